From an optimization exercise on the open Yosys and OpenROAD flow, aimed at small area, a short achievable clock period and few clock cycles per item; shortcuts taken in it are not production practice.
Where RTL was checked, it was by simulation tests only, not by an equivalence proof against the original.
Runs are listed by start time; runs that overlapped did not see each other's results, and the first one shown may already differ from the original design.
Some runs may be left out. An edit can pass the tests and still lose a function that they never use.
The RTL of runs 3 to 5 and 21 was laid out without a check of its function.
Power and IR drop assume default switching activity.

==> design.v <==
module sbox(b, Sb);
    input[7:0] b;
    output[7:0] Sb;
    wire[7:0] g;
    wire[9:0] m;
    wire[3:0] p,l;
    wire[17:0] e;
    Input M1(b, g, m);
    Top M2(g, m, p);
    Middle M3(p, l);
    Bottom M4(g, m, l, e);
    Output M5(e, Sb);
endmodule
module XOR(t, a, b);
    output t;
    input a,
    b;
    xor(t, a, b);
endmodule
module XNOR(t, a, b);
    output t;
    input a,
    b;
    xnor(t, a, b);
endmodule
module NAND(t, a, b);
    output t;
    input a,
    b;
    nand(t, a, b);
endmodule
module NOR(t, a, b);
    output t;
    input a,
    b;
    nor(t, a, b);
endmodule
module Input(b, g, m);
    input[7:0] b;
    output[7:0] g;
    output[9:0] m;
    wire t1,
        t2,
        t3,
        t4,
        t5,
        t6,
        t7,
        t8,
        t9,
        t10,
        t11,
        t12,
        t13,
        t14,
        t15,
        t16,
        t17;
    XOR m1(t1, b[7], b[5]);
    XNOR m2(t2, b[5], b[1]);
    XNOR m3(t3, b[0], t2);
    XOR m4(t4, b[6], b[2]);
    XOR m5(t5, b[3], t3);
    XOR m6(t6, b[4], t1);
    XOR m7(t7, b[1], t5);
    XOR m8(t8, b[1], t4);
    XOR m9(t9, t6, t8);
    XOR m10(t10, t6, t7);
    XNOR m11(t11, b[3], t1);
    XNOR m12(t12, b[6], t9);
    XOR m13(t13, t4, t10);
    XOR m14(t14, t2, t11);
    XOR m15(t15, t12, t14);
    XOR m16(t16, t3, t12);
    XOR m17(t17, t11, t16);
    assign g = {t15, t14, ~b[0], t2, t5, t13, t7, t10};
    assign m = {t12, t9, t17, b[1], t11, t4, t16, t8, t3, t6};
endmodule
module Top(g, m, d);
    input[7:0] g;
    input[9:0] m;
    output[3:0] d;
    wire t1,
        t2,
        t3,
        t4,
        t5,
        t6,
        t7,
        t8,
        t9,
        t10,
        t11,
        t12,
        t13,
        t14,
        t15,
        t16,
        t17,
        t18,
        t19,
        t20,
        t21,
        t22,
        t23,
        t24;
    NAND m1(t1, g[5], g[1]);
    NAND m2(t2, m[1], m[0]);
    NAND m3(t3, g[4], g[0]);
    NAND m4(t4, g[7], g[3]);
    NAND m5(t5, m[9], m[8]);
    NOR m6(t6, g[6], g[2]);
    NOR m7(t7, g[7], g[3]);
    NOR m8(t8, m[9], m[8]);
    NOR m9(t9, m[7], m[6]);
    NAND m10(t10, m[3], m[2]);
    NAND m11(t11, m[5], m[4]);
    NOR m12(t12, m[3], m[2]);
    XOR m13(t13, t1, t2);
    XOR m14(t14, t3, t2);
    XOR m15(t15, t4, t13);
    XOR m16(t16, t5, t14);
    XOR m17(t17, t9, t10);
    XOR m18(t18, t11, t12);
    XOR m19(t19, t6, t15);
    XOR m20(t20, t7, t16);
    XOR m21(t21, t19, t17);
    XOR m22(t22, t20, t18);
    XOR m23(t23, t8, t15);
    XOR m24(t24, t6, t16);
    assign d[3] = t21;
    assign d[2] = t22;
    assign d[1] = t23;
    assign d[0] = t24;
endmodule
module Middle(p, l);
    input[3:0] p;
    output[3:0] l;
    wire t1,
        t2,
        t3,
        t4,
        t5,
        t6,
        t7,
        t8,
        t9,
        t10,
        t11,
        t12,
        t13,
        t14,
        t15;
    NAND m1(t1, p[3], p[0]);
    NOR m2(t2, t1, p[2]);
    NAND m3(t3, p[2], p[0]);
    XOR m4(t4, p[1], t3);
    NOR m5(t5, p[2], t4);
    NAND m6(t6, p[1], t4);
    NOR m7(t7, p[3], t4);
    NOR m8(t8, t7, t2);
    XNOR m9(t9, t5, t7);
    XNOR m10(t10, t9, p[3]);
    NAND m11(t11, t6, t8);
    NAND m12(t12, t8, p[1]);
    XNOR m13(t13, p[0], t12);
    NAND m14(t14, t1, p[2]);
    NAND m15(t15, t9, t14);
    assign l[3] = t13;
    assign l[2] = t11;
    assign l[1] = t15;
    assign l[0] = t10;
endmodule
module Bottom(g, m, l, e);
    input[7:0] g;
    input[9:0] m;
    input[3:0] l;
    output[17:0] e;
    wire k4,
        k3,
        k2,
        k1,
        k0;
    XOR m1(k4, l[3], l[2]);
    XOR m2(k3, l[3], l[1]);
    XOR m3(k2, l[2], l[0]);
    XOR m4(k1, k3, k2);
    XOR m5(k0, l[1], l[0]);
    NAND m6(e[17], g[2], l[2]);
    NAND m7(e[16], g[3], l[3]);
    NAND m8(e[15], m[8], k4);
    NAND m9(e[14], m[2], k1);
    NAND m10(e[13], m[4], k2);
    NAND m11(e[12], m[6], k3);
    NAND m12(e[11], g[0], l[0]);
    NAND m13(e[10], g[1], l[1]);
    NAND m14(e[9], m[0], k0);
    NAND m15(e[8], g[6], l[2]);
    NAND m16(e[7], g[7], l[3]);
    NAND m17(e[6], m[9], k4);
    NAND m18(e[5], m[3], k1);
    NAND m19(e[4], m[5], k2);
    NAND m20(e[3], m[7], k3);
    NAND m21(e[2], g[4], l[0]);
    NAND m22(e[1], g[5], l[1]);
    NAND m23(e[0], m[1], k0);
endmodule
module Output(e, Sb);
    input[17:0] e;
    output[7:0] Sb;
    wire E11,
        E10,
        E9,
        E8,
        E7,
        E6,
        E5,
        E4,
        E3,
        E2,
        E1,
        E0;
    wire t1,
        t2,
        t3,
        t4,
        t5,
        t6,
        t7,
        t8,
        t9,
        t10,
        t11,
        t12,
        t13,
        t14,
        t15,
        t16;
    XOR m1(E11, e[17], e[16]);
    XOR m2(E10, e[15], e[16]);
    XOR m3(E9, e[14], e[13]);
    XOR m4(E8, e[12], e[13]);
    XOR m5(E7, e[11], e[10]);
    XOR m6(E6, e[9], e[10]);
    XOR m7(E5, e[8], e[7]);
    XOR m8(E4, e[6], e[7]);
    XOR m9(E3, e[5], e[4]);
    XOR m10(E2, e[3], e[4]);
    XOR m11(E1, e[2], e[1]);
    XOR m12(E0, e[0], e[1]);
    XOR m13(t1, E9, E7);
    XOR m14(t2, E1, t1);
    XOR m15(t3, E3, t2);
    XOR m16(t4, E5, E3);
    XOR m17(t5, E4, t4);
    XOR m18(t6, E4, E0);
    XOR m19(t7, E11, E7);
    XOR m20(t8, t1, t4);
    XOR m21(t9, t1, t6);
    XOR m22(t10, E2, t5);
    XOR m23(t11, E10, E8);
    XNOR m24(t12, t3, t11);
    XOR m25(t13, t10, t12);
    XNOR m26(t14, t3, t7);
    XNOR m27(t15, E10, E6);
    XOR m28(t16, t6, t14);
    assign Sb = {t15, t13, t8, t14, t11, t9, t12, t16};
endmodule
module ck (
    clk,en,init,out
);
    input               clk;
    input               en;
    input               init;
    output  [7:0]       out;
    reg     [7:0]       temp;
    wire    [7:0]       temp_cur;
    assign temp_cur = (!en) ? temp : (init ? 8'b00000000 : temp + 8'b00000111);
    always @(posedge clk) begin
        if (en)
            temp <= temp_cur;
    end
    assign out = {temp_cur[0],temp_cur[1],temp_cur[2],temp_cur[3],temp_cur[4],temp_cur[5],temp_cur[6],temp_cur[7]};
endmodule
module control (
    clk,rst,start,d_ck,
    ctrl_k,ctrl_s,ctrl_rt_s,ctrl_sbox,ctrl_sbox_k,ctrl_ck,ctrl_init_ck,
    done,ck,fk
);
    input           clk;
    input           rst;
    input           start;
    input   [7:0]   d_ck;
    output  [1:0]   ctrl_k;
    output  [2:0]   ctrl_s;
    output          ctrl_rt_s;
    output          ctrl_sbox;
    output          ctrl_sbox_k;
    output          ctrl_ck;
    output          ctrl_init_ck;
    output          done;
    output          ck;
    output          fk;
    localparam [0:127] d_fk = {32'ha3b1bac6,32'h56aa3350,32'h677d9197,32'hb27022dc};
    reg     [5:0]   round;   
    reg     [6:0]   count; 
    reg     [1:0]   ctrl_k;
    reg     [2:0]   ctrl_s;
    reg             ctrl_rt_s;
    reg             ctrl_sbox;
    reg             ctrl_sbox_k;
    reg             ctrl_ck;
    reg             ck;
    reg             ctrl_init_ck;
    reg             done;
    wire    [7:0]   d_ck;
    wire            fk;
    assign fk = d_fk[count];
    always @(posedge clk or negedge rst) begin
        if(!rst)begin
            count   <= 0;
            round   <= 0;
        end
        else begin  
            if (start == 0 ) begin
                count   <= 0;
                round   <= 0;
            end    
            else begin   
                if (round == 0 && count == 7'b1111111) begin   
                    round <= round + 6'b000001;
                    count <= 6'b000000;
                end 
                if (round == 35 && count == 7'b1111111) begin   
                    round <= 0;
                    count <= 6'b000000;
                end 
                else if (round != 0 && round != 35 && count == 7'b0011111) begin
                    round <= round + 6'b000001;
                    count <= 6'b000000;
                end
                else    count <= count +  7'b0000001; 
            end
        end
    end
    always @(*) begin
        if (round != 0 && 0 <= count && count <= 12) begin
            ctrl_k = 2'b01;
        end
        else if (round != 0 && 13 <= count && count <= 22) begin
            ctrl_k = 2'b11;
        end
        else if (round != 0 && 23 <= count && count <= 31) begin
            ctrl_k = 2'b10;
        end
        else ctrl_k = 2'b00;
    end
    always @(*) begin
        if ( 2 <= round && round <= 33 && 0 <= count && count <= 1) begin
            ctrl_s = 3'b001;
        end
        else if ( 2 <= round && round <= 33 && 2 <= count && count <= 9) begin
            ctrl_s = 3'b011;
        end
        else if ( 2 <= round && round <= 33 && 10 <= count && count <= 17) begin
            ctrl_s = 3'b010;
        end
        else if ( 2 <= round && round <= 33 && 18 <= count && count <= 23) begin
            ctrl_s = 3'b110;
        end
        else if ( 2 <= round && round <= 33 && 24 <= count && count <= 31) begin
            ctrl_s = 3'b111;
        end
        else if (round == 34) begin
            ctrl_s = 3'b101;
        end
        else if (round == 1 || (35 == round )) begin
            ctrl_s = 3'b100;
        end
        else ctrl_s = 3'b000;
    end
    always @(*) begin
        if (2 <= round && 24 <= count) begin
            ctrl_rt_s = 1;
        end
        else ctrl_rt_s = 0;
    end
    always @(*) begin
        if (count == 127) begin
            ctrl_sbox = 1;
        end
        else if (round != 0 && count[2:0] == 7) begin
            ctrl_sbox = 1;
        end
        else ctrl_sbox = 0;
    end
    always @(*) begin
        if (round != 0 && count[2:0] == 0) begin     
            ctrl_sbox_k = 1;
        end
        else ctrl_sbox_k = 0;
    end    
    always @(*) begin
        if (count == 120) 
            ctrl_ck = 1;
        else if (round !=0 && count[2:0] == 0 ) 
            ctrl_ck = 1;
        else ctrl_ck = 0;
    end
    always @(*) begin
        if (120 <= count && count <= 127) begin
            ck = d_ck[count[2:0]];
        end
        else if (round != 0) begin
            ck = d_ck[count[2:0]];
        end     
        else ck = 0;
    end
    always @(*) begin
        if (count == 120 ) 
            ctrl_init_ck = 1;
        else ctrl_init_ck = 0;
    end
    always @(*) begin
        if ( round == 35 ) begin
            done = 1;
        end
        else done = 0;
    end
endmodule
module reg_key (
    clk,in,fk,ck,rt_out_k,
    ctrl_k,
    out_rk,rt_in_k
);
    input           clk;
    input           in;
    input           fk;
    input           ck;
    input           rt_out_k;
    input   [1:0]   ctrl_k;
    output          out_rk;
    output          rt_in_k;
    reg    [31:0]   r0_p,r1_p,r2_p,r3_p;
    wire   [1:0]    ctrl_k;
    assign rt_in_k = r1_p[23] ^ r2_p[23] ^ r3_p[23] ^ ck;
    assign out_rk = r3_p[23];
    always @(posedge clk) begin
        r0_p[31:24] <= r0_p[30:23];
        r0_p[22:14] <= r0_p[21:13];
        r0_p[12:0] <= {r0_p[11:0],r1_p[31]};
        r1_p <= {r1_p[30:0],r2_p[31]};
        r2_p <= {r2_p[30:0],r3_p[31]};
        r3_p[31:24] <= r3_p[30:23];
        r3_p[22:14] <= r3_p[21:13];
        r3_p[12:1] <= r3_p[11:0];
        if (ctrl_k == 1) begin             
            r0_p[23] <= r0_p[22] ^ rt_out_k;
            r0_p[13] <= r0_p[12] ^ rt_out_k;
            r3_p[23] <= r3_p[22];
            r3_p[13] <= r3_p[12];
            r3_p[0] <= r0_p[31] ^ rt_out_k;
        end
        else if (ctrl_k == 3) begin
            r0_p[23] <= r0_p[22] ^ rt_out_k;
            r0_p[13] <= r0_p[12];
            r3_p[23] <= r3_p[22];
            r3_p[13] <= r3_p[12] ^ rt_out_k;
            r3_p[0] <= r0_p[31] ^ rt_out_k;
        end
        else if (ctrl_k == 2) begin
            r0_p[23] <= r0_p[22];
            r0_p[13] <= r0_p[12];
            r3_p[23] <= r3_p[22] ^ rt_out_k;
            r3_p[13] <= r3_p[12] ^ rt_out_k;
            r3_p[0] <= r0_p[31] ^ rt_out_k;
        end
        else begin
            r0_p[23] <= r0_p[22];
            r0_p[13] <= r0_p[12];
            r3_p[23] <= r3_p[22];
            r3_p[13] <= r3_p[12];
            r3_p[0] <= in ^ fk;
        end
    end
endmodule
module reg_state (
    clk,in,rk,rt_out_s,
    ctrl_s,ctrl_rt_s,done,
    out_c,rt_in_s
);
    input           clk;
    input           in;
    input           rk;
    input           rt_out_s;
    input   [2:0]   ctrl_s;
    input           ctrl_rt_s;
    input           done;
    output          out_c;
    output          rt_in_s;
    reg    [31:0]   r0_p,r1_p,r2_p,r3_p;
    wire   [2:0]    ctrl_s;
    wire            temp;
    wire            done;  
    assign temp = r0_p[23] ^ r1_p[23] ^ r2_p[23] ^ rk;
    assign rt_in_s = (ctrl_rt_s) ? temp ^ rt_out_s : temp;
    assign out_c = (done) ? r0_p[31] : 0 ;
    always @(posedge clk) begin
        r0_p[31: 1] <= r0_p[30: 0];
            r1_p[31: 1] <= r1_p[30: 0];
            r2_p[31:25] <= r2_p[30:24];
            r2_p[23:19] <= r2_p[22:18];
            r2_p[17:11] <= r2_p[16:10];
            r2_p[ 9: 3] <= r2_p[ 8: 2];
            r2_p[1] <= r2_p[0];
            r3_p[31:25] <= r3_p[30:24];
            r3_p[23:19] <= r3_p[22:18];
            r3_p[17:11] <= r3_p[16:10];
            r3_p[ 9: 3] <= r3_p[ 8: 2];
            r3_p[1] <= r3_p[0];
            if (ctrl_s == 1) begin  
                r0_p[ 0] <= r1_p[31];
                r1_p[ 0] <= r2_p[31];
                r2_p[24] <= r2_p[23];
                r2_p[18] <= r2_p[17];
                r2_p[10] <= r2_p[ 9];
                r2_p[ 2] <= r2_p[ 1];
                r2_p[ 0] <= r3_p[31] ^ rt_out_s;
                r3_p[24] <= r3_p[23] ^ rt_out_s;
                r3_p[18] <= r3_p[17] ^ rt_out_s;
                r3_p[10] <= r3_p[ 9] ^ rt_out_s;
                r3_p[ 2] <= r3_p[ 1] ^ rt_out_s;
                r3_p[ 0] <= r0_p[31];
            end
            else if (ctrl_s == 3) begin
                r0_p[ 0] <= r1_p[31];
                r1_p[ 0] <= r2_p[31];
                r2_p[24] <= r2_p[23];
                r2_p[18] <= r2_p[17];
                r2_p[10] <= r2_p[ 9];
                r2_p[ 2] <= r2_p[ 1] ^ rt_out_s;
                r2_p[ 0] <= r3_p[31] ^ rt_out_s;
                r3_p[24] <= r3_p[23] ^ rt_out_s;
                r3_p[18] <= r3_p[17] ^ rt_out_s;
                r3_p[10] <= r3_p[ 9] ^ rt_out_s;
                r3_p[ 2] <= r3_p[ 1];
                r3_p[ 0] <= r0_p[31];
            end
            else if (ctrl_s == 2) begin
                r0_p[ 0] <= r1_p[31];
                r1_p[ 0] <= r2_p[31];
                r2_p[24] <= r2_p[23];
                r2_p[18] <= r2_p[17];
                r2_p[10] <= r2_p[ 9] ^ rt_out_s;
                r2_p[ 2] <= r2_p[ 1] ^ rt_out_s;
                r2_p[ 0] <= r3_p[31] ^ rt_out_s;
                r3_p[24] <= r3_p[23] ^ rt_out_s;
                r3_p[18] <= r3_p[17] ^ rt_out_s;
                r3_p[10] <= r3_p[ 9];
                r3_p[ 2] <= r3_p[ 1];
                r3_p[ 0] <= r0_p[31];
            end
            else if (ctrl_s == 6) begin
                r0_p[ 0] <= r1_p[31];
                r1_p[ 0] <= r2_p[31];
                r2_p[24] <= r2_p[23];
                r2_p[18] <= r2_p[17] ^ rt_out_s;
                r2_p[10] <= r2_p[ 9] ^ rt_out_s;
                r2_p[ 2] <= r2_p[ 1] ^ rt_out_s;
                r2_p[ 0] <= r3_p[31] ^ rt_out_s;
                r3_p[24] <= r3_p[23] ^ rt_out_s;
                r3_p[18] <= r3_p[17];
                r3_p[10] <= r3_p[ 9];
                r3_p[ 2] <= r3_p[ 1];
                r3_p[ 0] <= r0_p[31];
            end
            else if (ctrl_s == 7) begin
                r0_p[ 0] <= r1_p[31];
                r1_p[ 0] <= r2_p[31];
                r2_p[24] <= r2_p[23] ^ rt_out_s;
                r2_p[18] <= r2_p[17] ^ rt_out_s;
                r2_p[10] <= r2_p[ 9] ^ rt_out_s;
                r2_p[ 2] <= r2_p[ 1] ^ rt_out_s;
                r2_p[ 0] <= r3_p[31] ^ rt_out_s;
                r3_p[24] <= r3_p[23];
                r3_p[18] <= r3_p[17];
                r3_p[10] <= r3_p[ 9];
                r3_p[ 2] <= r3_p[ 1];
                r3_p[ 0] <= r0_p[31];
            end
            else if (ctrl_s == 5) begin
                r0_p[ 0] <= r2_p[31];
                r1_p[ 0] <= r1_p[31];
                r2_p[24] <= r2_p[23];
                r2_p[18] <= r2_p[17];
                r2_p[10] <= r2_p[ 9];
                r2_p[ 2] <= r2_p[ 1];
                r2_p[ 0] <= r0_p[31];
                r3_p[24] <= r3_p[23];
                r3_p[18] <= r3_p[17];
                r3_p[10] <= r3_p[ 9];
                r3_p[ 2] <= r3_p[ 1];
                r3_p[ 0] <= r3_p[31];                
            end
            else if (ctrl_s == 4) begin
                r0_p[ 0] <= r1_p[31];
                r1_p[ 0] <= r2_p[31];
                r2_p[24] <= r2_p[23];
                r2_p[18] <= r2_p[17];
                r2_p[10] <= r2_p[ 9];
                r2_p[ 2] <= r2_p[ 1];
                r2_p[ 0] <= r3_p[31];
                r3_p[24] <= r3_p[23];
                r3_p[18] <= r3_p[17];
                r3_p[10] <= r3_p[ 9];
                r3_p[ 2] <= r3_p[ 1];
                r3_p[ 0] <= r0_p[31];
            end
            else begin
                r0_p[ 0] <= r1_p[31];
                r1_p[ 0] <= r2_p[31];
                r2_p[24] <= r2_p[23];
                r2_p[18] <= r2_p[17];
                r2_p[10] <= r2_p[ 9];
                r2_p[ 2] <= r2_p[ 1];
                r2_p[ 0] <= r3_p[31];
                r3_p[24] <= r3_p[23];
                r3_p[18] <= r3_p[17];
                r3_p[10] <= r3_p[ 9];
                r3_p[ 2] <= r3_p[ 1];
                r3_p[ 0] <= in;
            end
    end
endmodule
module reg_t (
    clk,in,sbox_out,ctrl_sbox,sbox_in,out
);
    input           clk;
    input           in;
    input   [7:0]   sbox_out;
    input           ctrl_sbox;              
    output          out;
    output  [7:0]   sbox_in;
    reg     [7:0]  temp_p;         
    assign sbox_in = {temp_p[6:0],in};
    assign out = temp_p[7]; 
    always @(posedge clk) begin         
        if (ctrl_sbox) 
            temp_p [7:0] <= sbox_out;   
        else  temp_p[7:0] <= {temp_p[6:0],in};  
    end
endmodule
module reg_t_k (
    clk,in,sbox_out,ctrl_sbox,sbox_in,out
);
    input           clk;
    input           in;
    input   [7:0]   sbox_out;
    input           ctrl_sbox;              
    output          out;
    output  [7:0]   sbox_in;
    reg     [7:0]  temp_p;         
    assign  sbox_in = temp_p[7:0];
    assign out = (ctrl_sbox) ? sbox_out[7] : temp_p[7]; 
    always @(posedge clk) begin         
        if (ctrl_sbox) begin
            temp_p [7:0] <= {sbox_out[6:0],in};  
        end  
        else  begin
            temp_p[7:0] <= {temp_p[6:0],in};
        end
    end
endmodule
module sm4_top (
    clk,rst,start,i_plaintext,i_key,
    o_data,o_done
);
    input           clk;
    input           rst;
    input           start;
    input           i_plaintext;
    input           i_key;
    output          o_data;
    output          o_done;
    wire            fk;
    wire            ck;
    wire            rk;
    wire            rt_out_k;
    wire            rt_in_k;
    wire    [1:0]   ctrl_k;
    wire    [2:0]   ctrl_s;
    wire            ctrl_rt_s;
    wire            rt_out_s;
    wire            rt_in_s;
    wire            ctrl_sbox;
    wire            ctrl_sbox_k;
    wire    [7:0]   sbox_in;
    wire    [7:0]   sbox_in_k;  
    wire    [7:0]   sbox_out;
    wire    [7:0]   sbox_in_s;
    wire            ctrl_ck;
    wire    [7:0]   d_ck;
    wire            ctrl_init_ck;
    assign sbox_in = (ctrl_sbox_k) ? sbox_in_k : sbox_in_s; 
    control c(
        .clk(clk),
        .rst(rst),
        .start(start),
        .d_ck(d_ck),
        .ctrl_k(ctrl_k),
        .ctrl_s(ctrl_s),
        .ctrl_rt_s(ctrl_rt_s),
        .ctrl_sbox(ctrl_sbox),
        .ctrl_sbox_k(ctrl_sbox_k),
        .ctrl_ck(ctrl_ck),
        .ctrl_init_ck(ctrl_init_ck),
        .done(o_done),
        .ck(ck),
        .fk(fk)
    );
    reg_key key(
    .clk(clk),
    .in(i_key),
    .fk(fk),
    .ck(ck),
    .rt_out_k(rt_out_k),
    .ctrl_k(ctrl_k),
    .out_rk(rk),
    .rt_in_k(rt_in_k)
    );
    reg_state state(
    .clk(clk),
    .in(i_plaintext),
    .rk(rk),
    .rt_out_s(rt_out_s),
    .ctrl_s(ctrl_s),
    .ctrl_rt_s(ctrl_rt_s),
    .done(o_done),
    .out_c(o_data),
    .rt_in_s(rt_in_s)
    );
    reg_t_k t_key(
    .clk(clk),
    .in(rt_in_k),
    .sbox_out(sbox_out),
    .ctrl_sbox(ctrl_sbox_k),
    .sbox_in(sbox_in_k),
    .out(rt_out_k)
    );
    reg_t t_state(
    .clk(clk),
    .in(rt_in_s),
    .sbox_out(sbox_out),
    .ctrl_sbox(ctrl_sbox),
    .sbox_in(sbox_in_s),
    .out(rt_out_s)
    );
    ck ck0(
    .clk(clk),
    .en(ctrl_ck),
    .init(ctrl_init_ck),
    .out(d_ck)
    );
    sbox s(
    .b(sbox_in),
    .Sb(sbox_out)
    );
endmodule
==> run.sh <==
#!/bin/bash
# synth_recipe.tcl (not shown) runs the flow's synth.tcl, then flattens the netlist and writes it again
# the make line also repeats each setting of config.mk as NAME=value (left out here)
make -C /OpenROAD-flow-scripts/flow DESIGN_CONFIG=/design/flow/config.mk WORK_HOME=/design/flow/orfs CLKGATE_MAP_FILE= SYNTH_SCRIPT=/design/flow/synth_recipe.tcl finish
==> config.mk <==
export PLATFORM = sky130hd
export DESIGN_NAME = sm4_top
export DESIGN_NICKNAME = sm4_top
export VERILOG_FILES = /design/flow/design.v
export SDC_FILE = /design/flow/constraint.sdc
export NUM_CORES = 4
export LEC_CHECK = 0
export CAP_MARGIN = 20
export CORE_MARGIN = 2
export CORE_UTILIZATION = 40
export SLEW_MARGIN = 20
==> constraint.sdc <==
create_clock -name core_clock -period 6.5 [get_ports {clk}]
set_input_delay 1.3000 -clock core_clock [delete_from_list [all_inputs] [get_ports {clk}]]
set_output_delay 1.3000 -clock core_clock [all_outputs]
set_load 0.01 [all_outputs]
==> key figures, run 1 <==
Timing
  • Tmin final: 6.08 ns
  • Final period utilization: 93.6%
  • Setup violators final: 0
  • Hold Fails Final Rpt: 0
  • Final slew viol count: 0
  • Max-slew headroom: 35.5%
  • Setup TNS: 0 ns
  • RSZ-0062 raised after global routing: false
  • Max Clock Freq: roughly 0.16 GHz
  • Slew @ Worst Pin: 0.960 ns
  • Final Skew: 0.00735 ns
  • Hold WS: ~0.32 ns

Worst setup path
  • Worst Path Max Fanout: 7
  • WP data arrival: 6.51 ns
  • Critical-path top delay cell: xnor3_2
  • RR Startpoint: c.round[5]
  • Crit path from: c.round[5]
  • CP required: about 6.9 ns
  • R2r setup slk: 0.42 ns
  • Register-to-Register Path Depth: 23
  • Cell breakdown of the critical path: nor4_4 > a21o_4 > mux2i_4 > xor2_2 > xor2_2 > ha_1 > buf_4 > nor2_1 > o21ai_1 > a21boi_2 > mux2_2 > xnor2_4 > nand2_1 > o21ai_0 > ha_1 > a221oi_1 > a31oi_1 > a41oi_1 > nand3_2 > xnor2_1 > xnor3_2 > xnor2_1 > mux2_2
  • Crit end category: register
  • Critical Path Sink: t_state.temp_p[6]
  • CP Launch Type: register
  • Worst Setup Path Type: reg -> reg
  • Reg2reg end: t_state.temp_p[6]
  • Worst stage delay on the critical path: approximately 0.52 ns

Detailed routing
  • Residual DRC: 0
  • Final ANT Viol Nets: 0
  • Iter 0 DRT Violations: 579
  • Post-DR wirelength/cell: 14.4 um
  • Vias per Instance: 4.80
  • Initial DRT Pass Iterations: 8
  • Via count: 6,079
  • Drt total wl: 18.2 mm

GRT
  • Total gr overflow: 0
  • Global-route wire length before repair: about 29 mm
  • Vias in the first global route: 5,620
  • Largest net degree at the start of global routing: 28
  • Initial antenna violation count: 0
  • GRT Util Overall: between 10% and 20%

Yosys
  • Library cells used by synthesis: 79
  • Post-synth ARST share: 4.44%
  • Largest family of logic cells by synthesized area: simple AND/OR/NAND/NOR gates
  • Synth Instances: 870
  • Count leader, synth: dfxtp_1
  • Mux share of post-synthesis cell area: under 10%
  • Yosys reg bits: around 290
  • Simple-gate share of the synthesized area: 11.7%
  • XOR/XNOR Fraction of Synth Area: a little under a tenth
  • Sequential fraction of the synthesis area: 59.8%
  • Synth Area in Compound Gates: 10.2%
  • Top post-synthesis cells by count: 272 x dfxtp_1, 73 x nand2_1, 72 x nor2_1, 52 x xnor2_1, 43 x o21ai_0
  • Post-synth EDFFs: 8
  • Synthesized Nets: 891
  • Primary FF master, synth: dfxtp_1
  • Cell taking the most area after synthesis: dfxtp_1
  • Synth Area in Adders: 1.99%
  • Ys Warns: 6
  • Share of Yosys cell area claimed by the top area cell type: 54.2%
  • Synth Area per Inst: 11.5 um2
  • Top cells by area, synth: dfxtp_1 54%, xnor2_1 4.5%, dfrtp_1 3.2%, nand2_1 2.7%, nor2_1 2.7%
  • Post-Syn Area: 0.0100 mm2

CTS
  • Htree depth: 1
  • Clock-pin slew on the worst setup and hold paths: 0.07 ns
  • CTS tree: built
  • Clock net sink count: slightly below 300
  • TritonCTS Buffers: 26
  • Clock latency (worst-skew pair): 0.53 ns
  • Clk root buf: clkbuf_16
  • Clock buffer depth: 3

Floorplan
  • I/O pin total: 7
  • Chip width: 162 um
  • Core area: around 0.025 mm2
  • Row count: 58
  • Starting Density: 40.4%
  • Total die area: 0.0264 mm2
  • DIE HEIGHT: 162 um

Outcome
  • Run status: timing/DRC/antenna clean

Flow run
  • Max-cap violations: 0

Cells and area
  • Post-route cell area: 0.0116 mm2
  • Area grow syn2layout: 15.8%
  • NumNets Final: 939
  • # diodes: 0
  • Fraction of layout cells with a size suffix above 1: 15.9%
  • Fin util: 46.8%

Placed design
  • Area after DPL: 0.0107 mm2
  • Placer Congestion: 0.861
  • Hpwl dp: 12.5 mm
  • Port-buffer cells: 6

Hold path
  • Hold_sp: state.r1_p[4]
  • Min-Delay Path Class: reg -> reg
  • Hold Crit Depth: 0
-- registers in the layout, summed over array words and instances, names as in the netlist --
name / count
c.count: 7
c.round: 6
t_state.temp_p: 8
state.r0_p: 32
state.r3_p: 32
key.r3_p: 32
key.r2_p: 32
t_key.temp_p: 8
key.r0_p: 32
key.r1_p: 32
ck0.temp: 8
state.r2_p: 32
state.r1_p: 32
-- layer usage --
layer | vias up | GRT usage, % | part of all wire [%]
met5 | - | 0 | 0
li1 | 3063 | - | -
met2 | 132 | 19.8 | 41
met3 | 38 | 2.19 | 4.0
met1 | 2846 | 20.9 | 52
met4 | 0 | 4.87 | 2.7
-- logic make-up after synthesis --
family | count (synthesis)
buffers and inverters | 43
DFF | 293
xor gates and xnor gates | 89
muxes | 39
AOI/OAI and AO/OA | 145
and+or+nand+nor | 245
adders and majority gates | 16
-- final cells by class --
cell class                      instances  area (um2)
Fill cell                            2237       13300
Sequential cell                       293        6010
Multi-Input combinational cell        534        3920
Clock buffer                           33         717
Tap cell                              330         413
Timing Repair Buffer                   44         345
Clock inverter                         13         160
Inverter                               19        71.3
-- per-stage QoR --
| step | cells | setup slack (ns) |
|---|---|---|
| after floorplan | 870 | 0.00861 |
| after global routing | 1266 | 0.00778 |
| final | 1266 | 0.418 |
| after CTS | 1259 | 0.157 |
| after detailed placement | 1213 | 0.207 |
| after global placement | 1213 | 0.359 |
-- repair_timing --
action                                  in CTS  in global routing
hold buffers                                 0                  0
gates resized for setup                      0                  5
endpoints found under the hold margin        0                  0
buffers inserted                             0                  7
endpoints found under the setup margin       0                 11
-- cells in the final DEF (no fill, tap or decap), drive strengths merged, types with 12 or more instances in the layout --
master  Yosys  routed
dfrtp      13      13
mux2       12      12
mux2i      25      25
inv        19      21
ha         16      16
dfxtp     272     272
clkbuf     14      33
nand2      76      76
nor2b      13      13
a211oi     14      14
nor3       16      16
o21ai      45      45
a21oi      31      31
nand3      19      19
xor2       27      27
buf        10      38
xnor2      56      56
nor2       74      74
-- critical path: cells and delay by family, from the launching register on --
family | cells | cell delay [ns]
AO/OA/AOI/OAI | 7 | 1.58
multiplexers | 3 | 0.90
adder cells (fa/ha/maj) | 2 | 0.68
XOR/XNOR | 6 | 1.48
AND/OR/NAND/NOR | 4 | 0.62
flip-flops | 1 | 0.47
buffers and inverters | 1 | 0.21
-- worst min path at each step --
stage,slack [ns],to
2_1_floorplan,0.31,key.r0_p[0]
6_report,0.32,state.r1_p[5]
4_1_cts,0.32,state.r1_p[5]
3_5_place_dp,0.31,key.r0_p[14]
3_3_place_gp,0.31,state.r3_p[25]
5_1_grt,0.32,state.r1_p[5]
Testbench counts, summed over its fixed seeds: cycles 86,016, blocks 64.
Power of run 1 is not shown: default switching activity piles up to over one toggle a cycle in this logic, so the estimate is an artifact.
==> inputs of run 2 (changes only) <==
==> design.v (replaced) <==
module sbox_lin(b, g, m);
    input  [7:0] b;
    output [7:0] g;
    output [9:0] m;
    wire t1  = b[7] ^ b[5];
    wire t2  = ~(b[5] ^ b[1]);
    wire t3  = ~(b[0] ^ t2);
    wire t4  = b[6] ^ b[2];
    wire t5  = b[3] ^ t3;
    wire t6  = b[4] ^ t1;
    wire t7  = b[1] ^ t5;
    wire t8  = b[1] ^ t4;
    wire t9  = t6 ^ t8;
    wire t10 = t6 ^ t7;
    wire t11 = ~(b[3] ^ t1);
    wire t12 = ~(b[6] ^ t9);
    wire t13 = t4 ^ t10;
    wire t14 = t2 ^ t11;
    wire t15 = t12 ^ t14;
    wire t16 = t3 ^ t12;
    wire t17 = t11 ^ t16;
    assign g = {t15, t14, ~b[0], t2, t5, t13, t7, t10};
    assign m = {t12, t9, t17, b[1], t11, t4, t16, t8, t3, t6};
endmodule
module sbox_top(b, l);
    input  [7:0] b;
    output [3:0] l;
    wire [7:0] g;
    wire [9:0] m;
    sbox_lin lin(.b(b), .g(g), .m(m));
    wire t1  = ~(g[5] & g[1]);
    wire t2  = ~(m[1] & m[0]);
    wire t3  = ~(g[4] & g[0]);
    wire t4  = ~(g[7] & g[3]);
    wire t5  = ~(m[9] & m[8]);
    wire t6  = ~(g[6] | g[2]);
    wire t7  = ~(g[7] | g[3]);
    wire t8  = ~(m[9] | m[8]);
    wire t9  = ~(m[7] | m[6]);
    wire t10 = ~(m[3] & m[2]);
    wire t11 = ~(m[5] & m[4]);
    wire t12 = ~(m[3] | m[2]);
    wire t13 = t1 ^ t2;
    wire t14 = t3 ^ t2;
    wire t15 = t4 ^ t13;
    wire t16 = t5 ^ t14;
    wire t17 = t9 ^ t10;
    wire t18 = t11 ^ t12;
    wire t19 = t6 ^ t15;
    wire t20 = t7 ^ t16;
    wire [3:0] p;
    assign p[3] = t19 ^ t17;
    assign p[2] = t20 ^ t18;
    assign p[1] = t8 ^ t15;
    assign p[0] = t6 ^ t16;
    wire u1  = ~(p[3] & p[0]);
    wire u2  = ~(u1 | p[2]);
    wire u3  = ~(p[2] & p[0]);
    wire u4  = p[1] ^ u3;
    wire u5  = ~(p[2] | u4);
    wire u6  = ~(p[1] & u4);
    wire u7  = ~(p[3] | u4);
    wire u8  = ~(u7 | u2);
    wire u9  = ~(u5 ^ u7);
    wire u10 = ~(u9 ^ p[3]);
    wire u11 = ~(u6 & u8);
    wire u12 = ~(u8 & p[1]);
    wire u13 = ~(p[0] ^ u12);
    wire u14 = ~(u1 & p[2]);
    wire u15 = ~(u9 & u14);
    assign l = {u13, u11, u15, u10};
endmodule
module sbox_bot(b, l, Sb);
    input  [7:0] b;
    input  [3:0] l;
    output [7:0] Sb;
    wire [7:0] g;
    wire [9:0] m;
    sbox_lin lin(.b(b), .g(g), .m(m));
    wire k4 = l[3] ^ l[2];
    wire k3 = l[3] ^ l[1];
    wire k2 = l[2] ^ l[0];
    wire k1 = k3 ^ k2;
    wire k0 = l[1] ^ l[0];
    wire [17:0] e;
    assign e[17] = ~(g[2] & l[2]);
    assign e[16] = ~(g[3] & l[3]);
    assign e[15] = ~(m[8] & k4);
    assign e[14] = ~(m[2] & k1);
    assign e[13] = ~(m[4] & k2);
    assign e[12] = ~(m[6] & k3);
    assign e[11] = ~(g[0] & l[0]);
    assign e[10] = ~(g[1] & l[1]);
    assign e[9]  = ~(m[0] & k0);
    assign e[8]  = ~(g[6] & l[2]);
    assign e[7]  = ~(g[7] & l[3]);
    assign e[6]  = ~(m[9] & k4);
    assign e[5]  = ~(m[3] & k1);
    assign e[4]  = ~(m[5] & k2);
    assign e[3]  = ~(m[7] & k3);
    assign e[2]  = ~(g[4] & l[0]);
    assign e[1]  = ~(g[5] & l[1]);
    assign e[0]  = ~(m[1] & k0);
    wire E11 = e[17] ^ e[16];
    wire E10 = e[15] ^ e[16];
    wire E9  = e[14] ^ e[13];
    wire E8  = e[12] ^ e[13];
    wire E7  = e[11] ^ e[10];
    wire E6  = e[9]  ^ e[10];
    wire E5  = e[8]  ^ e[7];
    wire E4  = e[6]  ^ e[7];
    wire E3  = e[5]  ^ e[4];
    wire E2  = e[3]  ^ e[4];
    wire E1  = e[2]  ^ e[1];
    wire E0  = e[0]  ^ e[1];
    wire v1  = E9 ^ E7;
    wire v2  = E1 ^ v1;
    wire v3  = E3 ^ v2;
    wire v4  = E5 ^ E3;
    wire v5  = E4 ^ v4;
    wire v6  = E4 ^ E0;
    wire v7  = E11 ^ E7;
    wire v8  = v1 ^ v4;
    wire v9  = v1 ^ v6;
    wire v10 = E2 ^ v5;
    wire v11 = E10 ^ E8;
    wire v12 = ~(v3 ^ v11);
    wire v13 = v10 ^ v12;
    wire v14 = ~(v3 ^ v7);
    wire v15 = ~(E10 ^ E6);
    wire v16 = v6 ^ v14;
    assign Sb = {v15, v13, v8, v14, v11, v9, v12, v16};
endmodule
module sm4_top (
    clk,rst,start,i_plaintext,i_key,
    o_data,o_done
);
    input           clk;
    input           rst;
    input           start;
    input           i_plaintext;
    input           i_key;
    output          o_data;
    output          o_done;
    localparam [1:0] PH_LOAD = 2'd0, PH_COMP = 2'd1, PH_OUT = 2'd2;
    localparam [127:0] FK = {32'ha3b1bac6, 32'h56aa3350, 32'h677d9197, 32'hb27022dc};
    reg     [1:0]   phase;
    reg     [6:0]   cnt;
    reg             done_r;
    reg             data_r;
    reg     [31:0]  w1, w2, w3, w4, w5, w6, w7, w8;
    reg     [31:0]  pb;      
    reg     [15:0]  pl;      
    wire comp = (phase == PH_COMP);
    wire outp = (phase == PH_OUT);
    wire [4:0] r = cnt[5:1];
    wire [6:0] n0 = {r, 2'b00};
    wire [7:0] ck0 = {1'b0, n0} * 8'd7;
    wire [7:0] ck1 = ck0 + 8'd7;
    wire [7:0] ck2 = ck0 + 8'd14;
    wire [7:0] ck3 = ck0 + 8'd21;
    wire [31:0] ck = {ck0, ck1, ck2, ck3};
    wire        s1key = ~cnt[0];
    wire [31:0] bin = w1 ^ w3 ^ w5 ^ (s1key ? ck : w2);
    wire [15:0] lin;
    sbox_top st0(.b(bin[31:24]), .l(lin[15:12]));
    sbox_top st1(.b(bin[23:16]), .l(lin[11: 8]));
    sbox_top st2(.b(bin[15: 8]), .l(lin[ 7: 4]));
    sbox_top st3(.b(bin[ 7: 0]), .l(lin[ 3: 0]));
    always @(posedge clk) begin
        pb <= bin;
        pl <= lin;
    end
    wire [31:0] s;
    sbox_bot sb0(.b(pb[31:24]), .l(pl[15:12]), .Sb(s[31:24]));
    sbox_bot sb1(.b(pb[23:16]), .l(pl[11: 8]), .Sb(s[23:16]));
    sbox_bot sb2(.b(pb[15: 8]), .l(pl[ 7: 4]), .Sb(s[15: 8]));
    sbox_bot sb3(.b(pb[ 7: 0]), .l(pl[ 3: 0]), .Sb(s[ 7: 0]));
    wire [31:0] lk = s ^ {s[18:0], s[31:19]} ^ {s[8:0], s[31:9]};
    wire [31:0] ld = s ^ {s[29:0], s[31:30]} ^ {s[21:0], s[31:22]}
                       ^ {s[13:0], s[31:14]} ^ {s[7:0], s[31:8]};
    wire        selk = cnt[0];
    wire        seld = ~cnt[0] & (cnt[6:2] != 5'd0);
    wire [31:0] nw = w8 ^ ({32{selk}} & lk) ^ ({32{seld}} & ld);
    wire fk = FK[7'd127 - cnt];
    always @(posedge clk) begin
        if (comp) begin
            w1 <= nw;
            w2 <= w1;
            w3 <= w2;
            w4 <= w3;
            w5 <= w4;
            w6 <= w5;
            w7 <= w6;
            w8 <= w7;
        end else begin
            w1 <= {w1[30:0], outp ? w1[31] : (i_key ^ fk)};
            w3 <= {w3[30:0], outp ? w3[31] : w1[31]};
            w5 <= {w5[30:0], outp ? w5[31] : w3[31]};
            w7 <= {w7[30:0], outp ? w7[31] : w5[31]};
            w6 <= {w6[30:0], i_plaintext};
            w8 <= {w8[30:0], w6[31]};
            w2 <= {w2[30:0], w8[31]};
            w4 <= {w4[30:0], w2[31]};
        end
    end
    wire [6:0] kn = cnt + 7'd1;
    wire [1:0] q = kn[6:5];
    wire       tap = (q == 2'd0) ? w1[30] : (q == 2'd1) ? w3[30] :
                     (q == 2'd2) ? w5[30] : w7[30];
    wire       comp_end = comp & (cnt == 7'd66);
    wire       out_end  = outp & (cnt == 7'd127);
    always @(posedge clk or negedge rst) begin
        if (!rst) begin
            phase  <= PH_LOAD;
            cnt    <= 7'd0;
            done_r <= 1'b0;
            data_r <= 1'b0;
        end else if (!start) begin
            phase  <= PH_LOAD;
            cnt    <= 7'd0;
            done_r <= 1'b0;
            data_r <= 1'b0;
        end else begin
            done_r <= comp_end | (outp & ~out_end);
            data_r <= comp_end ? nw[31] : (outp & ~out_end & tap);
            if (phase == PH_LOAD) begin
                cnt <= kn;
                if (cnt == 7'd127) phase <= PH_COMP;
            end else if (comp) begin
                cnt <= comp_end ? 7'd0 : kn;
                if (comp_end) phase <= PH_OUT;
            end else begin
                cnt <= kn;
                if (out_end) phase <= PH_LOAD;
            end
        end
    end
    assign o_done = done_r;
    assign o_data = data_r;
endmodule
==> key figures, run 2 <==
Outcome
  • Run status: timing/DRC/antenna clean

Yosys
  • Top post-synthesis cells by count: 803 x nand2_1, 304 x dfxtp_1, 282 x xnor2_1, 132 x xor2_1, 107 x nor2_1
  • Sequential fraction of the synthesis area: 30.4% (-29 points)
  • Cell taking the most area after synthesis: dfxtp_1
  • Share of Yosys cell area claimed by the top area cell type: 29.1% (-25 points)
  • Top cells by area, synth: dfxtp_1 29%, nand2_1 14%, xnor2_1 12%, xnor3_1 8.7%, xor2_1 5.5%
  • Library cells used by synthesis: 91 (+15%)
  • Count leader, synth: nand2_1
  • Post-synth ARST share: 3.49% (-0.94 points)
  • Post-synth EDFFs: 0 (-8)
  • Synth Instances: 2,481 (+190%)
  • Synth Area per Inst: 8.43 um2 (-27%)
  • Primary FF master, synth: dfxtp_1
  • Synthesized Nets: 2,519 (+180%)
  • Ys Warns: 1 (-5)
  • Yosys reg bits: 315 (+7.5%)
  • Post-Syn Area: 0.0209 mm2 (+110%)

Flow run
  • Max-cap violations: 0 (unchanged)

CTS
  • Clk root buf: clkbuf_16
  • Cts hold-fix bufs: 0 (unchanged)
  • CTS tree: built
  • Clock-pin slew on the worst setup and hold paths: 0.06 ns (about the same)
  • Clock latency (worst-skew pair): 0.55 ns (+0.02 ns)
  • Clock buffer depth: 3 (unchanged)
  • Clock net sink count: 315 (+7.5%)
  • TritonCTS Buffers: 35 (+35%)
  • Htree depth: 2 (+1)

Detailed routing
  • Initial DRT Pass Iterations: 5 (-3)
  • Via count: 16.6k (+170%)
  • Final ANT Viol Nets: 0 (unchanged)
  • Residual DRC: 0 (unchanged)
  • Vias per Instance: 5.20 (+8.3%)
  • Drt total wl: 55.0 mm (+200%)
  • Iter 0 DRT Violations: 1,299 (+120%)
  • Post-DR wirelength/cell: 17.3 um (+20%)

Placed design
  • Hpwl dp: 40.7 mm (+230%)
  • Placed Instances: 3,118 (+160%)
  • Port-buffer cells: 6 (unchanged)
  • Placer Congestion: 0.905 (+5.2%)

Timing
  • Final Skew: 0.0320 ns (+0.0247 ns)
  • Slew @ Worst Pin: 1.21 ns (+0.254 ns)
  • Hold WS: 0.430 ns (+0.110 ns)
  • Setup TNS: 0 ns (unchanged)
  • Final period utilization: 96.7% (+3.2 points)
  • Tmin final: 6.29 ns (+0.205 ns)
  • Setup violators final: 0 (unchanged)
  • Max Clock Freq: 0.159 GHz (-3.3%)
  • Hold Fails Final Rpt: 0 (unchanged)
  • Max-slew headroom: 19.1% (-16 points)
  • RSZ-0062 raised after global routing: true
  • Final slew viol count: 0 (unchanged)

Floorplan
  • Core area: 0.0515 mm2 (+110%)
  • Total die area: 0.0541 mm2 (+100%)
  • Row count: 83 (+43%)
  • DIE HEIGHT: 233 um (+43%)
  • Chip width: 233 um (+43%)
  • I/O pin total: 7 (unchanged)
  • Starting Density: 40.6% (+0.22 points)

GRT
  • Met2 usage: 32.2% (+12 points)
  • Met3 Usage GRT: 2.62% (+0.43 points)
  • Global-route wire length before repair: 87.2 mm (+200%)
  • Vias in the first global route: 15.9k (+180%)
  • Initial antenna violation count: 0 (unchanged)
  • Total gr overflow: 0 (unchanged)
  • Largest net degree at the start of global routing: 216 (+670%)
  • Gr busiest metal: met2
  • GRT Util Overall: 20.3% (+6.5 points)
  • Met1 GRT Util: 29.0% (+8.1 points)

Hold path
  • Min-Delay Path Class: reg -> reg
  • Hold Crit Depth: 2 (+2)
  • Worst Hold Endpoint: w5[31]
  • Hold_sp: w4[31]

Worst setup path
  • CP required: 6.92 ns (about the same)
  • Crit path buf inv count: 2 (+1)
  • WP data arrival: 6.71 ns (+0.20 ns)
  • RR Startpoint: cnt[3]
  • Cell breakdown of the critical path: buf_6 > fa_2 > fa_1 > buf_4 > nor3b_2 > xnor3_2 > mux2_2 > xnor3_2 > xor2_1 > ha_1 > xnor2_2 > xor3_2 > xnor2_1 > o221ai_2 > o2111a_1 > a21oi_1 > or2_2 > ha_1 > or3_1 > mux2i_1 > o41ai_1
  • Worst Path Max Fanout: 14 (+7)
  • CP delay by family, top: adder cells
  • Worst stage delay on the critical path: 0.61 ns (+0.09 ns)
  • Reg2reg end: pl[3]
  • CP Launch Type: register
  • Register-to-Register Path Depth: 21 (-8.7%)
  • Critical-path top delay cell: fa_1
  • Worst Setup Path Type: reg -> reg
  • Crit path from: cnt[3]
  • R2r setup slk: 0.21 ns (-0.21 ns)
  • Crit end category: register

Cells and area
  • # diodes: 0 (unchanged)
  • Commonest non-fill, non-tap cell in the layout: nand2_1
  • NumNets Final: 2,518 (+170%)
  • Fin util: 45.1% (-1.7 points)
  • Fraction of layout cells with a size suffix above 1: 8.91% (-7.0 points)
  • Final Non-Filler Cells: 3,184 (+150%)
  • Fillcell total: 5,081 (+130%)
  • Commonest cells after routing, fill and taps aside: 803 x nand2_1, 304 x dfxtp_1, 278 x xnor2_1, 127 x xor2_1, 106 x nor2_1
  • Area grow syn2layout: 11.0%
-- run 2: worst max path at each step --
stage	slack, ns	to	cells past startpoint
after floorplan	-0.06	pl[11]	25
after global placement	0.20	pl[3]	23
after detailed placement	0.08	pl[11]	22
after CTS	0.08	pl[11]	22
after global routing	-0.05	pl[3]	22
final	0.21	pl[3]	21
-- run 2: cell type report --
cell class | instances | area [um2] | share of cell area [%]
Sequential cell | 315 | 6360 | 27.4
Clock inverter | 13 | 170 | 0.733
Clock buffer | 48 | 955 | 4.11
Multi-Input combinational cell | 2003 | 14100 | 60.6
Tap cell | 680 | 851 | 3.67
Timing Repair Buffer | 77 | 626 | 2.70
Inverter | 48 | 180 | 0.776
-- run 2: routing by layer --
| layer | share of wire (%) | vias up |
|---|---|---|
| li1 | - | 8184 |
| met1 | 49 | 7907 |
| met2 | 45 | 386 |
| met3 | 4.5 | 85 |
| met4 | 2.2 | 0 |
| met5 | 0 | - |
-- run 2: worst reg2reg max path: cells and delay by family, from the launching register on --
kind                     cells  cell delay, ns
AND/OR/NAND/NOR              3            0.86
buffers and inverters        2            0.35
flip-flops                   1            0.41
XOR/XNOR                     6            1.60
adder cells (fa/ha/maj)      4            1.81
AO/OA/AOI/OAI                4            0.67
multiplexers                 2            0.47
-- run 2: repair_timing --
item,4_1_cts,5_1_grt
resized for setup,0,41
setup buffers,0,5
setup endpoints to repair,0,12
-- run 2: cells by family (layout without fill, tap and decap cells) --
logic type,count (synthesis),after routing,synth area share [%]
fa+ha+maj,33,33,2.15
simple gates,1078,1078,21.3
buf+inv,163,186,3.32
xor+xnor,534,534,30.1
mux,58,58,3.08
compound gates,300,300,9.64
flops,315,315,30.4
-- run 2: metrics by stage --
step | setup slack [ns] | instance area (um2)
after floorplan | -0.0630 | 20900
after global placement | 0.202 | 21900
after detailed placement | 0.0800 | 21900
after CTS | 0.0821 | 23000
after global routing | -0.0489 | 23200
final | 0.212 | 23200
Testbench counts for the RTL of run 2, summed over its fixed seeds: cycles 20,672, blocks 64.
Power of run 2 is left out for the same reason.
==> inputs of run 3 (changes only) <==
==> design.v (replaced) <==
module sbox_lin(b, g, m);
    input  [7:0] b;
    output [7:0] g;
    output [9:0] m;
    wire t1  = b[7] ^ b[5];
    wire t2  = ~(b[5] ^ b[1]);
    wire t3  = ~(b[0] ^ t2);
    wire t4  = b[6] ^ b[2];
    wire t5  = b[3] ^ t3;
    wire t6  = b[4] ^ t1;
    wire t7  = b[1] ^ t5;
    wire t8  = b[1] ^ t4;
    wire t9  = t6 ^ t8;
    wire t10 = t6 ^ t7;
    wire t11 = ~(b[3] ^ t1);
    wire t12 = ~(b[6] ^ t9);
    wire t13 = t4 ^ t10;
    wire t14 = t2 ^ t11;
    wire t15 = t12 ^ t14;
    wire t16 = t3 ^ t12;
    wire t17 = t11 ^ t16;
    assign g = {t15, t14, ~b[0], t2, t5, t13, t7, t10};
    assign m = {t12, t9, t17, b[1], t11, t4, t16, t8, t3, t6};
endmodule
module sbox_mul(g, m, p);
    input  [7:0] g;
    input  [9:0] m;
    output [3:0] p;
    wire t1  = ~(g[5] & g[1]);
    wire t2  = ~(m[1] & m[0]);
    wire t3  = ~(g[4] & g[0]);
    wire t4  = ~(g[7] & g[3]);
    wire t5  = ~(m[9] & m[8]);
    wire t6  = ~(g[6] | g[2]);
    wire t7  = ~(g[7] | g[3]);
    wire t8  = ~(m[9] | m[8]);
    wire t9  = ~(m[7] | m[6]);
    wire t10 = ~(m[3] & m[2]);
    wire t11 = ~(m[5] & m[4]);
    wire t12 = ~(m[3] | m[2]);
    wire t13 = t1 ^ t2;
    wire t14 = t3 ^ t2;
    wire t15 = t4 ^ t13;
    wire t16 = t5 ^ t14;
    wire t17 = t9 ^ t10;
    wire t18 = t11 ^ t12;
    wire t19 = t6 ^ t15;
    wire t20 = t7 ^ t16;
    assign p[3] = t19 ^ t17;
    assign p[2] = t20 ^ t18;
    assign p[1] = t8 ^ t15;
    assign p[0] = t6 ^ t16;
endmodule
module sbox_inv(p, l);
    input  [3:0] p;
    output [3:0] l;
    wire u1  = ~(p[3] & p[0]);
    wire u2  = ~(u1 | p[2]);
    wire u3  = ~(p[2] & p[0]);
    wire u4  = p[1] ^ u3;
    wire u5  = ~(p[2] | u4);
    wire u6  = ~(p[1] & u4);
    wire u7  = ~(p[3] | u4);
    wire u8  = ~(u7 | u2);
    wire u9  = ~(u5 ^ u7);
    wire u10 = ~(u9 ^ p[3]);
    wire u11 = ~(u6 & u8);
    wire u12 = ~(u8 & p[1]);
    wire u13 = ~(p[0] ^ u12);
    wire u14 = ~(u1 & p[2]);
    wire u15 = ~(u9 & u14);
    assign l = {u13, u11, u15, u10};
endmodule
module sbox_bot(g, m, l, Sb);
    input  [7:0] g;
    input  [9:0] m;
    input  [3:0] l;
    output [7:0] Sb;
    wire k4 = l[3] ^ l[2];
    wire k3 = l[3] ^ l[1];
    wire k2 = l[2] ^ l[0];
    wire k1 = k3 ^ k2;
    wire k0 = l[1] ^ l[0];
    wire [17:0] e;
    assign e[17] = ~(g[2] & l[2]);
    assign e[16] = ~(g[3] & l[3]);
    assign e[15] = ~(m[8] & k4);
    assign e[14] = ~(m[2] & k1);
    assign e[13] = ~(m[4] & k2);
    assign e[12] = ~(m[6] & k3);
    assign e[11] = ~(g[0] & l[0]);
    assign e[10] = ~(g[1] & l[1]);
    assign e[9]  = ~(m[0] & k0);
    assign e[8]  = ~(g[6] & l[2]);
    assign e[7]  = ~(g[7] & l[3]);
    assign e[6]  = ~(m[9] & k4);
    assign e[5]  = ~(m[3] & k1);
    assign e[4]  = ~(m[5] & k2);
    assign e[3]  = ~(m[7] & k3);
    assign e[2]  = ~(g[4] & l[0]);
    assign e[1]  = ~(g[5] & l[1]);
    assign e[0]  = ~(m[1] & k0);
    wire E11 = e[17] ^ e[16];
    wire E10 = e[15] ^ e[16];
    wire E9  = e[14] ^ e[13];
    wire E8  = e[12] ^ e[13];
    wire E7  = e[11] ^ e[10];
    wire E6  = e[9]  ^ e[10];
    wire E5  = e[8]  ^ e[7];
    wire E4  = e[6]  ^ e[7];
    wire E3  = e[5]  ^ e[4];
    wire E2  = e[3]  ^ e[4];
    wire E1  = e[2]  ^ e[1];
    wire E0  = e[0]  ^ e[1];
    wire v1  = E9 ^ E7;
    wire v2  = E1 ^ v1;
    wire v3  = E3 ^ v2;
    wire v4  = E5 ^ E3;
    wire v5  = E4 ^ v4;
    wire v6  = E4 ^ E0;
    wire v7  = E11 ^ E7;
    wire v8  = v1 ^ v4;
    wire v9  = v1 ^ v6;
    wire v10 = E2 ^ v5;
    wire v11 = E10 ^ E8;
    wire v12 = ~(v3 ^ v11);
    wire v13 = v10 ^ v12;
    wire v14 = ~(v3 ^ v7);
    wire v15 = ~(E10 ^ E6);
    wire v16 = v6 ^ v14;
    assign Sb = {v15, v13, v8, v14, v11, v9, v12, v16};
endmodule
module sm4_top (
    clk,rst,start,i_plaintext,i_key,
    o_data,o_done
);
    input           clk;
    input           rst;
    input           start;
    input           i_plaintext;
    input           i_key;
    output          o_data;
    output          o_done;
    localparam [1:0] PH_LOAD = 2'd0, PH_COMP = 2'd1, PH_OUT = 2'd2;
    localparam [127:0] FK = {32'ha3b1bac6, 32'h56aa3350, 32'h677d9197, 32'hb27022dc};
    localparam [6:0] COMP_LAST = 7'd100;
    reg     [1:0]   phase;
    reg     [6:0]   cnt;
    reg     [1:0]   m3;
    reg     [4:0]   rnd;
    reg             done_r;
    reg             data_r;
    reg             comp;    
    reg             outp;    
    reg             wk;      
    reg             wd;      
    reg     [31:0]  kr0, kr1, kr2, kr3;
    reg     [31:0]  dr0, dr1, dr2, dr3;
    reg     [31:0]  pre;     
    reg     [31:0]  s1b;     
    reg     [15:0]  s1p;     
    reg     [31:0]  s2s;     
    reg  [31:0] ck;
    always @(*) begin
        case (rnd)
            5'd0: ck = 32'h00070e15;
            5'd1: ck = 32'h1c232a31;
            5'd2: ck = 32'h383f464d;
            5'd3: ck = 32'h545b6269;
            5'd4: ck = 32'h70777e85;
            5'd5: ck = 32'h8c939aa1;
            5'd6: ck = 32'ha8afb6bd;
            5'd7: ck = 32'hc4cbd2d9;
            5'd8: ck = 32'he0e7eef5;
            5'd9: ck = 32'hfc030a11;
            5'd10: ck = 32'h181f262d;
            5'd11: ck = 32'h343b4249;
            5'd12: ck = 32'h50575e65;
            5'd13: ck = 32'h6c737a81;
            5'd14: ck = 32'h888f969d;
            5'd15: ck = 32'ha4abb2b9;
            5'd16: ck = 32'hc0c7ced5;
            5'd17: ck = 32'hdce3eaf1;
            5'd18: ck = 32'hf8ff060d;
            5'd19: ck = 32'h141b2229;
            5'd20: ck = 32'h30373e45;
            5'd21: ck = 32'h4c535a61;
            5'd22: ck = 32'h686f767d;
            5'd23: ck = 32'h848b9299;
            5'd24: ck = 32'ha0a7aeb5;
            5'd25: ck = 32'hbcc3cad1;
            5'd26: ck = 32'hd8dfe6ed;
            5'd27: ck = 32'hf4fb0209;
            5'd28: ck = 32'h10171e25;
            5'd29: ck = 32'h2c333a41;
            5'd30: ck = 32'h484f565d;
            5'd31: ck = 32'h646b7279;
        endcase
    end
    always @(posedge clk) begin
        if (m3 == 2'd2)
            pre <= kr1 ^ kr2 ^ ck ^ dr3;
        else
            pre <= dr1 ^ dr2 ^ kr0 ^ kr3;
    end
    wire [31:0] b = pre ^ kr0 ^ dr0;
    wire [31:0] p1;
    genvar gi;
    generate
        for (gi = 0; gi < 4; gi = gi + 1) begin : st1
            wire [7:0] g;
            wire [9:0] m;
            sbox_lin lin(.b(b[8*gi+7:8*gi]), .g(g), .m(m));
            sbox_mul mul(.g(g), .m(m), .p(p1[4*gi+3:4*gi]));
        end
    endgenerate
    always @(posedge clk) begin
        s1b <= b;
        s1p <= p1;
    end
    wire [31:0] s;
    generate
        for (gi = 0; gi < 4; gi = gi + 1) begin : st2
            wire [7:0] g;
            wire [9:0] m;
            wire [3:0] l;
            sbox_lin lin(.b(s1b[8*gi+7:8*gi]), .g(g), .m(m));
            sbox_inv inv(.p(s1p[4*gi+3:4*gi]), .l(l));
            sbox_bot bot(.g(g), .m(m), .l(l), .Sb(s[8*gi+7:8*gi]));
        end
    endgenerate
    always @(posedge clk) begin
        s2s <= s;
    end
    wire [31:0] lk = s2s ^ {s2s[18:0], s2s[31:19]} ^ {s2s[8:0], s2s[31:9]};
    wire [31:0] ld = s2s ^ {s2s[29:0], s2s[31:30]} ^ {s2s[21:0], s2s[31:22]}
                         ^ {s2s[13:0], s2s[31:14]} ^ {s2s[7:0], s2s[31:8]};
    wire [31:0] nk = kr3 ^ lk;
    wire [31:0] nd = dr3 ^ ld;
    wire fk = FK[7'd127 - cnt];
    always @(posedge clk) begin
        if (wk)
            kr0 <= nk;
        else if (comp)
            kr0 <= kr3;
        else
            kr0 <= {kr0[30:0], kr1[31]};
        if (wd)
            dr0 <= nd;
        else if (comp)
            dr0 <= dr3;
        else
            dr0 <= {dr0[30:0], outp ? dr0[31] : dr1[31]};
        if (comp) begin
            kr1 <= kr0;
            kr2 <= kr1;
            kr3 <= kr2;
            dr1 <= dr0;
            dr2 <= dr1;
            dr3 <= dr2;
        end else begin
            kr3 <= {kr3[30:0], i_key ^ fk};
            kr2 <= {kr2[30:0], kr3[31]};
            kr1 <= {kr1[30:0], kr2[31]};
            dr3 <= {dr3[30:0], outp ? dr3[31] : i_plaintext};
            dr2 <= {dr2[30:0], outp ? dr2[31] : dr3[31]};
            dr1 <= {dr1[30:0], outp ? dr1[31] : dr2[31]};
        end
    end
    wire [6:0] kn = cnt + 7'd1;
    wire [1:0] q = kn[6:5];
    wire       tap = (q == 2'd0) ? dr0[30] : (q == 2'd1) ? dr3[30] :
                     (q == 2'd2) ? dr2[30] : dr1[30];
    wire       comp_end = comp & (cnt == COMP_LAST);
    wire       out_end  = outp & (cnt == 7'd127);
    reg  [1:0] phase_n;
    reg  [6:0] cnt_n;
    reg  [1:0] m3_n;
    reg  [4:0] rnd_n;
    always @(*) begin
        phase_n = phase;
        cnt_n   = kn;
        m3_n    = 2'd2;
        rnd_n   = 5'd0;
        if (!start) begin
            phase_n = PH_LOAD;
            cnt_n   = 7'd0;
        end else if (phase == PH_LOAD) begin
            if (cnt == 7'd127) phase_n = PH_COMP;
        end else if (comp) begin
            m3_n  = (m3 == 2'd2) ? 2'd0 : m3 + 2'd1;
            rnd_n = (m3 == 2'd0) ? rnd + 5'd1 : rnd;
            if (comp_end) begin
                phase_n = PH_OUT;
                cnt_n   = 7'd0;
            end
        end else begin
            if (out_end) phase_n = PH_LOAD;
        end
    end
    always @(posedge clk or negedge rst) begin
        if (!rst) begin
            phase  <= PH_LOAD;
            cnt    <= 7'd0;
            m3     <= 2'd2;
            rnd    <= 5'd0;
            comp   <= 1'b0;
            outp   <= 1'b0;
            wk     <= 1'b0;
            wd     <= 1'b0;
            done_r <= 1'b0;
            data_r <= 1'b0;
        end else begin
            phase  <= phase_n;
            cnt    <= cnt_n;
            m3     <= m3_n;
            rnd    <= rnd_n;
            comp   <= (phase_n == PH_COMP);
            outp   <= (phase_n == PH_OUT);
            wk     <= (phase_n == PH_COMP) & (m3_n == 2'd2) & (cnt_n >= 7'd3);
            wd     <= (phase_n == PH_COMP) & (m3_n == 2'd0) & (cnt_n >= 7'd7);
            done_r <= start & (comp_end | (outp & ~out_end));
            data_r <= start & (comp_end ? nd[31] : (outp & ~out_end & tap));
        end
    end
    assign o_done = done_r;
    assign o_data = data_r;
endmodule
==> flow/run.sh (new file) <==
#!/bin/bash
# Standard ORFS layout, except that synthesis skips Yosys's full/half-adder
# extraction (ADDER_MAP_FILE empty): it turns XOR/AND pairs of the S-box and
# linear layers into slow adder cells that ABC cannot restructure.
set -euo pipefail
bash standard.sh ADDER_MAP_FILE= finish > standard.log 2>&1
==> standard.sh (new file) <==
#!/bin/bash
# synth_recipe.tcl (not shown) runs the flow's synth.tcl, then flattens the netlist and writes it again
# the make line also repeats each setting of config.mk as NAME=value (left out here)
make -C /OpenROAD-flow-scripts/flow DESIGN_CONFIG=/design/flow/config.mk WORK_HOME=/design/flow/orfs CLKGATE_MAP_FILE= SYNTH_SCRIPT=/design/flow/synth_recipe.tcl "${@:-finish}"
--- a/config.mk
+++ b/config.mk
@@ -8,4 +8,5 @@
 export CAP_MARGIN = 20
 export CORE_MARGIN = 2
 export CORE_UTILIZATION = 40
+export SETUP_SLACK_MARGIN = 4.0
 export SLEW_MARGIN = 20
removed: run.sh
==> key figures, run 3 <==
Outcome
  • Run status: timing/DRC/antenna clean

Yosys
  • Yosys reg bits: 390 (+24%)
  • Top cells by area, synth: dfxtp_1 31%, xnor2_1 15%, mux2_2 9.2%, xor2_1 6.4%, nor2_1 4.8%
  • Synth Area per Inst: 9.01 um2 (+6.9%)
  • Sequential fraction of the synthesis area: 33.8% (+3.4 points)
  • Synthesized Nets: 2,605 (+3.4%)
  • Synth Instances: 2,600 (+4.8%)
  • Top post-synthesis cells by count: 398 x xnor2_1, 368 x dfxtp_1, 298 x nor2_1, 192 x mux2_2, 182 x nand2_1
  • Share of Yosys cell area claimed by the top area cell type: 31.5% (+2.3 points)
  • Post-Syn Area: 0.0234 mm2 (+12%)
  • Cell taking the most area after synthesis: dfxtp_1
  • Primary FF master, synth: dfxtp_1
  • Count leader, synth: xnor2_1
  • Library cells used by synthesis: 83 (-8.8%)
  • Ys Warns: 1 (unchanged)
  • Post-synth EDFFs: 0 (unchanged)
  • Post-synth ARST share: 5.64% (+2.1 points)

Worst setup path
  • Worst Path Max Fanout: 3 (-11)
  • Worst stage delay on the critical path: 0.45 ns (-0.16 ns)
  • Crit end category: register
  • CP delay by family, top: XOR/XNOR gates
  • CP required: 6.99 ns (+0.07 ns)
  • Crit. path cell count: 8 (-62%)
  • CP Launch Type: register
  • Critical-path top delay cell: xnor3_2
  • Crit path buf inv count: 0 (-2)
  • Cell breakdown of the critical path: xnor3_2 > xnor3_2 > xnor3_2 > xor2_2 > or3_1 > a31oi_2 > xor2_1 > xnor2_1
  • Most used cell, CP: xnor3_2
  • Worst Setup Path Type: reg -> reg
  • WP data arrival: 3.17 ns (-3.54 ns)
  • Register-to-Register Path Depth: 8 (-62%)

GRT
  • GRT Util Overall: 20.7% (+0.40 points)
  • Largest net degree at the start of global routing: 79 (-63%)
  • Total gr overflow: 0 (unchanged)
  • Initial antenna violation count: 0 (unchanged)
  • Vias in the first global route: 17.9k (+12%)
  • Global-route wire length before repair: 100 mm (+15%)

Pwr
  • Leak pwr: 10.6 nW
  • Max VDD drop: ~0.31 mV
  • Comb power frac: 56.9%
  • Switching power: 5.93 mW
  • Final Power: 14.1 mW
  • Switching share of power: 42.2%
  • Sequential fraction of design power: 25.7%
  • Cell Int Power: 8.12 mW
  • Clock share of power: 17.4%
  • P per Cell Area: a little over 500 mW/mm2

Cells and area
  • Commonest non-fill, non-tap cell in the layout: xnor2_1
  • Area grow syn2layout: 17.4%
  • # diodes: 0 (unchanged)
  • NumNets Final: 2,638 (+4.8%)
  • Fin util: 47.5% (+2.5 points)
  • Fraction of layout cells with a size suffix above 1: 23.4% (+14 points)
  • Final Non-Filler Cells: 3,433 (+7.8%)
  • Commonest cells after routing, fill and taps aside: 352 x xnor2_1, 319 x dfxtp_1, 294 x nor2_1, 192 x mux2_2, 180 x nand2_1

Floorplan
  • Total die area: 0.0605 mm2 (+12%)
  • Chip width: 246 um (+5.7%)
  • I/O pin total: 7 (unchanged)
  • Core area: 0.0578 mm2 (+12%)
  • Row count: 88 (+6.0%)
  • Starting Density: 40.5% (-0.068 points)
  • DIE HEIGHT: 246 um (+5.7%)

CTS
  • Clock latency (worst-skew pair): 0.59 ns (+0.04 ns)
  • Htree depth: 2 (unchanged)
  • Clk root buf: clkbuf_16
  • Clock-pin slew on the worst setup and hold paths: 0.06 ns (about the same)
  • CTS tree: built
  • Clock net sink count: 390 (+24%)
  • TritonCTS Buffers: 44 (+26%)
  • Cts hold-fix bufs: 0 (unchanged)
  • Clock buffer depth: 3 (unchanged)

Timing
  • RSZ-0062 raised after global routing: true
  • Final slew viol count: 0 (unchanged)
  • Tmin final: 2.68 ns (-3.61 ns)
  • Setup TNS: 0 ns (unchanged)
  • Slew @ Worst Pin: 1.08 ns (-0.134 ns)
  • Max Clock Freq: 0.373 GHz (+130%)
  • Hold WS: 0.516 ns (+0.0857 ns)
  • Final Skew: 0.0284 ns (-0.00367 ns)
  • Final period utilization: 41.2% (-56 points)
  • Max-slew headroom: 27.8% (+8.8 points)
  • Hold Fails Final Rpt: 0 (unchanged)
  • Setup violators final: 0 (unchanged)

Placed design
  • Placed Instances: 3,241 (+3.9%)
  • Port-buffer cells: 6 (unchanged)
  • Placer Congestion: 0.883 (-2.4%)
  • Hpwl dp: 43.5 mm (+6.8%)

Detailed routing
  • Final ANT Viol Nets: 0 (unchanged)
  • Drt total wl: 64.5 mm (+17%)
  • Post-DR wirelength/cell: 18.8 um (+8.7%)
  • Residual DRC: 0 (unchanged)
  • Via count: 18.6k (+12%)
  • Vias per Instance: 5.42 (+4.2%)
  • Initial DRT Pass Iterations: 5 (unchanged)
  • Iter 0 DRT Violations: 1,399 (+7.7%)

Hold path
  • Hold Crit Depth: 1 (-1)
  • Min-Delay Path Class: reg -> reg

Flow run
  • Max-cap violations: 0 (unchanged)
==> run 3: changes by cell type after synthesis, moves of 45 or more <==
cell | before | now
nand2_1 | 803 | 182
a21oi_1 | 50 | 168
mux2_2 | 10 | 192
xnor2_1 | 282 | 398
nor3_1 | 28 | 73
nor2_1 | 107 | 298
xnor3_1 | 81 | 34
dfxtp_1 | 304 | 368
==> run 3: cell type report <==
cell class / instances / area [um2]
Tap cell: 765 / 957
Clock buffer: 61 / 1210
Sequential cell: 390 / 8070
Clock inverter: 20 / 193
Multi-Input combinational cell: 2017 / 15800
Inverter: 52 / 205
Timing Repair Buffer: 128 / 1000
Fill cell: 5338 / 30300
==> run 3: power by group through the flow <==
stage | registers, mW | clock network (mW) | logic, mW
floorplan | 3.06 | 0 | 5.96
global placement | 3.60 | 0 | 6.84
detailed placement | 3.62 | 0 | 6.95
CTS | 3.61 | 2.49 | 7.47
global route | 3.66 | 2.58 | 8.59
finish | 3.61 | 2.44 | 8.00
==> run 3: path summary, 6_finish.rpt <==
| kind | end | startpoint | slack [ns] |
|---|---|---|---|
| worst max-delay path | s1p[3] | pre[7] | 3.82 |
| worst min-delay path | kr1[31] | kr0[31] | 0.52 |
| worst max register to register | s1p[3] | pre[7] | 3.82 |
| worst min register to register | kr1[31] | kr0[31] | 0.52 |
| max in group asynchronous | comp | rst | 5.42 |
| min in group asynchronous | cnt[1] | rst | 0.68 |
==> run 3: per-layer routing <==
metal | routed length (um) | vias to the layer above | GRT usage, %
met5 | 0 | - | 0
met4 | 1680 | 0 | 6.24
met3 | 3290 | 120 | 3.47
met2 | 29900 | 507 | 33.8
met1 | 29600 | 9012 | 27.9
li1 | - | 8962 | -
==> run 3: cells by family (layout without fill, tap and decap cells) <==
logic type      count (synthesis)  in the layout  share of synthesized area (%)
flops                         390            390                           33.8
mux                           231            231                           10.9
fa+ha+maj                       1              1                         0.0427
xor+xnor                      623            624                           26.5
buf+inv                       194            261                           3.26
simple gates                  693            693                           13.0
compound gates                468            468                           12.5
==> run 3: stage by stage <==
stage          setup WS [ns]  instance area, um2
3_3_place_gp            3.28               24100
6_report                3.82               27500
2_1_floorplan           3.93               23600
5_1_grt                 3.73               27500
3_5_place_dp            3.18               24100
4_1_cts                 3.78               26600
==> run 3: what timing repair did <==
item / 4_1_cts / 5_1_grt
setup buffers: 57 / 53
resized for setup: 170 / 87
setup endpoints to repair: 123 / 32
pin swaps: 55 / 66
endpoints found under the hold margin: 0 / 0
gates cloned: 0 / 1
==> run 3: worst register-to-register path, cell delays in order, from the launching register on <==
cell and delay (ns):
dfxtp_2 0.32, xnor3_2 0.45, xnor3_2 0.43, xnor3_2 0.41
xor2_2 0.17, or3_1 0.33, a31oi_2 0.15, xor2_1 0.20
xnor2_1 0.14
==> inputs of run 4 (changes only) <==
--- a/config.mk
+++ b/config.mk
@@ -8,5 +8,4 @@
 export CAP_MARGIN = 20
 export CORE_MARGIN = 2
 export CORE_UTILIZATION = 40
-export SETUP_SLACK_MARGIN = 4.0
 export SLEW_MARGIN = 20
==> key figures, run 4 <==
Pwr
  • P per Cell Area: 511 mW/mm2 (about the same)
  • Switching share of power: 42.8% (+0.58 points)
  • Cell Int Power: 7.42 mW (-8.6%)
  • Leak pwr: 9.61 nW (-9.1%)
  • Comb power frac: 53.9% (-3.0 points)
  • Max VDD drop: 0.410 mV (+30%)
  • Clock share of power: 18.3% (+0.9 points)
  • Sequential fraction of design power: 27.8% (+2.1 points)
  • Switching power: 5.54 mW (-6.5%)

Detailed routing
  • Post-DR wirelength/cell: 18.3 um (-2.5%)
  • Drt total wl: 60.8 mm (-5.7%)
  • Iter 0 DRT Violations: 1,231 (-12%)
  • Final ANT Viol Nets: 0 (unchanged)
  • Initial DRT Pass Iterations: 5 (unchanged)
  • Vias per Instance: 5.39 (-0.57%)
  • Via count: 17.9k (-3.8%)
  • Residual DRC: 0 (unchanged)

GRT
  • Initial antenna violation count: 0 (unchanged)
  • GRT Util Overall: 20.0% (-0.70 points)
  • Global-route wire length before repair: 96.8 mm (-3.2%)
  • Vias in the first global route: 17.1k (-4.5%)
  • Total gr overflow: 0 (unchanged)
  • Largest net degree at the start of global routing: 106 (+34%)

Worst setup path
  • Critical-path top delay cell: dfxtp_1
  • CP Launch Type: register
  • Crit path buf inv count: 1 (+1)
  • Worst Path Max Fanout: 26 (+23)
  • Worst Setup Path Type: reg -> reg
  • Most used cell, CP: xnor2_1
  • CP delay by family, top: flip-flops
  • WP data arrival: 3.80 ns (+0.63 ns)
  • Crit end category: register
  • Worst stage delay on the critical path: 0.93 ns (+0.48 ns)
  • Cell breakdown of the critical path: clkinv_1 > a32oi_1 > a21oi_1 > nor4b_1 > xnor2_1 > xnor2_1 > xnor3_1
  • CP required: 6.94 ns (-0.05 ns)

Timing
  • Max-slew headroom: 27.4% (-0.47 points)
  • Setup violators final: 0 (unchanged)
  • Final period utilization: 51.6% (+10 points)
  • Tmin final: 3.35 ns (+0.675 ns)
  • Final slew viol count: 0 (unchanged)
  • Setup TNS: 0 ns (unchanged)
  • RSZ-0062 raised after global routing: false
  • Final Skew: 0.0347 ns (+0.00634 ns)
  • Max Clock Freq: 0.298 GHz (-20%)
  • Slew @ Worst Pin: 1.09 ns (+0.00791 ns)
  • Hold Fails Final Rpt: 0 (unchanged)

Yosys
  • Primary FF master, synth: dfxtp_1
  • Synth Area in Compound Gates: 12.5% (unchanged)
  • Synth Instances: 2,600 (unchanged)
  • Synth Area per Inst: 9.01 um2 (unchanged)
  • Post-Syn Area: 0.0234 mm2 (unchanged)
  • Synthesized Nets: 2,605 (unchanged)
  • Cell taking the most area after synthesis: dfxtp_1
  • Share of Yosys cell area claimed by the top area cell type: 31.5% (unchanged)
  • Yosys reg bits: 390 (unchanged)
  • Synth Area in Adders: 0.0427% (unchanged)
  • Library cells used by synthesis: 83 (unchanged)
  • Top cells by area, synth: dfxtp_1 31%, xnor2_1 15%, mux2_2 9.2%, xor2_1 6.4%, nor2_1 4.8%
  • Ys Warns: 1 (unchanged)
  • Simple-gate share of the synthesized area: 13.0% (unchanged)
  • Top post-synthesis cells by count: 398 x xnor2_1, 368 x dfxtp_1, 298 x nor2_1, 192 x mux2_2, 182 x nand2_1
  • Mux share of post-synthesis cell area: 10.9% (unchanged)
  • Count leader, synth: xnor2_1
  • Sequential fraction of the synthesis area: 33.8% (unchanged)
  • XOR/XNOR Fraction of Synth Area: 26.5% (unchanged)
  • Largest family of logic cells by synthesized area: XOR/XNOR gates
  • Post-synth ARST share: 5.64% (unchanged)
  • Post-synth EDFFs: 0 (unchanged)

Placed design
  • Port-buffer cells: 6 (unchanged)
  • Hpwl dp: 43.7 mm (+0.48%)
  • Placer Congestion: 0.925 (+4.7%)
  • Placed Instances: 3,240 (-0.031%)

CTS
  • Htree depth: 2 (unchanged)
  • Setup Fix Bufs, Post-CTS: 0 (-100%)
  • Clock buffer depth: 3 (unchanged)
  • Clk root buf: clkbuf_16
  • Clock-pin slew on the worst setup and hold paths: 0.06 ns (about the same)
  • CTS tree: built
  • Clock latency (worst-skew pair): 0.58 ns (about the same)
  • TritonCTS Buffers: 44 (unchanged)
  • Clock net sink count: 390 (unchanged)
  • Count of cells resized by post-cts repair: 0 (-100%)
  • Cts hold-fix bufs: 0 (unchanged)

Cells and area
  • Final Non-Filler Cells: 3,320 (-3.3%)
  • # diodes: 0 (unchanged)
  • Commonest non-fill, non-tap cell in the layout: xnor2_1
  • NumNets Final: 2,526 (-4.2%)
  • Fraction of layout cells with a size suffix above 1: 12.2% (-11 points)
  • Area grow syn2layout: 8.25%
  • Commonest cells after routing, fill and taps aside: 398 x xnor2_1, 367 x dfxtp_1, 297 x nor2_1, 192 x mux2_2, 182 x nand2_1

Floorplan
  • Starting Density: 40.5% (unchanged)
  • I/O pin total: 7 (unchanged)
  • DIE HEIGHT: 246 um (unchanged)
  • Total die area: 0.0605 mm2 (unchanged)
  • Core area: 0.0578 mm2 (unchanged)
  • Chip width: 246 um (unchanged)
  • Row count: 88 (unchanged)

Hold path
  • Min-Delay Path Class: reg -> reg

Flow run
  • Max-cap violations: 0 (unchanged)

Outcome
  • Run status: timing/DRC/antenna clean
[run 4: cell counts after synthesis]
Identical to the previous run, type by type.
[run 4: path summary, 6_finish.rpt]
path,start,depth (start not counted),slack (ns),end
setup / recovery,s1p[0],7,3.15,s2s[6]
min in group asynchronous,rst,1,0.69,phase[1]
hold / removal,dr2[0],2,0.50,dr3[0]
hold reg to reg,dr2[0],2,0.50,dr3[0]
setup reg to reg,s1p[0],7,3.15,s2s[6]
max in group asynchronous,rst,1,5.41,comp
[run 4: final cells by class]
cell class	instances	area (um2)
clock inverters	14	111
flip-flops and latches	390	7930
well taps	765	957
clock buffers	66	1260
inverters	52	195
multi-input cells	2016	14700
fillers	5542	32500
repair buffers	17	150
[run 4: cell families (layout without fill, tap and decap cells)]
kind of cell / after synthesis / after routing
adders and majority gates: 1 / 1
AOI/OAI and AO/OA: 468 / 468
xor gates and xnor gates: 623 / 623
buffers and inverters: 194 / 149
and+or+nand+nor: 693 / 693
DFF: 390 / 390
muxes: 231 / 231
[run 4: layer usage]
metal  share of wire [%]  track usage [%]
met1                  47             27.8
met2                  47             33.0
met3                 4.9             2.76
met4                 1.7             3.96
met5                   0                0
[run 4: metrics by stage]
stage | power (mW) | hold slack [ns] | setup slack, ns | cell area [um2] | utilization, %
global placement | 10.4 | 0.491 | 3.28 | 24000 | 41.5
floorplan | 8.97 | 0.456 | 3.66 | 23400 | -
CTS | 12.9 | 0.508 | 3.21 | 25400 | 43.9
detailed placement | 10.5 | 0.498 | 3.24 | 24000 | 41.5
finish | 13.0 | 0.503 | 3.15 | 25400 | 43.9
global route | 13.7 | 0.529 | 2.91 | 25400 | 43.9
[run 4: power by group through the flow]
| stage | combinational (mW) | sequential, mW | clock [mW] |
|---|---|---|---|
| 2_1_floorplan | 5.91 | 3.06 | 0 |
| 3_3_place_gp | 6.79 | 3.63 | 0 |
| 3_5_place_dp | 6.87 | 3.63 | 0 |
| 4_1_cts | 6.93 | 3.59 | 2.42 |
| 5_1_grt | 7.54 | 3.65 | 2.53 |
| 6_report | 6.98 | 3.61 | 2.38 |
[run 4: worst min-delay path, cell delays in order, from the launching register on]
cell and delay, ns:
dfxtp_1 0.33, nand2_1 0.06, o21ai_0 0.06
==> inputs of run 5 (changes only) <==
==> flow/run.sh (replaced) <==
#!/bin/bash
# The standard ORFS layout (standard.sh), with two synthesis changes:
#  - ADDER_MAP_FILE empty: Yosys's full/half-adder extraction would turn the
#    XOR/AND pairs of the S-box and linear layers into slow adder cells that
#    ABC cannot restructure.
#  - the 3-input XOR/XNOR cells are added to DONT_USE_CELLS (on top of the
#    platform's list): ABC chains them in the linear layers, and they are
#    slower than trees of 2-input XORs.
set -euo pipefail
PLATFORM_DONT_USE=$(sed -n '/^export DONT_USE_CELLS += /,/^#/p' \
    "$FLOW_HOME/platforms/sky130hd/config.mk" | grep -o 'sky130_fd_sc_hd__[a-z0-9_]*' | tr '\n' ' ')
EXTRA="sky130_fd_sc_hd__xor3_1 sky130_fd_sc_hd__xor3_2 sky130_fd_sc_hd__xor3_4 sky130_fd_sc_hd__xnor3_1 sky130_fd_sc_hd__xnor3_2 sky130_fd_sc_hd__xnor3_4"
bash standard.sh ADDER_MAP_FILE= "DONT_USE_CELLS=$PLATFORM_DONT_USE $EXTRA" finish > standard.log 2>&1
--- a/config.mk
+++ b/config.mk
@@ -8,4 +8,5 @@
 export CAP_MARGIN = 20
 export CORE_MARGIN = 2
 export CORE_UTILIZATION = 40
+export SETUP_SLACK_MARGIN = 4.0
 export SLEW_MARGIN = 20
==> key figures, run 5 <==
GRT
  • GRT Util Overall: 20.0% (about the same)
  • Largest net degree at the start of global routing: 71 (-33%)
  • Total gr overflow: 0 (unchanged)
  • Global-route wire length before repair: 96.8 mm (about the same)
  • Vias in the first global route: 17.5k (+2.4%)
  • Initial antenna violation count: 0 (unchanged)

Yosys
  • Synth Area per Inst: 8.72 um2 (-3.2%)
  • Share of Yosys cell area claimed by the top area cell type: 32.0% (+0.53 points)
  • Yosys reg bits: 390 (unchanged)
  • Top cells by area, synth: dfxtp_1 32%, xnor2_1 17%, mux2_2 9.4%, xor2_1 6.8%, nor2_1 5.0%
  • Sequential fraction of the synthesis area: 34.4% (+0.57 points)
  • Ys Warns: 1 (unchanged)
  • Post-synth EDFFs: 0 (unchanged)
  • Synthesized Nets: 2,646 (+1.6%)
  • Top post-synthesis cells by count: 444 x xnor2_1, 368 x dfxtp_1, 308 x nor2_1, 212 x nand2_1, 193 x mux2_2
  • Count leader, synth: xnor2_1
  • Cell taking the most area after synthesis: dfxtp_1
  • Post-Syn Area: 0.0230 mm2 (-1.6%)
  • Primary FF master, synth: dfxtp_1
  • Library cells used by synthesis: 74 (-11%)
  • Post-synth ARST share: 5.64% (unchanged)
  • Synth Instances: 2,641 (+1.6%)

Cells and area
  • Commonest non-fill, non-tap cell in the layout: xnor2_1
  • Commonest cells after routing, fill and taps aside: 369 x xnor2_1, 322 x dfxtp_1, 304 x nor2_1, 209 x nand2_1, 193 x mux2_2
  • NumNets Final: 2,688 (+6.4%)
  • Register area: 0.00805 mm2 (+1.6%)
  • Area grow syn2layout: 21.2%
  • Fillcell total: 5,093 (-8.1%)
  • # diodes: 0 (unchanged)
  • Fraction of layout cells with a size suffix above 1: 24.1% (+12 points)
  • Multi-input logic area: 0.0162 mm2 (+9.6%)

Worst setup path
  • Cell breakdown of the critical path: xnor2_4 > buf_12 > xnor2_4 > xor2_4 > nor2_1 > a21oi_1 > o22ai_1 > a211o_1 > xnor2_1 > xnor2_2 > xnor2_1
  • CP Launch Type: register
  • CP required: 6.95 ns (about the same)
  • Worst Setup Path Type: reg -> reg
  • Crit end category: register
  • Register-to-Register Path Depth: 11 (+4)
  • Worst stage delay on the critical path: 0.37 ns (-0.56 ns)
  • Critical-path top delay cell: dfxtp_4
  • Worst Path Max Fanout: 6 (-77%)
  • WP data arrival: 3.04 ns (-0.76 ns)

Timing
  • Setup violators final: 0 (unchanged)
  • Tmin final: 2.60 ns (-0.759 ns)
  • Final period utilization: 39.9% (-12 points)
  • Final slew viol count: 0 (unchanged)
  • Setup TNS: 0 ns (unchanged)
  • Hold WS: 0.511 ns (+0.00791 ns)
  • Max Clock Freq: 0.385 GHz (+29%)
  • Slew @ Worst Pin: 0.829 ns (-0.259 ns)
  • Final Skew: 0.0164 ns (-0.0184 ns)
  • RSZ-0062 raised after global routing: true
  • Hold Fails Final Rpt: 0 (unchanged)
  • Max-slew headroom: 44.7% (+17 points)

Floorplan
  • Row count: 87 (-1.1%)
  • Total die area: 0.0595 mm2 (-1.6%)
  • I/O pin total: 7 (unchanged)
  • Core area: 0.0567 mm2 (-1.9%)
  • Chip width: 244 um (-0.81%)
  • Starting Density: 40.6% (+0.10 points)
  • DIE HEIGHT: 244 um (-0.81%)

Pwr
  • Max VDD drop: 0.429 mV (+4.7%)
  • Leak pwr: 10.4 nW (+8.4%)
  • Final Power: 14.5 mW (+12%)
  • P per Cell Area: 520 mW/mm2 (+1.7%)

Detailed routing
  • Iter 0 DRT Violations: 1,378 (+12%)
  • Post-DR wirelength/cell: 18.0 um (-1.7%)
  • Initial DRT Pass Iterations: 8 (+3)
  • Vias per Instance: 5.37 (-0.31%)
  • Final ANT Viol Nets: 0 (unchanged)
  • Drt total wl: 62.6 mm (+2.8%)
  • Via count: 18.6k (+4.2%)
  • Residual DRC: 0 (unchanged)

CTS
  • TritonCTS Buffers: 44 (unchanged)
  • Clk root buf: clkbuf_16
  • Clock-pin slew on the worst setup and hold paths: 0.06 ns (about the same)
  • CTS tree: built
  • Htree depth: 2 (unchanged)
  • Clock net sink count: 390 (unchanged)
  • Clock latency (worst-skew pair): 0.57 ns (about the same)
  • Clock buffer depth: 3 (unchanged)

Outcome
  • Run status: timing/DRC/antenna clean

Hold path
  • Min-Delay Path Class: reg -> reg
  • Hold Crit Depth: 1 (-1)

Flow run
  • Max-cap violations: 0 (unchanged)

Placed design
  • Port-buffer cells: 6 (unchanged)
  • Placer Congestion: 0.927 (+0.19%)
  • Hpwl dp: 41.7 mm (-4.5%)
-- run 5: final cells by class --
cell class              instances  area share [%]
multi-input cells            2072            57.9
flip-flops and latches        390            28.9
clock buffers                  69            4.76
repair buffers                138            4.09
well taps                     756            3.39
inverters                      37           0.556
clock inverters                10           0.448
-- run 5: repair_timing --
| item | in CTS | in global routing |
|---|---|---|
| endpoints found under the setup margin | 160 | 48 |
| buffers inserted | 67 | 51 |
| pin swaps | 41 | 67 |
| cloned | 1 | 2 |
| endpoints found under the hold margin | 0 | 0 |
| resized for setup | 158 | 159 |
| hold buffers | 0 | 0 |
-- run 5: logic make-up (layout without fill, tap and decap cells) --
| logic type | count (synthesis) | in the layout | synth area share (%) |
|---|---|---|---|
| XOR/XNOR | 650 | 653 | 25.8 |
| multiplexers | 220 | 220 | 10.6 |
| AO/OA/AOI/OAI | 479 | 479 | 12.8 |
| flip-flops | 390 | 390 | 34.4 |
| buffers and inverters | 182 | 254 | 3.00 |
| AND/OR/NAND/NOR | 720 | 720 | 13.4 |
-- run 5: report_power, final --
| group | internal, mW | switching (mW) | total, mW | leakage, nW |
|---|---|---|---|---|
| sequential | 2.83 | 0.849 | 3.68 | 3.35 |
| combinational | 3.88 | 4.45 | 8.32 | 6.35 |
| clock | 1.52 | 0.996 | 2.51 | 0.718 |
| total | 8.22 | 6.29 | 14.5 | 10.4 |
-- run 5: routing by layer --
| metal | wire (um) | track usage, % | vias to the layer above |
|---|---|---|---|
| met3 | 2590 | 2.14 | 95 |
| met4 | 1270 | 5.47 | 0 |
| met2 | 30200 | 33.4 | 442 |
| met1 | 28600 | 27.4 | 9101 |
| li1 | - | - | 9009 |
| met5 | 0 | 0 | - |
-- run 5: critical path: cells and delay by family (launching register included) --
family / cells / cell delay [ns]
xor gates and xnor gates: 6 / 1.31
AOI/OAI and AO/OA: 3 / 0.57
DFF: 1 / 0.37
buffers and inverters: 1 / 0.15
and+or+nand+nor: 1 / 0.07
-- run 5: per-stage QoR --
stage	setup WS, ns	util, %	std cells	cell area (um2)
global route	3.78	49.2	3472	27900
floorplan	4.01	-	2641	23000
global placement	3.31	41.7	3272	23600
CTS	3.90	46.7	3419	26500
detailed placement	3.23	41.7	3272	23600
finish	3.90	49.2	3472	27900
-- run 5: final timing paths --
check | slack [ns] | end | start
min in group asynchronous | 0.71 | done_r | rst
worst max register to register | 3.90 | s2s[6] | s1b[7]
worst max-delay path | 3.90 | s2s[6] | s1b[7]
worst min-delay path | 0.51 | cnt[0] | cnt[0]
max in group asynchronous | 5.40 | comp | rst
worst min register to register | 0.51 | cnt[0] | cnt[0]
==> inputs of run 6 (changes only) <==
--- a/design.v
+++ b/design.v
@@ -154,6 +154,10 @@
     reg             outp;    
     reg             wk;      
     reg             wd;      
+    reg             krot;    
+    reg             kins;    
+    reg             klate;   
+    reg             kd;
     reg     [31:0]  kr0, kr1, kr2, kr3;
     reg     [31:0]  dr0, dr1, dr2, dr3;
     reg     [31:0]  pre;     
@@ -238,13 +242,20 @@
     wire [31:0] nk = kr3 ^ lk;
     wire [31:0] nd = dr3 ^ ld;
     wire fk = FK[7'd127 - cnt];
+    wire kbit = i_key ^ fk;
+    always @(posedge clk) kd <= kbit;
     always @(posedge clk) begin
         if (wk)
             kr0 <= nk;
-        else if (comp)
+        else if (krot)
             kr0 <= kr3;
         else
-            kr0 <= {kr0[30:0], kr1[31]};
+            kr0 <= {kr0[30:0], klate ? kd : kbit};
+        kr1 <= (krot | kins) ? kr0 : kr3;
+        kr2 <= kr1;
+        kr3 <= kr2;
+    end
+    always @(posedge clk) begin
         if (wd)
             dr0 <= nd;
         else if (comp)
@@ -252,16 +263,10 @@
         else
             dr0 <= {dr0[30:0], outp ? dr0[31] : dr1[31]};
         if (comp) begin
-            kr1 <= kr0;
-            kr2 <= kr1;
-            kr3 <= kr2;
             dr1 <= dr0;
             dr2 <= dr1;
             dr3 <= dr2;
         end else begin
-            kr3 <= {kr3[30:0], i_key ^ fk};
-            kr2 <= {kr2[30:0], kr3[31]};
-            kr1 <= {kr1[30:0], kr2[31]};
             dr3 <= {dr3[30:0], outp ? dr3[31] : i_plaintext};
             dr2 <= {dr2[30:0], outp ? dr2[31] : dr3[31]};
             dr1 <= {dr1[30:0], outp ? dr1[31] : dr2[31]};
@@ -308,6 +313,9 @@
             outp   <= 1'b0;
             wk     <= 1'b0;
             wd     <= 1'b0;
+            krot   <= 1'b0;
+            kins   <= 1'b0;
+            klate  <= 1'b0;
             done_r <= 1'b0;
             data_r <= 1'b0;
         end else begin
@@ -319,6 +327,10 @@
             outp   <= (phase_n == PH_OUT);
             wk     <= (phase_n == PH_COMP) & (m3_n == 2'd2) & (cnt_n >= 7'd3);
             wd     <= (phase_n == PH_COMP) & (m3_n == 2'd0) & (cnt_n >= 7'd7);
+            krot   <= (phase_n == PH_COMP) & (cnt_n != 7'd0);
+            kins   <= (phase_n == PH_LOAD) & (cnt_n[4:0] == 5'd0);
+            klate  <= ((phase_n == PH_LOAD) & (cnt_n >= 7'd96)) |
+                      ((phase_n == PH_COMP) & (cnt_n == 7'd0));
             done_r <= start & (comp_end | (outp & ~out_end));
             data_r <= start & (comp_end ? nd[31] : (outp & ~out_end & tap));
         end
==> key figures, run 6 <==
Worst setup path
  • Worst stage delay on the critical path: 0.38 ns (about the same)
  • CP Launch Type: register
  • Cell breakdown of the critical path: xnor2_4 > buf_12 > buf_4 > xnor2_4 > nor3_1 > o21ai_0 > o2111ai_2 > xor2_2 > xnor2_1 > xnor2_1 > xor2_1
  • Critical-path top delay cell: dfxtp_4
  • Crit. path cell count: 11 (unchanged)
  • Worst Setup Path Type: reg -> reg
  • Register-to-Register Path Depth: 11 (unchanged)
  • Crit end category: register
  • Worst Path Max Fanout: 6 (unchanged)
  • WP data arrival: 2.94 ns (-0.10 ns)
  • CP required: 6.95 ns (about the same)
  • Crit path buf inv count: 2 (+1)
  • CP delay by family, top: XOR/XNOR gates

GRT
  • Met1 GRT Util: 27.4% (-0.032 points)
  • Vias in the first global route: 17.6k (+0.80%)
  • Gr busiest metal: met2
  • Global-route wire length before repair: 96.9 mm (+0.10%)
  • Total gr overflow: 0 (unchanged)
  • Initial antenna violation count: 0 (unchanged)
  • Met2 usage: 34.1% (+0.65 points)
  • Met3 Usage GRT: 2.71% (+0.57 points)
  • Largest net degree at the start of global routing: 67 (-5.6%)
  • GRT Util Overall: 20.2% (+0.21 points)

Yosys
  • Post-synth ARST share: 6.35% (+0.70 points)
  • Top cells by area, synth: dfxtp_1 32%, xnor2_1 17%, xor2_1 7.3%, mux2_2 6.2%, nor2_1 5.3%
  • Count leader, synth: xnor2_1
  • Synth Instances: 2,637 (-0.15%)
  • Post-Syn Area: 0.0229 mm2 (-0.68%)
  • Library cells used by synthesis: 80 (+8.1%)
  • Synthesized Nets: 2,642 (-0.15%)
  • Primary FF master, synth: dfxtp_1
  • Sequential fraction of the synthesis area: 35.0% (+0.65 points)
  • Post-synth EDFFs: 0 (unchanged)
  • Synth Area per Inst: 8.68 um2 (-0.53%)
  • Yosys reg bits: 394 (+1.0%)
  • Ys Warns: 1 (unchanged)
  • Top post-synthesis cells by count: 442 x xnor2_1, 369 x dfxtp_1, 323 x nor2_1, 205 x nand2_1, 190 x xor2_1
  • Cell taking the most area after synthesis: dfxtp_1
  • Share of Yosys cell area claimed by the top area cell type: 32.3% (+0.31 points)

Floorplan
  • Starting Density: 40.5% (-0.12 points)
  • Core area: 0.0565 mm2 (-0.38%)
  • I/O pin total: 7 (unchanged)
  • Total die area: 0.0591 mm2 (-0.67%)
  • Chip width: 243 um (-0.34%)
  • DIE HEIGHT: 243 um (-0.34%)
  • Row count: 87 (unchanged)

Timing
  • Hold Fails Final Rpt: 0 (unchanged)
  • Tmin final: 2.49 ns (-0.102 ns)
  • Setup violators final: 0 (unchanged)
  • Setup TNS: 0 ns (unchanged)
  • Max-slew headroom: 36.5% (-8.2 points)
  • Final Skew: 0.0222 ns (+0.00581 ns)
  • Hold WS: 0.354 ns (-0.157 ns)
  • RSZ-0062 raised after global routing: true
  • Slew @ Worst Pin: 0.953 ns (+0.124 ns)
  • Final period utilization: 38.4% (-1.6 points)
  • Max Clock Freq: 0.401 GHz (+4.1%)
  • Final slew viol count: 0 (unchanged)

Cells and area
  • Commonest non-fill, non-tap cell in the layout: xnor2_1
  • Multi-input logic area: 0.0158 mm2 (-2.5%)
  • NumNets Final: 2,762 (+2.8%)
  • # diodes: 0 (unchanged)
  • Register area: 0.00815 mm2 (+1.3%)
  • Fraction of layout cells with a size suffix above 1: 24.3% (+0.18 points)
  • Fillcell total: 5,078 (-0.29%)
  • Area grow syn2layout: 24.2%
  • Commonest cells after routing, fill and taps aside: 381 x xnor2_1, 322 x dfxtp_1, 316 x nor2_1, 202 x nand2_1, 190 x buf_4

Outcome
  • Run status: timing/DRC/antenna clean

Detailed routing
  • Post-DR wirelength/cell: 18.0 um (about the same)
  • Residual DRC: 0 (unchanged)
  • Initial DRT Pass Iterations: 8 (unchanged)
  • Via count: 18.8k (+1.1%)
  • Vias per Instance: 5.32 (-0.97%)
  • Final ANT Viol Nets: 0 (unchanged)
  • Iter 0 DRT Violations: 1,377 (-0.073%)
  • Drt total wl: 63.9 mm (+2.1%)

CTS
  • Clock buffer depth: 3 (unchanged)
  • TritonCTS Buffers: 44 (unchanged)
  • CTS tree: built
  • Cts hold-fix bufs: 0 (unchanged)
  • Clock latency (worst-skew pair): 0.57 ns (about the same)
  • Clock-pin slew on the worst setup and hold paths: 0.06 ns (about the same)
  • Clock net sink count: 394 (+1.0%)
  • Clk root buf: clkbuf_16
  • Htree depth: 2 (unchanged)

Flow run
  • Max-cap violations: 0 (unchanged)

Placed design
  • Port-buffer cells: 6 (unchanged)
  • Hpwl dp: 41.4 mm (-0.83%)
  • Placer Congestion: 0.949 (+2.4%)

Hold path
  • Min-Delay Path Class: reg -> reg
  • Hold Crit Depth: 0 (-1)
run 6: logic make-up after synthesis:
logic type / after synthesis / synth area share (%)
muxes: 149 / 7.21
xor gates and xnor gates: 663 / 26.7
AOI/OAI and AO/OA: 501 / 13.7
buffers and inverters: 192 / 3.34
DFF: 394 / 35.0
adders and majority gates: 3 / 0.142
and+or+nand+nor: 735 / 13.9
run 6: layout make-up:
class / instances / share of cell area [%]
inverters: 41 / 0.647
repair inverters: 1 / 0.0176
clock inverters: 12 / 0.678
multi-input cells: 2052 / 55.5
clock buffers: 64 / 4.46
repair buffers: 223 / 6.72
well taps: 756 / 3.33
flip-flops and latches: 394 / 28.7
run 6: worst reg2reg max path, delay by kind of cell, from the launching register on:
family | cells | cell delay, ns
xor gates and xnor gates | 6 | 1.20
AOI/OAI and AO/OA | 2 | 0.44
DFF | 1 | 0.38
buffers and inverters | 2 | 0.29
and+or+nand+nor | 1 | 0.07
run 6: per-stage QoR:
| stage | area (um2) | setup slack [ns] | utilization, % | std cells |
|---|---|---|---|---|
| after floorplan | 22900 | 4.01 | - | 2637 |
| after global placement | 23500 | 3.25 | 41.6 | 3268 |
| after detailed placement | 23500 | 3.13 | 41.6 | 3268 |
| after CTS | 26400 | 3.93 | 46.6 | 3413 |
| after global routing | 28400 | 3.86 | 50.3 | 3543 |
| final | 28400 | 4.01 | 50.3 | 3543 |
run 6: timing repair:
action / 4_1_cts / 5_1_grt
gates cloned: 1 / 3
buffers inserted: 68 / 126
pin swaps: 41 / 104
endpoints found under the setup margin: 61 / 46
resized for setup: 144 / 187
run 6: worst paths after layout:
| path | startpoint | end | slack, ns |
|---|---|---|---|
| max | s1b[31] | s2s[24] | 4.01 |
| min | kr1[13] | kr2[13] | 0.35 |
| max reg2reg | s1b[31] | s2s[24] | 4.01 |
| min reg2reg | kr1[13] | kr2[13] | 0.35 |
| max in group asynchronous | rst | m3[1] | 5.07 |
| min in group asynchronous | rst | done_r | 1.12 |
run 6: layer usage:
layer | vias to the layer above | share of wire [%] | wire length (um)
li1 | 9130 | - | -
met1 | 9107 | 45 | 28500
met2 | 502 | 48 | 31000
met3 | 104 | 4.8 | 3070
met4 | 0 | 2.1 | 1360
met5 | - | 0 | 0
Testbench counts for the RTL of run 6, summed over its fixed seeds: cycles 22,848, blocks 64.
Power of run 6 is not shown: default switching activity piles up to over one toggle a cycle in this logic, so the estimate is an artifact.
==> inputs of run 7 (changes only) <==
--- a/config.mk
+++ b/config.mk
@@ -7,6 +7,6 @@
 export LEC_CHECK = 0
 export CAP_MARGIN = 20
 export CORE_MARGIN = 2
-export CORE_UTILIZATION = 40
-export SETUP_SLACK_MARGIN = 4.0
+export CORE_UTILIZATION = 60
+export SETUP_SLACK_MARGIN = 3.6
 export SLEW_MARGIN = 20
==> key figures, run 7 <==
Timing
  • Hold Fails Final Rpt: 0 (unchanged)
  • Final setup margin: 3.69 ns (-0.320 ns)
  • Max-slew headroom: 29.7% (-6.8 points)
  • Tmin final: 2.81 ns (+0.320 ns)
  • Setup violators final: 0 (unchanged)
  • Slew @ Worst Pin: 1.05 ns (+0.0995 ns)
  • Final Skew: 0.0172 ns (-0.00500 ns)
  • Setup TNS: 0 ns (unchanged)
  • RSZ-0062 raised after global routing: true
  • Final period utilization: 43.3% (+4.9 points)
  • Max Clock Freq: 0.355 GHz (-11%)
  • Final slew viol count: 0 (unchanged)

Worst setup path
  • Worst Setup Path Type: reg -> reg
  • RR Startpoint: s1b[29]
  • WP data arrival: 3.25 ns (+0.31 ns)
  • Worst stage delay on the critical path: 0.48 ns (+0.10 ns)
  • R2r setup slk: 3.69 ns (-0.32 ns)
  • Critical-path top delay cell: dfxtp_2
  • Worst Path Max Fanout: 11 (+5)
  • Register-to-Register Path Depth: 10 (-1)
  • CP Launch Type: register
  • Reg2reg end: s2s[30]
  • CP required: 6.94 ns (about the same)
  • Critical Path Sink: s2s[30]
  • Cell breakdown of the critical path: xor2_4 > xor2_2 > xor2_2 > nand2_1 > mux2i_1 > a22oi_1 > o221ai_1 > xor2_1 > xnor2_1 > xnor2_1
  • Crit path from: s1b[29]
  • Crit end category: register

Yosys
  • Post-synth EDFFs: 0 (unchanged)
  • Ys Warns: 1 (unchanged)
  • Post-synth ARST share: 6.35% (unchanged)
  • Yosys reg bits: 394 (unchanged)
  • Synth Area per Inst: 8.68 um2 (unchanged)
  • Library cells used by synthesis: 80 (unchanged)
  • Count leader, synth: xnor2_1
  • Synthesized Nets: 2,642 (unchanged)
  • Synth Instances: 2,637 (unchanged)
  • Share of Yosys cell area claimed by the top area cell type: 32.3% (unchanged)
  • Primary FF master, synth: dfxtp_1
  • Sequential fraction of the synthesis area: 35.0% (unchanged)
  • Top cells by area, synth: dfxtp_1 32%, xnor2_1 17%, xor2_1 7.3%, mux2_2 6.2%, nor2_1 5.3%
  • Cell taking the most area after synthesis: dfxtp_1
  • Top post-synthesis cells by count: 442 x xnor2_1, 369 x dfxtp_1, 323 x nor2_1, 205 x nand2_1, 190 x xor2_1
  • Post-Syn Area: 0.0229 mm2 (unchanged)

Hold path
  • Min-Delay Path Class: reg -> reg
  • Hold_sp: kr2[16]

CTS
  • Clock-pin slew on the worst setup and hold paths: 0.06 ns (about the same)
  • Clock buffer depth: 3 (unchanged)
  • Htree depth: 2 (unchanged)
  • Clk root buf: clkbuf_16
  • TritonCTS Buffers: 43 (-2.3%)
  • Clock latency (worst-skew pair): 0.57 ns (about the same)
  • Clock net sink count: 394 (unchanged)
  • CTS tree: built

GRT
  • Initial antenna violation count: 0 (unchanged)
  • Largest net degree at the start of global routing: 69 (+3.0%)
  • GRT Util Overall: 28.9% (+8.7 points)
  • Total gr overflow: 0 (unchanged)
  • Vias in the first global route: 16.7k (-5.2%)
  • Met2 usage: 46.9% (+13 points)
  • Met3 Usage GRT: 3.80% (+1.1 points)
  • Global-route wire length before repair: 90.7 mm (-6.3%)
  • Gr busiest metal: met2
  • Met1 GRT Util: 39.6% (+12 points)

Floorplan
  • Total die area: 0.0397 mm2 (-33%)
  • I/O pin total: 7 (unchanged)
  • Row count: 71 (-18%)
  • Starting Density: 60.9% (+20 points)
  • Chip width: 199 um (-18%)
  • Core area: 0.0376 mm2 (-33%)
  • DIE HEIGHT: 199 um (-18%)

Detailed routing
  • Via count: 18.0k (-4.5%)
  • Final ANT Viol Nets: 0 (unchanged)
  • Post-DR wirelength/cell: 18.3 um (+1.7%)
  • Residual DRC: 0 (unchanged)
  • Iter 0 DRT Violations: 1,202 (-13%)
  • Drt total wl: 57.5 mm (-10%)
  • Initial DRT Pass Iterations: 5 (-3)
  • Vias per Instance: 5.74 (+7.9%)

Cells and area
  • # diodes: 0 (unchanged)
  • Area grow syn2layout: 11.4%
  • Fillcell total: 3,076 (-39%)
  • Fraction of layout cells with a size suffix above 1: 14.7% (-9.6 points)
  • Register area: 0.00805 mm2 (-1.2%)
  • Multi-input logic area: 0.0147 mm2 (-6.5%)
  • Commonest non-fill, non-tap cell in the layout: xnor2_1
  • NumNets Final: 2,597 (-6.0%)
  • Commonest cells after routing, fill and taps aside: 417 x xnor2_1, 350 x dfxtp_1, 320 x nor2_1, 205 x nand2_1, 177 x a21oi_1

Outcome
  • Run status: timing/DRC/antenna clean

Placed design
  • Hpwl dp: 39.9 mm (-3.7%)
  • Port-buffer cells: 6 (unchanged)
  • Placer Congestion: 0.967 (+1.9%)
  • Place WS: 3.16 ns (+0.0260 ns)

Flow run
  • Max-cap violations: 0 (unchanged)
## run 7: cell counts after synthesis
No cell type changed its count.
## run 7: cell families after synthesis
kind of cell	share of synthesized area [%]
simple gates	13.9
xor+xnor	26.7
compound gates	13.7
flops	35.0
buf+inv	3.34
mux	7.21
fa+ha+maj	0.142
## run 7: worst min path at each step
stage | endpoint | depth (start not counted)
global route | kr3[16] | 0
CTS | kr3[16] | 0
floorplan | kr2[10] | 0
finish | kr3[16] | 0
detailed placement | kr2[21] | 0
global placement | kr3[2] | 0
## run 7: metrics by stage
stage	util (%)	cells	cell area, um2	hold slack, ns
5_1_grt	67.8	3138	25500	0.361
2_1_floorplan	-	2637	22900	0.349
3_3_place_gp	61.5	3018	23100	0.351
3_5_place_dp	61.5	3018	23100	0.354
4_1_cts	66.0	3098	24800	0.357
6_report	67.8	3138	25500	0.359
## run 7: area by class of cell
class | count | share of cell area (%)
Timing Repair Buffer | 60 | 1.83
Sequential cell | 394 | 31.6
Inverter | 41 | 0.619
Multi-Input combinational cell | 2052 | 57.8
Clock buffer | 66 | 4.80
Clock inverter | 14 | 0.849
Tap cell | 511 | 2.51
## run 7: worst max-delay path: cells and delay by family, from the launching register on
kind,cells,cell delay [ns]
xor+xnor,6,1.58
simple gates,1,0.14
mux,1,0.16
flops,1,0.48
compound gates,2,0.34
## run 7: layer usage
metal | share of wire [%] | wire (um) | vias to the layer above
met2 | 47 | 26800 | 429
li1 | - | - | 8822
met3 | 4.7 | 2690 | 87
met1 | 46 | 26400 | 8662
met5 | 0 | 0 | -
met4 | 2.9 | 1680 | 0
## run 7: repair_timing
item,4_1_cts,5_1_grt
pin swaps,0,18
endpoints found under the setup margin,30,38
hold buffers,0,0
setup buffers,0,39
resized for setup,39,58
gates cloned,0,1
Power of run 7 is left out for the same reason.
==> inputs of run 8 (changes only) <==
--- a/config.mk
+++ b/config.mk
@@ -5,8 +5,9 @@
 export SDC_FILE = /design/flow/constraint.sdc
 export NUM_CORES = 4
 export LEC_CHECK = 0
+export ABC_AREA = 1
 export CAP_MARGIN = 20
 export CORE_MARGIN = 2
-export CORE_UTILIZATION = 60
-export SETUP_SLACK_MARGIN = 3.6
+export CORE_UTILIZATION = 40
+export SETUP_SLACK_MARGIN = 4.0
 export SLEW_MARGIN = 20
==> key figures, run 8 <==
GRT
  • Vias in the first global route: 19.2k (+15%)
  • Total gr overflow: 0 (unchanged)
  • Largest net degree at the start of global routing: 115 (+67%)
  • GRT Util Overall: 21.3% (-7.5 points)
  • Global-route wire length before repair: 102 mm (+12%)
  • Initial antenna violation count: 0 (unchanged)

Yosys
  • Post-synth ARST share: 6.35% (unchanged)
  • Library cells used by synthesis: 41 (-49%)
  • Top post-synthesis cells by count: 1,223 x nand2_1, 369 x dfxtp_1, 336 x inv_1, 302 x nand3_1, 236 x xnor2_1
  • Sequential fraction of the synthesis area: 34.5% (-0.48 points)
  • Post-synth EDFFs: 0 (unchanged)
  • Primary FF master, synth: dfxtp_1
  • Synthesized Nets: 3,462 (+31%)
  • Post-Syn Area: 0.0232 mm2 (+1.4%)
  • Simple-gate share of the synthesized area: 31.4% (+18 points)
  • Top cells by area, synth: dfxtp_1 32%, nand2_1 20%, xnor2_1 8.9%, xor2_1 8.3%, nand3_1 6.5%
  • Cell taking the most area after synthesis: dfxtp_1
  • Largest family of logic cells by synthesized area: simple AND/OR/NAND/NOR gates
  • XOR/XNOR Fraction of Synth Area: 17.5% (-9.2 points)
  • Synth Area in Compound Gates: 9.19% (-4.5 points)
  • Synth Area per Inst: 6.71 um2 (-23%)
  • Share of Yosys cell area claimed by the top area cell type: 31.8% (-0.44 points)
  • Ys Warns: 1 (unchanged)
  • Count leader, synth: nand2_1
  • Mux share of post-synthesis cell area: 0% (-7.2 points)
  • Synth Area in Adders: 0% (-0.14 points)
  • Synth Instances: 3,457 (+31%)
  • Yosys reg bits: 394 (unchanged)

CTS
  • CTS tree: built
  • Clock buffer depth: 3 (unchanged)
  • TritonCTS Buffers: 45 (+4.7%)
  • Clock-pin slew on the worst setup and hold paths: 0.06 ns (about the same)
  • Clock net sink count: 394 (unchanged)
  • Clk root buf: clkbuf_16
  • Htree depth: 2 (unchanged)
  • Clock latency (worst-skew pair): 0.61 ns (+0.04 ns)

Placed design
  • Placer Congestion: 0.872 (-9.8%)
  • Hpwl dp: 46.4 mm (+16%)
  • Port-buffer cells: 6 (unchanged)

Worst setup path
  • Register-to-Register Path Depth: 5 (-5)
  • Cell breakdown of the critical path: buf_2
  • Critical Path Sink: o_data
  • Worst stage delay on the critical path: 0.39 ns (-0.09 ns)
  • Crit path from: data_r
  • CP required: 5.20 ns (-1.74 ns)
  • Crit. path cell count: 1 (-9)
  • CP Launch Type: register
  • Crit path buf inv count: 1 (+1)
  • Crit end category: output pin
  • Worst Path Max Fanout: 1 (-10)
  • RR Startpoint: wk
  • WP data arrival: 1.15 ns (-2.10 ns)
  • R2r setup slk: 4.14 ns (+0.45 ns)
  • Reg2reg end: kr0[0]
  • CP delay by family, top: flip-flops
  • Worst Setup Path Type: reg -> out
  • Critical-path top delay cell: dfrtp_1

Floorplan
  • Row count: 88 (+24%)
  • Core area: 0.0575 mm2 (+53%)
  • I/O pin total: 7 (unchanged)
  • DIE HEIGHT: 245 um (+23%)
  • Starting Density: 40.4% (-21 points)
  • Chip width: 245 um (+23%)
  • Total die area: 0.0599 mm2 (+51%)

Hold path
  • Min-Delay Path Class: reg -> reg

Timing
  • Final Skew: 0.0393 ns (+0.0221 ns)
  • Tmin final: 2.45 ns (-0.364 ns)
  • RSZ-0062 raised after global routing: true
  • Max Clock Freq: 0.408 GHz (+15%)
  • Setup violators final: 0 (unchanged)
  • Hold Fails Final Rpt: 0 (unchanged)
  • Max-slew headroom: 39.0% (+9.3 points)
  • Final period utilization: 37.7% (-5.6 points)
  • Setup TNS: 0 ns (unchanged)
  • Final slew viol count: 0 (unchanged)
  • Slew @ Worst Pin: 0.913 ns (-0.139 ns)

Detailed routing
  • Via count: 20.8k (+16%)
  • Post-DR wirelength/cell: 15.1 um (-18%)
  • Final ANT Viol Nets: 0 (unchanged)
  • Drt total wl: 63.8 mm (+11%)
  • Iter 0 DRT Violations: 1,460 (+21%)
  • Vias per Instance: 4.92 (-14%)
  • Residual DRC: 0 (unchanged)
  • Initial DRT Pass Iterations: 6 (+1)

Cells and area
  • Area grow syn2layout: 12.0%
  • Fin util: 45.2% (-23 points)
  • Fraction of layout cells with a size suffix above 1: 9.25% (-5.4 points)
  • Fillcell total: 5,874 (+91%)
  • # diodes: 0 (unchanged)
  • Commonest cells after routing, fill and taps aside: 1,179 x nand2_1, 339 x dfxtp_1, 324 x inv_1, 281 x nand3_1, 232 x xnor2_1
  • Commonest non-fill, non-tap cell in the layout: nand2_1
  • NumNets Final: 3,442 (+33%)

Flow run
  • Max-cap violations: 0 (unchanged)

Outcome
  • Run status: timing/DRC/antenna clean
[run 8: cell count changes after synthesis, moves of 24 or more]
cell / delta
nor3_1: -74
xor2_1: +29
nand2_2: +34
a21oi_1: -41
nand3_1: +273
mux2_2: -126
inv_1: +303
nand4_1: +24
a211oi_1: -24
o21ai_0: +121
clkbuf_1: -42
nand2_1: +1018
nor2_1: -220
xnor2_1: -206
[run 8: per-stage QoR]
step	setup slack [ns]	instance area (um2)	cells	hold slack, ns
after floorplan	4.36	23200	3457	0.349
after global placement	3.56	24000	4147	0.350
after detailed placement	3.50	24000	4147	0.354
after CTS	4.03	25500	4226	0.340
after global routing	3.94	26000	4234	0.346
final	4.05	26000	4234	0.342
[run 8: final cells by class]
class | count | area (um2) | share of cell area (%)
Timing Repair Buffer | 24 | 201 | 0.775
Tap cell | 765 | 957 | 3.68
Clock inverter | 18 | 255 | 0.982
Clock buffer | 61 | 1270 | 4.87
Inverter | 365 | 1380 | 5.30
Sequential cell | 394 | 8060 | 31.0
Multi-Input combinational cell | 2607 | 13900 | 53.4
[run 8: worst min-delay path by stage]
stage               cells past startpoint  endpoint  slack (ns)  startpoint
floorplan                               0   kr2[14]        0.35     kr1[14]
global placement                        0   kr3[20]        0.35     kr2[20]
detailed placement                      0    kr3[7]        0.35      kr2[7]
CTS                                     0   kr2[13]        0.34     kr1[13]
global route                            0   kr2[13]        0.35     kr1[13]
finish                                  0   kr2[13]        0.34     kr1[13]
[run 8: logic make-up after synthesis]
logic type	Yosys count
compound gates	407
buf+inv	456
flops	394
xor+xnor	459
simple gates	1741
[run 8: what timing repair did]
action                                  CTS  global route
endpoints found under the setup margin    3            67
gates resized for setup                   9           139
buffers inserted                          0             8
hold buffers                              0             0
pin swaps                                 0            14
gates cloned                              0             0
[run 8: routing by layer]
| layer | vias up | track usage [%] | wire, um |
|---|---|---|---|
| met5 | - | 0 | 0 |
| met2 | 440 | 35.0 | 28800 |
| met4 | 0 | 6.38 | 1830 |
| met3 | 118 | 3.04 | 3180 |
| li1 | 10828 | - | - |
| met1 | 9435 | 29.0 | 30000 |
Power of run 8 is not shown: the default activity estimate is doubtful for this run.
==> inputs of run 9 (changes only) <==
--- a/config.mk
+++ b/config.mk
@@ -9,5 +9,5 @@
 export CAP_MARGIN = 20
 export CORE_MARGIN = 2
 export CORE_UTILIZATION = 40
-export SETUP_SLACK_MARGIN = 4.0
+export SETUP_SLACK_MARGIN = 4.4
 export SLEW_MARGIN = 20
==> key figures, run 9 <==
Cells and area
  • Fin util: 55.6% (+10 points)
  • NumNets Final: 3,663 (+6.4%)
  • Fraction of layout cells with a size suffix above 1: 34.2% (+25 points)
  • Area grow syn2layout: 37.7%
  • Final Non-Filler Cells: 4,453 (+5.2%)
  • # diodes: 0 (unchanged)
  • Post-route cell area: 0.0320 mm2 (+23%)
  • Commonest non-fill, non-tap cell in the layout: nand2_1
  • Commonest cells after routing, fill and taps aside: 812 x nand2_1, 284 x dfxtp_1, 263 x nand2_2, 245 x inv_1, 221 x o21ai_0

Yosys
  • Cell taking the most area after synthesis: dfxtp_1
  • Synth Area per Inst: 6.71 um2 (unchanged)
  • Top post-synthesis cells by count: 1,223 x nand2_1, 369 x dfxtp_1, 336 x inv_1, 302 x nand3_1, 236 x xnor2_1
  • Yosys reg bits: 394 (unchanged)
  • Synthesized Nets: 3,462 (unchanged)
  • Library cells used by synthesis: 41 (unchanged)
  • Ys Warns: 1 (unchanged)
  • Count leader, synth: nand2_1
  • Sequential fraction of the synthesis area: 34.5% (unchanged)
  • Post-Syn Area: 0.0232 mm2 (unchanged)
  • Post-synth ARST share: 6.35% (unchanged)
  • Post-synth EDFFs: 0 (unchanged)
  • Primary FF master, synth: dfxtp_1
  • Synth Instances: 3,457 (unchanged)
  • Top cells by area, synth: dfxtp_1 32%, nand2_1 20%, xnor2_1 8.9%, xor2_1 8.3%, nand3_1 6.5%
  • Share of Yosys cell area claimed by the top area cell type: 31.8% (unchanged)

Worst setup path
  • Worst Path Max Fanout: 1 (unchanged)
  • WP data arrival: 1.07 ns (-0.08 ns)
  • Crit path from: done_r
  • CP delay by family, top: flip-flops
  • R2r setup slk: 4.25 ns (+0.11 ns)
  • CP Launch Type: register
  • Crit end category: output pin
  • Crit. path cell count: 1 (unchanged)
  • Critical-path top delay cell: dfrtp_1
  • CP required: 5.20 ns (about the same)
  • Reg2reg end: s2s[30]
  • Cell breakdown of the critical path: buf_2
  • Worst Setup Path Type: reg -> out
  • Critical Path Sink: o_done
  • Crit path buf inv count: 1 (unchanged)
  • RR Startpoint: s1p[14]
  • Worst stage delay on the critical path: 0.35 ns (-0.04 ns)
  • Register-to-Register Path Depth: 18 (+13)

Timing
  • Max Clock Freq: 0.421 GHz (+3.2%)
  • Max-slew headroom: 34.4% (-4.6 points)
  • Final slew viol count: 0 (unchanged)
  • Setup violators final: 0 (unchanged)
  • Final Skew: 0.0279 ns (-0.0114 ns)
  • Setup TNS: 0 ns (unchanged)
  • Final period utilization: 36.5% (-1.2 points)
  • Tmin final: 2.37 ns (-0.0755 ns)
  • Hold Fails Final Rpt: 0 (unchanged)
  • Slew @ Worst Pin: 0.982 ns (+0.0690 ns)
  • RSZ-0062 raised after global routing: true

Floorplan
  • Total die area: 0.0599 mm2 (unchanged)
  • Chip width: 245 um (unchanged)
  • Row count: 88 (unchanged)
  • Starting Density: 40.4% (unchanged)
  • Core area: 0.0575 mm2 (unchanged)
  • I/O pin total: 7 (unchanged)
  • DIE HEIGHT: 245 um (unchanged)

Hold path
  • Min-Delay Path Class: reg -> reg

Detailed routing
  • Residual DRC: 0 (unchanged)
  • Drt total wl: 75.5 mm (+18%)
  • Vias per Instance: 5.10 (+3.8%)
  • Iter 0 DRT Violations: 1,366 (-6.4%)
  • Final ANT Viol Nets: 0 (unchanged)
  • Post-DR wirelength/cell: 17.0 um (+13%)
  • Via count: 22.7k (+9.2%)
  • Initial DRT Pass Iterations: 5 (-1)

GRT
  • Largest net degree at the start of global routing: 95 (-17%)
  • Global-route wire length before repair: 107 mm (+4.7%)
  • Initial antenna violation count: 0 (unchanged)
  • Vias in the first global route: 20.1k (+4.9%)
  • Total gr overflow: 0 (unchanged)
  • GRT Util Overall: 22.2% (+0.88 points)

CTS
  • Clock latency (worst-skew pair): 0.59 ns (-0.02 ns)
  • Clock buffer depth: 3 (unchanged)
  • Clock-pin slew on the worst setup and hold paths: 0.06 ns (about the same)
  • CTS tree: built
  • Clock net sink count: 394 (unchanged)
  • Htree depth: 2 (unchanged)
  • TritonCTS Buffers: 46 (+2.2%)
  • Clk root buf: clkbuf_16

Placed design
  • Placed Instances: 4,145 (-0.048%)
  • Hpwl dp: 46.3 mm (-0.28%)
  • Area after DPL: 0.0240 mm2 (about the same)
  • Placer Congestion: 0.878 (+0.78%)
  • Port-buffer cells: 6 (unchanged)

Outcome
  • Run status: timing/DRC/antenna clean

Flow run
  • Max-cap violations: 0 (unchanged)
==> run 9: per-layer routing <==
metal  vias up  global-route usage, %  wire length (um)
met1     10687                   28.9             31800
met5         -                      0                 0
li1      11289                      -                 -
met2       582                   37.7             37200
met4         0                   7.01              2440
met3       169                   3.29              4170
==> run 9: layout make-up <==
| type | count | area [um2] |
|---|---|---|
| Tap cell | 765 | 957 |
| Clock buffer | 68 | 1360 |
| Timing Repair Buffer | 243 | 1970 |
| Fill cell | 5161 | 25500 |
| Clock inverter | 10 | 78.8 |
| Timing Repair inverter | 1 | 7.51 |
| Sequential cell | 394 | 8250 |
| Multi-Input combinational cell | 2607 | 17900 |
| Inverter | 365 | 1490 |
==> run 9: worst min-delay path by stage <==
stage | startpoint | endpoint | slack, ns | depth (start not counted)
6_report | kr2[6] | kr3[6] | 0.35 | 0
4_1_cts | kr2[27] | kr3[27] | 0.36 | 0
2_1_floorplan | kr1[14] | kr2[14] | 0.35 | 0
5_1_grt | kr2[6] | kr3[6] | 0.35 | 0
3_3_place_gp | kr2[5] | kr3[5] | 0.35 | 0
3_5_place_dp | kr2[15] | kr3[15] | 0.35 | 0
==> run 9: metrics by stage <==
stage               hold WS [ns]  setup WS, ns
finish                     0.347          4.13
global route               0.354          4.08
CTS                        0.356          4.10
detailed placement         0.354          3.63
global placement           0.351          3.67
floorplan                  0.349          4.41
==> run 9: logic make-up after synthesis <==
family / count (synthesis) / synth area share (%)
AO/OA/AOI/OAI: 407 / 9.19
XOR/XNOR: 459 / 17.5
buffers and inverters: 456 / 7.40
flip-flops: 394 / 34.5
AND/OR/NAND/NOR: 1741 / 31.4
==> run 9: worst register-to-register path, stage by stage (launching register included) <==
cell	delay, ns
dfxtp_4	0.37
buf_12	0.13
buf_6	0.11
o21ai_4	0.20
inv_2	0.11
nand2_2	0.10
nand2_2	0.06
inv_2	0.09
nand2_4	0.05
inv_2	0.05
nand4_1	0.19
nand2_4	0.14
nand2_4	0.07
nand2_4	0.07
nand2_4	0.08
nand2_4	0.11
nand2_2	0.06
nand3_2	0.08
nand2_1	0.05
==> run 9: repair_timing <==
item	in CTS	in global routing
setup buffers	66	163
gates resized for setup	369	938
endpoints found under the setup margin	148	70
pin swaps	89	342
hold buffers	0	0
gates cloned	0	1
Power of run 9 is not shown: default switching activity piles up to over one toggle a cycle in this logic, so the estimate is an artifact.
==> inputs of run 10 (changes only) <==
--- a/config.mk
+++ b/config.mk
@@ -9,5 +9,5 @@
 export CAP_MARGIN = 20
 export CORE_MARGIN = 2
 export CORE_UTILIZATION = 40
-export SETUP_SLACK_MARGIN = 4.4
+export SETUP_SLACK_MARGIN = 3.8
 export SLEW_MARGIN = 20
==> key figures, run 10 <==
Detailed routing
  • Via count: 20.6k (-9.2%)
  • Final ANT Viol Nets: 0 (unchanged)
  • Drt total wl: 63.4 mm (-16%)
  • Residual DRC: 0 (unchanged)
  • Initial DRT Pass Iterations: 5 (unchanged)
  • Vias per Instance: 4.88 (-4.3%)
  • Iter 0 DRT Violations: 1,521 (+11%)
  • Post-DR wirelength/cell: 15.0 um (-12%)

Yosys
  • Synthesized Nets: 3,462 (unchanged)
  • Synth Instances: 3,457 (unchanged)
  • Top post-synthesis cells by count: 1,223 x nand2_1, 369 x dfxtp_1, 336 x inv_1, 302 x nand3_1, 236 x xnor2_1
  • Yosys reg bits: 394 (unchanged)
  • Largest family of logic cells by synthesized area: simple AND/OR/NAND/NOR gates
  • Top cells by area, synth: dfxtp_1 32%, nand2_1 20%, xnor2_1 8.9%, xor2_1 8.3%, nand3_1 6.5%
  • Cell taking the most area after synthesis: dfxtp_1
  • Post-synth ARST share: 6.35% (unchanged)
  • Count leader, synth: nand2_1
  • Synth Area per Inst: 6.71 um2 (unchanged)
  • Post-Syn Area: 0.0232 mm2 (unchanged)
  • Primary FF master, synth: dfxtp_1
  • Ys Warns: 1 (unchanged)
  • Post-synth EDFFs: 0 (unchanged)
  • Simple-gate share of the synthesized area: 31.4% (unchanged)
  • Synth Area in Adders: 0% (unchanged)
  • Sequential fraction of the synthesis area: 34.5% (unchanged)
  • XOR/XNOR Fraction of Synth Area: 17.5% (unchanged)
  • Synth Area in Compound Gates: 9.19% (unchanged)
  • Share of Yosys cell area claimed by the top area cell type: 31.8% (unchanged)
  • Mux share of post-synthesis cell area: 0% (unchanged)
  • Library cells used by synthesis: 41 (unchanged)

Timing
  • Max Clock Freq: 0.388 GHz (-7.9%)
  • Slew @ Worst Pin: 1.08 ns (+0.0992 ns)
  • Hold Fails Final Rpt: 0 (unchanged)
  • Final slew viol count: 0 (unchanged)
  • Final Skew: 0.0396 ns (+0.0118 ns)
  • RSZ-0062 raised after global routing: true
  • Final period utilization: 39.7% (+3.1 points)
  • Tmin final: 2.58 ns (+0.204 ns)
  • Setup TNS: 0 ns (unchanged)
  • Setup violators final: 0 (unchanged)
  • Max-slew headroom: 27.9% (-6.5 points)

Cells and area
  • NumNets Final: 3,436 (-6.2%)
  • Commonest non-fill, non-tap cell in the layout: nand2_1
  • # diodes: 0 (unchanged)
  • Area grow syn2layout: 9.98%
  • Fraction of layout cells with a size suffix above 1: 5.60% (-29 points)
  • Commonest cells after routing, fill and taps aside: 1,220 x nand2_1, 368 x dfxtp_1, 334 x inv_1, 302 x nand3_1, 236 x xnor2_1
  • Fillcell total: 5,927 (+15%)

Flow run
  • Max-cap violations: 0 (unchanged)

GRT
  • Total gr overflow: 0 (unchanged)
  • GRT Util Overall: 21.3% (-0.89 points)
  • Largest net degree at the start of global routing: 115 (+21%)
  • Met3 Usage GRT: 3.04% (-0.25 points)
  • Global-route wire length before repair: 102 mm (-4.5%)
  • Met2 usage: 35.0% (-2.7 points)
  • Met1 GRT Util: 28.9% (about the same)
  • Gr busiest metal: met2
  • Vias in the first global route: 19.2k (-4.6%)
  • Initial antenna violation count: 0 (unchanged)

Worst setup path
  • Crit end category: output pin
  • CP delay by family, top: flip-flops
  • Crit path buf inv count: 1 (unchanged)
  • Worst Setup Path Type: reg -> out
  • RR Startpoint: comp
  • WP data arrival: 1.28 ns (+0.21 ns)
  • CP required: 5.20 ns (about the same)
  • R2r setup slk: 4.00 ns (-0.25 ns)
  • Worst Path Max Fanout: 1 (unchanged)
  • Worst stage delay on the critical path: 0.38 ns (+0.03 ns)
  • CP Launch Type: register
  • Cell breakdown of the critical path: dlygate4sd2_1
  • Critical-path top delay cell: dfrtp_1
  • Register-to-Register Path Depth: 5 (-13)
  • Reg2reg end: dr3[0]
  • Crit. path cell count: 1 (unchanged)

Placed design
  • Port-buffer cells: 6 (unchanged)
  • Placer Congestion: 0.872 (-0.77%)
  • Hpwl dp: 46.4 mm (+0.28%)

Floorplan
  • Row count: 88 (unchanged)
  • Total die area: 0.0599 mm2 (unchanged)
  • Core area: 0.0575 mm2 (unchanged)
  • Starting Density: 40.4% (unchanged)
  • DIE HEIGHT: 245 um (unchanged)
  • I/O pin total: 7 (unchanged)
  • Chip width: 245 um (unchanged)

CTS
  • Clock buffer depth: 3 (unchanged)
  • Clock-pin slew on the worst setup and hold paths: 0.06 ns (about the same)
  • Clock net sink count: 394 (unchanged)
  • Htree depth: 2 (unchanged)
  • Clk root buf: clkbuf_16
  • CTS tree: built
  • Clock latency (worst-skew pair): 0.61 ns (+0.02 ns)
  • TritonCTS Buffers: 45 (-2.2%)
  • Cts hold-fix bufs: 0 (unchanged)

Hold path
  • Hold Crit Depth: 0 (unchanged)
  • Min-Delay Path Class: reg -> reg
  • Hold_sp: kr1[13]
  • Worst Hold Endpoint: kr2[13]

Outcome
  • Run status: timing/DRC/antenna clean
## run 10: cell counts after synthesis
Identical to the previous run, type by type.
## run 10: kinds of logic after synthesis
| kind of cell | count (synthesis) |
|---|---|
| AOI/OAI and AO/OA | 407 |
| DFF | 394 |
| and+or+nand+nor | 1741 |
| xor gates and xnor gates | 459 |
| buffers and inverters | 456 |
## run 10: per-layer routing
metal | vias up | routed length, um | share of wire [%]
met5 | - | 0 | 0
met4 | 0 | 1890 | 3.0
li1 | 10812 | - | -
met1 | 9274 | 29900 | 47
met3 | 121 | 3320 | 5.2
met2 | 437 | 28300 | 45
## run 10: repair_timing
action                                  4_1_cts  5_1_grt
gates resized for setup                       2        6
endpoints found under the setup margin        2        8
endpoints found under the hold margin         0        0
setup buffers                                 0        2
## run 10: worst max-delay path by stage
stage | startpoint | to
6_report | data_r | o_data
4_1_cts | data_r | o_data
3_3_place_gp | start | rnd[2]
3_5_place_dp | start | rnd[2]
2_1_floorplan | start | rnd[2]
5_1_grt | dr0[13] | s1p[7]
## run 10: final cells by class
type	count	area, um2	area share (%)
tap	765	957	3.75
clock buffer	61	1270	4.96
timing repair buffer	18	148	0.579
multi-input combinational	2607	13500	52.9
sequential	394	8020	31.4
clock inverter	18	255	1.00
inverter	365	1370	5.38
## run 10: per-stage QoR
step                      utilization [%]  setup WS (ns)  instances  area (um2)  hold WS [ns]
after floorplan                         -           4.36       3457       23200         0.349
after global placement               41.7           3.56       4147       24000         0.350
after detailed placement             41.7           3.50       4147       24000         0.354
after CTS                            44.3           3.88       4226       25500         0.340
after global routing                 44.4           3.77       4228       25500         0.348
final                                44.4           3.92       4228       25500         0.343
Power of run 10 is not shown: the default activity estimate is doubtful for this run.
==> inputs of run 11 (changes only) <==
--- a/config.mk
+++ b/config.mk
@@ -9,5 +9,7 @@
 export CAP_MARGIN = 20
 export CORE_MARGIN = 2
 export CORE_UTILIZATION = 40
-export SETUP_SLACK_MARGIN = 3.8
+export CTS_CLUSTER_DIAMETER = 100
+export CTS_CLUSTER_SIZE = 30
+export SETUP_SLACK_MARGIN = 4.0
 export SLEW_MARGIN = 20
==> key figures, run 11 <==
Cells and area
  • Fraction of layout cells with a size suffix above 1: 8.15% (+2.6 points)
  • NumNets Final: 3,416 (-0.58%)
  • Commonest cells after routing, fill and taps aside: 1,183 x nand2_1, 332 x dfxtp_1, 326 x inv_1, 285 x nand3_1, 232 x xnor2_1
  • Fillcell total: 5,987 (+1.0%)
  • # diodes: 0 (unchanged)
  • Final Non-Filler Cells: 4,187 (-0.97%)
  • Register area: 0.00808 mm2 (+0.78%)
  • Multi-input logic area: 0.0138 mm2 (+2.3%)
  • Area grow syn2layout: 8.06%
  • Commonest non-fill, non-tap cell in the layout: nand2_1

Flow run
  • Max-cap violations: 0 (unchanged)

CTS
  • Clock latency (worst-skew pair): 0.57 ns (-0.04 ns)
  • Htree depth: 1 (-1)
  • Clk root buf: clkbuf_16
  • TritonCTS Buffers: 19 (-58%)
  • Clock-pin slew on the worst setup and hold paths: 0.11 ns (+0.05 ns)
  • Cts hold-fix bufs: 0 (unchanged)
  • CTS tree: built
  • Clock net sink count: 394 (unchanged)
  • Clock buffer depth: 3 (unchanged)

Yosys
  • Primary FF master, synth: dfxtp_1
  • Ys Warns: 1 (unchanged)
  • Library cells used by synthesis: 41 (unchanged)
  • Synth Instances: 3,457 (unchanged)
  • Count leader, synth: nand2_1
  • Top post-synthesis cells by count: 1,223 x nand2_1, 369 x dfxtp_1, 336 x inv_1, 302 x nand3_1, 236 x xnor2_1
  • Post-Syn Area: 0.0232 mm2 (unchanged)
  • Post-synth EDFFs: 0 (unchanged)
  • Share of Yosys cell area claimed by the top area cell type: 31.8% (unchanged)
  • Top cells by area, synth: dfxtp_1 32%, nand2_1 20%, xnor2_1 8.9%, xor2_1 8.3%, nand3_1 6.5%
  • Sequential fraction of the synthesis area: 34.5% (unchanged)
  • Synth Area per Inst: 6.71 um2 (unchanged)
  • Yosys reg bits: 394 (unchanged)
  • Cell taking the most area after synthesis: dfxtp_1
  • Synthesized Nets: 3,462 (unchanged)
  • Post-synth ARST share: 6.35% (unchanged)

Timing
  • Max Clock Freq: 0.416 GHz (+7.3%)
  • Setup violators final: 0 (unchanged)
  • RSZ-0062 raised after global routing: true
  • Final period utilization: 37.0% (-2.7 points)
  • Setup TNS: 0 ns (unchanged)
  • Final Skew: 0.0456 ns (+0.00600 ns)
  • Slew @ Worst Pin: 0.903 ns (-0.178 ns)
  • Max-slew headroom: 39.7% (+12 points)
  • Final slew viol count: 0 (unchanged)
  • Final setup margin: 4.10 ns (+0.175 ns)
  • Tmin final: 2.40 ns (-0.175 ns)
  • Hold Fails Final Rpt: 0 (unchanged)

Worst setup path
  • Worst stage delay on the critical path: 0.41 ns (+0.03 ns)
  • Worst Setup Path Type: reg -> out
  • CP delay by family, top: flip-flops
  • CP required: 5.20 ns (about the same)
  • Cell breakdown of the critical path: clkbuf_2
  • Worst Path Max Fanout: 1 (unchanged)
  • Crit path buf inv count: 1 (unchanged)
  • CP Launch Type: register
  • WP data arrival: 1.10 ns (-0.18 ns)
  • Crit end category: output pin
  • Critical-path top delay cell: dfrtp_1

Detailed routing
  • Vias per Instance: 4.91 (+0.63%)
  • Initial DRT Pass Iterations: 5 (unchanged)
  • Drt total wl: 63.0 mm (-0.76%)
  • Residual DRC: 0 (unchanged)
  • Final ANT Viol Nets: 0 (unchanged)
  • Iter 0 DRT Violations: 1,346 (-12%)
  • Via count: 20.6k (-0.35%)
  • Post-DR wirelength/cell: 15.0 um (+0.21%)

Placed design
  • Placed Instances: 4,147 (unchanged)
  • Port-buffer cells: 6 (unchanged)
  • Placer Congestion: 0.872 (unchanged)
  • Hpwl dp: 46.4 mm (unchanged)
  • Place WS: 3.50 ns (unchanged)

Floorplan
  • I/O pin total: 7 (unchanged)
  • DIE HEIGHT: 245 um (unchanged)
  • Starting Density: 40.4% (unchanged)
  • Chip width: 245 um (unchanged)
  • Core area: 0.0575 mm2 (unchanged)
  • Row count: 88 (unchanged)
  • Total die area: 0.0599 mm2 (unchanged)

Hold path
  • Min-Delay Path Class: reg -> reg

GRT
  • GRT Util Overall: 20.9% (-0.45 points)
  • Total gr overflow: 0 (unchanged)
  • Vias in the first global route: 18.9k (-1.4%)
  • Global-route wire length before repair: 101 mm (-1.2%)
  • Initial antenna violation count: 0 (unchanged)
  • Largest net degree at the start of global routing: 115 (unchanged)

Outcome
  • Run status: timing/DRC/antenna clean
run 11: cell counts after synthesis:
No cell type changed its count.
run 11: cell type report:
| class | count | area share (%) |
|---|---|---|
| flip-flops and latches | 394 | 32.2 |
| repair buffers | 24 | 0.804 |
| clock buffers | 22 | 1.98 |
| multi-input cells | 2607 | 55.1 |
| inverters | 365 | 5.49 |
| clock inverters | 10 | 0.579 |
| well taps | 765 | 3.82 |
run 11: kinds of logic after synthesis:
family | share of synthesized area [%]
and+or+nand+nor | 31.4
AOI/OAI and AO/OA | 9.19
buffers and inverters | 7.40
DFF | 34.5
xor gates and xnor gates | 17.5
run 11: worst paths after layout:
kind,from,slack (ns),cells after the start,endpoint
min in group asynchronous,rst,1.08,2,done_r
max in group asynchronous,rst,5.13,2,m3[1]
worst max-delay path,data_r,4.10,1,o_data
worst min register to register,kr1[13],0.35,0,kr2[13]
worst max register to register,wk,4.14,5,kr0[16]
worst min-delay path,kr1[13],0.35,0,kr2[13]
run 11: metal layers:
layer	vias to the layer above	GRT usage [%]	part of all wire, %
li1	10738	-	-
met3	92	1.80	4.8
met4	0	5.45	2.7
met5	-	0	0
met2	424	34.9	45
met1	9318	28.8	47
run 11: what timing repair did:
action | 4_1_cts | 5_1_grt
setup buffers | 0 | 8
setup endpoints to repair | 2 | 70
pin swaps | 0 | 12
gates resized for setup | 4 | 140
run 11: per-stage QoR:
step | util, % | hold WS (ns) | cell area (um2)
2_1_floorplan | - | 0.349 | 23200
3_3_place_gp | 41.7 | 0.350 | 24000
3_5_place_dp | 41.7 | 0.354 | 24000
5_1_grt | 43.6 | 0.354 | 25100
4_1_cts | 42.8 | 0.355 | 24600
6_report | 43.6 | 0.351 | 25100
Power of run 11 is not shown: the default activity estimate is doubtful for this run.
==> inputs of run 12 (changes only) <==
--- a/design.v
+++ b/design.v
@@ -317,7 +317,6 @@
             kins   <= 1'b0;
             klate  <= 1'b0;
             done_r <= 1'b0;
-            data_r <= 1'b0;
         end else begin
             phase  <= phase_n;
             cnt    <= cnt_n;
@@ -332,9 +331,10 @@
             klate  <= ((phase_n == PH_LOAD) & (cnt_n >= 7'd96)) |
                       ((phase_n == PH_COMP) & (cnt_n == 7'd0));
             done_r <= start & (comp_end | (outp & ~out_end));
-            data_r <= start & (comp_end ? nd[31] : (outp & ~out_end & tap));
         end
     end
+    always @(posedge clk)
+        data_r <= start & (comp_end ? nd[31] : (outp & ~out_end & tap));
     assign o_done = done_r;
     assign o_data = data_r;
 endmodule
--- a/config.mk
+++ b/config.mk
@@ -9,7 +9,7 @@
 export CAP_MARGIN = 20
 export CORE_MARGIN = 2
 export CORE_UTILIZATION = 40
-export CTS_CLUSTER_DIAMETER = 100
-export CTS_CLUSTER_SIZE = 30
+export CTS_CLUSTER_DIAMETER = 80
+export CTS_CLUSTER_SIZE = 24
 export SETUP_SLACK_MARGIN = 4.0
 export SLEW_MARGIN = 20
==> key figures, run 12 <==
Worst setup path
  • Crit. path cell count: 1 (unchanged)
  • Crit path from: data_r
  • WP data arrival: 1.14 ns (+0.04 ns)
  • CP required: 5.20 ns (about the same)
  • Worst stage delay on the critical path: 0.30 ns (-0.11 ns)
  • Critical-path top delay cell: dfxtp_1
  • Cell breakdown of the critical path: dlygate4sd2_1
  • CP Launch Type: register
  • RR Startpoint: rnd[1]
  • CP delay by family, top: flip-flops
  • Worst Setup Path Type: reg -> out
  • Register-to-Register Path Depth: 8 (+3)
  • Worst Path Max Fanout: 1 (unchanged)
  • Crit path buf inv count: 1 (unchanged)
  • Crit end category: output pin

Yosys
  • Primary FF master, synth: dfxtp_1
  • Post-synth EDFFs: 0 (unchanged)
  • Top cells by area, synth: dfxtp_1 32%, nand2_1 20%, xnor2_1 8.9%, xor2_1 8.3%, nand3_1 6.5%
  • Share of Yosys cell area claimed by the top area cell type: 31.9% (+0.093 points)
  • Top post-synthesis cells by count: 1,223 x nand2_1, 370 x dfxtp_1, 336 x inv_1, 302 x nand3_1, 236 x xnor2_1
  • Ys Warns: 1 (unchanged)
  • Cell taking the most area after synthesis: dfxtp_1
  • Library cells used by synthesis: 41 (unchanged)
  • Synth Instances: 3,457 (unchanged)
  • Post-synth ARST share: 6.09% (-0.25 points)
  • Synth Area per Inst: 6.71 um2 (about the same)
  • Sequential fraction of the synthesis area: 34.5% (about the same)
  • Synthesized Nets: 3,462 (unchanged)
  • Post-Syn Area: 0.0232 mm2 (about the same)
  • Count leader, synth: nand2_1
  • Yosys reg bits: 394 (unchanged)

Floorplan
  • Core area: 0.0575 mm2 (unchanged)
  • Chip width: 245 um (about the same)
  • Total die area: 0.0599 mm2 (about the same)
  • DIE HEIGHT: 245 um (about the same)
  • I/O pin total: 7 (unchanged)
  • Starting Density: 40.4% (about the same)
  • Row count: 88 (unchanged)

CTS
  • Clock-pin slew on the worst setup and hold paths: 0.10 ns (about the same)
  • Clk root buf: clkbuf_16
  • Htree depth: 1 (unchanged)
  • Clock latency (worst-skew pair): 0.58 ns (about the same)
  • TritonCTS Buffers: 24 (+5)
  • Cts hold-fix bufs: 0 (unchanged)
  • Clock net sink count: 394 (unchanged)
  • Clock buffer depth: 3 (unchanged)
  • CTS tree: built

Cells and area
  • Commonest non-fill, non-tap cell in the layout: nand2_1
  • NumNets Final: 3,418 (+0.059%)
  • Area grow syn2layout: 9.19%
  • Commonest cells after routing, fill and taps aside: 1,178 x nand2_1, 332 x dfxtp_1, 326 x inv_1, 283 x nand3_1
  • Fraction of layout cells with a size suffix above 1: 8.75% (+0.60 points)
  • Final Non-Filler Cells: 4,193 (+0.14%)
  • Fillcell total: 6,029 (+0.70%)
  • Post-route cell area: 0.0253 mm2 (+1.0%)
  • # diodes: 0 (unchanged)

Flow run
  • Max-cap violations: 0 (unchanged)

Timing
  • Max-slew headroom: 30.9% (-8.8 points)
  • Final Skew: 0.0245 ns (-0.0211 ns)
  • Setup violators final: 0 (unchanged)
  • Hold WS: 0.357 ns (+0.00671 ns)
  • Setup TNS: 0 ns (unchanged)
  • Hold Fails Final Rpt: 0 (unchanged)
  • RSZ-0062 raised after global routing: true
  • Final period utilization: 37.5% (+0.50 points)
  • Slew @ Worst Pin: 1.03 ns (+0.127 ns)
  • Tmin final: 2.44 ns (+0.0327 ns)
  • Final slew viol count: 0 (unchanged)
  • Max Clock Freq: 0.411 GHz (-1.3%)

Hold path
  • Hold Crit Depth: 0 (unchanged)
  • Min-Delay Path Class: reg -> reg
  • Hold_sp: kr1[20]

GRT
  • GRT Util Overall: 20.8% (-0.072 points)
  • Global-route wire length before repair: 101 mm (+0.69%)
  • Initial antenna violation count: 0 (unchanged)
  • Total gr overflow: 0 (unchanged)
  • Largest net degree at the start of global routing: 99 (-14%)
  • Vias in the first global route: 18.9k (+0.25%)

Detailed routing
  • Drt total wl: 62.7 mm (-0.40%)
  • Initial DRT Pass Iterations: 5 (unchanged)
  • Final ANT Viol Nets: 0 (unchanged)
  • Via count: 20.6k (+0.36%)
  • Vias per Instance: 4.92 (+0.22%)
  • Iter 0 DRT Violations: 1,523 (+13%)
  • Post-DR wirelength/cell: 15.0 um (-0.54%)
  • Residual DRC: 0 (unchanged)

Placed design
  • Area after DPL: 0.0240 mm2 (about the same)
  • Placer Congestion: 0.877 (+0.62%)
  • Port-buffer cells: 6 (unchanged)
  • Placed Instances: 4,146 (-0.024%)
  • Hpwl dp: 45.9 mm (-1.1%)

Outcome
  • Run status: timing/DRC/antenna clean
-- run 12: changes by cell type after synthesis, sizes merged --
cell   delta
dfxtp     +1
dfrtp     -1
-- run 12: cells by family after synthesis --
family / count (synthesis) / share of synthesized area, %
flip-flops: 394 / 34.5
AO/OA/AOI/OAI: 407 / 9.19
XOR/XNOR: 459 / 17.5
AND/OR/NAND/NOR: 1741 / 31.4
buffers and inverters: 456 / 7.40
-- run 12: stage by stage --
step	util, %	setup slack (ns)
final	44.1	4.06
after global routing	44.1	3.97
after CTS	43.2	4.01
after detailed placement	41.7	3.50
after global placement	41.7	3.54
after floorplan	-	4.36
-- run 12: path summary, 6_finish.rpt --
| path | end | slack (ns) |
|---|---|---|
| worst max-delay path | o_data | 4.06 |
| worst min-delay path | kr2[20] | 0.36 |
| worst max register to register | pre[6] | 4.15 |
| worst min register to register | kr2[20] | 0.36 |
| max in group asynchronous | comp | 5.38 |
| min in group asynchronous | wk | 0.70 |
-- run 12: layout make-up --
type | count | area (um2) | area share [%]
Sequential cell | 394 | 8070 | 31.9
Tap cell | 765 | 957 | 3.78
Timing Repair Buffer | 21 | 181 | 0.716
Inverter | 365 | 1380 | 5.44
Clock inverter | 12 | 176 | 0.697
Clock buffer | 29 | 651 | 2.57
Multi-Input combinational cell | 2607 | 13900 | 54.9
-- run 12: metal layers --
metal / GRT usage (%) / wire length (um) / share of wire (%)
met2: 34.6 / 28200 / 45
met3: 1.95 / 2460 / 3.9
met5: 0 / 0 / 0
met4: 5.60 / 1740 / 2.8
met1: 28.8 / 30300 / 48
-- run 12: timing repair --
action / CTS / global route
buffers inserted: 1 / 5
pin swaps: 0 / 10
setup endpoints to repair: 26 / 39
resized for setup: 5 / 155
Testbench counts for the RTL of run 12, summed over its fixed seeds: cycles 22,848, blocks 64.
Power of run 12 is not shown: the default activity estimate is doubtful for this run.
==> inputs of run 13 (changes only) <==
--- a/config.mk
+++ b/config.mk
@@ -9,7 +9,7 @@
 export CAP_MARGIN = 20
 export CORE_MARGIN = 2
 export CORE_UTILIZATION = 40
-export CTS_CLUSTER_DIAMETER = 80
-export CTS_CLUSTER_SIZE = 24
-export SETUP_SLACK_MARGIN = 4.0
+export CTS_CLUSTER_DIAMETER = 100
+export CTS_CLUSTER_SIZE = 30
+export SETUP_SLACK_MARGIN = 4.1
 export SLEW_MARGIN = 20
==> key figures, run 13 <==
Outcome
  • Run status: timing/DRC/antenna clean

GRT
  • Initial antenna violation count: 0 (unchanged)
  • GRT Util Overall: 20.7% (-0.11 points)
  • Largest net degree at the start of global routing: 99 (unchanged)
  • Total gr overflow: 0 (unchanged)
  • Global-route wire length before repair: 101 mm (-0.47%)
  • Vias in the first global route: 18.8k (-0.62%)

Floorplan
  • Starting Density: 40.4% (unchanged)
  • Chip width: 245 um (unchanged)
  • Core area: 0.0575 mm2 (unchanged)
  • I/O pin total: 7 (unchanged)
  • DIE HEIGHT: 245 um (unchanged)
  • Row count: 88 (unchanged)
  • Total die area: 0.0599 mm2 (unchanged)

Yosys
  • Top cells by area, synth: dfxtp_1 32%, nand2_1 20%, xnor2_1 8.9%, xor2_1 8.3%, nand3_1 6.5%
  • Top post-synthesis cells by count: 1,223 x nand2_1, 370 x dfxtp_1, 336 x inv_1, 302 x nand3_1, 236 x xnor2_1
  • Ys Warns: 1 (unchanged)
  • Library cells used by synthesis: 41 (unchanged)
  • Primary FF master, synth: dfxtp_1
  • Yosys reg bits: 394 (unchanged)
  • Synthesized Nets: 3,462 (unchanged)
  • Post-synth EDFFs: 0 (unchanged)
  • Cell taking the most area after synthesis: dfxtp_1
  • Synth Instances: 3,457 (unchanged)
  • Count leader, synth: nand2_1
  • Synth Area per Inst: 6.71 um2 (unchanged)
  • Share of Yosys cell area claimed by the top area cell type: 31.9% (unchanged)
  • Post-Syn Area: 0.0232 mm2 (unchanged)
  • Sequential fraction of the synthesis area: 34.5% (unchanged)
  • Post-synth ARST share: 6.09% (unchanged)

Detailed routing
  • Via count: 20.8k (+0.68%)
  • Residual DRC: 0 (unchanged)
  • Final ANT Viol Nets: 0 (unchanged)
  • Drt total wl: 63.6 mm (+1.3%)
  • Met2 routed WL: 29.0 mm (+2.8%)
  • Vias per Instance: 4.94 (+0.40%)
  • Initial DRT Pass Iterations: 5 (unchanged)
  • WL met3: 2.86 mm (+16%)
  • Post-DR wirelength/cell: 15.1 um (+1.0%)
  • Top Metal Used: met4
  • Met1 Routed Length: 30.1 mm (-0.71%)
  • Iter 0 DRT Violations: 1,486 (-2.4%)

Timing
  • Tmin final: 2.36 ns (-0.0737 ns)
  • Slew @ Worst Pin: 1.03 ns (-0.00254 ns)
  • RSZ-0062 raised after global routing: true
  • Max-slew headroom: 31.1% (+0.17 points)
  • Hold Fails Final Rpt: 0 (unchanged)
  • Max Clock Freq: 0.423 GHz (+3.1%)
  • Final Skew: 0.0267 ns (+0.00220 ns)
  • Final period utilization: 36.3% (-1.1 points)
  • Setup violators final: 0 (unchanged)
  • Final slew viol count: 0 (unchanged)
  • Setup TNS: 0 ns (unchanged)

Worst setup path
  • Critical-path top delay cell: dfrtp_1
  • CP required: 5.20 ns (about the same)
  • Crit path buf inv count: 1 (unchanged)
  • CP delay by family, top: flip-flops
  • Worst Setup Path Type: reg -> out
  • Worst Path Max Fanout: 1 (unchanged)
  • Crit end category: output pin
  • Worst stage delay on the critical path: 0.37 ns (+0.07 ns)
  • Cell breakdown of the critical path: buf_2
  • WP data arrival: 1.06 ns (-0.08 ns)
  • CP Launch Type: register

Cells and area
  • Commonest cells after routing, fill and taps aside: 1,119 x nand2_1, 318 x inv_1, 316 x dfxtp_1, 259 x nand3_1, 231 x o21ai_0
  • Final Non-Filler Cells: 4,205 (+0.29%)
  • Area grow syn2layout: 11.1%
  • Multi-input logic area: 0.0144 mm2 (+3.4%)
  • Commonest non-fill, non-tap cell in the layout: nand2_1
  • NumNets Final: 3,439 (+0.61%)
  • Fin util: 44.8% (+0.78 points)
  • Fraction of layout cells with a size suffix above 1: 12.7% (+4.0 points)
  • # diodes: 0 (unchanged)
  • Fillcell total: 5,973 (-0.93%)
  • Register area: 0.00811 mm2 (+0.53%)

CTS
  • Cts hold-fix bufs: 0 (unchanged)
  • Htree depth: 1 (unchanged)
  • Clk root buf: clkbuf_16
  • Clock buffer depth: 3 (unchanged)
  • Clock-pin slew on the worst setup and hold paths: 0.12 ns (+0.02 ns)
  • Clock latency (worst-skew pair): 0.56 ns (-0.02 ns)
  • Clock net sink count: 394 (unchanged)
  • TritonCTS Buffers: 18 (-25%)
  • CTS tree: built

Flow run
  • Max-cap violations: 0 (unchanged)

Placed design
  • Placer Congestion: 0.877 (unchanged)
  • Placed Instances: 4,146 (unchanged)
  • Port-buffer cells: 6 (unchanged)
  • Hpwl dp: 45.9 mm (unchanged)

Hold path
  • Min-Delay Path Class: reg -> reg
-- run 13: cell count changes in the layout (fill, tap and decap cells not counted), sizes merged --
cell,delta
buf,+29
bufinv,-2
clkbuf,-10
clkinvlp,+1
dlygate4sd2,-1
inv,-5
-- run 13: final timing paths --
kind | from | endpoint | slack (ns) | cells past startpoint
worst max-delay path | done_r | o_done | 4.14 | 1
worst min-delay path | kr2[9] | kr3[9] | 0.36 | 0
worst max register to register | m3[1] | pre[13] | 4.22 | 8
worst min register to register | kr2[9] | kr3[9] | 0.36 | 0
max in group asynchronous | rst | comp | 5.39 | 1
min in group asynchronous | rst | cnt[4] | 0.70 | 1
-- run 13: per-layer routing --
metal | vias up | GRT usage (%)
li1 | 10762 | -
met1 | 9519 | 28.7
met2 | 427 | 34.5
met3 | 80 | 1.90
met4 | 0 | 5.15
met5 | - | 0
-- run 13: cells by family after synthesis --
| group | after synthesis | synth area share [%] |
|---|---|---|
| DFF | 394 | 34.5 |
| xor gates and xnor gates | 459 | 17.5 |
| AOI/OAI and AO/OA | 407 | 9.19 |
| and+or+nand+nor | 1741 | 31.4 |
| buffers and inverters | 456 | 7.40 |
-- run 13: timing repair --
| item | CTS | global route |
|---|---|---|
| setup endpoints to repair | 34 | 48 |
| resized for setup | 14 | 304 |
| pin swaps | 0 | 48 |
| gates cloned | 0 | 0 |
| setup buffers | 4 | 29 |
-- run 13: metrics by stage --
step	worst slack (ns)	instance area, um2	hold slack [ns]
after floorplan	4.36	23200	0.349
after global placement	3.54	24000	0.351
after detailed placement	3.50	24000	0.355
after CTS	4.13	24500	0.370
after global routing	4.00	25800	0.374
final	4.14	25800	0.361
-- run 13: area by class of cell --
class	count	area share, %
tap	765	3.71
inverter	365	5.38
sequential	394	31.5
timing repair buffer	48	1.50
clock buffer	20	1.86
multi-input combinational	2607	55.8
clock inverter	6	0.272
-- run 13: worst register-to-register path: stages (launching register included) --
cell	delay, ns
dfstp_2	0.55
inv_1	0.09
nor2_4	0.08
buf_4	0.44
clkinv_2	0.44
buf_4	0.38
o21ai_0	0.13
a21oi_1	0.06
nor2_1	0.09
Power of run 13 is not shown: the default activity estimate is doubtful for this run.
==> inputs of run 14 (changes only) <==
--- a/config.mk
+++ b/config.mk
@@ -8,7 +8,7 @@
 export ABC_AREA = 1
 export CAP_MARGIN = 20
 export CORE_MARGIN = 2
-export CORE_UTILIZATION = 40
+export CORE_UTILIZATION = 55
 export CTS_CLUSTER_DIAMETER = 100
 export CTS_CLUSTER_SIZE = 30
 export SETUP_SLACK_MARGIN = 4.1
==> key figures, run 14 <==
Worst setup path
  • Cell breakdown of the critical path: buf_2
  • Reg2reg end: pre[22]
  • WP data arrival: 1.07 ns (about the same)
  • Critical-path top delay cell: dfrtp_1
  • Worst Path Max Fanout: 1 (unchanged)
  • R2r setup slk: 4.21 ns (about the same)
  • Crit path buf inv count: 1 (unchanged)
  • Crit end category: output pin
  • Worst stage delay on the critical path: 0.38 ns (about the same)
  • Worst Setup Path Type: reg -> out
  • Register-to-Register Path Depth: 10 (+2)
  • CP delay by family, top: flip-flops
  • CP required: 5.20 ns (about the same)
  • CP Launch Type: register
  • RR Startpoint: rnd[1]

Detailed routing
  • Final ANT Viol Nets: 0 (unchanged)
  • Vias per Instance: 5.33 (+7.9%)
  • Via count: 21.2k (+2.2%)
  • Drt total wl: 65.9 mm (+3.7%)
  • Post-DR wirelength/cell: 16.6 um (+9.6%)
  • Iter 0 DRT Violations: 1,576 (+6.1%)
  • Residual DRC: 0 (unchanged)
  • Initial DRT Pass Iterations: 6 (+1)

Placed design
  • Placer Congestion: 0.903 (+2.9%)
  • Hpwl dp: 47.5 mm (+3.7%)
  • Port-buffer cells: 6 (unchanged)
  • Placed Instances: 3,919 (-5.5%)

Floorplan
  • Total die area: 0.0438 mm2 (-27%)
  • Row count: 75 (-15%)
  • Chip width: 209 um (-14%)
  • Starting Density: 55.5% (+15 points)
  • I/O pin total: 7 (unchanged)
  • DIE HEIGHT: 209 um (-14%)
  • Core area: 0.0418 mm2 (-27%)

Outcome
  • Run status: timing/DRC/antenna clean

Cells and area
  • Area grow syn2layout: 9.58%
  • NumNets Final: 3,441 (+0.058%)
  • Final Non-Filler Cells: 3,982 (-5.3%)
  • Commonest non-fill, non-tap cell in the layout: nand2_1
  • # diodes: 0 (unchanged)
  • Fillcell total: 3,938 (-34%)
  • Fraction of layout cells with a size suffix above 1: 12.1% (-0.59 points)
  • Commonest cells after routing, fill and taps aside: 1,131 x nand2_1, 317 x inv_1, 316 x dfxtp_1, 265 x nand3_1, 232 x o21ai_0
  • Fin util: 60.9% (+16 points)

Hold path
  • Min-Delay Path Class: reg -> reg
  • Worst Hold Endpoint: kr2[27]
  • Hold Crit Depth: 0 (unchanged)
  • Hold_sp: kr1[27]

Yosys
  • Library cells used by synthesis: 41 (unchanged)
  • Share of Yosys cell area claimed by the top area cell type: 31.9% (unchanged)
  • Ys Warns: 1 (unchanged)
  • Primary FF master, synth: dfxtp_1
  • Sequential fraction of the synthesis area: 34.5% (unchanged)
  • Top cells by area, synth: dfxtp_1 32%, nand2_1 20%, xnor2_1 8.9%, xor2_1 8.3%, nand3_1 6.5%
  • Yosys reg bits: 394 (unchanged)
  • Synthesized Nets: 3,462 (unchanged)
  • Top post-synthesis cells by count: 1,223 x nand2_1, 370 x dfxtp_1, 336 x inv_1, 302 x nand3_1, 236 x xnor2_1
  • Count leader, synth: nand2_1
  • Post-Syn Area: 0.0232 mm2 (unchanged)
  • Post-synth ARST share: 6.09% (unchanged)
  • Cell taking the most area after synthesis: dfxtp_1
  • Post-synth EDFFs: 0 (unchanged)
  • Synth Area per Inst: 6.71 um2 (unchanged)
  • Synth Instances: 3,457 (unchanged)

CTS
  • TritonCTS Buffers: 18 (unchanged)
  • CTS tree: built
  • Cts hold-fix bufs: 0 (unchanged)
  • Clock buffer depth: 3 (unchanged)
  • Clk root buf: clkbuf_16
  • Htree depth: 1 (unchanged)
  • Clock latency (worst-skew pair): 0.56 ns (about the same)
  • Clock net sink count: 394 (unchanged)
  • Clock-pin slew on the worst setup and hold paths: 0.12 ns (about the same)

GRT
  • Total gr overflow: 0 (unchanged)
  • Initial antenna violation count: 0 (unchanged)
  • Largest net degree at the start of global routing: 106 (+7.1%)
  • Vias in the first global route: 19.4k (+3.3%)
  • GRT Util Overall: 29.2% (+8.5 points)
  • Global-route wire length before repair: 103 mm (+1.8%)

Timing
  • Final slew viol count: 0 (unchanged)
  • Setup violators final: 0 (unchanged)
  • Final Skew: 0.0304 ns (+0.00366 ns)
  • Max Clock Freq: 0.422 GHz (-0.31%)
  • Final period utilization: 36.4% (+0.11 points)
  • Hold Fails Final Rpt: 0 (unchanged)
  • Max-slew headroom: 32.7% (+1.7 points)
  • RSZ-0062 raised after global routing: true
  • Setup TNS: 0 ns (unchanged)
  • Slew @ Worst Pin: 1.01 ns (-0.0185 ns)
  • Tmin final: 2.37 ns (+0.00729 ns)

Flow run
  • Max-cap violations: 0 (unchanged)
## run 14: area by class of cell
type	count	area [um2]	area share [%]
multi-input combinational	2607	14300	56.2
sequential	394	8110	31.9
inverter	365	1390	5.46
timing repair buffer	50	388	1.53
clock buffer	22	508	2.00
clock inverter	5	63.8	0.251
tap	539	674	2.65
## run 14: worst max-delay path by stage
stage,start,cells after the start,slack [ns],to
finish,done_r,1,4.13,o_done
CTS,s1b[17],18,4.11,s2s[22]
global route,s1p[8],17,4.03,s2s[22]
global placement,start,7,3.58,rnd[2]
floorplan,start,6,4.36,rnd[2]
detailed placement,start,7,3.54,rnd[2]
## run 14: repair_timing
action	CTS	global route
gates resized for setup	14	273
gates cloned	0	0
endpoints found under the setup margin	12	93
buffers inserted	0	36
pin swaps	1	39
## run 14: logic make-up after synthesis
| group | count (synthesis) | share of synthesized area (%) |
|---|---|---|
| simple gates | 1741 | 31.4 |
| compound gates | 407 | 9.19 |
| buf+inv | 456 | 7.40 |
| flops | 394 | 34.5 |
| xor+xnor | 459 | 17.5 |
## run 14: metrics by stage
| step | hold slack [ns] | cell area [um2] | worst slack [ns] |
|---|---|---|---|
| floorplan | 0.349 | 23200 | 4.36 |
| detailed placement | 0.354 | 23700 | 3.54 |
| finish | 0.350 | 25400 | 4.13 |
| CTS | 0.355 | 24200 | 4.11 |
| global route | 0.359 | 25400 | 4.03 |
| global placement | 0.351 | 23700 | 3.58 |
## run 14: worst reg2reg max path: cells and delay by family, from the launching register on
family / cells / cell delay, ns
buffers and inverters: 3 / 0.25
and+or+nand+nor: 4 / 0.80
xor gates and xnor gates: 2 / 0.37
AOI/OAI and AO/OA: 1 / 0.13
DFF: 1 / 0.63
## run 14: routing by layer
layer,global-route usage (%),vias to the layer above,wire (um)
li1,-,10788,-
met1,40.5,9761,29800
met2,49.0,587,30600
met3,2.87,101,3860
met4,7.02,0,1630
met5,0,-,0
Power of run 14 is not shown: the default activity estimate is doubtful for this run.
==> inputs of run 15 (changes only) <==
--- a/config.mk
+++ b/config.mk
@@ -8,8 +8,8 @@
 export ABC_AREA = 1
 export CAP_MARGIN = 20
 export CORE_MARGIN = 2
-export CORE_UTILIZATION = 55
+export CORE_UTILIZATION = 40
 export CTS_CLUSTER_DIAMETER = 100
 export CTS_CLUSTER_SIZE = 30
-export SETUP_SLACK_MARGIN = 4.1
+export SETUP_SLACK_MARGIN = 4.2
 export SLEW_MARGIN = 20
==> key figures, run 15 <==
Timing
  • Hold WS: 0.362 ns (+0.0122 ns)
  • Hold Fails Final Rpt: 0 (unchanged)
  • Slew @ Worst Pin: 1.00 ns (-0.00774 ns)
  • Final Skew: 0.0261 ns (-0.00432 ns)
  • Setup violators final: 0 (unchanged)
  • Max Clock Freq: 0.424 GHz (+0.52%)
  • Max-slew headroom: 32.8% (+0.10 points)
  • Tmin final: 2.36 ns (-0.0122 ns)
  • Final slew viol count: 0 (unchanged)
  • Setup TNS: 0 ns (unchanged)
  • RSZ-0062 raised after global routing: true
  • Final period utilization: 36.3% (-0.19 points)

Yosys
  • Top cells by area, synth: dfxtp_1 32%, nand2_1 20%, xnor2_1 8.9%, xor2_1 8.3%, nand3_1 6.5%
  • Yosys reg bits: 394 (unchanged)
  • Synth Instances: 3,457 (unchanged)
  • Ys Warns: 1 (unchanged)
  • Count leader, synth: nand2_1
  • Cell taking the most area after synthesis: dfxtp_1
  • Post-synth ARST share: 6.09% (unchanged)
  • Top post-synthesis cells by count: 1,223 x nand2_1, 370 x dfxtp_1, 336 x inv_1, 302 x nand3_1, 236 x xnor2_1
  • Sequential fraction of the synthesis area: 34.5% (unchanged)
  • Share of Yosys cell area claimed by the top area cell type: 31.9% (unchanged)
  • Synth Area per Inst: 6.71 um2 (unchanged)
  • Post-Syn Area: 0.0232 mm2 (unchanged)
  • Post-synth EDFFs: 0 (unchanged)
  • Primary FF master, synth: dfxtp_1
  • Synthesized Nets: 3,462 (unchanged)
  • Library cells used by synthesis: 41 (unchanged)

CTS
  • Htree depth: 1 (unchanged)
  • CTS tree: built
  • Clock latency (worst-skew pair): 0.55 ns (about the same)
  • Clock-pin slew on the worst setup and hold paths: 0.12 ns (about the same)
  • Clk root buf: clkbuf_16
  • Clock buffer depth: 3 (unchanged)
  • TritonCTS Buffers: 18 (unchanged)
  • Clock net sink count: 394 (unchanged)

Floorplan
  • DIE HEIGHT: 245 um (+17%)
  • I/O pin total: 7 (unchanged)
  • Core area: 0.0575 mm2 (+38%)
  • Row count: 88 (+17%)
  • Total die area: 0.0599 mm2 (+37%)
  • Starting Density: 40.4% (-15 points)
  • Chip width: 245 um (+17%)

Cells and area
  • Fin util: 46.8% (-14 points)
  • Commonest non-fill, non-tap cell in the layout: nand2_1
  • # diodes: 0 (unchanged)
  • NumNets Final: 3,480 (+1.1%)
  • Fillcell total: 5,861 (+49%)
  • Register area: 0.00815 mm2 (+0.49%)
  • Area grow syn2layout: 15.9%
  • Commonest cells after routing, fill and taps aside: 1,053 x nand2_1, 308 x inv_1, 301 x dfxtp_1, 230 x o21ai_0, 227 x xnor2_1
  • Post-route cell area: 0.0269 mm2 (+5.8%)
  • Multi-input logic area: 0.0151 mm2 (+5.9%)
  • Fraction of layout cells with a size suffix above 1: 17.6% (+5.5 points)

Flow run
  • Max-cap violations: 0 (unchanged)

Placed design
  • Port-buffer cells: 6 (unchanged)
  • Placer Congestion: 0.877 (-2.9%)
  • Area after DPL: 0.0240 mm2 (+1.2%)
  • Hpwl dp: 45.9 mm (-3.6%)

Worst setup path
  • Crit path buf inv count: 1 (unchanged)
  • R2r setup slk: 4.28 ns (+0.07 ns)
  • Worst Path Max Fanout: 1 (unchanged)
  • Crit. path cell count: 1 (unchanged)
  • Worst stage delay on the critical path: 0.37 ns (about the same)
  • Critical-path top delay cell: dfrtp_1
  • Register-to-Register Path Depth: 17 (+7)
  • Crit end category: output pin
  • Cell breakdown of the critical path: buf_2
  • CP delay by family, top: flip-flops
  • RR Startpoint: s1b[6]
  • CP Launch Type: register
  • CP required: 5.20 ns (about the same)
  • Critical Path Sink: o_done
  • WP data arrival: 1.06 ns (about the same)
  • Reg2reg end: s2s[6]
  • Worst Setup Path Type: reg -> out
  • Crit path from: done_r

GRT
  • Total gr overflow: 0 (unchanged)
  • Met3 Usage GRT: 1.90% (-0.97 points)
  • Global-route wire length before repair: 101 mm (-1.7%)
  • GRT Util Overall: 20.7% (-8.5 points)
  • Initial antenna violation count: 0 (unchanged)
  • Vias in the first global route: 18.9k (-3.0%)
  • Gr busiest metal: met2
  • Met1 GRT Util: 28.7% (-12 points)
  • Largest net degree at the start of global routing: 99 (-6.6%)
  • Met2 usage: 34.5% (-14 points)

Detailed routing
  • Final ANT Viol Nets: 0 (unchanged)
  • Vias per Instance: 4.96 (-6.9%)
  • Initial DRT Pass Iterations: 5 (-1)
  • Via count: 21.1k (-0.75%)
  • Residual DRC: 0 (unchanged)
  • Post-DR wirelength/cell: 15.3 um (-7.8%)
  • Drt total wl: 64.8 mm (-1.7%)
  • Iter 0 DRT Violations: 1,451 (-7.9%)

Outcome
  • Run status: timing/DRC/antenna clean

Hold path
  • Min-Delay Path Class: reg -> reg
## run 15: kinds of logic after synthesis
logic type / after synthesis / synth area share (%)
buffers and inverters: 456 / 7.40
AND/OR/NAND/NOR: 1741 / 31.4
AO/OA/AOI/OAI: 407 / 9.19
XOR/XNOR: 459 / 17.5
flip-flops: 394 / 34.5
## run 15: worst min-delay path by stage
stage	start	end	slack, ns	cells past startpoint
6_report	kr2[9]	kr3[9]	0.36	0
3_3_place_gp	kr2[16]	kr3[16]	0.35	0
5_1_grt	kr2[9]	kr3[9]	0.37	0
4_1_cts	kr2[31]	kr3[31]	0.37	0
2_1_floorplan	kr1[14]	kr2[14]	0.35	0
3_5_place_dp	kr2[31]	kr3[31]	0.35	0
## run 15: what timing repair did
item                                   4_1_cts  5_1_grt
gates resized for setup                     41      486
setup endpoints to repair                   86       85
setup buffers                                4       70
endpoints found under the hold margin        0        0
hold buffers                                 0        0
pin swaps                                    1       96
## run 15: final cells by class
type                       instances  area share [%]
clock buffer                      20            1.78
clock inverter                     6           0.261
inverter                         365            5.23
multi-input combinational       2607            56.3
sequential                       394            30.3
tap                              765            3.56
timing repair buffer              89            2.59
## run 15: per-stage QoR
| stage | setup slack [ns] | cells |
|---|---|---|
| finish | 4.14 | 4246 |
| global route | 4.03 | 4246 |
| CTS | 4.13 | 4176 |
| detailed placement | 3.50 | 4146 |
| global placement | 3.54 | 4146 |
| floorplan | 4.36 | 3457 |
## run 15: per-layer routing
metal | vias to the layer above | wire length (um)
met5 | - | 0
met3 | 88 | 3000
li1 | 10874 | -
met4 | 0 | 1590
met2 | 430 | 30000
met1 | 9686 | 30200
Power of run 15 is not shown: the default activity estimate is doubtful for this run.
==> inputs of run 16 (changes only) <==
--- a/design.v
+++ b/design.v
@@ -161,7 +161,7 @@
     reg     [31:0]  kr0, kr1, kr2, kr3;
     reg     [31:0]  dr0, dr1, dr2, dr3;
     reg     [31:0]  pre;     
-    reg     [31:0]  s1b;     
+    reg     [71:0]  s1g;     
     reg     [15:0]  s1p;     
     reg     [31:0]  s2s;     
     reg  [31:0] ck;
@@ -208,7 +208,8 @@
             pre <= dr1 ^ dr2 ^ kr0 ^ kr3;
     end
     wire [31:0] b = pre ^ kr0 ^ dr0;
-    wire [31:0] p1;
+    wire [15:0] p1;
+    wire [71:0] gm1;
     genvar gi;
     generate
         for (gi = 0; gi < 4; gi = gi + 1) begin : st1
@@ -216,21 +217,20 @@
             wire [9:0] m;
             sbox_lin lin(.b(b[8*gi+7:8*gi]), .g(g), .m(m));
             sbox_mul mul(.g(g), .m(m), .p(p1[4*gi+3:4*gi]));
+            assign gm1[18*gi+17:18*gi] = {g, m};
         end
     endgenerate
     always @(posedge clk) begin
-        s1b <= b;
+        s1g <= gm1;
         s1p <= p1;
     end
     wire [31:0] s;
     generate
         for (gi = 0; gi < 4; gi = gi + 1) begin : st2
-            wire [7:0] g;
-            wire [9:0] m;
             wire [3:0] l;
-            sbox_lin lin(.b(s1b[8*gi+7:8*gi]), .g(g), .m(m));
             sbox_inv inv(.p(s1p[4*gi+3:4*gi]), .l(l));
-            sbox_bot bot(.g(g), .m(m), .l(l), .Sb(s[8*gi+7:8*gi]));
+            sbox_bot bot(.g(s1g[18*gi+17:18*gi+10]), .m(s1g[18*gi+9:18*gi]), .l(l),
+                         .Sb(s[8*gi+7:8*gi]));
         end
     endgenerate
     always @(posedge clk) begin
--- a/config.mk
+++ b/config.mk
@@ -11,5 +11,5 @@
 export CORE_UTILIZATION = 40
 export CTS_CLUSTER_DIAMETER = 100
 export CTS_CLUSTER_SIZE = 30
-export SETUP_SLACK_MARGIN = 4.2
+export SETUP_SLACK_MARGIN = 4.1
 export SLEW_MARGIN = 20
==> key figures, run 16 <==
Yosys
  • Synth Area per Inst: 7.26 um2 (+8.1%)
  • Post-synth ARST share: 5.53% (-0.56 points)
  • Post-synth EDFFs: 0 (unchanged)
  • Top cells by area, synth: dfxtp_1 35%, nand2_1 15%, xnor2_1 8.6%, xor2_1 8.4%, nand3_1 5.5%
  • Top post-synthesis cells by count: 936 x nand2_1, 410 x dfxtp_1, 296 x inv_1, 256 x nand3_1, 235 x o21ai_0
  • Synthesized Nets: 3,240 (-6.4%)
  • Share of Yosys cell area claimed by the top area cell type: 35.0% (+3.0 points)
  • Count leader, synth: nand2_1
  • Post-Syn Area: 0.0235 mm2 (+1.2%)
  • Ys Warns: 1 (unchanged)
  • Synth Instances: 3,235 (-6.4%)
  • Sequential fraction of the synthesis area: 37.5% (+3.0 points)
  • Primary FF master, synth: dfxtp_1
  • Yosys reg bits: 434 (+10%)
  • Cell taking the most area after synthesis: dfxtp_1
  • Library cells used by synthesis: 43 (+4.9%)

Hold path
  • Worst Hold Endpoint: kr3[21]
  • Hold Crit Depth: 0 (unchanged)
  • Min-Delay Path Class: reg -> reg
  • Hold_sp: kr2[21]

Timing
  • Hold Fails Final Rpt: 0 (unchanged)
  • Tmin final: 2.34 ns (-0.0141 ns)
  • Slew @ Worst Pin: 0.941 ns (-0.0603 ns)
  • Max-slew headroom: 37.0% (+4.2 points)
  • Setup violators final: 0 (unchanged)
  • Final slew viol count: 0 (unchanged)
  • Final Skew: 0.0320 ns (+0.00596 ns)
  • Setup TNS: 0 ns (unchanged)
  • Max Clock Freq: 0.427 GHz (+0.60%)
  • Final period utilization: 36.0% (-0.22 points)
  • RSZ-0062 raised after global routing: true

Floorplan
  • Total die area: 0.0606 mm2 (+1.2%)
  • Row count: 88 (unchanged)
  • I/O pin total: 7 (unchanged)
  • DIE HEIGHT: 246 um (+0.59%)
  • Starting Density: 40.6% (+0.25 points)
  • Core area: 0.0578 mm2 (+0.57%)
  • Chip width: 246 um (+0.59%)

Worst setup path
  • Reg2reg end: pre[14]
  • Crit path from: done_r
  • Critical-path top delay cell: dfrtp_1
  • Register-to-Register Path Depth: 9 (-8)
  • Worst stage delay on the critical path: 0.37 ns (about the same)
  • R2r setup slk: 4.18 ns (-0.10 ns)
  • Cell breakdown of the critical path: clkbuf_2
  • WP data arrival: 1.04 ns (-0.02 ns)
  • CP required: 5.20 ns (about the same)
  • CP Launch Type: register
  • RR Startpoint: rnd[1]
  • CP delay by family, top: flip-flops
  • Worst Path Max Fanout: 1 (unchanged)
  • Worst Setup Path Type: reg -> out
  • Crit path buf inv count: 1 (unchanged)
  • Crit end category: output pin

Cells and area
  • # diodes: 0 (unchanged)
  • Area grow syn2layout: 8.99%
  • Commonest cells after routing, fill and taps aside: 903 x nand2_1, 361 x dfxtp_1, 295 x inv_1, 247 x nand3_1, 232 x o21ai_0
  • Fraction of layout cells with a size suffix above 1: 13.6% (-4.1 points)
  • Fillcell total: 5,922 (+1.0%)
  • Multi-input logic area: 0.0134 mm2 (-11%)
  • NumNets Final: 3,209 (-7.8%)
  • Biggest register: s1g
  • Commonest non-fill, non-tap cell in the layout: nand2_1
  • Max FFs per register: just over 70
  • Register area: 0.00890 mm2 (+9.2%)

CTS
  • Cts hold-fix bufs: 0 (unchanged)
  • Clock buffer depth: 3 (unchanged)
  • Clock-pin slew on the worst setup and hold paths: 0.12 ns (about the same)
  • CTS tree: built
  • Clk root buf: clkbuf_16
  • Clock latency (worst-skew pair): 0.57 ns (+0.02 ns)
  • Clock net sink count: 434 (+10%)
  • Htree depth: 1 (unchanged)
  • TritonCTS Buffers: 21 (+3)

GRT
  • Total gr overflow: 0 (unchanged)
  • Global-route wire length before repair: 97.9 mm (-3.0%)
  • GRT Util Overall: 20.4% (-0.35 points)
  • Initial antenna violation count: 0 (unchanged)
  • Vias in the first global route: 17.9k (-5.2%)
  • Largest net degree at the start of global routing: 120 (+21%)

Outcome
  • Run status: timing/DRC/antenna clean

Detailed routing
  • Residual DRC: 0 (unchanged)
  • Final ANT Viol Nets: 0 (unchanged)
  • Vias per Instance: 4.83 (-2.8%)
  • Drt total wl: 61.5 mm (-5.1%)
  • Post-DR wirelength/cell: 15.5 um (+1.3%)
  • Iter 0 DRT Violations: 1,328 (-8.5%)
  • Initial DRT Pass Iterations: 9 (+4)
  • Via count: 19.2k (-8.9%)

Placed design
  • Port-buffer cells: 6 (unchanged)
  • Hpwl dp: 45.5 mm (-0.80%)
  • Placer Congestion: 0.878 (+0.10%)

Flow run
  • Max-cap violations: 0 (unchanged)
-- run 16: cell count changes in the layout (fill, tap and decap cells not counted), moves of 9 or more --
cell	change
buf_4	-55
dfxtp_1	+60
dfxtp_2	-12
inv_1	-13
inv_4	-12
nand2_1	-150
nand2_2	-44
nand3_1	+22
nand3_2	-18
nand3_4	-20
nand4_1	-21
o21ai_4	-9
xor2_1	+17
-- run 16: repair_timing --
| action | in CTS | in global routing |
|---|---|---|
| pin swaps | 0 | 22 |
| endpoints found under the setup margin | 6 | 44 |
| buffers inserted | 1 | 17 |
| resized for setup | 7 | 151 |
-- run 16: area by class of cell --
class | count | share of cell area (%)
multi-input combinational | 2365 | 52.4
sequential | 434 | 34.8
inverter | 346 | 5.09
tap | 765 | 3.74
clock buffer | 25 | 2.15
timing repair buffer | 36 | 1.28
clock inverter | 8 | 0.523
-- run 16: how the worst max path moves through the flow --
stage,to,cells after the start
6_report,o_done,1
3_5_place_dp,rnd[3],7
4_1_cts,o_done,1
3_3_place_gp,rnd[3],7
2_1_floorplan,wk,6
5_1_grt,s1p[15],21
-- run 16: per-stage QoR --
step           instance area (um2)  hold WS (ns)  setup WS [ns]  utilization [%]  instances
2_1_floorplan                23500         0.349           4.40                -       3235
5_1_grt                      25600         0.358           4.02             44.3       3979
4_1_cts                      25000         0.347           4.02             43.2       3961
6_report                     25600         0.343           4.16             44.3       3979
3_5_place_dp                 24300         0.354           3.57             42.0       3927
3_3_place_gp                 24300         0.351           3.65             42.0       3927
-- run 16: layer usage --
metal	wire, um	part of all wire, %	up-vias	GRT usage, %
met1	29100	47	8687	28.1
met4	1640	2.7	0	5.40
li1	-	-	10031	-
met2	27500	45	398	33.1
met5	0	0	-	0
met3	3270	5.3	89	2.92
-- run 16: worst register-to-register path: cells and delay by family (launching register included) --
kind	cells	cell delay, ns
AND/OR/NAND/NOR	5	0.55
XOR/XNOR	1	0.22
flip-flops	1	0.72
buffers and inverters	1	0.10
AO/OA/AOI/OAI	2	0.65
-- run 16: cells by family (layout without fill, tap and decap cells) --
| kind of cell | Yosys count | after routing | share of synthesized area (%) |
|---|---|---|---|
| simple gates | 1494 | 1494 | 28.7 |
| xor+xnor | 467 | 467 | 17.8 |
| buf+inv | 436 | 415 | 6.98 |
| flops | 434 | 434 | 37.5 |
| compound gates | 404 | 404 | 8.96 |
Testbench counts for the RTL of run 16, summed over its fixed seeds: cycles 22,848, blocks 64.
Power of run 16 is not shown: the default activity estimate is doubtful for this run.
==> inputs of run 17 (changes only) <==
--- a/config.mk
+++ b/config.mk
@@ -9,7 +9,7 @@
 export CAP_MARGIN = 20
 export CORE_MARGIN = 2
 export CORE_UTILIZATION = 40
-export CTS_CLUSTER_DIAMETER = 100
-export CTS_CLUSTER_SIZE = 30
+export CTS_CLUSTER_DIAMETER = 90
+export CTS_CLUSTER_SIZE = 26
 export SETUP_SLACK_MARGIN = 4.1
 export SLEW_MARGIN = 20
==> key figures, run 17 <==
Yosys
  • Share of Yosys cell area claimed by the top area cell type: 35.0% (unchanged)
  • Ys Warns: 1 (unchanged)
  • Sequential fraction of the synthesis area: 37.5% (unchanged)
  • Count leader, synth: nand2_1
  • Top post-synthesis cells by count: 936 x nand2_1, 410 x dfxtp_1, 296 x inv_1, 256 x nand3_1, 235 x o21ai_0
  • Synth Instances: 3,235 (unchanged)
  • Synthesized Nets: 3,240 (unchanged)
  • Cell taking the most area after synthesis: dfxtp_1
  • Primary FF master, synth: dfxtp_1
  • Post-synth EDFFs: 0 (unchanged)
  • Post-synth ARST share: 5.53% (unchanged)
  • Top cells by area, synth: dfxtp_1 35%, nand2_1 15%, xnor2_1 8.6%, xor2_1 8.4%, nand3_1 5.5%
  • Library cells used by synthesis: 43 (unchanged)
  • Synth Area per Inst: 7.26 um2 (unchanged)
  • Post-Syn Area: 0.0235 mm2 (unchanged)
  • Yosys reg bits: 434 (unchanged)

Worst setup path
  • Worst Path Max Fanout: 1 (unchanged)
  • Crit end category: output pin
  • Crit path buf inv count: 1 (unchanged)
  • R2r setup slk: 4.18 ns (about the same)
  • Worst Setup Path Type: reg -> out
  • CP required: 5.20 ns (about the same)
  • CP Launch Type: register
  • Crit path from: done_r
  • RR Startpoint: rnd[1]
  • Cell breakdown of the critical path: clkbuf_2
  • Worst stage delay on the critical path: 0.37 ns (about the same)
  • WP data arrival: 1.06 ns (+0.02 ns)
  • Critical-path top delay cell: dfrtp_1
  • CP delay by family, top: flip-flops
  • Register-to-Register Path Depth: 9 (unchanged)
  • Reg2reg end: pre[14]

Floorplan
  • Core area: 0.0578 mm2 (unchanged)
  • Total die area: 0.0606 mm2 (unchanged)
  • Chip width: 246 um (unchanged)
  • I/O pin total: 7 (unchanged)
  • DIE HEIGHT: 246 um (unchanged)
  • Starting Density: 40.6% (unchanged)
  • Row count: 88 (unchanged)

Detailed routing
  • Residual DRC: 0 (unchanged)
  • Initial DRT Pass Iterations: 5 (-4)
  • Via count: 19.2k (+0.083%)
  • Post-DR wirelength/cell: 15.5 um (+0.26%)
  • Vias per Instance: 4.82 (about the same)
  • Drt total wl: 61.8 mm (+0.44%)
  • Final ANT Viol Nets: 0 (unchanged)
  • Iter 0 DRT Violations: 1,300 (-2.1%)

Placed design
  • Hpwl dp: 45.5 mm (unchanged)
  • Port-buffer cells: 6 (unchanged)
  • Placer Congestion: 0.878 (unchanged)

Timing
  • Setup TNS: 0 ns (unchanged)
  • Final Skew: 0.0220 ns (-0.0100 ns)
  • Slew @ Worst Pin: 0.926 ns (-0.0147 ns)
  • Hold Fails Final Rpt: 0 (unchanged)
  • Setup violators final: 0 (unchanged)
  • Final period utilization: 36.3% (+0.29 points)
  • Final slew viol count: 0 (unchanged)
  • Max-slew headroom: 38.0% (+0.99 points)
  • Max Clock Freq: 0.423 GHz (-0.80%)
  • Tmin final: 2.36 ns (+0.0188 ns)
  • RSZ-0062 raised after global routing: true

CTS
  • Clock-pin slew on the worst setup and hold paths: 0.10 ns (-0.02 ns)
  • Clock latency (worst-skew pair): 0.59 ns (+0.02 ns)
  • Htree depth: 1 (unchanged)
  • Clock buffer depth: 3 (unchanged)
  • Clock net sink count: 434 (unchanged)
  • CTS tree: built
  • TritonCTS Buffers: 25 (+19%)
  • Clk root buf: clkbuf_16

GRT
  • Vias in the first global route: 17.9k (+0.21%)
  • Global-route wire length before repair: 98.0 mm (about the same)
  • Initial antenna violation count: 0 (unchanged)
  • Total gr overflow: 0 (unchanged)
  • GRT Util Overall: 20.4% (about the same)
  • Largest net degree at the start of global routing: 120 (unchanged)

Cells and area
  • Commonest cells after routing, fill and taps aside: 899 x nand2_1, 366 x dfxtp_1, 295 x inv_1, 248 x nand3_1, 233 x o21ai_0
  • Area grow syn2layout: 9.64%
  • Fraction of layout cells with a size suffix above 1: 13.7% (+0.095 points)
  • Max FFs per register: 72 (unchanged)
  • Biggest register: s1g
  • # diodes: 0 (unchanged)
  • NumNets Final: 3,212 (+0.093%)
  • Fin util: 44.5% (+0.26 points)
  • Commonest non-fill, non-tap cell in the layout: nand2_1

Outcome
  • Run status: timing/DRC/antenna clean

Hold path
  • Worst Hold Endpoint: kr3[21]
  • Hold_sp: kr2[21]
  • Hold Crit Depth: 0 (unchanged)
  • Min-Delay Path Class: reg -> reg

Flow run
  • Max-cap violations: 0 (unchanged)
==> run 17: cell counts after synthesis <==
No cell type changed its count.
==> run 17: kinds of logic (layout without fill, tap and decap cells) <==
kind of cell           after synthesis  after routing  share of synthesized area, %
AND/OR/NAND/NOR                   1494           1494                          28.7
XOR/XNOR                           467            467                          17.8
buffers and inverters              436            422                          6.98
flip-flops                         434            434                          37.5
AO/OA/AOI/OAI                      404            404                          8.96
==> run 17: area by class of cell <==
cell class | instances | area [um2]
Tap cell | 765 | 957
Multi-Input combinational cell | 2365 | 13400
Fill cell | 5888 | 32100
Clock inverter | 15 | 223
Clock buffer | 26 | 629
Inverter | 346 | 1310
Timing Repair Buffer | 35 | 308
Sequential cell | 434 | 8900
==> run 17: repair_timing <==
action                                  in CTS  in global routing
endpoints found under the setup margin       6                 42
pin swaps                                    0                 19
hold buffers                                 0                  0
gates resized for setup                      7                147
buffers inserted                             1                 16
==> run 17: through the flow <==
| step | area [um2] | hold WS [ns] | std cells | setup WS (ns) |
|---|---|---|---|---|
| 2_1_floorplan | 23500 | 0.349 | 3235 | 4.40 |
| 3_3_place_gp | 24300 | 0.351 | 3927 | 3.65 |
| 3_5_place_dp | 24300 | 0.354 | 3927 | 3.57 |
| 4_1_cts | 25100 | 0.358 | 3969 | 4.01 |
| 5_1_grt | 25700 | 0.373 | 3986 | 4.04 |
| 6_report | 25700 | 0.354 | 3986 | 4.14 |
==> run 17: per-layer routing <==
layer / part of all wire (%) / up-vias / global-route usage [%]
li1: - / 10049 / -
met1: 47 / 8690 / 28.1
met2: 45 / 391 / 33.1
met3: 5.4 / 91 / 3.03
met4: 2.4 / 0 / 5.28
met5: 0 / - / 0
==> run 17: worst max-delay path by stage <==
stage / endpoint / slack (ns) / depth (start not counted)
floorplan: wk / 4.40 / 6
global placement: rnd[3] / 3.65 / 7
detailed placement: rnd[3] / 3.57 / 7
CTS: o_done / 4.01 / 1
global route: s1p[15] / 4.04 / 21
finish: o_done / 4.14 / 1
Power of run 17 is not shown: the default activity estimate is doubtful for this run.
==> inputs of run 18 (changes only) <==
--- a/design.v
+++ b/design.v
@@ -161,7 +161,7 @@
     reg     [31:0]  kr0, kr1, kr2, kr3;
     reg     [31:0]  dr0, dr1, dr2, dr3;
     reg     [31:0]  pre;     
-    reg     [71:0]  s1g;     
+    reg     [31:0]  s1b;     
     reg     [15:0]  s1p;     
     reg     [31:0]  s2s;     
     reg  [31:0] ck;
@@ -208,8 +208,7 @@
             pre <= dr1 ^ dr2 ^ kr0 ^ kr3;
     end
     wire [31:0] b = pre ^ kr0 ^ dr0;
-    wire [15:0] p1;
-    wire [71:0] gm1;
+    wire [31:0] p1;
     genvar gi;
     generate
         for (gi = 0; gi < 4; gi = gi + 1) begin : st1
@@ -217,20 +216,21 @@
             wire [9:0] m;
             sbox_lin lin(.b(b[8*gi+7:8*gi]), .g(g), .m(m));
             sbox_mul mul(.g(g), .m(m), .p(p1[4*gi+3:4*gi]));
-            assign gm1[18*gi+17:18*gi] = {g, m};
         end
     endgenerate
     always @(posedge clk) begin
-        s1g <= gm1;
+        s1b <= b;
         s1p <= p1;
     end
     wire [31:0] s;
     generate
         for (gi = 0; gi < 4; gi = gi + 1) begin : st2
+            wire [7:0] g;
+            wire [9:0] m;
             wire [3:0] l;
+            sbox_lin lin(.b(s1b[8*gi+7:8*gi]), .g(g), .m(m));
             sbox_inv inv(.p(s1p[4*gi+3:4*gi]), .l(l));
-            sbox_bot bot(.g(s1g[18*gi+17:18*gi+10]), .m(s1g[18*gi+9:18*gi]), .l(l),
-                         .Sb(s[8*gi+7:8*gi]));
+            sbox_bot bot(.g(g), .m(m), .l(l), .Sb(s[8*gi+7:8*gi]));
         end
     endgenerate
     always @(posedge clk) begin
--- a/config.mk
+++ b/config.mk
@@ -8,8 +8,8 @@
 export ABC_AREA = 1
 export CAP_MARGIN = 20
 export CORE_MARGIN = 2
-export CORE_UTILIZATION = 40
-export CTS_CLUSTER_DIAMETER = 90
-export CTS_CLUSTER_SIZE = 26
+export CORE_UTILIZATION = 50
+export CTS_CLUSTER_DIAMETER = 100
+export CTS_CLUSTER_SIZE = 28
 export SETUP_SLACK_MARGIN = 4.1
 export SLEW_MARGIN = 20
==> key figures, run 18 <==
Outcome
  • Run status: timing/DRC/antenna clean

Yosys
  • Synth Instances: 3,457 (+6.9%)
  • Synth Area per Inst: 6.71 um2 (-7.5%)
  • Cell taking the most area after synthesis: dfxtp_1
  • Ys Warns: 1 (unchanged)
  • Count leader, synth: nand2_1
  • Post-synth ARST share: 6.09% (+0.56 points)
  • Synthesized Nets: 3,462 (+6.9%)
  • Sequential fraction of the synthesis area: 34.5% (-3.0 points)
  • Yosys reg bits: 394 (-9.2%)
  • Primary FF master, synth: dfxtp_1
  • Library cells used by synthesis: 41 (-4.7%)
  • Post-synth EDFFs: 0 (unchanged)
  • Post-Syn Area: 0.0232 mm2 (-1.2%)
  • Top cells by area, synth: dfxtp_1 32%, nand2_1 20%, xnor2_1 8.9%, xor2_1 8.3%, nand3_1 6.5%
  • Share of Yosys cell area claimed by the top area cell type: 31.9% (-3.0 points)
  • Top post-synthesis cells by count: 1,223 x nand2_1, 370 x dfxtp_1, 336 x inv_1, 302 x nand3_1, 236 x xnor2_1

Timing
  • Setup violators final: 0 (unchanged)
  • Final period utilization: 36.5% (+0.13 points)
  • RSZ-0062 raised after global routing: true
  • Hold Fails Final Rpt: 0 (unchanged)
  • Final slew viol count: 0 (unchanged)
  • Max-slew headroom: 32.6% (-5.5 points)
  • Tmin final: 2.37 ns (+0.00877 ns)
  • Setup TNS: 0 ns (unchanged)
  • Final Skew: 0.0457 ns (+0.0237 ns)
  • Max Clock Freq: 0.422 GHz (-0.37%)
  • Slew @ Worst Pin: 1.01 ns (+0.0841 ns)
  • Hold WS: 0.364 ns (+0.00945 ns)

Worst setup path
  • CP required: 5.20 ns (about the same)
  • R2r setup slk: 4.23 ns (+0.05 ns)
  • Cell breakdown of the critical path: buf_2
  • Worst Path Max Fanout: 1 (unchanged)
  • CP Launch Type: register
  • WP data arrival: 1.07 ns (about the same)
  • Worst stage delay on the critical path: 0.38 ns (about the same)
  • CP delay by family, top: flip-flops
  • Critical-path top delay cell: dfrtp_1
  • Crit end category: output pin
  • Worst Setup Path Type: reg -> out
  • Crit path buf inv count: 1 (unchanged)

Cells and area
  • Area grow syn2layout: 9.84%
  • # diodes: 0 (unchanged)
  • Fraction of layout cells with a size suffix above 1: 11.8% (-1.8 points)
  • Fillcell total: 4,361 (-26%)
  • Commonest cells after routing, fill and taps aside: 1,133 x nand2_1, 317 x inv_1, 316 x dfxtp_1, 255 x nand3_1, 232 x o21ai_0
  • NumNets Final: 3,428 (+6.7%)
  • Commonest non-fill, non-tap cell in the layout: nand2_1

CTS
  • TritonCTS Buffers: 19 (-24%)
  • CTS tree: built
  • Clock net sink count: 394 (-9.2%)
  • Clock-pin slew on the worst setup and hold paths: 0.11 ns (about the same)
  • Clock buffer depth: 3 (unchanged)
  • Clock latency (worst-skew pair): 0.56 ns (-0.03 ns)
  • Clk root buf: clkbuf_16
  • Htree depth: 1 (unchanged)

Floorplan
  • DIE HEIGHT: 219 um (-11%)
  • Row count: 78 (-11%)
  • I/O pin total: 7 (unchanged)
  • Chip width: 219 um (-11%)
  • Total die area: 0.0481 mm2 (-21%)
  • Core area: 0.0456 mm2 (-21%)
  • Starting Density: 50.9% (+10 points)

Flow run
  • Max-cap violations: 0 (unchanged)

Placed design
  • Placer Congestion: 0.901 (+2.6%)
  • Port-buffer cells: 6 (unchanged)
  • Hpwl dp: 47.9 mm (+5.3%)

Detailed routing
  • Post-DR wirelength/cell: 16.2 um (+4.5%)
  • Initial DRT Pass Iterations: 9 (+4)
  • Iter 0 DRT Violations: 1,495 (+15%)
  • Residual DRC: 0 (unchanged)
  • Vias per Instance: 5.23 (+8.5%)
  • Via count: 21.1k (+9.6%)
  • Final ANT Viol Nets: 0 (unchanged)
  • Drt total wl: 65.2 mm (+5.6%)

GRT
  • Initial antenna violation count: 0 (unchanged)
  • Total gr overflow: 0 (unchanged)
  • Global-route wire length before repair: 102 mm (+4.0%)
  • Largest net degree at the start of global routing: 95 (-21%)
  • Vias in the first global route: 19.0k (+5.9%)
  • GRT Util Overall: 26.7% (+6.4 points)

Hold path
  • Min-Delay Path Class: reg -> reg
-- run 18: cell count changes in the layout (fill, tap and decap cells not counted), moves of 7 or more --
cell / delta
dfxtp_1: -50
inv_1: +22
nand2_1: +234
nand2_2: -22
nand2_4: -13
nand3_1: +7
nand3_2: +11
nand3b_1: +8
nand4_1: +21
o21ai_1: -8
xor2_1: -15
-- run 18: what timing repair did --
| item | CTS | global route |
|---|---|---|
| pin swaps | 0 | 30 |
| buffers inserted | 3 | 19 |
| gates resized for setup | 24 | 279 |
| hold buffers | 0 | 0 |
| setup endpoints to repair | 31 | 45 |
-- run 18: cell type report --
| class | count | area, um2 | share of cell area (%) |
|---|---|---|---|
| multi-input combinational | 2607 | 14400 | 56.4 |
| inverter | 365 | 1380 | 5.41 |
| clock inverter | 4 | 88.8 | 0.349 |
| clock buffer | 22 | 487 | 1.91 |
| sequential | 394 | 8120 | 31.9 |
| timing repair buffer | 36 | 290 | 1.14 |
| tap | 600 | 751 | 2.95 |
-- run 18: final timing paths --
path | startpoint | to | depth (start not counted)
worst min register to register | kr2[8] | kr3[8] | 0
worst min-delay path | kr2[8] | kr3[8] | 0
min in group asynchronous | rst | m3[0] | 1
max in group asynchronous | rst | comp | 1
worst max register to register | s1p[4] | s2s[10] | 11
worst max-delay path | done_r | o_done | 1
-- run 18: kinds of logic after synthesis --
kind of cell | count (synthesis) | synth area share [%]
buffers and inverters | 456 | 7.40
AO/OA/AOI/OAI | 407 | 9.19
XOR/XNOR | 459 | 17.5
AND/OR/NAND/NOR | 1741 | 31.4
flip-flops | 394 | 34.5
-- run 18: metrics by stage --
step                setup WS (ns)  cell area [um2]  util (%)  cells
floorplan                    4.36            23200         -   3457
global placement             3.56            23700      52.1   3980
detailed placement           3.46            23700      52.1   3980
CTS                          4.10            24400      53.5   4009
global route                 4.05            25500      55.9   4028
finish                       4.13            25500      55.9   4028
-- run 18: metal layers --
layer	part of all wire (%)	vias up	global-route usage (%)
met5	0	-	0
met4	2.4	0	6.60
met1	48	9780	38.2
li1	-	10753	-
met3	4.6	89	2.29
met2	45	447	43.5
Testbench counts for the RTL of run 18, summed over its fixed seeds: cycles 22,848, blocks 64.
Power of run 18 is not shown: the default activity estimate is doubtful for this run.
==> inputs of run 19 (changes only) <==
--- a/design.v
+++ b/design.v
@@ -161,7 +161,7 @@
     reg     [31:0]  kr0, kr1, kr2, kr3;
     reg     [31:0]  dr0, dr1, dr2, dr3;
     reg     [31:0]  pre;     
-    reg     [31:0]  s1b;     
+    reg     [71:0]  s1g;     
     reg     [15:0]  s1p;     
     reg     [31:0]  s2s;     
     reg  [31:0] ck;
@@ -208,7 +208,8 @@
             pre <= dr1 ^ dr2 ^ kr0 ^ kr3;
     end
     wire [31:0] b = pre ^ kr0 ^ dr0;
-    wire [31:0] p1;
+    wire [15:0] p1;
+    wire [71:0] gm1;
     genvar gi;
     generate
         for (gi = 0; gi < 4; gi = gi + 1) begin : st1
@@ -216,21 +217,20 @@
             wire [9:0] m;
             sbox_lin lin(.b(b[8*gi+7:8*gi]), .g(g), .m(m));
             sbox_mul mul(.g(g), .m(m), .p(p1[4*gi+3:4*gi]));
+            assign gm1[18*gi+17:18*gi] = {g, m};
         end
     endgenerate
     always @(posedge clk) begin
-        s1b <= b;
+        s1g <= gm1;
         s1p <= p1;
     end
     wire [31:0] s;
     generate
         for (gi = 0; gi < 4; gi = gi + 1) begin : st2
-            wire [7:0] g;
-            wire [9:0] m;
             wire [3:0] l;
-            sbox_lin lin(.b(s1b[8*gi+7:8*gi]), .g(g), .m(m));
             sbox_inv inv(.p(s1p[4*gi+3:4*gi]), .l(l));
-            sbox_bot bot(.g(g), .m(m), .l(l), .Sb(s[8*gi+7:8*gi]));
+            sbox_bot bot(.g(s1g[18*gi+17:18*gi+10]), .m(s1g[18*gi+9:18*gi]), .l(l),
+                         .Sb(s[8*gi+7:8*gi]));
         end
     endgenerate
     always @(posedge clk) begin
--- a/config.mk
+++ b/config.mk
@@ -10,6 +10,6 @@
 export CORE_MARGIN = 2
 export CORE_UTILIZATION = 50
 export CTS_CLUSTER_DIAMETER = 100
-export CTS_CLUSTER_SIZE = 28
-export SETUP_SLACK_MARGIN = 4.1
+export CTS_CLUSTER_SIZE = 30
+export SETUP_SLACK_MARGIN = 4.05
 export SLEW_MARGIN = 20
==> key figures, run 19 <==
GRT
  • GRT Util Overall: 26.0% (-0.70 points)
  • Global-route wire length before repair: 98.9 mm (-3.0%)
  • Initial antenna violation count: 0 (unchanged)
  • Largest net degree at the start of global routing: 113 (+19%)
  • Vias in the first global route: 18.5k (-2.5%)
  • Total gr overflow: 0 (unchanged)

Timing
  • Setup violators final: 0 (unchanged)
  • Max-slew headroom: 30.5% (-2.0 points)
  • Final period utilization: 36.9% (+0.42 points)
  • Max Clock Freq: 0.417 GHz (-1.1%)
  • RSZ-0062 raised after global routing: true
  • Tmin final: 2.40 ns (+0.0272 ns)
  • Final Skew: 0.0322 ns (-0.0135 ns)
  • Hold Fails Final Rpt: 0 (unchanged)
  • Setup TNS: 0 ns (unchanged)
  • Slew @ Worst Pin: 1.04 ns (+0.0317 ns)
  • Final slew viol count: 0 (unchanged)

Yosys
  • Post-synth ARST share: 5.53% (-0.56 points)
  • Top cells by area, synth: dfxtp_1 35%, nand2_1 15%, xnor2_1 8.6%, xor2_1 8.4%, nand3_1 5.5%
  • Count leader, synth: nand2_1
  • Primary FF master, synth: dfxtp_1
  • Sequential fraction of the synthesis area: 37.5% (+3.0 points)
  • Synth Instances: 3,235 (-6.4%)
  • Post-Syn Area: 0.0235 mm2 (+1.2%)
  • Top post-synthesis cells by count: 936 x nand2_1, 410 x dfxtp_1, 296 x inv_1, 256 x nand3_1, 235 x o21ai_0
  • Library cells used by synthesis: 43 (+4.9%)
  • Share of Yosys cell area claimed by the top area cell type: 35.0% (+3.0 points)
  • Cell taking the most area after synthesis: dfxtp_1
  • Ys Warns: 1 (unchanged)
  • Yosys reg bits: 434 (+10%)
  • Synth Area per Inst: 7.26 um2 (+8.1%)
  • Synthesized Nets: 3,240 (-6.4%)
  • Post-synth EDFFs: 0 (unchanged)

CTS
  • Clock latency (worst-skew pair): 0.56 ns (about the same)
  • Htree depth: 1 (unchanged)
  • Clock buffer depth: 3 (unchanged)
  • Clock-pin slew on the worst setup and hold paths: 0.11 ns (about the same)
  • Clk root buf: clkbuf_16
  • CTS tree: built
  • Clock net sink count: 434 (+10%)
  • TritonCTS Buffers: 19 (unchanged)

Worst setup path
  • Cell breakdown of the critical path: clkdlybuf4s15_1
  • R2r setup slk: 4.20 ns (-0.03 ns)
  • CP Launch Type: register
  • Worst Path Max Fanout: 1 (unchanged)
  • WP data arrival: 1.10 ns (+0.03 ns)
  • Crit path buf inv count: 1 (unchanged)
  • Crit. path cell count: 1 (unchanged)
  • RR Startpoint: kr0[30]
  • Register-to-Register Path Depth: 16 (+5)
  • Worst Setup Path Type: reg -> out
  • Critical Path Sink: o_data
  • CP required: 5.20 ns (about the same)
  • Critical-path top delay cell: dfxtp_1
  • Worst stage delay on the critical path: 0.32 ns (-0.06 ns)
  • Crit path from: data_r
  • CP delay by family, top: flip-flops
  • Crit end category: output pin
  • Reg2reg end: s1p[14]

Flow run
  • Max-cap violations: 0 (unchanged)

Detailed routing
  • Initial DRT Pass Iterations: 5 (-4)
  • Residual DRC: 0 (unchanged)
  • Iter 0 DRT Violations: 1,375 (-8.0%)
  • Vias per Instance: 5.21 (-0.45%)
  • Via count: 19.8k (-6.0%)
  • Final ANT Viol Nets: 0 (unchanged)
  • Drt total wl: 63.8 mm (-2.2%)
  • Post-DR wirelength/cell: 16.8 um (+3.6%)

Placed design
  • Hpwl dp: 47.1 mm (-1.6%)
  • Area after DPL: 0.0240 mm2 (+1.3%)
  • Port-buffer cells: 6 (unchanged)
  • Placer Congestion: 0.886 (-1.7%)

Floorplan
  • Core area: 0.0465 mm2 (+1.9%)
  • Starting Density: 50.5% (-0.36 points)
  • I/O pin total: 7 (unchanged)
  • Total die area: 0.0487 mm2 (+1.2%)
  • Chip width: 221 um (+0.59%)
  • Row count: 79 (+1.3%)
  • DIE HEIGHT: 221 um (+0.59%)

Outcome
  • Run status: timing/DRC/antenna clean

Cells and area
  • Max FFs per register: 72
  • # diodes: 0 (unchanged)
  • Area grow syn2layout: 6.40%
  • Post-route cell area: 0.0250 mm2 (-2.0%)
  • Biggest register: s1g
  • NumNets Final: 3,194 (-6.8%)
  • Fraction of layout cells with a size suffix above 1: 11.7% (-0.11 points)
  • Commonest non-fill, non-tap cell in the layout: nand2_1
  • Commonest cells after routing, fill and taps aside: 916 x nand2_1, 374 x dfxtp_1, 296 x inv_1, 251 x nand3_1, 234 x o21ai_0

Hold path
  • Min-Delay Path Class: reg -> reg
[run 19: changes by cell type after synthesis, sizes merged, moves of 3 or more]
cell	before	now
o21ai	246	253
nand4	28	7
nand3b	13	6
nand2	1259	1060
o31ai	4	0
xor2	223	231
clkbuf	79	76
dfxtp	370	410
nand3	320	304
inv	360	342
o22ai	4	1
[run 19: repair_timing]
action                     in CTS  in global routing
resized for setup               3                 91
pin swaps                       0                  5
setup buffers                   1                  7
setup endpoints to repair       5                 33
hold buffers                    0                  0
[run 19: metal layers]
layer  up-vias  global-route usage, %  wire [um]
met3       104                   2.74       3510
met2       480                   44.4      29400
li1      10015                      -          -
met5         -                      0          0
met1      9198                   34.9      29000
met4         0                   7.24       1780
[run 19: how the worst min path moves through the flow]
stage                 start  endpoint  slack [ns]  depth (start not counted)
floorplan           kr1[14]   kr2[14]        0.35                          0
global placement    kr1[27]   kr2[27]        0.35                          0
detailed placement  kr2[13]   kr3[13]        0.35                          0
CTS                 kr2[13]   kr3[13]        0.36                          0
global route         kr2[0]    kr3[0]        0.37                          0
finish              kr2[13]   kr3[13]        0.36                          0
[run 19: kinds of logic (layout without fill, tap and decap cells)]
logic type,count (synthesis),after routing,synth area share [%]
buffers and inverters,436,396,6.98
XOR/XNOR,467,467,17.8
AND/OR/NAND/NOR,1494,1494,28.7
flip-flops,434,434,37.5
AO/OA/AOI/OAI,404,404,8.96
[run 19: layout make-up]
cell class / count / area (um2)
tap: 607 / 759
inverter: 346 / 1300
multi-input combinational: 2365 / 13200
timing repair buffer: 23 / 210
fill: 4506 / 21500
clock buffer: 23 / 510
sequential: 434 / 8870
clock inverter: 4 / 78.8
[run 19: metrics by stage]
stage | cells | util (%) | setup WS [ns] | hold slack [ns]
after global routing | 3802 | 53.8 | 4.01 | 0.366
after CTS | 3795 | 53.1 | 3.97 | 0.362
after floorplan | 3235 | - | 4.40 | 0.349
after detailed placement | 3767 | 51.7 | 3.59 | 0.354
after global placement | 3767 | 51.7 | 3.65 | 0.351
final | 3802 | 53.8 | 4.10 | 0.362
Testbench counts for the RTL of run 19, summed over its fixed seeds: cycles 22,848, blocks 64.
Power of run 19 is not shown: the default activity estimate is doubtful for this run.
==> inputs of run 20 (changes only) <==
--- a/config.mk
+++ b/config.mk
@@ -8,8 +8,8 @@
 export ABC_AREA = 1
 export CAP_MARGIN = 20
 export CORE_MARGIN = 2
-export CORE_UTILIZATION = 50
-export CTS_CLUSTER_DIAMETER = 100
-export CTS_CLUSTER_SIZE = 30
+export CORE_UTILIZATION = 60
+export CTS_CLUSTER_DIAMETER = 90
+export CTS_CLUSTER_SIZE = 28
 export SETUP_SLACK_MARGIN = 4.05
 export SLEW_MARGIN = 20
==> key figures, run 20 <==
Cells and area
  • NumNets Final: 3,195 (+0.031%)
  • Area grow syn2layout: 6.79%
  • Fillcell total: 3,468 (-23%)
  • Max FFs per register: 72 (unchanged)
  • Multi-input logic area: 0.0133 mm2 (+0.65%)
  • Fraction of layout cells with a size suffix above 1: 12.4% (+0.65 points)
  • # diodes: 0 (unchanged)
  • Commonest non-fill, non-tap cell in the layout: nand2_1
  • Register area: 0.00888 mm2 (+0.11%)
  • Commonest cells after routing, fill and taps aside: 910 x nand2_1, 373 x dfxtp_1, 294 x inv_1, 246 x nand3_1, 231 x o21ai_0
  • Biggest register: s1g

Floorplan
  • Chip width: 202 um (-8.6%)
  • Core area: 0.0386 mm2 (-17%)
  • Total die area: 0.0407 mm2 (-16%)
  • I/O pin total: 7 (unchanged)
  • Starting Density: 60.7% (+10 points)
  • DIE HEIGHT: 202 um (-8.6%)
  • Row count: 72 (-8.9%)

GRT
  • Initial antenna violation count: 0 (unchanged)
  • Met2 usage: 50.8% (+6.4 points)
  • GRT Util Overall: 30.6% (+4.6 points)
  • Total gr overflow: 0 (unchanged)
  • Global-route wire length before repair: 100 mm (+1.4%)
  • Met1 GRT Util: 41.1% (+6.2 points)
  • Met3 Usage GRT: 4.27% (+1.5 points)
  • Vias in the first global route: 19.2k (+4.0%)
  • Largest net degree at the start of global routing: 81 (-28%)
  • Gr busiest metal: met2

Yosys
  • Post-Syn Area: 0.0235 mm2 (unchanged)
  • Sequential fraction of the synthesis area: 37.5% (unchanged)
  • Ys Warns: 1 (unchanged)
  • Share of Yosys cell area claimed by the top area cell type: 35.0% (unchanged)
  • Synth Area per Inst: 7.26 um2 (unchanged)
  • Library cells used by synthesis: 43 (unchanged)
  • Top cells by area, synth: dfxtp_1 35%, nand2_1 15%, xnor2_1 8.6%, xor2_1 8.4%, nand3_1 5.5%
  • Primary FF master, synth: dfxtp_1
  • Top post-synthesis cells by count: 936 x nand2_1, 410 x dfxtp_1, 296 x inv_1, 256 x nand3_1, 235 x o21ai_0
  • Post-synth ARST share: 5.53% (unchanged)
  • Count leader, synth: nand2_1
  • Post-synth EDFFs: 0 (unchanged)
  • Cell taking the most area after synthesis: dfxtp_1
  • Synthesized Nets: 3,240 (unchanged)
  • Synth Instances: 3,235 (unchanged)
  • Yosys reg bits: 434 (unchanged)

Worst setup path
  • CP delay by family, top: flip-flops
  • Worst Setup Path Type: reg -> out
  • Worst Path Max Fanout: 1 (unchanged)
  • Cell breakdown of the critical path: clkdlybuf4s15_1
  • Critical-path top delay cell: dfxtp_1
  • CP required: 5.20 ns (about the same)
  • WP data arrival: 1.11 ns (about the same)
  • CP Launch Type: register
  • Worst stage delay on the critical path: 0.32 ns (about the same)
  • Crit end category: output pin
  • Crit path buf inv count: 1 (unchanged)

CTS
  • Clock buffer depth: 3 (unchanged)
  • Clk root buf: clkbuf_16
  • Clock net sink count: 434 (unchanged)
  • Cts hold-fix bufs: 0 (unchanged)
  • Clock-pin slew on the worst setup and hold paths: 0.11 ns (about the same)
  • CTS tree: built
  • Htree depth: 1 (unchanged)
  • TritonCTS Buffers: 21 (+2)
  • Clock latency (worst-skew pair): 0.56 ns (about the same)

Timing
  • Final slew viol count: 0 (unchanged)
  • Max-slew headroom: 32.6% (+2.1 points)
  • Final Skew: 0.0173 ns (-0.0149 ns)
  • Hold Fails Final Rpt: 0 (unchanged)
  • Tmin final: 2.41 ns (+0.0118 ns)
  • Final period utilization: 37.1% (+0.18 points)
  • Setup violators final: 0 (unchanged)
  • Slew @ Worst Pin: 1.01 ns (-0.0329 ns)
  • Setup TNS: 0 ns (unchanged)
  • RSZ-0062 raised after global routing: true
  • Max Clock Freq: 0.415 GHz (-0.49%)

Placed design
  • Placer Congestion: 0.898 (+1.4%)
  • Port-buffer cells: 6 (unchanged)
  • Hpwl dp: 45.7 mm (-3.1%)

Flow run
  • Max-cap violations: 0 (unchanged)

Detailed routing
  • Initial DRT Pass Iterations: 6 (+1)
  • Residual DRC: 0 (unchanged)
  • Post-DR wirelength/cell: 16.9 um (+0.71%)
  • Drt total wl: 62.8 mm (-1.6%)
  • Final ANT Viol Nets: 0 (unchanged)
  • Via count: 20.1k (+1.3%)
  • Iter 0 DRT Violations: 1,377 (+0.15%)
  • Vias per Instance: 5.40 (+3.6%)

Hold path
  • Min-Delay Path Class: reg -> reg

Outcome
  • Run status: timing/DRC/antenna clean
run 20: cell count changes in the layout (fill, tap and decap cells not counted), sizes merged:
cell    delta
clkinv     -1
clkbuf     -1
buf        -1
bufinv     +2
inv        +4
run 20: final cells by class:
type | instances | share of cell area, %
well taps | 518 | 2.59
clock inverters | 9 | 0.674
multi-input cells | 2365 | 53.2
clock buffers | 22 | 2.11
flip-flops and latches | 434 | 35.4
inverters | 346 | 5.20
repair buffers | 22 | 0.809
run 20: cells by family (layout without fill, tap and decap cells):
| group | after synthesis | in the layout | share of synthesized area, % |
|---|---|---|---|
| AO/OA/AOI/OAI | 404 | 404 | 8.96 |
| XOR/XNOR | 467 | 467 | 17.8 |
| buffers and inverters | 436 | 399 | 6.98 |
| flip-flops | 434 | 434 | 37.5 |
| AND/OR/NAND/NOR | 1494 | 1494 | 28.7 |
run 20: final timing paths:
check,slack [ns],start,endpoint,cells past startpoint
max,4.09,data_r,o_data,1
min,0.36,kr1[23],kr2[23],0
max reg2reg,4.22,dr0[3],s1p[3],15
min reg2reg,0.36,kr1[23],kr2[23],0
max in group asynchronous,5.39,rst,comp,1
min in group asynchronous,0.71,rst,klate,1
run 20: timing repair:
action | 4_1_cts | 5_1_grt
pin swaps | 0 | 9
setup endpoints to repair | 6 | 35
resized for setup | 3 | 124
setup buffers | 1 | 6
run 20: routing by layer:
layer / up-vias / wire length [um] / part of all wire [%]
met5: - / 0 / 0
met4: 0 / 2340 / 3.7
met3: 166 / 4060 / 6.5
met2: 569 / 28500 / 45
met1: 9285 / 27900 / 44
li1: 10030 / - / -
run 20: metrics by stage:
step / hold WS, ns / instances / worst slack (ns) / area [um2] / util, %
floorplan: 0.349 / 3235 / 4.40 / 23500 / -
global placement: 0.352 / 3678 / 3.65 / 23900 / 61.9
detailed placement: 0.354 / 3678 / 3.60 / 23900 / 61.9
CTS: 0.358 / 3710 / 3.99 / 24600 / 63.8
global route: 0.373 / 3716 / 4.03 / 25100 / 64.9
finish: 0.363 / 3716 / 4.09 / 25100 / 64.9
Power of run 20 is not shown: the default activity estimate is doubtful for this run.
==> inputs of run 21 (changes only) <==
--- a/design.v
+++ b/design.v
@@ -158,6 +158,7 @@
     reg             kins;    
     reg             klate;   
     reg             kd;
+    reg             s1k;     
     reg     [31:0]  kr0, kr1, kr2, kr3;
     reg     [31:0]  dr0, dr1, dr2, dr3;
     reg     [31:0]  pre;     
@@ -203,11 +204,11 @@
     end
     always @(posedge clk) begin
         if (m3 == 2'd2)
-            pre <= kr1 ^ kr2 ^ ck ^ dr3;
+            pre <= kr1 ^ kr2 ^ ck;
         else
-            pre <= dr1 ^ dr2 ^ kr0 ^ kr3;
+            pre <= dr1 ^ dr2 ^ kr0;
     end
-    wire [31:0] b = pre ^ kr0 ^ dr0;
+    wire [31:0] b = pre ^ (s1k ? kr0 : dr0);
     wire [15:0] p1;
     wire [71:0] gm1;
     genvar gi;
@@ -316,6 +317,7 @@
             krot   <= 1'b0;
             kins   <= 1'b0;
             klate  <= 1'b0;
+            s1k    <= 1'b0;
             done_r <= 1'b0;
         end else begin
             phase  <= phase_n;
@@ -327,6 +329,7 @@
             wk     <= (phase_n == PH_COMP) & (m3_n == 2'd2) & (cnt_n >= 7'd3);
             wd     <= (phase_n == PH_COMP) & (m3_n == 2'd0) & (cnt_n >= 7'd7);
             krot   <= (phase_n == PH_COMP) & (cnt_n != 7'd0);
+            s1k    <= (m3_n == 2'd0);
             kins   <= (phase_n == PH_LOAD) & (cnt_n[4:0] == 5'd0);
             klate  <= ((phase_n == PH_LOAD) & (cnt_n >= 7'd96)) |
                       ((phase_n == PH_COMP) & (cnt_n == 7'd0));
--- a/config.mk
+++ b/config.mk
@@ -8,8 +8,8 @@
 export ABC_AREA = 1
 export CAP_MARGIN = 20
 export CORE_MARGIN = 2
-export CORE_UTILIZATION = 60
-export CTS_CLUSTER_DIAMETER = 90
-export CTS_CLUSTER_SIZE = 28
+export CORE_UTILIZATION = 50
+export CTS_CLUSTER_DIAMETER = 100
+export CTS_CLUSTER_SIZE = 30
 export SETUP_SLACK_MARGIN = 4.05
 export SLEW_MARGIN = 20
==> key figures, run 21 <==
Detailed routing
  • Initial DRT Pass Iterations: 7 (+1)
  • Via count: 20.1k (+0.075%)
  • Residual DRC: 0 (unchanged)
  • Post-DR wirelength/cell: 17.2 um (+2.1%)
  • Final ANT Viol Nets: 0 (unchanged)
  • Iter 0 DRT Violations: 1,497 (+8.7%)
  • Vias per Instance: 5.22 (-3.3%)
  • Drt total wl: 66.3 mm (+5.6%)

CTS
  • Cts hold-fix bufs: 0 (unchanged)
  • Clock net sink count: 435 (+0.23%)
  • Clk root buf: clkbuf_16
  • Clock-pin slew on the worst setup and hold paths: 0.12 ns (about the same)
  • CTS tree: built
  • Clock buffer depth: 3 (unchanged)
  • TritonCTS Buffers: 18 (-14%)
  • Clock latency (worst-skew pair): 0.56 ns (about the same)
  • Htree depth: 1 (unchanged)

Yosys
  • Library cells used by synthesis: 42 (-2.3%)
  • Synth Instances: 3,178 (-1.8%)
  • Cell taking the most area after synthesis: dfxtp_1
  • Post-Syn Area: 0.0224 mm2 (-4.5%)
  • Ys Warns: 1 (unchanged)
  • Top cells by area, synth: dfxtp_1 37%, nand2_1 17%, xor2_1 8.6%, xnor2_1 6.5%, o21ai_0 5.9%
  • Synthesized Nets: 3,183 (-1.8%)
  • Post-synth EDFFs: 0 (unchanged)
  • Top post-synthesis cells by count: 1,028 x nand2_1, 410 x dfxtp_1, 324 x inv_1, 266 x o21ai_0, 231 x nand3_1
  • Share of Yosys cell area claimed by the top area cell type: 36.6% (+1.7 points)
  • Sequential fraction of the synthesis area: 39.4% (+1.9 points)
  • Synth Area per Inst: 7.05 um2 (-2.8%)
  • Primary FF master, synth: dfxtp_1
  • Post-synth ARST share: 5.75% (+0.22 points)
  • Count leader, synth: nand2_1
  • Yosys reg bits: 435 (+0.23%)

GRT
  • Largest net degree at the start of global routing: 88 (+8.6%)
  • Vias in the first global route: 19.0k (-1.2%)
  • Global-route wire length before repair: 101 mm (+0.21%)
  • Initial antenna violation count: 0 (unchanged)
  • GRT Util Overall: 26.8% (-3.8 points)
  • Total gr overflow: 0 (unchanged)

Worst setup path
  • CP required: 6.95 ns (+1.75 ns)
  • Worst Path Max Fanout: 8 (+7)
  • Worst Setup Path Type: reg -> reg
  • Crit end category: register
  • Crit path buf inv count: 4 (+3)
  • CP delay by family, top: simple AND/OR/NAND/NOR gates
  • Critical-path top delay cell: dfrtp_4
  • WP data arrival: 3.09 ns (+1.98 ns)
  • Worst stage delay on the critical path: 0.54 ns (+0.22 ns)
  • Cell breakdown of the critical path: buf_12 > buf_12 > nand2_2 > nand2_2 > nand2_1 > nand2_1 > nand2_2 > nand3_2 > nand2_2 > inv_2 > nand2_4 > nand2_4 > nand2_8 > nand3b_1 > nand2_4 > nand2_4 > xor2_2 > inv_1 > nand2_1 > nand2_1
  • CP Launch Type: register

Floorplan
  • Starting Density: 50.7% (-10 points)
  • DIE HEIGHT: 216 um (+6.9%)
  • Total die area: 0.0465 mm2 (+14%)
  • I/O pin total: 7 (unchanged)
  • Chip width: 216 um (+6.9%)
  • Core area: 0.0442 mm2 (+14%)
  • Row count: 77 (+6.9%)

Placed design
  • Port-buffer cells: 6 (unchanged)
  • Place WS: 3.32 ns (-0.280 ns)
  • Hpwl dp: 44.6 mm (-2.3%)
  • Placed Instances: 3,678 (unchanged)
  • Placer Congestion: 0.882 (-1.8%)

Cells and area
  • Biggest register: s1g
  • Multi-input logic area: 0.0138 mm2 (+3.5%)
  • Max FFs per register: 72 (unchanged)
  • NumNets Final: 3,252 (+1.8%)
  • Area grow syn2layout: 19.3%
  • Fillcell total: 3,931 (+13%)
  • Register area: 0.00887 mm2 (about the same)
  • Commonest cells after routing, fill and taps aside: 811 x nand2_1, 399 x dfxtp_1, 310 x inv_1, 257 x o21ai_0, 206 x xor2_1
  • # diodes: 0 (unchanged)
  • Final Non-Filler Cells: 3,844 (+3.4%)
  • Fraction of layout cells with a size suffix above 1: 20.3% (+7.9 points)
  • Commonest non-fill, non-tap cell in the layout: nand2_1

Timing
  • Tmin final: 2.64 ns (+0.235 ns)
  • Setup TNS: 0 ns (unchanged)
  • Final slew viol count: 0 (unchanged)
  • Max-slew headroom: 37.3% (+4.7 points)
  • Max Clock Freq: 0.378 GHz (-8.9%)
  • Final period utilization: 40.7% (+3.6 points)
  • RSZ-0062 raised after global routing: true
  • Hold Fails Final Rpt: 0 (unchanged)
  • Setup violators final: 0 (unchanged)
  • Final setup margin: 3.86 ns (-0.235 ns)
  • Slew @ Worst Pin: 0.939 ns (-0.0699 ns)
  • Final Skew: 0.0266 ns (+0.00935 ns)

Outcome
  • Run status: timing/DRC/antenna clean

Hold path
  • Min-Delay Path Class: reg -> reg

Flow run
  • Max-cap violations: 0 (unchanged)
==> run 21: changes by cell type in the layout (fill, tap and decap cells not counted), moves of 24 or more <==
cell,delta
buf_4,+111
nand2_1,-99
nand3_1,-82
xnor2_1,-69
nand2_2,+58
nand2_4,+41
dfxtp_1,+26
o21ai_0,+26
dfxtp_2,-24
==> run 21: through the flow <==
step	hold WS [ns]	util, %	area [um2]
5_1_grt	0.374	60.5	26700
4_1_cts	0.365	56.0	24800
3_3_place_gp	0.352	51.6	22800
6_report	0.360	60.5	26700
3_5_place_dp	0.353	51.6	22800
2_1_floorplan	0.349	-	22400
==> run 21: kinds of logic (layout without fill, tap and decap cells) <==
kind of cell	Yosys count	in the layout	synth area share [%]
AND/OR/NAND/NOR	1452	1452	27.0
buffers and inverters	460	534	7.99
AO/OA/AOI/OAI	439	439	10.1
flip-flops	435	435	39.4
XOR/XNOR	391	391	15.4
multiplexers	1	1	0.0503
==> run 21: what timing repair did <==
action                     CTS  global route
setup endpoints to repair   70            58
pin swaps                   61           152
resized for setup          194           383
gates cloned                 2             5
buffers inserted            82            51
==> run 21: worst paths after layout <==
kind / startpoint / endpoint / slack, ns / depth (start not counted)
setup / recovery: s1k / s1p[10] / 3.86 / 20
setup reg to reg: s1k / s1p[10] / 3.86 / 20
hold / removal: kr2[0] / kr3[0] / 0.36 / 0
min in group asynchronous: rst / rnd[1] / 1.09 / 2
max in group asynchronous: rst / m3[1] / 5.11 / 2
hold reg to reg: kr2[0] / kr3[0] / 0.36 / 0
==> run 21: area by class of cell <==
cell class,instances,share of cell area (%)
Timing Repair Buffer,156,5.40
Sequential cell,435,33.2
Multi-Input combinational cell,2283,51.6
Clock buffer,22,1.82
Timing Repair inverter,1,0.0749
Inverter,352,5.06
Tap cell,592,2.77
Clock inverter,3,0.0796
==> run 21: per-layer routing <==
layer / part of all wire, % / GRT usage (%) / up-vias
li1: - / - / 10026
met1: 44 / 35.6 / 9333
met2: 47 / 45.8 / 558
met3: 4.9 / 2.78 / 148
met4: 3.6 / 8.41 / 0
met5: 0 / 0 / -
==> run 21: worst register-to-register path, delay by kind of cell (launching register included) <==
kind,cells,cell delay (ns)
simple gates,15,1.34
flops,1,0.54
buf+inv,4,0.49
xor+xnor,1,0.16
Power of run 21 is not shown: the default activity estimate is doubtful for this run.
==> inputs of run 22 (changes only) <==
--- a/design.v
+++ b/design.v
@@ -158,7 +158,6 @@
     reg             kins;    
     reg             klate;   
     reg             kd;
-    reg             s1k;     
     reg     [31:0]  kr0, kr1, kr2, kr3;
     reg     [31:0]  dr0, dr1, dr2, dr3;
     reg     [31:0]  pre;     
@@ -204,11 +203,11 @@
     end
     always @(posedge clk) begin
         if (m3 == 2'd2)
-            pre <= kr1 ^ kr2 ^ ck;
+            pre <= kr1 ^ kr2 ^ ck ^ dr3;
         else
-            pre <= dr1 ^ dr2 ^ kr0;
+            pre <= dr1 ^ dr2 ^ kr0 ^ kr3;
     end
-    wire [31:0] b = pre ^ (s1k ? kr0 : dr0);
+    wire [31:0] b = pre ^ kr0 ^ dr0;
     wire [15:0] p1;
     wire [71:0] gm1;
     genvar gi;
@@ -317,7 +316,6 @@
             krot   <= 1'b0;
             kins   <= 1'b0;
             klate  <= 1'b0;
-            s1k    <= 1'b0;
             done_r <= 1'b0;
         end else begin
             phase  <= phase_n;
@@ -329,7 +327,6 @@
             wk     <= (phase_n == PH_COMP) & (m3_n == 2'd2) & (cnt_n >= 7'd3);
             wd     <= (phase_n == PH_COMP) & (m3_n == 2'd0) & (cnt_n >= 7'd7);
             krot   <= (phase_n == PH_COMP) & (cnt_n != 7'd0);
-            s1k    <= (m3_n == 2'd0);
             kins   <= (phase_n == PH_LOAD) & (cnt_n[4:0] == 5'd0);
             klate  <= ((phase_n == PH_LOAD) & (cnt_n >= 7'd96)) |
                       ((phase_n == PH_COMP) & (cnt_n == 7'd0));
--- a/config.mk
+++ b/config.mk
@@ -6,10 +6,10 @@
 export NUM_CORES = 4
 export LEC_CHECK = 0
 export ABC_AREA = 1
-export CAP_MARGIN = 20
+export CAP_MARGIN = 10
 export CORE_MARGIN = 2
 export CORE_UTILIZATION = 50
 export CTS_CLUSTER_DIAMETER = 100
 export CTS_CLUSTER_SIZE = 30
 export SETUP_SLACK_MARGIN = 4.05
-export SLEW_MARGIN = 20
+export SLEW_MARGIN = 10
==> key figures, run 22 <==
Flow run
  • Max-cap violations: 0 (unchanged)

Detailed routing
  • Top Metal Used: met4
  • Post-DR wirelength/cell: 16.8 um (-2.7%)
  • Via count: 19.8k (-1.2%)
  • Residual DRC: 0 (unchanged)
  • Met1 Routed Length: 28.9 mm (-1.5%)
  • Drt total wl: 63.8 mm (-3.8%)
  • Met2 routed WL: 29.4 mm (-6.0%)
  • Initial DRT Pass Iterations: 5 (-2)
  • Iter 0 DRT Violations: 1,375 (-8.1%)
  • Final ANT Viol Nets: 0 (unchanged)
  • Vias per Instance: 5.21 (-0.14%)
  • WL met3: 3.66 mm (+13%)

Timing
  • Hold Fails Final Rpt: 0 (unchanged)
  • Max Clock Freq: 0.417 GHz (+10%)
  • Setup violators final: 0 (unchanged)
  • Final Skew: 0.0316 ns (+0.00496 ns)
  • RSZ-0062 raised after global routing: true
  • Tmin final: 2.40 ns (-0.247 ns)
  • Slew @ Worst Pin: 1.05 ns (+0.108 ns)
  • Setup TNS: 0 ns (unchanged)
  • Max-slew headroom: 29.9% (-7.3 points)
  • Final period utilization: 36.9% (-3.8 points)
  • Final slew viol count: 0 (unchanged)

Worst setup path
  • Worst Path Max Fanout: 1 (-7)
  • Crit end category: output pin
  • CP delay by family, top: flip-flops
  • Crit path buf inv count: 1 (-3)
  • R2r setup slk: 4.20 ns (+0.34 ns)
  • CP required: 5.20 ns (-1.75 ns)
  • Cell breakdown of the critical path: clkdlybuf4s15_1
  • Crit path from: data_r
  • RR Startpoint: kr0[30]
  • Worst stage delay on the critical path: 0.32 ns (-0.22 ns)
  • Worst Setup Path Type: reg -> out
  • CP Launch Type: register
  • Critical-path top delay cell: dfxtp_1
  • WP data arrival: 1.10 ns (-1.99 ns)

Yosys
  • Share of Yosys cell area claimed by the top area cell type: 35.0% (-1.7 points)
  • Library cells used by synthesis: 43 (+2.4%)
  • Primary FF master, synth: dfxtp_1
  • Synth Area per Inst: 7.26 um2 (+2.9%)
  • Post-synth ARST share: 5.53% (-0.22 points)
  • Top post-synthesis cells by count: 936 x nand2_1, 410 x dfxtp_1, 296 x inv_1, 256 x nand3_1, 235 x o21ai_0
  • Synthesized Nets: 3,240 (+1.8%)
  • Post-synth EDFFs: 0 (unchanged)
  • Cell taking the most area after synthesis: dfxtp_1
  • Yosys reg bits: 434 (-0.23%)
  • Sequential fraction of the synthesis area: 37.5% (-1.9 points)
  • Ys Warns: 1 (unchanged)
  • Post-Syn Area: 0.0235 mm2 (+4.7%)
  • Synth Instances: 3,235 (+1.8%)
  • Count leader, synth: nand2_1
  • Top cells by area, synth: dfxtp_1 35%, nand2_1 15%, xnor2_1 8.6%, xor2_1 8.4%, nand3_1 5.5%

Floorplan
  • Chip width: 221 um (+2.3%)
  • Core area: 0.0465 mm2 (+5.1%)
  • I/O pin total: 7 (unchanged)
  • Total die area: 0.0487 mm2 (+4.7%)
  • Starting Density: 50.5% (-0.15 points)
  • DIE HEIGHT: 221 um (+2.3%)
  • Row count: 79 (+2.6%)

GRT
  • Global-route wire length before repair: 98.9 mm (-1.6%)
  • Total gr overflow: 0 (unchanged)
  • GRT Util Overall: 26.0% (-0.79 points)
  • Largest net degree at the start of global routing: 113 (+28%)
  • Vias in the first global route: 18.5k (-2.7%)
  • Initial antenna violation count: 0 (unchanged)

Placed design
  • Hpwl dp: 47.1 mm (+5.6%)
  • Port-buffer cells: 6 (unchanged)
  • Placer Congestion: 0.886 (+0.43%)
  • Placed Instances: 3,767 (+2.4%)

Cells and area
  • Final Non-Filler Cells: 3,802 (-1.1%)
  • Fin util: 53.8% (-6.7 points)
  • Fraction of layout cells with a size suffix above 1: 11.7% (-8.6 points)
  • NumNets Final: 3,194 (-1.8%)
  • Commonest cells after routing, fill and taps aside: 916 x nand2_1, 374 x dfxtp_1, 296 x inv_1, 251 x nand3_1, 234 x o21ai_0
  • Biggest register: s1g
  • Commonest non-fill, non-tap cell in the layout: nand2_1
  • # diodes: 0 (unchanged)
  • Area grow syn2layout: 6.42%
  • Max FFs per register: 72 (unchanged)

CTS
  • Clock buffer depth: 3 (unchanged)
  • TritonCTS Buffers: 19 (+1)
  • Clock latency (worst-skew pair): 0.56 ns (about the same)
  • Clock-pin slew on the worst setup and hold paths: 0.11 ns (about the same)
  • Htree depth: 1 (unchanged)
  • Clock net sink count: 434 (-0.23%)
  • CTS tree: built
  • Clk root buf: clkbuf_16

Hold path
  • Hold_sp: kr2[13]
  • Min-Delay Path Class: reg -> reg

Outcome
  • Run status: timing/DRC/antenna clean
-- run 22: area by class of cell --
| class | count | area, um2 |
|---|---|---|
| repair buffers | 23 | 215 |
| flip-flops and latches | 434 | 8870 |
| clock buffers | 23 | 510 |
| well taps | 607 | 759 |
| inverters | 346 | 1300 |
| clock inverters | 4 | 78.8 |
| fillers | 4506 | 21500 |
| multi-input cells | 2365 | 13200 |
-- run 22: worst paths after layout --
path / cells after the start / end
setup reg to reg: 16 / s1p[14]
setup / recovery: 1 / o_data
max in group asynchronous: 1 / comp
hold reg to reg: 0 / kr3[13]
min in group asynchronous: 1 / krot
hold / removal: 0 / kr3[13]
-- run 22: metrics by stage --
step / setup WS (ns) / hold slack (ns) / instance area (um2)
after floorplan: 4.40 / 0.349 / 23500
after global placement: 3.65 / 0.351 / 24000
after detailed placement: 3.59 / 0.354 / 24000
after CTS: 3.97 / 0.362 / 24600
after global routing: 4.01 / 0.366 / 25000
final: 4.10 / 0.362 / 25000
-- run 22: cells by family (layout without fill, tap and decap cells) --
logic type	count (synthesis)	count (layout)	synth area share, %
compound gates	404	404	8.96
xor+xnor	467	467	17.8
buf+inv	436	396	6.98
flops	434	434	37.5
simple gates	1494	1494	28.7
-- run 22: per-layer routing --
metal / global-route usage [%] / up-vias
met3: 2.74 / 104
met2: 44.4 / 496
met1: 34.9 / 9202
li1: - / 10016
met5: 0 / -
met4: 7.24 / 0
-- run 22: repair_timing --
item                                    CTS  global route
pin swaps                                 0             5
hold buffers                              0             0
gates resized for setup                   3            91
setup buffers                             1             7
endpoints found under the setup margin    5            33
gates cloned                              0             0
Testbench counts for the RTL of run 22, summed over its fixed seeds: cycles 22,848, blocks 64.
Power of run 22 is not shown: the default activity estimate is doubtful for this run.
==> inputs of run 23 (changes only) <==
--- a/config.mk
+++ b/config.mk
@@ -6,10 +6,10 @@
 export NUM_CORES = 4
 export LEC_CHECK = 0
 export ABC_AREA = 1
-export CAP_MARGIN = 10
+export CAP_MARGIN = 20
 export CORE_MARGIN = 2
-export CORE_UTILIZATION = 50
+export CORE_UTILIZATION = 45
 export CTS_CLUSTER_DIAMETER = 100
 export CTS_CLUSTER_SIZE = 30
-export SETUP_SLACK_MARGIN = 4.05
-export SLEW_MARGIN = 10
+export SETUP_SLACK_MARGIN = 4.1
+export SLEW_MARGIN = 20
==> key figures, run 23 <==
Detailed routing
  • Final ANT Viol Nets: 0 (unchanged)
  • Residual DRC: 0 (unchanged)
  • Post-DR wirelength/cell: 16.5 um (-1.8%)
  • Initial DRT Pass Iterations: 6 (+1)
  • Via count: 19.9k (+0.55%)
  • Vias per Instance: 5.13 (-1.6%)
  • Drt total wl: 64.0 mm (+0.31%)
  • Iter 0 DRT Violations: 1,493 (+8.6%)

Worst setup path
  • Worst stage delay on the critical path: 0.37 ns (+0.05 ns)
  • CP required: 5.20 ns (about the same)
  • WP data arrival: 1.08 ns (-0.02 ns)
  • Cell breakdown of the critical path: buf_2
  • CP Launch Type: register
  • Critical-path top delay cell: dfrtp_1
  • CP delay by family, top: flip-flops
  • Worst Setup Path Type: reg -> out
  • Crit end category: output pin
  • R2r setup slk: 4.21 ns (about the same)
  • Reg2reg end: pre[14]
  • Register-to-Register Path Depth: 9 (-7)
  • Crit path buf inv count: 1 (unchanged)
  • Crit. path cell count: 1 (unchanged)
  • Worst Path Max Fanout: 1 (unchanged)
  • RR Startpoint: rnd[0]

Timing
  • RSZ-0062 raised after global routing: true
  • Max Clock Freq: 0.420 GHz (+0.62%)
  • Final period utilization: 36.7% (-0.23 points)
  • Final slew viol count: 0 (unchanged)
  • Slew @ Worst Pin: 0.949 ns (-0.0986 ns)
  • Final Skew: 0.0400 ns (+0.00841 ns)
  • Setup TNS: 0 ns (unchanged)
  • Setup violators final: 0 (unchanged)
  • Max-slew headroom: 36.5% (+6.6 points)
  • Hold Fails Final Rpt: 0 (unchanged)
  • Tmin final: 2.38 ns (-0.0148 ns)

Floorplan
  • Core area: 0.0514 mm2 (+11%)
  • I/O pin total: 7 (unchanged)
  • Total die area: 0.0540 mm2 (+11%)
  • Starting Density: 45.7% (-4.9 points)
  • Chip width: 232 um (+5.3%)
  • DIE HEIGHT: 232 um (+5.3%)
  • Row count: 83 (+5.1%)

Yosys
  • Count leader, synth: nand2_1
  • Post-synth ARST share: 5.53% (unchanged)
  • Sequential fraction of the synthesis area: 37.5% (unchanged)
  • Top cells by area, synth: dfxtp_1 35%, nand2_1 15%, xnor2_1 8.6%, xor2_1 8.4%, nand3_1 5.5%
  • Synth Instances: 3,235 (unchanged)
  • Top post-synthesis cells by count: 936 x nand2_1, 410 x dfxtp_1, 296 x inv_1, 256 x nand3_1, 235 x o21ai_0
  • Share of Yosys cell area claimed by the top area cell type: 35.0% (unchanged)
  • Post-synth EDFFs: 0 (unchanged)
  • Synthesized Nets: 3,240 (unchanged)
  • Post-Syn Area: 0.0235 mm2 (unchanged)
  • Synth Area per Inst: 7.26 um2 (unchanged)
  • Library cells used by synthesis: 43 (unchanged)
  • Cell taking the most area after synthesis: dfxtp_1
  • Yosys reg bits: 434 (unchanged)
  • Ys Warns: 1 (unchanged)
  • Primary FF master, synth: dfxtp_1

GRT
  • GRT Util Overall: 23.5% (-2.5 points)
  • Global-route wire length before repair: 101 mm (+2.1%)
  • Initial antenna violation count: 0 (unchanged)
  • Total gr overflow: 0 (unchanged)
  • Vias in the first global route: 18.8k (+1.8%)
  • Largest net degree at the start of global routing: 101 (-11%)

Cells and area
  • Fin util: 49.4% (-4.3 points)
  • Fillcell total: 5,089 (+13%)
  • Commonest non-fill, non-tap cell in the layout: nand2_1
  • Max FFs per register: 72 (unchanged)
  • # diodes: 0 (unchanged)
  • NumNets Final: 3,201 (+0.22%)
  • Fraction of layout cells with a size suffix above 1: 13.6% (+1.9 points)
  • Commonest cells after routing, fill and taps aside: 896 x nand2_1, 360 x dfxtp_1, 295 x inv_1, 244 x nand3_1, 229 x o21ai_0
  • Biggest register: s1g
  • Area grow syn2layout: 8.25%

CTS
  • Clock net sink count: 434 (unchanged)
  • Clock-pin slew on the worst setup and hold paths: 0.12 ns (about the same)
  • Htree depth: 1 (unchanged)
  • Clk root buf: clkbuf_16
  • Clock latency (worst-skew pair): 0.58 ns (+0.02 ns)
  • Cts hold-fix bufs: 0 (unchanged)
  • CTS tree: built
  • TritonCTS Buffers: 20 (+1)
  • Clock buffer depth: 3 (unchanged)

Placed design
  • Placer Congestion: 0.890 (+0.49%)
  • Port-buffer cells: 6 (unchanged)
  • Hpwl dp: 47.2 mm (+0.15%)

Outcome
  • Run status: timing/DRC/antenna clean

Hold path
  • Min-Delay Path Class: reg -> reg
  • Worst Hold Endpoint: kr2[28]
  • Hold_sp: kr1[28]
  • Hold Crit Depth: 0 (unchanged)

Flow run
  • Max-cap violations: 0 (unchanged)
==> run 23: how the worst max path moves through the flow <==
stage	from	end	slack, ns
3_5_place_dp	start	rnd[3]	3.54
6_report	done_r	o_done	4.12
2_1_floorplan	start	wk	4.40
4_1_cts	done_r	o_done	4.09
5_1_grt	s1p[10]	s2s[16]	4.05
3_3_place_gp	start	rnd[3]	3.60
==> run 23: worst reg2reg max path: cells and delay by family (launching register included) <==
| kind | cells | cell delay, ns |
|---|---|---|
| DFF | 1 | 0.77 |
| buffers and inverters | 1 | 0.13 |
| xor gates and xnor gates | 1 | 0.20 |
| and+or+nand+nor | 5 | 0.54 |
| AOI/OAI and AO/OA | 2 | 0.58 |
==> run 23: repair_timing <==
item                                    CTS  global route
endpoints found under the setup margin   13            49
setup buffers                             0            12
hold endpoints to repair                  0             0
cloned                                    0             0
resized for setup                        13           169
pin swaps                                 0            22
==> run 23: area by class of cell <==
type	count	area, um2	area share [%]
tap	680	851	3.35
sequential	434	8910	35.1
inverter	346	1310	5.15
clock inverter	6	87.6	0.345
timing repair buffer	29	246	0.970
clock buffer	24	537	2.11
multi-input combinational	2365	13500	53.0
==> run 23: cells by family (layout without fill, tap and decap cells) <==
kind of cell,Yosys count,in the layout,synth area share (%)
xor+xnor,467,467,17.8
flops,434,434,37.5
simple gates,1494,1494,28.7
compound gates,404,404,8.96
buf+inv,436,405,6.98
==> run 23: routing by layer <==
layer  up-vias  GRT usage [%]  wire length (um)
met5         -              0                 0
met4         0           5.95              1460
met3        98           2.57              2970
met2       429           40.3             30100
met1      9373           31.4             29400
li1      10027              -                 -
==> run 23: metrics by stage <==
| step | area [um2] | hold WS (ns) | cells | setup WS (ns) |
|---|---|---|---|---|
| final | 25400 | 0.359 | 3884 | 4.12 |
| after global routing | 25400 | 0.363 | 3884 | 4.05 |
| after CTS | 24800 | 0.363 | 3872 | 4.09 |
| after detailed placement | 24100 | 0.355 | 3842 | 3.54 |
| after global placement | 24100 | 0.351 | 3842 | 3.60 |
| after floorplan | 23500 | 0.349 | 3235 | 4.40 |
Power of run 23 is not shown: the default activity estimate is doubtful for this run.
==> inputs of run 24 (changes only) <==
==> run.sh (new file) <==
#!/bin/bash
# synth_recipe.tcl (not shown) runs the flow's synth.tcl, then flattens the netlist and writes it again
# the make line also repeats each setting of config.mk as NAME=value (left out here)
make -C /OpenROAD-flow-scripts/flow DESIGN_CONFIG=/design/flow/config.mk WORK_HOME=/design/flow/orfs CLKGATE_MAP_FILE= SYNTH_SCRIPT=/design/flow/synth_recipe.tcl finish
--- a/config.mk
+++ b/config.mk
@@ -8,8 +8,8 @@
 export ABC_AREA = 1
 export CAP_MARGIN = 20
 export CORE_MARGIN = 2
-export CORE_UTILIZATION = 45
+export CORE_UTILIZATION = 40
 export CTS_CLUSTER_DIAMETER = 100
 export CTS_CLUSTER_SIZE = 30
-export SETUP_SLACK_MARGIN = 4.1
+export SETUP_SLACK_MARGIN = 4.0
 export SLEW_MARGIN = 20
removed: flow/run.sh
removed: standard.sh
==> key figures, run 24 <==
Detailed routing
  • Final ANT Viol Nets: 0 (unchanged)
  • Initial DRT Pass Iterations: 5 (-1)
  • Residual DRC: 0 (unchanged)
  • Post-DR wirelength/cell: 16.6 um (+0.62%)
  • Via count: 18.9k (-5.0%)
  • Drt total wl: 63.4 mm (-0.81%)
  • Vias per Instance: 4.95 (-3.6%)
  • Iter 0 DRT Violations: 1,530 (+2.5%)

Yosys
  • Cell taking the most area after synthesis: dfxtp_1
  • Ys Warns: 1 (unchanged)
  • Post-Syn Area: 0.0224 mm2 (-4.4%)
  • Top cells by area, synth: dfxtp_1 37%, nand2_1 15%, xnor2_1 10%, xor2_1 10%, inv_1 5.0%
  • Yosys reg bits: 434 (unchanged)
  • Count leader, synth: nand2_1
  • Synthesized Nets: 3,049 (-5.9%)
  • Synth Instances: 3,017 (-6.7%)
  • Top post-synthesis cells by count: 899 x nand2_1, 410 x dfxtp_1, 296 x inv_1, 258 x xnor2_1, 255 x xor2_1
  • Sequential fraction of the synthesis area: 39.3% (+1.7 points)
  • Post-synth ARST share: 5.53% (unchanged)
  • Post-synth EDFFs: 0 (unchanged)
  • Synth Area per Inst: 7.44 um2 (+2.5%)
  • Primary FF master, synth: dfxtp_1
  • Library cells used by synthesis: 45 (+4.7%)
  • Share of Yosys cell area claimed by the top area cell type: 36.6% (+1.6 points)

Outcome
  • Run status: timing/DRC/antenna clean

CTS
  • Cts hold-fix bufs: 0 (unchanged)
  • Clock net sink count: 434 (unchanged)
  • Clock buffer depth: 3 (unchanged)
  • Clock latency (worst-skew pair): 0.58 ns (about the same)
  • Clk root buf: clkbuf_16
  • Clock-pin slew on the worst setup and hold paths: 0.11 ns (about the same)
  • Htree depth: 1 (unchanged)
  • TritonCTS Buffers: 20 (unchanged)
  • CTS tree: built

Timing
  • Max Clock Freq: 0.371 GHz (-12%)
  • Setup violators final: 0 (unchanged)
  • Final slew viol count: 0 (unchanged)
  • Tmin final: 2.70 ns (+0.317 ns)
  • RSZ-0062 raised after global routing: true
  • Max-slew headroom: 32.7% (-3.8 points)
  • Slew @ Worst Pin: 1.01 ns (+0.0608 ns)
  • Final period utilization: 41.5% (+4.9 points)
  • Hold Fails Final Rpt: 0 (unchanged)
  • Final Skew: 0.0339 ns (-0.00615 ns)
  • Setup TNS: 0 ns (unchanged)

Floorplan
  • DIE HEIGHT: 241 um (+3.6%)
  • I/O pin total: 7 (unchanged)
  • Total die area: 0.0580 mm2 (+7.4%)
  • Row count: 86 (+3.6%)
  • Chip width: 241 um (+3.6%)
  • Starting Density: 40.6% (-5.1 points)
  • Core area: 0.0553 mm2 (+7.6%)

Cells and area
  • # diodes: 0 (unchanged)
  • Max FFs per register: 72 (unchanged)
  • Fillcell total: 5,355 (+5.2%)
  • Commonest cells after routing, fill and taps aside: 770 x nand2_1, 370 x dfxtp_1, 260 x inv_1, 235 x xnor2_1, 221 x xor2_1
  • Commonest non-fill, non-tap cell in the layout: nand2_1
  • Area grow syn2layout: 17.2%
  • Biggest register: s1g
  • Fraction of layout cells with a size suffix above 1: 17.9% (+4.3 points)
  • Register area: 0.00890 mm2 (-0.14%)
  • Multi-input logic area: 0.0137 mm2 (+1.3%)
  • NumNets Final: 3,104 (-3.0%)

GRT
  • Initial antenna violation count: 0 (unchanged)
  • Total gr overflow: 0 (unchanged)
  • Largest net degree at the start of global routing: 101 (unchanged)
  • Vias in the first global route: 18.2k (-3.4%)
  • Global-route wire length before repair: 97.4 mm (-3.5%)
  • GRT Util Overall: 21.3% (-2.2 points)

Placed design
  • Placer Congestion: 0.890 (about the same)
  • Hpwl dp: 43.7 mm (-7.5%)
  • Port-buffer cells: 6 (unchanged)

Worst setup path
  • Cell breakdown of the critical path: or2_4 > nand2_2 > nand2_1 > nand2_1 > nand2_1 > nand2_2 > xor2_4 > xor2_1 > inv_1 > ha_4 > inv_4 > nand3_4 > nand2_4 > nand2_4 > xor2_1 > nor2_1 > nor2_1 > nand3_1 > nand2_1 > inv_1
  • Worst Path Max Fanout: 3 (+2)
  • WP data arrival: 3.17 ns (+2.09 ns)
  • CP Launch Type: register
  • CP required: 6.97 ns (+1.77 ns)
  • Critical-path top delay cell: dfxtp_4
  • Worst stage delay on the critical path: 0.36 ns (about the same)
  • Worst Setup Path Type: reg -> reg
  • Most used cell, CP: nand2_1
  • Crit path buf inv count: 3 (+2)
  • CP delay by family, top: simple AND/OR/NAND/NOR gates
  • Crit end category: register

Hold path
  • Min-Delay Path Class: reg -> reg

Flow run
  • Max-cap violations: 0 (unchanged)
run 24: path summary, 6_finish.rpt:
path / start / depth (start not counted) / slack, ns / endpoint
worst max-delay path: kr0[31] / 20 / 3.80 / s1p[14]
worst min-delay path: kr2[12] / 0 / 0.36 / kr3[12]
worst max register to register: kr0[31] / 20 / 3.80 / s1p[14]
worst min register to register: kr2[12] / 0 / 0.36 / kr3[12]
max in group asynchronous: rst / 1 / 5.38 / comp
min in group asynchronous: rst / 1 / 0.70 / cnt[2]
run 24: per-stage QoR:
stage               setup WS, ns  instance area (um2)  hold WS [ns]  std cells  util, %
floorplan                   3.98                22500         0.349       3017        -
global placement            3.27                23300         0.352       3690     42.1
detailed placement          3.24                23300         0.355       3690     42.1
CTS                         3.80                25000         0.357       3788     45.2
global route                3.61                26300         0.366       3829     47.5
finish                      3.80                26300         0.358       3829     47.5
run 24: area by class of cell:
cell class	instances	area share (%)
timing repair buffer	122	3.75
tap	748	3.56
sequential	434	33.8
inverter	312	4.54
multi-input combinational	2182	51.9
clock inverter	7	0.333
clock buffer	24	2.04
run 24: kinds of logic (layout without fill, tap and decap cells):
kind of cell               after synthesis  count (layout)  share of synthesized area [%]
and+or+nand+nor                       1246            1247                           22.8
adders and majority gates               27              27                           1.51
xor gates and xnor gates               524             524                           20.8
muxes                                    1               1                         0.0502
buffers and inverters                  402             465                           6.73
AOI/OAI and AO/OA                      383             383                           8.78
DFF                                    434             434                           39.3
run 24: timing repair:
item                                    in CTS  in global routing
gates cloned                                 1                  0
endpoints found under the setup margin      76                 51
buffers inserted                            66                 41
resized for setup                          149                259
pin swaps                                   81                129
run 24: routing by layer:
metal | wire length (um) | GRT usage, %
met5 | 0 | 0
met4 | 1880 | 6.14
met3 | 2900 | 2.26
met2 | 30700 | 37.3
met1 | 27900 | 27.7
Power of run 24 is left out: the tool's default activity adds up to more than one toggle a clock period on the data nets, which glitch-free logic cannot reach.

## static timing again, ports no longer ideal
The results above use ideal ports. As a check the final layouts listed here were re-extracted and re-timed, cells and wires unchanged. Step 1 (the two cells are an assumption about what drives the block):
set clk [get_ports {clk}]
set_driving_cell -lib_cell sky130_fd_sc_hd__clkbuf_16 $clk
set_driving_cell -lib_cell sky130_fd_sc_hd__buf_2 [delete_from_list [all_inputs] $clk]
Step 2 moves the port delays by t, midway between the first and last clock arrival at a register: inputs arrive t later, outputs are due t later. That takes back most of the time a late clock gives input paths. a / b / c = no drivers / after step 1 / after step 2; a / b = the first two.
run | t, ns | slack for setup (ns) | worst data-port slew with drivers (ns)
run 1 | 0.573 | 0.418 / 0.418 / 0.418 | 0.03
run 2 | 0.593 | 0.212 / 0.212 / 0.212 | 0.05
run 3 | 0.638 | 3.821 / 3.821 / 3.659 | 0.03
run 4 | 0.626 | 3.146 / 3.146 / 3.146 | 0.03
run 5 | 0.621 | 3.905 / 3.905 / 3.705 | 0.03
run 6 | 0.615 | 4.006 / 3.987 / 3.604 | 0.05
run 7 | 0.619 | 3.686 / 3.686 / 3.557 | 0.05
run 8 | 0.652 | 4.051 / 3.993 / 3.578 | 0.03
run 9 | 0.639 | 4.126 / 4.063 / 3.958 | 0.03
run 10 | 0.653 | 3.922 / 3.864 / 3.504 | 0.03
run 11 | 0.607 | 4.097 / 4.040 / 3.643 | 0.03
run 12 | 0.627 | 4.065 / 4.000 / 3.611 | 0.03
run 13 | 0.605 | 4.138 / 4.079 / 3.666 | 0.03
run 14 | 0.601 | 4.131 / 4.071 / 3.687 | 0.05
run 15 | 0.599 | 4.143 / 4.084 / 4.074 | 0.03
run 16 | 0.617 | 4.157 / 4.097 / 3.652 | 0.03
run 17 | 0.635 | 4.139 / 4.080 / 3.655 | 0.03
run 18 | 0.608 | 4.130 / 4.063 / 3.618 | 0.06
run 19 | 0.595 | 4.103 / 4.050 / 3.618 | 0.03
run 20 | 0.607 | 4.091 / 4.031 / 3.640 | 0.03
run 21 | 0.611 | 3.856 / 3.856 / 3.683 | 0.04
run 22 | 0.595 | 4.103 / 4.050 / 3.618 | 0.03
run 23 | 0.621 | 4.118 / 4.054 / 3.627 | 0.03
run 24 | 0.620 | 3.801 / 3.801 / 3.551 | 0.03
After both steps every run listed still meets setup and hold. For run 18, which loses most, drivers alone change the setup slack by -0.067 ns; drivers and shift together by -0.512 ns.
